This is an optimization exercise on Yosys and OpenROAD, whose aim is small area, a short achievable clock period and few clock cycles, not a production implementation. RTL that was checked went through simulation tests only; none was proved equivalent to the original. Order is by start time. A run may have started before the one above it ended, and the first run may already hold edits. The series may have gaps, and a smaller design here may also do less where the tests do not look. For runs 4 to 9, only the layout was checked, not whether the RTL still works. No activity file was given, so power comes from the tool's default toggle rates.

## run.sh

```bash
#!/bin/bash
# synth_recipe.tcl (not shown) runs the flow's synth.tcl, then flattens the netlist and writes it again
# the make line also repeats each setting of config.mk as NAME=value (left out here)
make -C /OpenROAD-flow-scripts/flow DESIGN_CONFIG=/design/flow/config.mk WORK_HOME=/design/flow/orfs CLKGATE_MAP_FILE= SYNTH_SCRIPT=/design/flow/synth_recipe.tcl finish
```

## config.mk

```make
export PLATFORM = sky130hd
export DESIGN_NAME = recon_top_level
export DESIGN_NICKNAME = recon_top_level
export VERILOG_FILES = /design/flow/design.v
export SDC_FILE = /design/flow/constraint.sdc
export NUM_CORES = 4
export LEC_CHECK = 0
export CAP_MARGIN = 20
export CORE_MARGIN = 2
export CORE_UTILIZATION = 40
export SLEW_MARGIN = 20
```

## constraint.sdc

```tcl
create_clock -name core_clock -period 8.5 [get_ports {clk}]
set_input_delay 1.7000 -clock core_clock [delete_from_list [all_inputs] [get_ports {clk}]]
set_output_delay 1.7000 -clock core_clock [all_outputs]
set_load 0.01 [all_outputs]
```

## design.v

```verilog
`timescale 1ns / 1ps
module add_sub #(parameter WIDTH = 15)(
input signed [WIDTH:0] a,b,
input sel, 
output signed [WIDTH:0] out
);
wire [WIDTH+1:0] sum;
assign sum = sel?a-b:a+b;
assign out = {sum[WIDTH+1],sum[WIDTH-1:0]};
endmodule
`timescale 1ns / 1ps
module mux #(parameter WIDTH = 15)(
input [WIDTH:0] a,b,
input sel,
output [WIDTH:0]out
);
assign out = sel?b:a;
endmodule
`timescale 1ns / 1ps
module shifter#(parameter WIDTH = 15)(
input signed [WIDTH:0] a,
output signed [WIDTH:0] b,
input m , 
input [3:0] i
);
assign b = m? (a)>>>i :((i!=0)?(a)>>>(i-1):a);
endmodule
`timescale 1ns / 1ps
module rom#(parameter WIDTH = 15)(
input clk,
input sel ,
input [3:0] i,
output [WIDTH:0] rom_out
    );
 reg [WIDTH:0] rom_mem [0:19] ;
 initial begin
 rom_mem[0] =  16'b0000010000000000;
 rom_mem[1] =  16'b0000001000000000;
 rom_mem[2] =  16'b0000000100000000;
 rom_mem[3] =  16'b0000000010000000;
 rom_mem[4] =  16'b0000000001000000;
 rom_mem[5] =  16'b0000000000100000;
 rom_mem[6] =  16'b0000000000010000;
 rom_mem[7] =  16'b0000000000001000;
 rom_mem[8] =  16'b0000000000000100;
 rom_mem[9] =  16'b0000000000000010;
 rom_mem[10] =  16'b0000001000110010;
 rom_mem[11] =  16'b0000000100000110;
 rom_mem[12] =  16'b0000000010000001;
 rom_mem[13] =  16'b0000000001000000;
 rom_mem[14] =  16'b0000000000100000;
 rom_mem[15] =  16'b0000000000010000;
 rom_mem[16] =  16'b0000000000001000;
 rom_mem[17] =  16'b0000000000000100;
 rom_mem[18] =  16'b0000000000000010;
 rom_mem[19] =  16'b0000000000000001;
 end   
 assign rom_out = sel?rom_mem[i+9]:rom_mem[i-1];
endmodule
`timescale 1ns / 1ps
module recon_controlpath(
input clk,reset,
output reg selmx,selmy,selmz,
output reg [3:0]  i
);
reg start;
always @ (posedge clk) begin
    if(reset) begin 
        i <= 0;
        selmx <= 0;
        selmy <= 0;
        selmz <= 0; 
        start <= 1;
    end
    else if(start) begin
        if(i!=0) begin
        selmx <= 1;
        selmy <= 1;
        selmz <= 1; 
        end
        if(i != 10) begin
         i <= i+1;
        end
        else if (i==10) begin
            start <= 0;
            i <= 0;
            selmx <= 0;
            selmy <= 0;
            selmz <= 0; 
        end
    end
end
endmodule
`timescale 1ns / 1ps
module recon_datapath#(parameter WIDTH = 15)(
input clk,
input m,div,
input [WIDTH:0] Xo,Yo,Zo ,
input selmx,selmy,selmz,
output reg [WIDTH:0] Xout,Yout, Zout,
input [WIDTH:0] z_rom,
input [3:0] i
);
wire [WIDTH:0] x_mux, y_mux , z_mux;
wire [WIDTH:0] x_asout, y_asout , z_asout; 
wire [WIDTH:0] x_fout;
mux m_x(Xo , Xout , selmx , x_mux);
mux m_y(Yo , Yout , selmy , y_mux);
mux m_z(Zo , Zout , selmz , z_mux);
reg [WIDTH:0] Xi , Yi , Zi;
wire di = div?(~y_mux[15]):z_mux[15];
always @ (posedge clk) begin 
if(i!=0) begin
    Xout <= x_fout;
    Yout <= y_asout;
    Zout <= z_asout;
end
end
wire [WIDTH:0] x_sft, y_sft; 
shifter shftx(x_mux ,x_sft ,m, i);
shifter shfty(y_mux ,y_sft,m, i);
add_sub X_as(x_mux , y_sft ,di, x_asout);
add_sub Y_as(y_mux , x_sft ,di, y_asout);
add_sub Z_as(z_mux , z_rom ,~(di), z_asout);
mux m_xout(x_mux, x_asout , m , x_fout);
endmodule
`timescale 1ns / 1ps
module recon#(parameter WIDTH = 15)(
input clk,reset,m,div,
input [WIDTH:0] Xo, Yo ,Zo,
output [WIDTH:0] Xout , Yout , Zout,
output [3:0] i
);
wire selmx,selmy,selmz;
wire [WIDTH:0] rom_out ;
recon_datapath dt(clk,m,div,Xo,Yo,Zo,selmx, selmy,selmz,Xout, Yout, Zout ,rom_out, i);
recon_controlpath ct(clk,reset,selmx,selmy,selmz,i);
rom rm(clk,m,i,rom_out);
endmodule
`timescale 1ns / 1ps
module latch#(parameter WIDTH=15)(
input [WIDTH:0] Xout,Yout,Zout,
input [3:0] i,
input clk,reset,
output reg [WIDTH:0] X_H,Y_H,Z_H,
input af_en);
always@(posedge clk) begin
    if(reset) begin
        X_H<=16'b0;
        Y_H<=16'b0;
        Z_H<=16'b0;
    end
    else if(i==10&af_en)begin
        X_H<=16'b0000010011010100;
        Y_H<=16'b0;
        Z_H<=Yout;
    end
end
endmodule
`timescale 1ns / 1ps
module ResetLogic#(parameter WIDTH=15 )(
input ext_reset,
input clk,
output reg reset1,reset2,reset3,complete
);
reg [5:0] counter;
always@(posedge clk)begin
    if(ext_reset) begin
        reset1<=1;
        reset2<=1;
        reset3 <=1;
        complete <= 0;
        counter<=0;
    end
    else if(counter==0)begin
        counter<=counter+1;
        reset1<=0;
    end
    else if(counter==11) begin
        reset2<=0;
        counter <= counter + 1;
    end
    else if (counter == 22) begin 
        reset3 <= 0;
        counter <= counter + 1;
    end
    else if(counter ==33) begin
        complete <= 1;
    end
    else if(counter <34) begin 
        counter <= counter + 1;
    end
end
endmodule
`timescale 1ns / 1ps
module Neuron#(parameter WIDTH=15)(
input [WIDTH:0] Xo,Yo,Zo,
input clk,reset,
output [WIDTH:0] Sin_H,Cos_H,Z, 
output reset3,complete,
output [WIDTH:0] Yout,
input af_en
);
wire reset1,reset2;
wire zz;
assign Z=Yout;
wire[WIDTH:0] Xout,Zout;
wire [3:0] i1,i2;
wire [WIDTH:0] X_H,Y_H,Z_H;
reg [3:0] i1_d;
ResetLogic RL(reset,clk,reset1,reset2,reset3,complete);
recon linear(clk,reset1,1'b0,1'b0,Xo, Yo ,Zo,Xout , Yout , Zout, i1);
always @(posedge clk) i1_d <= i1;
latch l1(Xout,Yout,Zout, i1_d,clk,reset1,X_H,Y_H,Z_H,af_en);
recon hyperbolic(clk,reset2,1'b1,1'b0,X_H,Y_H,Z_H,Cos_H,Sin_H,zz,i2);
endmodule
`timescale 1ns / 1ps
module recon_top_level#(parameter WIDTH = 15)( 
input [WIDTH:0] Xo, Zo , Yo,
input clk,
input ext_reset,
input [1:0] sel,
output [WIDTH:0] mac_out,
output [WIDTH:0] f,
input af_en,
output complete
);
wire [WIDTH:0] z, coshz, sinhz;
wire reset3;
Neuron #(WIDTH)inneuron(Xo,Yo,Zo,clk,ext_reset, sinhz,coshz,z,reset3,complete,mac_out,af_en);
wire sign_z=z[WIDTH];
wire [WIDTH:0]relu ;
assign relu=sign_z?0:z;
wire [WIDTH:0] ez, ez_1;
add_sub #(WIDTH) adder1(coshz, sinhz, sel[0], ez);
add_sub #(WIDTH) adder2(ez, 16'b0000010000000000, sel[0], ez_1);
wire [WIDTH:0] w2,w3;
wire [WIDTH:0] divisor , dividend;
mux  #(WIDTH)m1(ez, coshz, sel[0], w2);
mux #(WIDTH) m2(ez_1, sinhz, sel[0], w3);
wire [WIDTH:0] div_out;
assign divisor =  {w3[15], (w3[14:0]>>2) };
assign dividend = {w2[15], (w2[14:0]>>2) };
wire [WIDTH:0] X_divout,Y_divout;
recon #(WIDTH) r_div(
 clk,reset3,1'b0,1'b1,
divisor, dividend ,16'b0,
 X_divout , Y_divout , div_out
);
assign f=sel[1]?(sel[0]?mac_out:relu):div_out;  
endmodule
```

==> results.json, run 1 <==
{
  "cts_hold_buffers": 0,
  "cts.repair.resized": 0,
  "cts_tree": "built",
  "timing.fmax_mhz": 124,
  "yosysSeqAreaShare_pct": 26.8,
  "cp_common_cell": "a21oi_1",
  "cts_inserted_buffers": 17,
  "antenna_found_initial": 1,
  "critPathMaxFanout": 14,
  "crit_type": "primary input to flop",
  "postSynthAreaPerCell_sq_um": 8.27,
  "timing.final.crit_share_pct": 95.2,
  "start_kind": "primary input",
  "grt_max_degree": 50,
  "worstSkewPairLatency_ps": 500,
  "r2r_end": "r_div.dt.Yout[15]$_DFFE_PN_",
  "power_density_nw_per_um2": 160,
  "synth_top_area_share_pct": 21.4,
  "yosysTopAreaCell": "edfxtp_1",
  "worst_pin_slew_ps": 1070,
  "maxSlewViolCount": 0,
  "hpwl_microns": 49000,
  "clock_sinks": 199,
  "slew_headroom_pct": 28.2,
  "reg2reg_depth": 35,
  "synthTopCellsByArea": "edfxtp_1 (21%), ha_1 (9.7%), xnor2_1 (5.8%)",
  "hp-start": "inneuron.l1.Z_H[3]$_SDFFE_PP0P_",
  "ys_types": 99,
  "critPathSlowestCell": "or3_1",
  "whs_path_depth": 2,
  "netlist_top_cells_count": "nand2_1 (293), nor2_1 (223), a21oi_1 (218)",
  "drtIter0Drc": 1457,
  "die_w_microns": 229,
  "synthArstFlopShare_pct": 0,
  "holdCritPathClass": "flop to flop",
  "avgViaCountPerCell": 5.66,
  "yosysMostFrequentCell": "nand2_1",
  "wl_per_cell_microns": 19.2,
  "nFillCells": 4983,
  "hold-path-endpoint": "inneuron.l1.Z_H[3]$_SDFFE_PP0P_",
  "antenna_left": 0,
  "seq_area_sq_um": 5430,
  "crit_required_ps": 8750,
  "r2r-start": "inneuron.hyperbolic.dt.Yout[1]$_DFFE_PP_",
  "cp.arrival_ps": 8340,
  "placementRows": 82,
  "grt_usage_pct": 23.8,
  "worst-path-buf-inv": 4,
  "h-tree-depth": 4,
  "die_h_microns": 229,
  "syn2layout_area_growth_pct": 14.5,
  "hold_viol_final": 0,
  "multi_input_area_sq_um": 13900,
  "setup_violations": 0,
  "io_buffers": 85,
  "finalPower_mw": 3.69,
  "drc": 0,
  "synth_edf_count": 144,
  "grt_setup_unrepaired": "false",
  "slowest_delay_ps": 390,
  "pin_count": 86,
  "dp.cells": 3220,
  "syn-cell-area_sq_um": 20200,
  "die-area_sq_um": 52400,
  "ys.flop_type": "edfxtp_1",
  "fin_setup_tns_ps": 0,
  "leakage_nw": 9.08,
  "overflow": 0,
  "clkSlewWorstSetupHoldPaths_ps": 80,
  "cts_setup_buffers": 0,
  "yosysWarnings": 7,
  "final_cells": 3253,
  "syn_nets": 2664,
  "cp_top_family": "compound AO/OA/AOI/OAI gates",
  "cap_viol_max_count": 0,
  "ys_ff_latch": 199,
  "place.gp.congestion": 0.950,
  "end_kind": "flop",
  "start_util_pct": 40.4,
  "syn_inst": 2447,
  "clockBufferDepth": 2,
  "drtPass1Iterations": 7,
  "routed_wl_microns": 62400,
  "drive_above_1_share_pct": 13.0,
  "final_nets": 2784,
  "core_sq_um": 50100,
  "cts_root_buf": "clkbuf_16",
  "vias": 18400,
  "r2r_slack_ps": 430,
  "grt_pass1_wl_microns": 98800,
  "grt_pass1_vias": 17900,
  "fin_crit_ps": 8090,
  "skew_ps": 22.6,
  "status": "finished clean",
  "vdd_drop_max_mv": 0.155
}
## worst reg2reg max path, delay by kind of cell, from the launching register on
family | cells | cell delay [ps]
and+or+nand+nor | 11 | 2720
adders and majority gates | 3 | 970
buffers and inverters | 2 | 360
muxes | 1 | 370
DFF | 1 | 480
AOI/OAI and AO/OA | 17 | 2800
xor gates and xnor gates | 1 | 140
## layout by cell type (no fill, tap or decap), types with 41 or more instances in the layout
cell type	instances
a21oi_1	214
xor2_1	61
edfxtp_1	144
mux2i_1	62
nor2_1	221
nand2_1	291
nor3_1	41
and2_1	47
inv_1	133
o21ai_0	168
mux2_2	87
buf_4	131
ha_1	156
dfxtp_1	54
xnor2_1	132
nand3_1	49
clkdlybuf4s50_1	84
## logic make-up after synthesis
logic type | count (synthesis) | share of synthesized area, %
AOI/OAI and AO/OA | 676 | 21.1
adders and majority gates | 164 | 10.4
and+or+nand+nor | 781 | 17.7
muxes | 173 | 10.6
xor gates and xnor gates | 195 | 8.51
DFF | 199 | 26.8
buffers and inverters | 259 | 4.87
## power breakdown
| group | internal [mW] | switching [mW] |
|---|---|---|
| registers | 1.21 | 0.124 |
| clock network | 0.414 | 0.437 |
| logic | 0.705 | 0.809 |
## through the flow
stage	utilization, %	hold slack [ps]	instance area, sq um	setup slack (ps)
detailed placement	45.0	447	22500	-23.5
floorplan	-	329	20300	31.1
finish	46.2	461	23200	407
global placement	45.0	444	22500	22.7
global route	46.2	491	23200	1.33
CTS	46.2	465	23100	301
## registers in the layout (all words and copies together) (netlist names), 6 cells and up
name	cells
inneuron.linear.dt.Zout	16
r_div.dt.Zout	16
inneuron.RL.counter	6
r_div.dt.Xout	16
inneuron.linear.dt.Yout	16
inneuron.hyperbolic.dt.Zout	16
r_div.dt.Yout	16
inneuron.linear.dt.Xout	16
inneuron.hyperbolic.dt.Yout	16
inneuron.l1.Z_H	16
inneuron.hyperbolic.dt.Xout	16
## layer usage
layer	up-vias	share of wire, %	GRT usage [%]
met2	571	46	38.9
li1	9027	-	-
met3	95	5.5	3.67
met1	8731	46	32.1
met5	-	0	0
met4	0	2.6	8.02
## worst max path at each step
stage	startpoint	to	slack (ps)	cells past startpoint
after CTS	inneuron.hyperbolic.dt.Yout[1]$_DFFE_PP_	r_div.dt.Yout[15]$_DFFE_PN_	300	35
after detailed placement	sel[0]	r_div.dt.Yout[15]$_DFFE_PN_	-20	39
after floorplan	sel[0]	r_div.dt.Yout[15]$_DFFE_PN_	30	38
after global placement	sel[0]	r_div.dt.Yout[15]$_DFFE_PN_	20	37
after global routing	inneuron.hyperbolic.dt.Yout[1]$_DFFE_PP_	r_div.dt.Yout[13]$_DFFE_PN_	1	39
final	sel[0]	r_div.dt.Yout[15]$_DFFE_PN_	410	35
## cell type report
cell class	instances	share of cell area [%]
Multi-Input combinational cell	1989	60.0
Sequential cell	199	23.4
Timing Repair Buffer	217	7.99
Tap cell	672	3.63
Inverter	143	2.32
Clock buffer	19	2.00
Clock inverter	13	0.562
Antenna cell	1	0.0108
Testbench counts, summed over its fixed seeds: cycles 84,000.
==> inputs of run 2 (changes only) <==
==> design.v (replaced) <==
module recon_top_level #(parameter WIDTH = 15)(
  input  [WIDTH:0] Xo, Zo, Yo,
  input            clk,
  input            ext_reset,
  input  [1:0]     sel,
  output [WIDTH:0] mac_out,
  output [WIDTH:0] f,
  input            af_en,
  output           complete
);
  localparam [1:0] P_MAC = 2'd0, P_EXP = 2'd1, P_PREP = 2'd2, P_DIV = 2'd3;
  reg [15:0] X, Y, Z, M;
  reg [3:0]  cnt;
  reg [1:0]  ph;
  reg        busy, done;
  assign mac_out  = M;
  assign f        = Z;
  assign complete = done;
  function [15:0] addsub(input [15:0] a, input [15:0] b, input sub);
    reg [16:0] s;
    begin
      s = sub ? ({a[15], a} - {b[15], b}) : ({a[15], a} + {b[15], b});
      addsub = {s[16], s[14:0]};
    end
  endfunction
  function [15:0] divop(input [15:0] w);
    divop = {w[15], w[14:0] >> 2};
  endfunction
  wire start = ext_reset;
  wire [15:0] xa = start ? Xo : X;
  wire [15:0] ya = start ? Yo : Y;
  wire [15:0] za = start ? Zo : Z;
  wire [3:0]  s  = start ? 4'd0 : cnt;
  wire hyp  = !start && ph == P_EXP;
  wire prep = !start && ph == P_PREP;
  wire dv   = !start && ph == P_DIV;
  reg [15:0] rom;
  always @* begin
    if (hyp)
      case (s)
        4'd1:  rom = 16'h0232;
        4'd2:  rom = 16'h0106;
        4'd3:  rom = 16'h0081;
        4'd4:  rom = 16'h0040;
        4'd5:  rom = 16'h0020;
        4'd6:  rom = 16'h0010;
        4'd7:  rom = 16'h0008;
        4'd8:  rom = 16'h0004;
        4'd9:  rom = 16'h0002;
        default: rom = 16'h0001;
      endcase
    else
      rom = 16'h0400 >> s;
  end
  wire di = prep ? sel[0] : dv ? ~ya[15] : za[15];
  wire [31:0] ysx = {{16{ya[15]}}, ya} >> s;
  wire [15:0] ysh = ysx[15:0];
  wire [31:0] xsx = {{16{xa[15]}}, xa} >> s;
  wire [15:0] xsh = xsx[15:0];
  wire [15:0] x_n = addsub(xa, ysh, di);
  wire [15:0] y_n = addsub(ya, xsh, di);
  wire [15:0] z_n = addsub(za, rom, ~di);
  wire [15:0] ez1 = addsub(x_n, 16'h0400, sel[0]);
  wire [15:0] w2  = sel[0] ? X : x_n;
  wire [15:0] w3  = sel[0] ? Y : ez1;
  always @(posedge clk) begin
    if (start) begin
      X    <= Xo;
      Y    <= y_n;
      Z    <= z_n;
      cnt  <= 4'd1;
      ph   <= P_MAC;
      busy <= 1'b1;
      done <= 1'b0;
    end else if (busy) begin
      case (ph)
        P_MAC: begin
          Y   <= y_n;
          Z   <= z_n;
          cnt <= cnt + 4'd1;
          if (cnt == 4'd9) begin
            M <= y_n;
            if (sel[1]) begin
              Z    <= (sel[0] || !y_n[15]) ? y_n : 16'h0000;
              busy <= 1'b0;
              done <= 1'b1;
            end else if (!af_en) begin
              Z    <= sel[0] ? 16'h07fe : 16'h0002;
              busy <= 1'b0;
              done <= 1'b1;
            end else begin
              X   <= 16'h04d4;
              Y   <= 16'h0000;
              Z   <= y_n;
              cnt <= 4'd1;
              ph  <= P_EXP;
            end
          end
        end
        P_EXP: begin
          X   <= x_n;
          Y   <= y_n;
          Z   <= z_n;
          cnt <= cnt + 4'd1;
          if (cnt == 4'd10) begin
            cnt <= 4'd0;
            ph  <= P_PREP;
          end
        end
        P_PREP: begin
          X  <= divop(w3);
          Y  <= divop(w2);
          Z  <= 16'h0000;
          ph <= P_DIV;
        end
        default: begin
          Y   <= y_n;
          Z   <= z_n;
          cnt <= cnt + 4'd1;
          if (cnt == 4'd9) begin
            busy <= 1'b0;
            done <= 1'b1;
          end
        end
      endcase
    end
  end
endmodule
==> run 2 against run 1 <==
Against the previous run:
- count of clock-buffer cells in the layout down 9
- power down 5.8%
- synthesized area down 53%
- via count down 48%
- first-iteration DRC count down 7.5%
- global-route usage up 4.8 points
- die area down 53%
- worst setup slack better by 700 ps
- clock power down 49%
==> results.json, run 2 <==
{
  "status": "finished clean",
  "avgViaCountPerCell": 6.16,
  "worst_pin_slew_ps": 1020,
  "start_kind": "primary input",
  "crit_required_ps": 8570,
  "vias": 9580,
  "drtIter0Drc": 1348,
  "routed_wl_microns": 35800,
  "syn_inst": 1187,
  "antennaDiodeCount": 0,
  "hold_viol_final": 0,
  "hpwl_microns": 27700,
  "p_sw_mw": 1.71,
  "hold-path-endpoint": "done$_SDFFE_PP0P_",
  "io_buffers": 85,
  "cp_top_family": "compound AO/OA/AOI/OAI gates",
  "ys.flop_type": "edfxtp_1",
  "power.share.sequential_pct": 19.8,
  "grtUsageMet3_pct": 3.96,
  "grt_setup_unrepaired": "false",
  "critPathSlowestCell": "a311oi_1",
  "vdd_drop_max_mv": 0.127,
  "grt_pass1_wl_microns": 53400,
  "maxSlewViolCount": 0,
  "crit_type": "primary input to flop",
  "worst-path-buf-inv": 3,
  "hp-start": "done$_SDFFE_PP0P_",
  "p_comb_share_pct": 67.7,
  "start_util_pct": 40.5,
  "wl_per_cell_microns": 23.0,
  "cts_root_buf": "clkbuf_16",
  "ys_ff_latch": 72,
  "syn2layout_area_growth_pct": 15.1,
  "synth_top_area_share_pct": 20.4,
  "r2r-start": "cnt[0]$_SDFFE_PP1P_",
  "timing.final.crit_share_pct": 87.0,
  "swShare_pct": 49.0,
  "synth_edf_count": 64,
  "seq_area_sq_um": 2080,
  "grt_pass1_vias": 8801,
  "end_kind": "flop",
  "cts_inserted_buffers": 9,
  "holdCritPathClass": "flop to flop",
  "grtUsageMet1_pct": 41.7,
  "mostFrequentLayoutCells": "nand2_1 (127), nor2_1 (101), a21oi_1 (99)",
  "r2r_end": "Y[15]$_DFFE_PP_",
  "fin_crit_ps": 7390,
  "yosysWarnings": 1,
  "cts.repair.resized": 0,
  "ys_types": 85,
  "die_h_microns": 157,
  "p_int_mw": 1.77,
  "grt.busiest_layer": "met2",
  "power_frac_clock_pct": 12.6,
  "pin_count": 86,
  "setup_violations": 0,
  "cap_viol_max_count": 0,
  "power_density_nw_per_um2": 321,
  "fin_setup_tns_ps": 0,
  "cts_tree": "built",
  "place.gp.congestion": 0.948,
  "drc": 0,
  "worstSkewPairLatency_ps": 360,
  "whs_path_depth": 2,
  "r2r_slack_ps": 1920,
  "yosysMostFrequentCell": "nand2_1",
  "slowest_delay_ps": 580,
  "final_nets": 1353,
  "slew_headroom_pct": 31.8,
  "core_sq_um": 23300,
  "syn_nets": 1308,
  "cp.arrival_ps": 7470,
  "postSynthAreaPerCell_sq_um": 7.93,
  "grt_use_met2_pct": 43.0,
  "clkSlewWorstSetupHoldPaths_ps": 60,
  "nFillCells": 2392,
  "path_cells": "buf_4 > nand2b_1 > inv_2 > a22o_1 > a22oi_1 > a21oi_1 > o21ai_0 > inv_1 > ha_1 > or3b_2 > o21ai_0 > xnor2_1 > ha_1 > or4_1 > o21ai_0 > a211o_1 > nand3_1 > nand2_1 > and3b_1 > a311oi_1 > o211ai_1",
  "antenna_found_initial": 0,
  "antenna_left": 0,
  "critPathMaxFanout": 53,
  "synthTopCellsByArea": "edfxtp_1 (20%), ha_1 (8.6%), a21oi_1 (5.3%)",
  "cts_setup_buffers": 0,
  "leakage_nw": 4.28,
  "grt_max_degree": 54,
  "cts_hold_buffers": 0,
  "multi_input_area_sq_um": 6810,
  "final_common_cell": "nand2_1",
  "drtPass1Iterations": 5,
  "skew_ps": 11.3,
  "cp_common_cell": "o21ai_0",
  "grt_usage_pct": 28.6,
  "reg2reg_depth": 19,
  "timing.fmax_mhz": 135,
  "die-area_sq_um": 24800,
  "placementRows": 56,
  "fin_util_pct": 46.6,
  "syn-cell-area_sq_um": 9420,
  "synthArstFlopShare_pct": 0,
  "die_w_microns": 157,
  "h-tree-depth": 3,
  "overflow": 0,
  "yosysSeqAreaShare_pct": 22.1,
  "netlist_top_cells_count": "nand2_1 (127), nor2_1 (101), a21oi_1 (100)",
  "yosysTopAreaCell": "edfxtp_1",
  "drive_above_1_share_pct": 8.57,
  "clockBufferDepth": 2,
  "clock_sinks": 72
}
run 2: cell types whose count changed in the layout (fill, tap and decap cells not counted), sizes merged, moves of 33 or more:
cell    before  now
dfxtp       55    8
xor2        61   28
buf        133   16
nor2       223  101
mux2        87   42
and2        48   14
xnor2      133   47
a21oi      224  100
inv        148   66
o21ai      175   92
ha         157   65
edfxtp     144   64
nand2      294  127
run 2: final cells by class:
class	instances	share of cell area [%]
Clock buffer	10	2.11
Timing Repair Buffer	100	8.98
Sequential cell	72	19.2
Inverter	66	2.29
Clock inverter	6	0.855
Multi-Input combinational cell	983	62.8
Tap cell	319	3.68
run 2: worst register-to-register path, stage by stage (launching register included):
cell	delay, ps
dfxtp_2	870
buf_4	460
mux4_2	560
nand2_1	90
o311a_1	360
o221ai_1	240
inv_1	130
ha_1	180
or3b_2	480
o21ai_0	220
xnor2_1	100
ha_1	240
or4_1	570
o21ai_0	370
a211o_1	220
nand3_1	120
nand2_1	140
and3b_1	190
a311oi_1	580
o211ai_1	180
run 2: routing by layer:
| layer | part of all wire, % | vias up |
|---|---|---|
| met5 | 0 | - |
| li1 | - | 4466 |
| met4 | 3.6 | 0 |
| met2 | 43 | 518 |
| met3 | 9.0 | 73 |
| met1 | 45 | 4523 |
run 2: cells by family (layout without fill, tap and decap cells):
logic type / after synthesis / in the layout / synth area share [%]
muxes: 84 / 84 / 11.2
xor gates and xnor gates: 75 / 75 / 6.98
and+or+nand+nor: 381 / 381 / 19.1
DFF: 72 / 72 / 22.1
adders and majority gates: 68 / 68 / 9.27
buffers and inverters: 132 / 182 / 5.63
AOI/OAI and AO/OA: 375 / 375 / 25.7
run 2: worst max-delay path by stage:
stage,start,endpoint,cells after the start
6_report,ext_reset,Y[15]$_DFFE_PP_,21
3_3_place_gp,ext_reset,Y[15]$_DFFE_PP_,21
2_1_floorplan,ext_reset,Z[15]$_DFFE_PP_,26
5_1_grt,ext_reset,Y[15]$_DFFE_PP_,22
4_1_cts,ext_reset,Y[15]$_DFFE_PP_,21
3_5_place_dp,ext_reset,Y[15]$_DFFE_PP_,21
run 2: per-stage QoR:
stage	setup WS, ps	area (sq um)	total power, mW	instances	hold WS, ps
6_report	1110	10800	3.48	1556	492
3_5_place_dp	899	10500	2.99	1540	472
3_3_place_gp	1040	10500	2.98	1540	478
2_1_floorplan	1370	9420	2.29	1187	473
4_1_cts	1260	10800	3.44	1556	497
5_1_grt	829	10800	3.71	1556	511
run 2: power by group through the flow:
| stage | Sequential (mW) | Clock (mW) | Combinational [mW] |
|---|---|---|---|
| 2_1_floorplan | 0.636 | 0 | 1.66 |
| 3_3_place_gp | 0.695 | 0 | 2.29 |
| 3_5_place_dp | 0.691 | 0 | 2.30 |
| 4_1_cts | 0.684 | 0.440 | 2.31 |
| 5_1_grt | 0.696 | 0.451 | 2.56 |
| 6_report | 0.687 | 0.438 | 2.35 |
Testbench counts for the RTL of run 2, summed over its fixed seeds: cycles 36,243.
==> inputs of run 3 (changes only) <==
--- a/config.mk
+++ b/config.mk
@@ -8,4 +8,5 @@
 export CAP_MARGIN = 20
 export CORE_MARGIN = 2
 export CORE_UTILIZATION = 40
+export SETUP_SLACK_MARGIN = 5
 export SLEW_MARGIN = 20
==> run 3 against run 2 <==
Against the previous run:
- count of clock-buffer cells in the layout stayed put
- largest power group unchanged
- utilization grew 14 points
- worst setup slack improved by 1500 ps
- global-route usage increased by 4.6 points
- via count rose by 15%
- cell count increased by 11%
==> results.json, run 3 <==
{
  "grt_usage_pct": 33.3,
  "syn_inst": 1187,
  "clock_sinks": 72,
  "ys.flop_type": "edfxtp_1",
  "cap_viol_max_count": 0,
  "grt_pass1_vias": 9966,
  "end_kind": "flop",
  "finalPower_mw": 4.96,
  "timing.final.crit_share_pct": 68.8,
  "maxSlewViolCount": 0,
  "ys_ff_latch": 72,
  "h-tree-depth": 3,
  "place.gp.congestion": 0.990,
  "pin_count": 86,
  "final_common_cell": "buf_4",
  "final_nets": 1528,
  "routed_wl_microns": 43200,
  "start_util_pct": 40.5,
  "cp_top_family": "compound AO/OA/AOI/OAI gates",
  "place_area_sq_um": 10600,
  "core_sq_um": 23300,
  "placementRows": 56,
  "slew_headroom_pct": 31.4,
  "yosysSeqAreaShare_pct": 22.1,
  "yosysTopAreaCell": "edfxtp_1",
  "power_density_nw_per_um2": 349,
  "worst_pin_slew_ps": 1030,
  "grt_setup_unrepaired": "true",
  "reg2reg_depth": 20,
  "syn-cell-area_sq_um": 9420,
  "cts_root_buf": "clkbuf_16",
  "finalWorstSetupSlack_ps": 2650,
  "cts_inserted_buffers": 9,
  "drive_above_1_share_pct": 36.5,
  "cts_tree": "built",
  "syn_nets": 1308,
  "avgViaCountPerCell": 6.37,
  "worst-path-buf-inv": 3,
  "r2r-start": "cnt[2]$_SDFFE_PP0P_",
  "cts_hold_buffers": 0,
  "holdCritPathClass": "flop to flop",
  "postSynthAreaPerCell_sq_um": 7.93,
  "synthArstFlopShare_pct": 0,
  "leakage_nw": 5.75,
  "grt_max_degree": 38,
  "r2r_end": "X[15]$_DFFE_PP_",
  "worstSkewPairLatency_ps": 370,
  "antenna_found_initial": 0,
  "cp.arrival_ps": 5960,
  "start_kind": "primary input",
  "synth_edf_count": 64,
  "clockBufferDepth": 2,
  "fin_crit_ps": 5850,
  "yosysWarnings": 1,
  "grt_pass1_wl_microns": 61300,
  "power_frac_clock_pct": 8.3,
  "crit_required_ps": 8620,
  "nFillCells": 1984,
  "slowest_delay_ps": 540,
  "antennaDiodeCount": 0,
  "swShare_pct": 47.1,
  "dp.cells": 1542,
  "netlist_top_cells_count": "nand2_1 (127), nor2_1 (101), a21oi_1 (100)",
  "p_sw_mw": 2.33,
  "cp.depth": 19,
  "wl_per_cell_microns": 25.0,
  "final_cells": 1731,
  "skew_ps": 11.1,
  "critical_path.endpoint": "X[15]$_DFFE_PP_",
  "p_int_mw": 2.62,
  "power.share.sequential_pct": 13.6,
  "ys_types": 85,
  "yosysMostFrequentCell": "nand2_1",
  "synthTopCellsByArea": "edfxtp_1 (20%), ha_1 (8.6%), a21oi_1 (5.3%)",
  "critPathMaxFanout": 5,
  "overflow": 0,
  "die_h_microns": 157,
  "crit_path_start": "ext_reset",
  "io_buffers": 85,
  "antenna_left": 0,
  "syn2layout_area_growth_pct": 50.7,
  "drc": 0,
  "clkSlewWorstSetupHoldPaths_ps": 70,
  "mostFrequentLayoutCells": "buf_4 (145), nand2_1 (109), nor2_1 (82)",
  "path_cells": "buf_16 > buf_12 > or4b_4 > o211ai_1 > o22ai_2 > o21ai_2 > buf_6 > nor4_4 > a41oi_2 > xnor2_1 > ha_2 > or4_4 > nand3b_1 > a41o_1 > o41ai_2 > xnor2_2 > nor4bb_2 > o21a_1 > o21ai_1",
  "synth_top_area_share_pct": 20.4,
  "drtIter0Drc": 1315,
  "fin_setup_tns_ps": 0,
  "drtPass1Iterations": 6,
  "vdd_drop_max_mv": 0.156,
  "status": "finished clean",
  "setup_violations": 0,
  "timing.fmax_mhz": 171,
  "die_w_microns": 157,
  "crit_type": "primary input to flop",
  "die-area_sq_um": 24800,
  "fin_area_sq_um": 14200,
  "p_comb_share_pct": 78.1,
  "r2r_slack_ps": 2970,
  "vias": 11000,
  "critPathSlowestCell": "or4_4",
  "hold_viol_final": 0,
  "place_ws_ps": 1200,
  "hpwl_microns": 28100
}
run 3: cell counts after synthesis:
Identical to the previous run, type by type.
run 3: how the worst min path moves through the flow:
stage,to,from,depth (start not counted),slack [ps]
after floorplan,busy$_SDFF_PP1_,busy$_SDFF_PP1_,2,480
after global placement,done$_SDFFE_PP0P_,done$_SDFFE_PP0P_,2,470
after detailed placement,done$_SDFFE_PP0P_,done$_SDFFE_PP0P_,2,460
after CTS,done$_SDFFE_PP0P_,done$_SDFFE_PP0P_,2,490
after global routing,done$_SDFFE_PP0P_,done$_SDFFE_PP0P_,2,520
final,done$_SDFFE_PP0P_,done$_SDFFE_PP0P_,2,490
run 3: area by class of cell:
type	count	area [sq um]	share of cell area, %
sequential	72	2090	14.7
tap	319	399	2.81
clock inverter	6	68.8	0.485
inverter	66	268	1.89
multi-input combinational	984	8430	59.4
timing repair buffer	274	2720	19.1
clock buffer	10	229	1.61
run 3: power groups by stage:
stage | sequential, mW | clock (mW) | combinational, mW
2_1_floorplan | 0.636 | 0 | 1.70
3_3_place_gp | 0.675 | 0 | 2.37
3_5_place_dp | 0.675 | 0 | 2.39
4_1_cts | 0.671 | 0.410 | 3.21
5_1_grt | 0.683 | 0.424 | 4.07
6_report | 0.675 | 0.411 | 3.87
run 3: repair_timing:
item	4_1_cts	5_1_grt
setup buffers	97	66
cloned	9	1
endpoints found under the setup margin	99	81
gates resized for setup	224	155
pin swaps	77	118
run 3: per-stage QoR:
stage / utilization, % / hold slack [ps]
after global routing: 61.0 / 516
after floorplan: - / 477
final: 61.0 / 490
after global placement: 45.7 / 470
after detailed placement: 45.7 / 462
after CTS: 55.4 / 495
run 3: per-layer routing:
layer  part of all wire (%)  global-route usage (%)
met3                     12                    7.08
met4                    5.8                    14.5
met5                      0                       0
met1                     40                    45.4
met2                     43                    50.6
run 3: worst reg2reg max path, delay by kind of cell, from the launching register on:
kind | cells | cell delay [ps]
xor gates and xnor gates | 2 | 380
adders and majority gates | 1 | 190
buffers and inverters | 3 | 730
and+or+nand+nor | 6 | 1600
DFF | 1 | 710
muxes | 1 | 400
AOI/OAI and AO/OA | 7 | 1250
run 3: logic make-up (layout without fill, tap and decap cells):
| group | after synthesis | in the layout | share of synthesized area (%) |
|---|---|---|---|
| simple gates | 381 | 381 | 19.1 |
| fa+ha+maj | 68 | 68 | 9.27 |
| xor+xnor | 75 | 75 | 6.98 |
| compound gates | 375 | 375 | 25.7 |
| mux | 84 | 85 | 11.2 |
| flops | 72 | 72 | 22.1 |
| buf+inv | 132 | 356 | 5.63 |
==> inputs of run 4 (changes only) <==
==> design.v (replaced) <==
module pfx_add15 (
  input  [14:0] a, b,
  input         cin,
  output [14:0] s,
  output        cout
);
  wire [15:0] g0 = {a & b, cin};
  wire [15:0] p0 = {a ^ b, 1'b0};
  wire [15:0] g1, p1, g2, p2, g3, p3, g4, p4;
  genvar i;
  generate
    for (i = 0; i < 16; i = i + 1) begin : l1
      if (i & 1) begin
        assign g1[i] = g0[i] | (p0[i] & g0[i-1]);
        assign p1[i] = p0[i] & p0[i-1];
      end else begin
        assign g1[i] = g0[i];
        assign p1[i] = p0[i];
      end
    end
    for (i = 0; i < 16; i = i + 1) begin : l2
      if (i & 2) begin
        assign g2[i] = g1[i] | (p1[i] & g1[(i & ~3) + 1]);
        assign p2[i] = p1[i] & p1[(i & ~3) + 1];
      end else begin
        assign g2[i] = g1[i];
        assign p2[i] = p1[i];
      end
    end
    for (i = 0; i < 16; i = i + 1) begin : l3
      if (i & 4) begin
        assign g3[i] = g2[i] | (p2[i] & g2[(i & ~7) + 3]);
        assign p3[i] = p2[i] & p2[(i & ~7) + 3];
      end else begin
        assign g3[i] = g2[i];
        assign p3[i] = p2[i];
      end
    end
    for (i = 0; i < 16; i = i + 1) begin : l4
      if (i & 8) begin
        assign g4[i] = g3[i] | (p3[i] & g3[7]);
        assign p4[i] = p3[i] & p3[7];
      end else begin
        assign g4[i] = g3[i];
        assign p4[i] = p3[i];
      end
    end
  endgenerate
  assign s    = p0[15:1] ^ g4[14:0];
  assign cout = g4[15];
endmodule
module wadd (
  input  [15:0] a, b,
  input         cin,
  output [15:0] r
);
  wire [14:0] lo;
  wire        c15;
  pfx_add15 u (.a(a[14:0]), .b(b[14:0]), .cin(cin), .s(lo), .cout(c15));
  assign r = {(a[15] == b[15]) ? a[15] : ~c15, lo};
endmodule
module wadd2 (
  input  [15:0] y, a, b,
  input         cin0, cin1,
  output [15:0] r
);
  wire [14:0] L = y[14:0];
  wire [14:0] ss = L ^ a[14:0] ^ b[14:0];
  wire [15:0] cc = {(L & a[14:0]) | (L & b[14:0]) | (a[14:0] & b[14:0]), cin0};
  wire [14:0] lo;
  wire        cpa_c;
  pfx_add15 u (.a(ss), .b(cc[14:0]), .cin(cin1), .s(lo), .cout(cpa_c));
  wire [14:0] lo0_unused;
  wire        c0;
  pfx_add15 u0 (.a(L), .b(a[14:0]), .cin(cin0), .s(lo0_unused), .cout(c0));
  wire csa_c = cc[15];
  wire c1 = (csa_c & cpa_c) | ((csa_c ^ cpa_c) & ~c0);
  wire s1 = (y[15] == a[15]) ? y[15] : ~c0;
  wire s2 = (s1 == b[15]) ? s1 : ~c1;
  assign r = {s2, lo};
endmodule
module recon_top_level #(parameter WIDTH = 15)(
  input  [WIDTH:0] Xo, Zo, Yo,
  input            clk,
  input            ext_reset,
  input  [1:0]     sel,
  output [WIDTH:0] mac_out,
  output [WIDTH:0] f,
  input            af_en,
  output           complete
);
  localparam [2:0] P_MAC = 3'd0, P_EXP = 3'd1, P_PRE1 = 3'd2, P_PRE2 = 3'd3,
                   P_DIV = 3'd4, P_IDLE = 3'd5;
  reg [15:0] X, Y, Z, M;
  reg [3:0]  cnt;
  reg [2:0]  ph;
  reg        D0, D1;           
  reg        s0, s1, af;       
  reg        done;
  assign mac_out  = M;
  assign f        = Z;
  assign complete = done;
  function [15:0] divop(input [15:0] w);
    divop = {w[15], w[14:0] >> 2};
  endfunction
  wire mac  = ph == P_MAC;
  wire hyp  = ph == P_EXP;
  wire pre1 = ph == P_PRE1;
  wire pre2 = ph == P_PRE2;
  wire dv   = ph == P_DIV;
  wire [31:0] xsx = {{16{X[15]}}, X} >> cnt;
  wire [31:0] ysx = {{16{Y[15]}}, Y} >> cnt;
  wire [15:0] xs = xsx[15:0];
  wire [15:0] ys = ysx[15:0];
  wire dy0 = mac ? D0 : dv ? ~Y[15] : Z[15];
  wire dy1 = mac & D1;
  wire [15:0] ya = xs ^ {16{dy0}};
  wire [15:0] yb = mac ? ({xs[15], xs[15:1]} ^ {16{dy1}}) : 16'h0000;
  wire [15:0] y_n;
  wadd2 yadd (.y(Y), .a(ya), .b(yb), .cin0(dy0), .cin1(dy1), .r(y_n));
  wire dx = hyp & Z[15];
  wire [15:0] x_n;
  wadd xadd (.a(X), .b(ys ^ {16{dx}}), .cin(dx), .r(x_n));
  reg [15:0] r0, r1;
  always @* begin
    r1 = 16'h0000;
    if (mac) begin
      r0 = 16'h0400 >> (cnt + 4'd2);
      r1 = 16'h0400 >> (cnt + 4'd3);
    end else if (hyp)
      case (cnt)
        4'd1:  r0 = 16'h0232;
        4'd2:  r0 = 16'h0106;
        4'd3:  r0 = 16'h0081;
        4'd4:  r0 = 16'h0040;
        4'd5:  r0 = 16'h0020;
        4'd6:  r0 = 16'h0010;
        4'd7:  r0 = 16'h0008;
        4'd8:  r0 = 16'h0004;
        4'd9:  r0 = 16'h0002;
        default: r0 = 16'h0001;
      endcase
    else
      r0 = 16'h0400 >> cnt;
  end
  wire dz0 = pre2 ? 1'b1 : dv ? ~Y[15] : Z[15];
  wire [15:0] z1;
  wadd zadd0 (.a(Z), .b(dz0 ? r0 : ~r0), .cin(~dz0), .r(z1));
  wire dz1 = z1[15];
  wire [15:0] z_n = z1 + (dz1 ? r1 : -r1);
  wire        i_d0 = Zo[15];
  wire [15:0] i_z1 = Zo + (i_d0 ? 16'h0400 : 16'hfc00);
  wire        i_d1 = i_z1[15];
  wire [15:0] i_z2 = i_z1 + (i_d1 ? 16'h0200 : 16'hfe00);
  always @(posedge clk) begin
    if (ext_reset) begin
      X    <= Xo;
      Y    <= Yo;
      Z    <= i_z2;
      D0   <= i_d0;
      D1   <= i_d1;
      s0   <= sel[0];
      s1   <= sel[1];
      af   <= af_en;
      cnt  <= 4'd0;
      ph   <= P_MAC;
      done <= 1'b0;
    end else begin
      case (ph)
        P_MAC: begin
          Y   <= y_n;
          Z   <= z_n;
          D0  <= Z[15];
          D1  <= dz1;
          cnt <= cnt + 4'd2;
          if (cnt == 4'd8) begin
            M <= y_n;
            if (s1) begin
              Z    <= (s0 || !y_n[15]) ? y_n : 16'h0000;
              ph   <= P_IDLE;
              done <= 1'b1;
            end else if (!af) begin
              Z    <= s0 ? 16'h07fe : 16'h0002;
              ph   <= P_IDLE;
              done <= 1'b1;
            end else begin
              X   <= 16'h04d4;
              Y   <= 16'h0000;
              Z   <= y_n;
              cnt <= 4'd1;
              ph  <= P_EXP;
            end
          end
        end
        P_EXP: begin
          X   <= x_n;
          Y   <= y_n;
          Z   <= z1;
          cnt <= cnt + 4'd1;
          if (cnt == 4'd10) begin
            cnt <= 4'd0;
            if (s0) begin
              X  <= divop(y_n);
              Y  <= divop(x_n);
              Z  <= 16'h0000;
              ph <= P_DIV;
            end else
              ph <= P_PRE1;
          end
        end
        P_PRE1: begin
          X  <= x_n;
          Z  <= x_n;
          ph <= P_PRE2;
        end
        P_PRE2: begin
          X  <= divop(z1);
          Y  <= divop(Z);
          Z  <= 16'h0000;
          ph <= P_DIV;
        end
        P_DIV: begin
          Y   <= y_n;
          Z   <= z1;
          cnt <= cnt + 4'd1;
          if (cnt == 4'd9) begin
            ph   <= P_IDLE;
            done <= 1'b1;
          end
        end
        default: ;
      endcase
    end
  end
endmodule
--- a/config.mk
+++ b/config.mk
@@ -8,5 +8,4 @@
 export CAP_MARGIN = 20
 export CORE_MARGIN = 2
 export CORE_UTILIZATION = 40
-export SETUP_SLACK_MARGIN = 5
 export SLEW_MARGIN = 20
==> run 4 against run 3 <==
Against the previous run:
- largest cell class unchanged
- sequential share of layout area is 4.7 points higher
- first-iteration DRC count is 14% lower
- clock skew is 4.8 ps higher
- non-clock buffer count is 162 lower
- critical endpoint is now Z[14]$_DFFE_PP_
- highest routed layer unchanged
- count of clock-buffer cells in the layout is 1 lower
- maximum frequency is 22% lower
==> results.json, run 4 <==
{
  "status": "finished clean",
  "clockBufferDepth": 2,
  "h-tree-depth": 3,
  "crit_path_start": "cnt[1]$_SDFFE_PP0N_",
  "synth_top_area_share_pct": 18.8,
  "crit_type": "flop to flop",
  "slew_headroom_pct": 28.2,
  "timing.fmax_mhz": 133,
  "synthTopCellsByArea": "edfxtp_1 (19%), ha_1 (11%), xnor2_1 (6.7%)",
  "grt_max_degree": 62,
  "drc": 0,
  "cp.arrival_ps": 7600,
  "cp_top_family": "compound AO/OA/AOI/OAI gates",
  "crit_required_ps": 8580,
  "routed_wl_microns": 41300,
  "syn-cell-area_sq_um": 11000,
  "r2r_slack_ps": 990,
  "critPathSlowestCell": "a2111oi_0",
  "io_buffers": 85,
  "hpwl_microns": 32500,
  "cts_hold_buffers": 0,
  "finalWorstSetupSlack_ps": 988,
  "critPathMaxFanout": 22,
  "cts_root_buf": "clkbuf_16",
  "synth_edf_count": 69,
  "drtIter0Drc": 1135,
  "whs_path_depth": 2,
  "clkSlewWorstSetupHoldPaths_ps": 70,
  "worst-path-buf-inv": 1,
  "antenna_left": 0,
  "syn_inst": 1313,
  "slowest_delay_ps": 630,
  "place_ws_ps": 1120,
  "r2r_end": "Z[14]$_DFFE_PP_",
  "core_sq_um": 27000,
  "ys.flop_type": "edfxtp_1",
  "yosysTopAreaCell": "edfxtp_1",
  "ys_types": 78,
  "drive_above_1_share_pct": 7.03,
  "die_w_microns": 170,
  "fin_crit_ps": 7510,
  "start_util_pct": 40.8,
  "syn2layout_area_growth_pct": 13.6,
  "postSynthAreaPerCell_sq_um": 8.40,
  "fin_hold_ws_ps": 491,
  "grt_setup_unrepaired": "false",
  "path_cells": "inv_2 > ha_1 > a21oi_1 > a311oi_1 > xnor2_1 > ha_1 > or2_2 > a21oi_1 > a211oi_1 > a31oi_1 > o21ai_2 > a21o_1 > o21ai_0 > fa_1 > a21o_1 > a21o_1 > a2111oi_0 > o31ai_1 > nor3_1 > o21bai_1 > a21bo_2 > xor2_1 > a221oi_1 > a22oi_1",
  "r2r-start": "cnt[1]$_SDFFE_PP0N_",
  "grt_pass1_vias": 10100,
  "setup_violations": 0,
  "cts_tree": "built",
  "drtPass1Iterations": 5,
  "ys_ff_latch": 87,
  "vias": 10600,
  "die_h_microns": 170,
  "cp.depth": 24,
  "mostFrequentLayoutCells": "nor2_1 (122), a21oi_1 (122), nand2_1 (100)",
  "yosysSeqAreaShare_pct": 22.1,
  "worstSkewPairLatency_ps": 370,
  "cts_setup_buffers": 0,
  "holdCritPathClass": "flop to flop",
  "cp_common_cell": "a21o_1",
  "pin_count": 86,
  "place.gp.congestion": 0.950,
  "fin_setup_tns_ps": 0,
  "synthArstFlopShare_pct": 0,
  "clock_sinks": 87,
  "yosysWarnings": 1,
  "grt_pass1_wl_microns": 61600,
  "wl_per_cell_microns": 24.2,
  "final_nets": 1534,
  "netlist_top_cells_count": "a21oi_1 (122), nor2_1 (122), nand2_1 (100)",
  "worst_pin_slew_ps": 1080,
  "end_kind": "flop",
  "cts.repair.resized": 0,
  "cts_inserted_buffers": 9,
  "hp-start": "done$_SDFFE_PP0P_",
  "skew_ps": 15.9,
  "die-area_sq_um": 28900,
  "maxSlewViolCount": 0,
  "grt_usage_pct": 28.4,
  "overflow": 0,
  "timing.final.crit_share_pct": 88.4,
  "placementRows": 60,
  "syn_nets": 1487,
  "hold_viol_final": 0,
  "antenna_found_initial": 0,
  "cap_viol_max_count": 0,
  "start_kind": "flop",
  "antennaDiodeCount": 0,
  "avgViaCountPerCell": 6.23,
  "reg2reg_depth": 24,
  "hold-path-endpoint": "done$_SDFFE_PP0P_"
}
run 4: cell count changes after synthesis, moves of 21 or more:
cell / before / now
mux2_2: 35 / 12
a21oi_1: 100 / 122
nor2_1: 101 / 122
nand2_1: 127 / 100
fa_1: 3 / 27
clkbuf_1: 41 / 65
ha_1: 65 / 94
xnor2_1: 47 / 84
run 4: routing by layer:
layer	up-vias	track usage, %	share of wire, %
met5	-	0	0
met4	0	13.1	5.0
met3	107	4.12	7.8
met2	531	44.0	44
met1	5063	39.0	43
li1	4930	-	-
run 4: worst register-to-register path: cells and delay by family, from the launching register on:
kind,cells,cell delay [ps]
and+or+nand+nor,2,350
DFF,1,480
xor gates and xnor gates,2,350
AOI/OAI and AO/OA,16,4430
buffers and inverters,1,330
adders and majority gates,3,1290
run 4: per-stage QoR:
step	util, %	cells	cell area, sq um
detailed placement	45.2	1690	12200
CTS	46.4	1706	12500
global placement	45.2	1690	12200
finish	46.4	1706	12500
floorplan	-	1313	11000
global route	46.4	1706	12500
run 4: worst max-delay path by stage:
stage	end	slack (ps)
floorplan	Z[5]$_DFFE_PP_	1450
global placement	Z[14]$_DFFE_PP_	1210
detailed placement	Z[14]$_DFFE_PP_	1120
CTS	Z[14]$_DFFE_PP_	1080
global route	Z[14]$_DFFE_PP_	350
finish	Z[14]$_DFFE_PP_	990
run 4: final cells by class:
cell class | instances | area (sq um)
repair buffers | 112 | 1050
multi-input cells | 1075 | 8040
fillers | 2659 | 14500
flip-flops and latches | 87 | 2430
clock inverters | 7 | 80.1
well taps | 341 | 427
inverters | 75 | 282
clock buffers | 9 | 225
run 4: logic make-up after synthesis:
logic type / count (synthesis) / share of synthesized area [%]
multiplexers: 58 / 7.49
XOR/XNOR: 115 / 9.13
buffers and inverters: 151 / 5.28
AND/OR/NAND/NOR: 356 / 14.8
AO/OA/AOI/OAI: 424 / 25.6
flip-flops: 87 / 22.1
adder cells (fa/ha/maj): 122 / 15.7
Power of run 4 is left out: the tool's default activity adds up to more than one toggle a clock period on the data nets, which glitch-free logic cannot reach.
==> inputs of run 5 (changes only) <==
--- a/config.mk
+++ b/config.mk
@@ -8,4 +8,5 @@
 export CAP_MARGIN = 20
 export CORE_MARGIN = 2
 export CORE_UTILIZATION = 40
+export SETUP_SLACK_MARGIN = 2.5
 export SLEW_MARGIN = 20
==> run 5 against run 4 <==
Against the previous run:
- global-route usage rose by 0.95 points
- hold slack improved by 11 ps
- via count rose by 5.5%
- non-clock buffer count rose by 96
- clock skew fell by 2.6 ps
- highest routed layer unchanged
==> results.json, run 5 <==
{
  "syn_inst": 1313,
  "grt_pass1_wl_microns": 63900,
  "clock_sinks": 87,
  "worst_pin_slew_ps": 1200,
  "nFillCells": 2527,
  "io_buffers": 85,
  "netlist_top_cells_count": "a21oi_1 (122), nor2_1 (122), nand2_1 (100)",
  "syn_nets": 1487,
  "fin_area_sq_um": 14000,
  "yosysSeqAreaShare_pct": 22.1,
  "worstSkewPairLatency_ps": 360,
  "mostFrequentLayoutCells": "a21oi_1 (116), nor2_1 (113), buf_4 (103)",
  "h-tree-depth": 3,
  "cp.arrival_ps": 6210,
  "drive_above_1_share_pct": 19.2,
  "cp_common_cell": "o21ai_2",
  "finalWorstSetupSlack_ps": 2400,
  "cts_tree": "built",
  "start_util_pct": 40.8,
  "antenna_found_initial": 0,
  "fin_crit_ps": 6100,
  "drtPass1Iterations": 7,
  "critPathSlowestCell": "fa_1",
  "ys.flop_type": "edfxtp_1",
  "cts_inserted_buffers": 9,
  "avgViaCountPerCell": 6.22,
  "synth_top_area_share_pct": 18.8,
  "end_kind": "flop",
  "critPathMaxFanout": 5,
  "syn2layout_area_growth_pct": 27.3,
  "placementRows": 60,
  "cts_root_buf": "clkbuf_16",
  "clkSlewWorstSetupHoldPaths_ps": 80,
  "place_ws_ps": 1060,
  "syn-cell-area_sq_um": 11000,
  "cap_viol_max_count": 0,
  "multi_input_area_sq_um": 8630,
  "maxSlewViolCount": 0,
  "die_w_microns": 170,
  "start_kind": "flop",
  "grt_max_degree": 63,
  "ys_types": 78,
  "timing.final.crit_share_pct": 71.7,
  "vias": 11200,
  "routed_wl_microns": 43300,
  "overflow": 0,
  "pin_count": 86,
  "seq_area_sq_um": 2460,
  "holdCritPathClass": "flop to flop",
  "worst-path-buf-inv": 3,
  "setup_violations": 0,
  "timing.fmax_mhz": 164,
  "slew_headroom_pct": 19.6,
  "yosysTopAreaCell": "edfxtp_1",
  "drc": 0,
  "crit_type": "flop to flop",
  "grt_pass1_vias": 10400,
  "fin_util_pct": 51.9,
  "core_sq_um": 27000,
  "status": "finished clean",
  "clockBufferDepth": 2,
  "slowest_delay_ps": 470,
  "synthArstFlopShare_pct": 0,
  "hpwl_microns": 32300,
  "ys_ff_latch": 87,
  "antenna_left": 0,
  "cp_top_family": "compound AO/OA/AOI/OAI gates",
  "final_nets": 1630,
  "die-area_sq_um": 28900,
  "fin_setup_tns_ps": 0,
  "synthTopCellsByArea": "edfxtp_1 (19%), ha_1 (11%), xnor2_1 (6.7%)",
  "drtIter0Drc": 1409,
  "place_area_sq_um": 12200,
  "grt_setup_unrepaired": "true",
  "wl_per_cell_microns": 24.1,
  "cts_hold_buffers": 0,
  "antennaDiodeCount": 0,
  "place.gp.congestion": 0.952,
  "hold_viol_final": 0,
  "yosysWarnings": 1,
  "final_common_cell": "a21oi_1",
  "grt_usage_pct": 29.3,
  "postSynthAreaPerCell_sq_um": 8.40,
  "die_h_microns": 170,
  "synth_edf_count": 69,
  "skew_ps": 13.2,
  "crit_required_ps": 8620
}
-- run 5: layout make-up --
| class | instances | area share [%] |
|---|---|---|
| clock buffers | 9 | 1.60 |
| clock inverters | 7 | 0.383 |
| inverters | 75 | 2.14 |
| multi-input cells | 1075 | 61.5 |
| flip-flops and latches | 87 | 17.5 |
| well taps | 341 | 3.04 |
| repair buffers | 208 | 13.8 |
-- run 5: routing by layer --
metal / vias to the layer above / GRT usage (%) / share of wire (%) / routed length, microns
li1: 5115 / - / - / -
met1: 5381 / 39.5 / 41 / 17600
met2: 611 / 47.4 / 46 / 19800
met3: 108 / 3.93 / 8.7 / 3770
met4: 0 / 12.0 / 4.9 / 2130
met5: - / 0 / 0 / 0
-- run 5: worst paths after layout --
path,from,to,slack (ps),depth (start not counted)
worst max-delay path,cnt[1]$_SDFFE_PP0N_,Z[5]$_DFFE_PP_,2400,28
worst min-delay path,done$_SDFFE_PP0P_,done$_SDFFE_PP0P_,500,2
worst max register to register,cnt[1]$_SDFFE_PP0N_,Z[5]$_DFFE_PP_,2400,28
worst min register to register,done$_SDFFE_PP0P_,done$_SDFFE_PP0P_,500,2
-- run 5: kinds of logic (layout without fill, tap and decap cells) --
kind of cell,count (synthesis),after routing,share of synthesized area [%]
multiplexers,58,58,7.49
AND/OR/NAND/NOR,356,356,14.8
flip-flops,87,87,22.1
XOR/XNOR,115,115,9.13
AO/OA/AOI/OAI,424,424,25.6
buffers and inverters,151,299,5.28
adder cells (fa/ha/maj),122,122,15.7
-- run 5: tightest hold or removal path: cells and delay by family, from the launching register on --
family	cells	cell delay, ps
DFF	1	350
and+or+nand+nor	1	70
AOI/OAI and AO/OA	1	50
-- run 5: timing repair --
item	4_1_cts	5_1_grt
gates cloned	1	0
setup buffers	59	43
pin swaps	29	65
gates resized for setup	82	74
setup endpoints to repair	20	19
-- run 5: per-stage QoR --
step           hold WS (ps)  instances
6_report                502       1802
5_1_grt                 535       1802
4_1_cts                 511       1759
3_5_place_dp            494       1683
3_3_place_gp            492       1683
2_1_floorplan           503       1313
Power of run 5 is left out for the same reason.
==> inputs of run 6 (changes only) <==
==> design.v (replaced) <==
module pfx_add15 (
  input  [14:0] a, b,
  input         cin,
  output [14:0] s,
  output        cout
);
  wire [15:0] g0 = {a & b, cin};
  wire [15:0] p0 = {a ^ b, 1'b0};
  wire [15:0] g1, p1, g2, p2, g3, p3, g4, p4;
  genvar i;
  generate
    for (i = 0; i < 16; i = i + 1) begin : l1
      if (i & 1) begin
        assign g1[i] = g0[i] | (p0[i] & g0[i-1]);
        assign p1[i] = p0[i] & p0[i-1];
      end else begin
        assign g1[i] = g0[i];
        assign p1[i] = p0[i];
      end
    end
    for (i = 0; i < 16; i = i + 1) begin : l2
      if (i & 2) begin
        assign g2[i] = g1[i] | (p1[i] & g1[(i & ~3) + 1]);
        assign p2[i] = p1[i] & p1[(i & ~3) + 1];
      end else begin
        assign g2[i] = g1[i];
        assign p2[i] = p1[i];
      end
    end
    for (i = 0; i < 16; i = i + 1) begin : l3
      if (i & 4) begin
        assign g3[i] = g2[i] | (p2[i] & g2[(i & ~7) + 3]);
        assign p3[i] = p2[i] & p2[(i & ~7) + 3];
      end else begin
        assign g3[i] = g2[i];
        assign p3[i] = p2[i];
      end
    end
    for (i = 0; i < 16; i = i + 1) begin : l4
      if (i & 8) begin
        assign g4[i] = g3[i] | (p3[i] & g3[7]);
        assign p4[i] = p3[i] & p3[7];
      end else begin
        assign g4[i] = g3[i];
        assign p4[i] = p3[i];
      end
    end
  endgenerate
  assign s    = p0[15:1] ^ g4[14:0];
  assign cout = g4[15];
endmodule
module wadd (
  input  [15:0] a, b,
  input         cin,
  output [15:0] r
);
  wire [14:0] lo;
  wire        c15;
  pfx_add15 u (.a(a[14:0]), .b(b[14:0]), .cin(cin), .s(lo), .cout(c15));
  assign r = {(a[15] == b[15]) ? a[15] : ~c15, lo};
endmodule
module wadd3 (
  input  [15:0] y, t0, t1, t2,
  input         cin0, cin1, cin2,
  input         three,
  output [15:0] r
);
  wire [14:0] L = y[14:0];
  wire [14:0] a = t0[14:0], b = t1[14:0], c = t2[14:0];
  wire [14:0] s1 = L ^ a ^ b;
  wire [15:0] k1 = {(L & a) | (L & b) | (a & b), cin0};
  wire [14:0] s2 = s1 ^ k1[14:0] ^ c;
  wire [15:0] k2 = {(s1 & k1[14:0]) | (s1 & c) | (k1[14:0] & c), cin1};
  wire [14:0] lo;
  wire        cpa_c;
  pfx_add15 u (.a(three ? s2 : L), .b(three ? k2[14:0] : a),
               .cin(three ? cin2 : cin0), .s(lo), .cout(cpa_c));
  wire [14:0] u0s, u1s;
  wire        c0, co2;
  pfx_add15 u0 (.a(L), .b(a), .cin(cin0), .s(u0s), .cout(c0));
  pfx_add15 u1 (.a(s1), .b(k1[14:0]), .cin(cin1), .s(u1s), .cout(co2));
  wire c1 = k1[15] ^ co2 ^ c0;
  wire c2 = k2[15] ^ cpa_c ^ co2;
  wire S1 = (y[15] == t0[15]) ? y[15] : ~c0;
  wire S2 = (S1 == t1[15]) ? S1 : ~c1;
  wire S3 = (S2 == t2[15]) ? S2 : ~c2;
  assign r = {three ? S3 : S1, lo};
endmodule
module recon_top_level #(parameter WIDTH = 15)(
  input  [WIDTH:0] Xo, Zo, Yo,
  input            clk,
  input            ext_reset,
  input  [1:0]     sel,
  output [WIDTH:0] mac_out,
  output [WIDTH:0] f,
  input            af_en,
  output           complete
);
  localparam [2:0] P_MAC = 3'd0, P_EXP = 3'd1, P_PRE1 = 3'd2, P_PRE2 = 3'd3,
                   P_DIV = 3'd4, P_IDLE = 3'd5;
  reg [15:0] X, Y, Z, M;
  reg [3:0]  cnt;
  reg [2:0]  ph;
  reg        s0, s1, af;       
  reg        done;
  assign mac_out  = M;
  assign f        = Z;
  assign complete = done;
  function [15:0] divop(input [15:0] w);
    divop = {w[15], w[14:0] >> 2};
  endfunction
  wire mac  = ph == P_MAC;
  wire hyp  = ph == P_EXP;
  wire dv   = ph == P_DIV;
  wire mac3 = mac && cnt != 4'd9;
  wire dy0 = mac ? Z[0] : dv ? ~Y[15] : Z[15];
  wire dy1 = mac3 & Z[1];
  wire dy2 = mac3 & Z[2];
  wire [31:0] xsx = {{16{X[15]}}, X} >> cnt;
  wire [31:0] ysx = {{16{Y[15]}}, Y} >> cnt;
  wire [15:0] xs = hyp ? xsx[15:0] : X;
  wire [15:0] ys = ysx[15:0];
  wire [15:0] t0 = xs ^ {16{dy0}};
  wire [15:0] t1 = mac3 ? ({X[15], X[15:1]} ^ {16{dy1}}) : 16'h0000;
  wire [15:0] t2 = mac3 ? ({{2{X[15]}}, X[15:2]} ^ {16{dy2}}) : 16'h0000;
  wire [15:0] y_n;
  wadd3 yadd (.y(Y), .t0(t0), .t1(t1), .t2(t2), .cin0(dy0), .cin1(dy1),
              .cin2(dy2), .three(mac3), .r(y_n));
  wire dx = hyp & Z[15];
  wire [15:0] x_n;
  wadd xadd (.a(X), .b(ys ^ {16{dx}}), .cin(dx), .r(x_n));
  reg [15:0] rz;
  always @*
    case (cnt)
      4'd1:  rz = 16'h0232;
      4'd2:  rz = 16'h0106;
      4'd3:  rz = 16'h0081;
      4'd4:  rz = 16'h0040;
      4'd5:  rz = 16'h0020;
      4'd6:  rz = 16'h0010;
      4'd7:  rz = 16'h0008;
      4'd8:  rz = 16'h0004;
      4'd9:  rz = 16'h0002;
      default: rz = 16'h0001;
    endcase
  wire [15:0] z_n;
  wadd zadd (.a(Z), .b(Z[15] ? rz : ~rz), .cin(~Z[15]), .r(z_n));
  wire       zin = Zo[15:11] == 5'b00000 || Zo[15:11] == 5'b11111;
  wire [9:0] dvec = zin ? {~Zo[2], ~Zo[3], ~Zo[4], ~Zo[5], ~Zo[6], ~Zo[7],
                           ~Zo[8], ~Zo[9], ~Zo[10], Zo[11]}
                        : {10{Zo[15]}};
  wire q = ~Y[15];
  always @(posedge clk) begin
    if (ext_reset) begin
      X    <= Xo;
      Y    <= Yo;
      Z    <= {6'b000000, dvec};
      s0   <= sel[0];
      s1   <= sel[1];
      af   <= af_en;
      cnt  <= 4'd0;
      ph   <= P_MAC;
      done <= 1'b0;
    end else begin
      case (ph)
        P_MAC: begin
          Y   <= y_n;
          X   <= {{3{X[15]}}, X[15:3]};
          Z   <= {3'b000, Z[15:3]};
          cnt <= cnt + 4'd3;
          if (cnt == 4'd9) begin
            M <= y_n;
            if (s1) begin
              Z    <= (s0 || !y_n[15]) ? y_n : 16'h0000;
              ph   <= P_IDLE;
              done <= 1'b1;
            end else if (!af) begin
              Z    <= s0 ? 16'h07fe : 16'h0002;
              ph   <= P_IDLE;
              done <= 1'b1;
            end else begin
              X   <= 16'h04d4;
              Y   <= 16'h0000;
              Z   <= y_n;
              cnt <= 4'd1;
              ph  <= P_EXP;
            end
          end
        end
        P_EXP: begin
          X   <= x_n;
          Y   <= y_n;
          Z   <= z_n;
          cnt <= cnt + 4'd1;
          if (cnt == 4'd10) begin
            cnt <= 4'd0;
            if (s0) begin
              X  <= divop(y_n);
              Y  <= divop(x_n);
              ph <= P_DIV;
            end else
              ph <= P_PRE1;
          end
        end
        P_PRE1: begin
          X  <= x_n;
          Y  <= 16'h0400;
          ph <= P_PRE2;
        end
        P_PRE2: begin
          X  <= divop(x_n);
          Y  <= divop(X);
          ph <= P_DIV;
        end
        P_DIV: begin
          Y   <= y_n;
          X   <= {X[15], X[15:1]};
          Z   <= {Z[14:0], q};
          cnt <= cnt + 4'd1;
          if (cnt == 4'd9) begin
            Z    <= {{5{~Z[8]}}, Z[7:0], q, 2'b10};
            ph   <= P_IDLE;
            done <= 1'b1;
          end
        end
        default: ;
      endcase
    end
  end
endmodule
--- a/config.mk
+++ b/config.mk
@@ -8,5 +8,5 @@
 export CAP_MARGIN = 20
 export CORE_MARGIN = 2
 export CORE_UTILIZATION = 40
-export SETUP_SLACK_MARGIN = 2.5
+export SETUP_SLACK_MARGIN = 3
 export SLEW_MARGIN = 20
==> run 6 against run 5 <==
Against the previous run:
- first-iteration DRC count is 7.5% higher
- final area down 1.8%
- still clean on timing, DRC and antenna
- worst setup slack better by 140 ps
- via count up 1.3%
- register-to-register slack better by 140 ps
==> results.json, run 6 <==
{
  "status": "finished clean",
  "grt_usage_pct": 29.0,
  "yosysWarnings": 1,
  "r2r_end": "X[15]$_DFFE_PP_",
  "skew_ps": 10.7,
  "dp.cells": 1692,
  "grt_pass1_vias": 10700,
  "yosysSeqAreaShare_pct": 21.5,
  "cp_top_family": "compound AO/OA/AOI/OAI gates",
  "worstSkewPairLatency_ps": 360,
  "place.gp.congestion": 0.960,
  "clockBufferDepth": 2,
  "critPathMaxFanout": 6,
  "avgViaCountPerCell": 6.22,
  "start_util_pct": 40.3,
  "final_cells": 1827,
  "synth_top_area_share_pct": 17.0,
  "crit_type": "flop to flop",
  "syn2layout_area_growth_pct": 28.0,
  "antennaDiodeCount": 0,
  "h-tree-depth": 3,
  "antenna_left": 0,
  "hold_viol_final": 0,
  "clkSlewWorstSetupHoldPaths_ps": 80,
  "holdCritPathClass": "flop to flop",
  "placementRows": 60,
  "end_kind": "flop",
  "clock_sinks": 85,
  "yosysTopAreaCell": "edfxtp_1",
  "r2r-start": "cnt[0]$_SDFFE_PP0N_",
  "hpwl_microns": 29500,
  "syn_inst": 1333,
  "cts_inserted_buffers": 9,
  "ys.flop_type": "edfxtp_1",
  "fin_crit_ps": 5960,
  "timing.fmax_mhz": 168,
  "fin_util_pct": 51.6,
  "drc": 0,
  "syn_nets": 1504,
  "syn-cell-area_sq_um": 10800,
  "mostFrequentLayoutCells": "nand2_1 (159), buf_4 (119), nor2_1 (112)",
  "pin_count": 86,
  "setup_violations": 0,
  "fin_setup_tns_ps": 0,
  "routed_wl_microns": 41800,
  "reg2reg_depth": 22,
  "overflow": 0,
  "synthTopCellsByArea": "edfxtp_1 (17%), ha_1 (9.1%), fa_1 (7.4%)",
  "whs_path_depth": 2,
  "cts_tree": "built",
  "io_buffers": 83,
  "die-area_sq_um": 28300,
  "synth_edf_count": 61,
  "r2r_slack_ps": 2540,
  "grt_setup_unrepaired": "true",
  "worst_pin_slew_ps": 1030,
  "cts_root_buf": "clkbuf_16",
  "hold-path-endpoint": "done$_SDFFE_PP0P_",
  "ys_types": 81,
  "wl_per_cell_microns": 22.9,
  "die_h_microns": 168,
  "start_kind": "flop",
  "finalWorstSetupSlack_ps": 2540,
  "final_nets": 1652,
  "hp-start": "done$_SDFFE_PP0P_",
  "grt_pass1_wl_microns": 62900,
  "drtPass1Iterations": 8,
  "timing.final.crit_share_pct": 70.1,
  "slew_headroom_pct": 30.8,
  "maxSlewViolCount": 0,
  "drive_above_1_share_pct": 19.2,
  "postSynthAreaPerCell_sq_um": 8.08,
  "grt_max_degree": 44,
  "crit_required_ps": 8610,
  "place_ws_ps": 1740,
  "vias": 11400,
  "die_w_microns": 168,
  "cap_viol_max_count": 0,
  "drtIter0Drc": 1515,
  "cts_hold_buffers": 0,
  "antenna_found_initial": 1,
  "cp.arrival_ps": 6070,
  "nFillCells": 2547,
  "yosysMostFrequentCell": "nand2_1",
  "slowest_delay_ps": 520,
  "final_common_cell": "nand2_1",
  "critPathSlowestCell": "fa_1",
  "path_cells": "buf_4 > bufbuf_16 > o311ai_1 > o21ai_2 > a211oi_2 > a21oi_2 > xnor2_2 > fa_1 > inv_1 > fa_1 > o21ai_1 > ha_1 > o21a_1 > o31a_1 > o41ai_4 > a2111o_1 > a21oi_2 > nor2_2 > xnor2_2 > maj3_2 > or2_4 > a221o_1",
  "ys_ff_latch": 85,
  "synthArstFlopShare_pct": 0,
  "worst-path-buf-inv": 3,
  "netlist_top_cells_count": "nand2_1 (162), nor2_1 (117), a21oi_1 (113)",
  "core_sq_um": 26700
}
[run 6: cell types whose count changed after synthesis, sizes merged, moves of 10 or more]
cell | previous run | this run
a21o | 26 | 14
nand2 | 100 | 163
ha | 94 | 78
fa | 27 | 40
buf | 11 | 22
a21oi | 123 | 113
nand2b | 16 | 5
mux2 | 13 | 2
o211ai | 5 | 18
[run 6: worst max path at each step]
stage                              from         endpoint  slack [ps]  depth (start not counted)
finish              cnt[0]$_SDFFE_PP0N_  X[15]$_DFFE_PP_        2540                         22
global placement    cnt[1]$_SDFFE_PP0N_   Z[6]$_DFFE_PP_        1790                         21
global route        cnt[0]$_SDFFE_PP0N_  X[15]$_DFFE_PP_        2340                         22
floorplan           cnt[1]$_SDFFE_PP0N_  X[15]$_DFFE_PP_        3000                         25
detailed placement  cnt[1]$_SDFFE_PP0N_   Z[6]$_DFFE_PP_        1740                         21
CTS                 cnt[1]$_SDFFE_PP0N_  X[15]$_DFFE_PP_        2710                         22
[run 6: worst reg2reg max path, cell delays in order (launching register included)]
cell and delay [ps]:
dfxtp_4 370, buf_4 150, bufbuf_16 260, o311ai_1 440, o21ai_2 170, a211oi_2 280, a21oi_2 70, xnor2_2 170
fa_1 520, inv_1 60, fa_1 490, o21ai_1 70, ha_1 300, o21a_1 190, o31a_1 140, o41ai_4 480
a2111o_1 310, a21oi_2 90, nor2_2 140, xnor2_2 120, maj3_2 350, or2_4 240, a221o_1 310
[run 6: what timing repair did]
action / CTS / global route
cloned: 6 / 0
gates resized for setup: 79 / 67
pin swaps: 37 / 44
buffers inserted: 91 / 22
hold endpoints to repair: 0 / 0
setup endpoints to repair: 53 / 42
[run 6: layout make-up]
cell class / instances / area (sq um) / share of cell area (%)
Inverter: 84 / 324 / 2.35
Clock inverter: 7 / 76.3 / 0.553
Multi-Input combinational cell: 1071 / 8250 / 59.9
Clock buffer: 9 / 225 / 1.63
Timing Repair inverter: 2 / 10.0 / 0.0726
Timing Repair Buffer: 228 / 2150 / 15.6
Tap cell: 341 / 427 / 3.09
Sequential cell: 85 / 2320 / 16.9
[run 6: per-stage QoR]
| stage | hold slack [ps] | area (sq um) |
|---|---|---|
| after global routing | 485 | 13800 |
| final | 449 | 13800 |
| after global placement | 438 | 11900 |
| after CTS | 456 | 13300 |
| after floorplan | 470 | 10800 |
| after detailed placement | 438 | 11900 |
[run 6: cell families (layout without fill, tap and decap cells)]
family | Yosys count | after routing | share of synthesized area [%]
flops | 85 | 85 | 21.5
xor+xnor | 108 | 108 | 8.78
buf+inv | 177 | 330 | 6.45
compound gates | 406 | 406 | 25.0
mux | 48 | 48 | 5.91
simple gates | 389 | 389 | 15.7
fa+ha+maj | 120 | 120 | 16.7
[run 6: per-layer routing]
metal,routed length [microns],global-route usage (%)
met1,16900,39.9
met4,1860,13.0
met2,18600,44.8
met3,4430,4.84
met5,9,0
Power of run 6 is left out for the same reason.
==> inputs of run 7 (changes only) <==
--- a/config.mk
+++ b/config.mk
@@ -8,5 +8,4 @@
 export CAP_MARGIN = 20
 export CORE_MARGIN = 2
 export CORE_UTILIZATION = 40
-export SETUP_SLACK_MARGIN = 3
 export SLEW_MARGIN = 20
==> run 7 against run 6 <==
Against the previous run:
- hold slack better by 1.6 ps
- first-iteration DRC count is 5.1% lower
- cell count is 7.0% lower
- still clean on timing, DRC and antenna
- register-to-register slack worse by 1200 ps
- via count is 7.6% lower
- maximum frequency is 17% lower
- synthesized area stayed put
- worst setup slack worse by 1200 ps
- synthesized cell count stayed put
- largest cell class unchanged
- routed wire length is 7.7% lower
==> results.json, run 7 <==
{
  "fin_setup_tns_ps": 0,
  "syn_inst": 1333,
  "clkSlewWorstSetupHoldPaths_ps": 80,
  "holdCritPathClass": "flop to flop",
  "placementRows": 60,
  "ys_types": 81,
  "vias": 10500,
  "ys_ff_latch": 85,
  "grt_max_degree": 49,
  "synthTopCellsByArea": "edfxtp_1 (17%), ha_1 (9.1%), fa_1 (7.4%)",
  "core_sq_um": 26700,
  "syn_nets": 1504,
  "crit_path_start": "cnt[1]$_SDFFE_PP0N_",
  "drtIter0Drc": 1437,
  "worstSkewPairLatency_ps": 360,
  "avgViaCountPerCell": 6.18,
  "cts_tree": "built",
  "hold_viol_final": 0,
  "h-tree-depth": 3,
  "overflow": 0,
  "antenna_left": 0,
  "clock_sinks": 85,
  "grt_setup_unrepaired": "false",
  "cts_root_buf": "clkbuf_16",
  "grt_pass1_vias": 9858,
  "netlist_top_cells_count": "nand2_1 (162), nor2_1 (117), a21oi_1 (113)",
  "routed_wl_microns": 38500,
  "fin_hold_ws_ps": 451,
  "hpwl_microns": 29100,
  "timing.fmax_mhz": 140,
  "cts.repair.resized": 0,
  "setup_violations": 0,
  "critPathMaxFanout": 44,
  "postSynthAreaPerCell_sq_um": 8.08,
  "grt_pass1_wl_microns": 59400,
  "fin_crit_ps": 7140,
  "hp-start": "done$_SDFFE_PP0P_",
  "drc": 0,
  "clockBufferDepth": 2,
  "place.gp.congestion": 0.967,
  "start_util_pct": 40.3,
  "nFillCells": 2640,
  "maxSlewViolCount": 0,
  "die_h_microns": 168,
  "syn2layout_area_growth_pct": 12.7,
  "dp.cells": 1684,
  "synthArstFlopShare_pct": 0,
  "crit_required_ps": 8580,
  "cap_viol_max_count": 0,
  "cts_hold_buffers": 0,
  "yosysWarnings": 1,
  "status": "finished clean",
  "synth_top_area_share_pct": 17.0,
  "worst_pin_slew_ps": 1270,
  "cp.arrival_ps": 7220,
  "drive_above_1_share_pct": 5.74,
  "die-area_sq_um": 28300,
  "ys.flop_type": "edfxtp_1",
  "drtPass1Iterations": 6,
  "skew_ps": 16.4,
  "final_cells": 1700,
  "timing.final.crit_share_pct": 84.0,
  "r2r-start": "cnt[1]$_SDFFE_PP0N_",
  "antenna_found_initial": 0,
  "yosysMostFrequentCell": "nand2_1",
  "yosysSeqAreaShare_pct": 21.5,
  "yosysTopAreaCell": "edfxtp_1",
  "mostFrequentLayoutCells": "nand2_1 (162), nor2_1 (117), a21oi_1 (113)",
  "die_w_microns": 168,
  "multi_input_area_sq_um": 7790,
  "cts_inserted_buffers": 9,
  "cts_setup_buffers": 0,
  "crit_type": "flop to flop",
  "io_buffers": 83,
  "synth_edf_count": 61,
  "pin_count": 86,
  "final_common_cell": "nand2_1",
  "start_kind": "flop",
  "grt_usage_pct": 27.3,
  "slew_headroom_pct": 14.9,
  "seq_area_sq_um": 2310,
  "syn-cell-area_sq_um": 10800,
  "antennaDiodeCount": 0,
  "wl_per_cell_microns": 22.7,
  "end_kind": "flop",
  "final_nets": 1525
}
[run 7: cell counts after synthesis]
No cell type changed its count.
[run 7: kinds of logic after synthesis]
| group | after synthesis | synth area share (%) |
|---|---|---|
| adder cells (fa/ha/maj) | 120 | 16.7 |
| multiplexers | 48 | 5.91 |
| flip-flops | 85 | 21.5 |
| XOR/XNOR | 108 | 8.78 |
| AO/OA/AOI/OAI | 406 | 25.0 |
| buffers and inverters | 177 | 6.45 |
| AND/OR/NAND/NOR | 389 | 15.7 |
[run 7: through the flow]
| step | worst slack, ps | area [sq um] | util, % |
|---|---|---|---|
| 2_1_floorplan | 2520 | 10800 | - |
| 5_1_grt | 838 | 12100 | 45.4 |
| 4_1_cts | 1420 | 12100 | 45.4 |
| 6_report | 1360 | 12100 | 45.4 |
| 3_5_place_dp | 1460 | 11800 | 44.2 |
| 3_3_place_gp | 1600 | 11800 | 44.2 |
[run 7: final cells by class]
class,instances,share of cell area (%)
Clock buffer,9,1.86
Clock inverter,7,0.753
Timing Repair Buffer,103,8.04
Sequential cell,85,19.1
Tap cell,341,3.52
Inverter,84,2.60
Multi-Input combinational cell,1071,64.2
[run 7: final timing paths]
path              depth (start not counted)  slack [ps]                 to
hold reg to reg                           2         450  done$_SDFFE_PP0P_
setup / recovery                         20        1360    Y[10]$_DFFE_PP_
setup reg to reg                         20        1360    Y[10]$_DFFE_PP_
hold / removal                            2         450  done$_SDFFE_PP0P_
[run 7: metal layers]
| metal | wire, microns | global-route usage (%) | share of wire (%) | vias up |
|---|---|---|---|---|
| li1 | - | - | - | 4837 |
| met1 | 16300 | 38.2 | 42 | 4994 |
| met2 | 17000 | 42.6 | 44 | 576 |
| met3 | 3700 | 3.93 | 9.6 | 91 |
| met4 | 1460 | 10.6 | 3.8 | 0 |
| met5 | 0 | 0 | 0 | - |
[run 7: critical path, cell delays in order (launching register included)]
cell,delay (ps)
dfxtp_2,880
inv_1,330
ha_1,280
and3b_1,170
buf_4,260
nor3_2,190
buf_4,410
nand2_1,140
fa_1,580
fa_1,420
a21oi_1,190
ha_1,260
nor2b_1,140
o31a_1,250
o41ai_1,550
a211o_1,280
o21bai_1,90
xnor2_1,770
o21ai_0,220
a211oi_1,330
a21oi_1,70
Power of run 7 is left out for the same reason.
==> inputs of run 8 (changes only) <==
==> design.v (replaced) <==
module pfx_add15 (
  input  [14:0] a, b,
  input         cin,
  output [14:0] s,
  output        cout
);
  wire [15:0] g0 = {a & b, cin};
  wire [15:0] p0 = {a ^ b, 1'b0};
  wire [15:0] g1, p1, g2, p2, g3, p3, g4, p4;
  genvar i;
  generate
    for (i = 0; i < 16; i = i + 1) begin : l1
      if (i & 1) begin
        assign g1[i] = g0[i] | (p0[i] & g0[i-1]);
        assign p1[i] = p0[i] & p0[i-1];
      end else begin
        assign g1[i] = g0[i];
        assign p1[i] = p0[i];
      end
    end
    for (i = 0; i < 16; i = i + 1) begin : l2
      if (i & 2) begin
        assign g2[i] = g1[i] | (p1[i] & g1[(i & ~3) + 1]);
        assign p2[i] = p1[i] & p1[(i & ~3) + 1];
      end else begin
        assign g2[i] = g1[i];
        assign p2[i] = p1[i];
      end
    end
    for (i = 0; i < 16; i = i + 1) begin : l3
      if (i & 4) begin
        assign g3[i] = g2[i] | (p2[i] & g2[(i & ~7) + 3]);
        assign p3[i] = p2[i] & p2[(i & ~7) + 3];
      end else begin
        assign g3[i] = g2[i];
        assign p3[i] = p2[i];
      end
    end
    for (i = 0; i < 16; i = i + 1) begin : l4
      if (i & 8) begin
        assign g4[i] = g3[i] | (p3[i] & g3[7]);
        assign p4[i] = p3[i] & p3[7];
      end else begin
        assign g4[i] = g3[i];
        assign p4[i] = p3[i];
      end
    end
  endgenerate
  assign s    = p0[15:1] ^ g4[14:0];
  assign cout = g4[15];
endmodule
module wadd (
  input  [15:0] a, b,
  input         cin,
  output [15:0] r
);
  wire [14:0] lo;
  wire        c15;
  pfx_add15 u (.a(a[14:0]), .b(b[14:0]), .cin(cin), .s(lo), .cout(c15));
  assign r = {(a[15] == b[15]) ? a[15] : ~c15, lo};
endmodule
module wadd3 (
  input  [15:0] y, t0, t1, t2, e0,
  input         cin0, cin1, cin2,
  input         three,
  output [15:0] r
);
  wire [14:0] L = y[14:0];
  wire [14:0] a = t0[14:0], b = t1[14:0], c = t2[14:0];
  wire [14:0] s1 = L ^ a ^ b;
  wire [15:0] k1 = {(L & a) | (L & b) | (a & b), cin0};
  wire [14:0] s2 = s1 ^ k1[14:0] ^ c;
  wire [15:0] k2 = {(s1 & k1[14:0]) | (s1 & c) | (k1[14:0] & c), cin1};
  wire [14:0] lo;
  wire        cpa_c;
  pfx_add15 u (.a(three ? s2 : L), .b(three ? k2[14:0] : e0[14:0]),
               .cin(three ? cin2 : cin0), .s(lo), .cout(cpa_c));
  wire [14:0] u0s, u1s;
  wire        c0, co2;
  pfx_add15 u0 (.a(L), .b(a), .cin(cin0), .s(u0s), .cout(c0));
  pfx_add15 u1 (.a(s1), .b(k1[14:0]), .cin(cin1), .s(u1s), .cout(co2));
  wire c1 = k1[15] ^ co2 ^ c0;
  wire c2 = k2[15] ^ cpa_c ^ co2;
  wire S1 = (y[15] == t0[15]) ? y[15] : ~c0;
  wire S2 = (S1 == t1[15]) ? S1 : ~c1;
  wire S3 = (S2 == t2[15]) ? S2 : ~c2;
  wire E1 = (y[15] == e0[15]) ? y[15] : ~cpa_c;
  assign r = {three ? S3 : E1, lo};
endmodule
module recon_top_level #(parameter WIDTH = 15)(
  input  [WIDTH:0] Xo, Zo, Yo,
  input            clk,
  input            ext_reset,
  input  [1:0]     sel,
  output [WIDTH:0] mac_out,
  output [WIDTH:0] f,
  input            af_en,
  output           complete
);
  reg [15:0] X, Y, Z, M;
  reg [3:0]  cnt;
  reg        mac, hyp, pre1, pre2, dv;
  reg        three;            
  reg        last;             
  reg        s0, s1, af;       
  reg        done;
  assign mac_out  = M;
  assign f        = Z;
  assign complete = done;
  function [15:0] divop(input [15:0] w);
    divop = {w[15], w[14:0] >> 2};
  endfunction
  wire dy0 = mac ? Z[0] : dv ? ~Y[15] : Z[15];
  wire dy1 = three & Z[1];
  wire dy2 = three & Z[2];
  wire [31:0] xsx = {{16{X[15]}}, X} >> cnt;
  wire [31:0] ysx = {{16{Y[15]}}, Y} >> cnt;
  wire [15:0] xs = hyp ? xsx[15:0] : X;
  wire [15:0] ys = ysx[15:0];
  wire [15:0] e0 = xs ^ {16{dy0}};
  wire [15:0] t0 = X ^ {16{dy0}};
  wire [15:0] t1 = three ? ({X[15], X[15:1]} ^ {16{dy1}}) : 16'h0000;
  wire [15:0] t2 = three ? ({{2{X[15]}}, X[15:2]} ^ {16{dy2}}) : 16'h0000;
  wire [15:0] y_n;
  wadd3 yadd (.y(Y), .t0(t0), .t1(t1), .t2(t2), .e0(e0), .cin0(dy0),
              .cin1(dy1), .cin2(dy2), .three(three), .r(y_n));
  wire dx = hyp & Z[15];
  wire [15:0] x_n;
  wadd xadd (.a(X), .b(ys ^ {16{dx}}), .cin(dx), .r(x_n));
  reg [15:0] rz;
  always @*
    case (cnt)
      4'd1:  rz = 16'h0232;
      4'd2:  rz = 16'h0106;
      4'd3:  rz = 16'h0081;
      4'd4:  rz = 16'h0040;
      4'd5:  rz = 16'h0020;
      4'd6:  rz = 16'h0010;
      4'd7:  rz = 16'h0008;
      4'd8:  rz = 16'h0004;
      4'd9:  rz = 16'h0002;
      default: rz = 16'h0001;
    endcase
  wire [15:0] z_n;
  wadd zadd (.a(Z), .b(Z[15] ? rz : ~rz), .cin(~Z[15]), .r(z_n));
  wire       zin = Zo[15:11] == 5'b00000 || Zo[15:11] == 5'b11111;
  wire [9:0] dvec = zin ? {~Zo[2], ~Zo[3], ~Zo[4], ~Zo[5], ~Zo[6], ~Zo[7],
                           ~Zo[8], ~Zo[9], ~Zo[10], Zo[11]}
                        : {10{Zo[15]}};
  wire q = ~Y[15];
  wire go_exp = !s1 && af;
  wire [15:0] zmac = (s1 && !s0 && y_n[15]) ? 16'h0000 : y_n;
  always @(posedge clk) begin
    if (ext_reset) begin
      X     <= Xo;
      Y     <= Yo;
      Z     <= {6'b000000, dvec};
      s0    <= sel[0];
      s1    <= sel[1];
      af    <= af_en;
      cnt   <= 4'd0;
      mac   <= 1'b1;
      hyp   <= 1'b0;
      pre1  <= 1'b0;
      pre2  <= 1'b0;
      dv    <= 1'b0;
      three <= 1'b1;
      last  <= 1'b0;
      done  <= 1'b0;
    end else begin
      if (mac) begin
        Y     <= y_n;
        X     <= {{3{X[15]}}, X[15:3]};
        Z     <= {3'b000, Z[15:3]};
        cnt   <= cnt + 4'd3;
        three <= cnt != 4'd6;
        last  <= cnt == 4'd6;
        if (last) begin
          M     <= y_n;
          mac   <= 1'b0;
          three <= 1'b0;
          last  <= 1'b0;
          if (go_exp) begin
            X   <= 16'h04d4;
            Y   <= 16'h0000;
            Z   <= y_n;
            cnt <= 4'd1;
            hyp <= 1'b1;
          end else begin
            Z    <= s1 ? zmac : s0 ? 16'h07fe : 16'h0002;
            done <= 1'b1;
          end
        end
      end
      if (hyp) begin
        X    <= x_n;
        Y    <= y_n;
        Z    <= z_n;
        cnt  <= cnt + 4'd1;
        last <= cnt == 4'd9;
        if (last) begin
          cnt  <= 4'd0;
          hyp  <= 1'b0;
          last <= 1'b0;
          if (s0) begin
            X  <= divop(y_n);
            Y  <= divop(x_n);
            dv <= 1'b1;
          end else
            pre1 <= 1'b1;
        end
      end
      if (pre1) begin
        X    <= x_n;
        Y    <= 16'h0400;
        pre1 <= 1'b0;
        pre2 <= 1'b1;
      end
      if (pre2) begin
        X    <= divop(x_n);
        Y    <= divop(X);
        pre2 <= 1'b0;
        dv   <= 1'b1;
      end
      if (dv) begin
        Y    <= y_n;
        X    <= {X[15], X[15:1]};
        Z    <= {Z[14:0], q};
        cnt  <= cnt + 4'd1;
        last <= cnt == 4'd8;
        if (last) begin
          Z    <= {{5{~Z[8]}}, Z[7:0], q, 2'b10};
          dv   <= 1'b0;
          last <= 1'b0;
          done <= 1'b1;
        end
      end
    end
  end
endmodule
==> run 8 against run 7 <==
Against the previous run:
- still clean on timing, DRC and antenna
- first-iteration DRC count fell by 11%
- routed wire length rose by 7.1%
- critical path depth rose by 1
- global-route usage barely moved
- synthesized cell count rose by 4.7%
- die area rose by 5.6%
- sequential cell count rose by 4
- synthesized area rose by 5.7%
- count of clock-buffer cells in the layout did not move
- cell count rose by 5.7%
- critical path type unchanged
- critical endpoint is now Z[4]$_DFFE_PP_
- largest cell class unchanged
==> results.json, run 8 <==
{
  "status": "finished clean",
  "drive_above_1_share_pct": 7.33,
  "synthArstFlopShare_pct": 0,
  "wl_per_cell_microns": 23.0,
  "netlist_top_cells_count": "nand2_1 (154), nor2_1 (114), a21oi_1 (102)",
  "cap_viol_max_count": 0,
  "grt_pass1_wl_microns": 62900,
  "skew_ps": 9.34,
  "grt_pass1_vias": 10500,
  "end_kind": "flop",
  "nFillCells": 2807,
  "holdCritPathClass": "flop to flop",
  "drtPass1Iterations": 6,
  "slew_headroom_pct": 22.4,
  "synth_top_area_share_pct": 16.1,
  "avgViaCountPerCell": 6.12,
  "cts_tree": "built",
  "io_buffers": 83,
  "start_kind": "flop",
  "clock_sinks": 89,
  "multi_input_area_sq_um": 8260,
  "die-area_sq_um": 29800,
  "hold_viol_final": 0,
  "maxSlewViolCount": 0,
  "critPathSlowestCell": "o31ai_4",
  "cp.depth": 21,
  "setup_violations": 0,
  "finalWorstSetupSlack_ps": 2080,
  "postSynthAreaPerCell_sq_um": 8.16,
  "clockBufferDepth": 2,
  "grt_max_degree": 69,
  "mostFrequentLayoutCells": "nand2_1 (154), nor2_1 (114), a21oi_1 (102)",
  "syn_inst": 1396,
  "syn-cell-area_sq_um": 11400,
  "fin_hold_ws_ps": 480,
  "worstSkewPairLatency_ps": 370,
  "grt_setup_unrepaired": "false",
  "whs_path_depth": 2,
  "core_sq_um": 27900,
  "cp.arrival_ps": 6500,
  "worst-path-buf-inv": 5,
  "place_ws_ps": 2230,
  "critPathMaxFanout": 54,
  "seq_area_sq_um": 2400,
  "antenna_left": 0,
  "overflow": 0,
  "antenna_found_initial": 0,
  "worst_pin_slew_ps": 1160,
  "fin_setup_tns_ps": 0,
  "die_h_microns": 173,
  "synth_edf_count": 61,
  "crit_required_ps": 8580,
  "slowest_delay_ps": 780,
  "synthTopCellsByArea": "edfxtp_1 (16%), ha_1 (8.7%), fa_1 (7.0%)",
  "final_nets": 1586,
  "path_cells": "buf_4 > and2_1 > o31ai_4 > buf_4 > xor2_1 > inv_1 > fa_1 > inv_1 > fa_1 > nand2_1 > o21ai_0 > ha_1 > a21o_1 > a21o_1 > a21o_1 > o21ai_0 > nand3_1 > nor3b_1 > buf_4 > o21ai_2 > a31oi_1",
  "place.gp.congestion": 0.953,
  "placementRows": 61,
  "dp.cells": 1781,
  "drtIter0Drc": 1284,
  "routed_wl_microns": 41300,
  "timing.final.crit_share_pct": 75.5,
  "clkSlewWorstSetupHoldPaths_ps": 80,
  "timing.fmax_mhz": 156,
  "drc": 0,
  "pin_count": 86,
  "syn_nets": 1568,
  "ys.flop_type": "edfxtp_1",
  "die_w_microns": 173,
  "final_cells": 1797,
  "cts_hold_buffers": 0,
  "fin_crit_ps": 6420,
  "antennaDiodeCount": 0,
  "crit_type": "flop to flop",
  "cts_setup_buffers": 0,
  "yosysTopAreaCell": "edfxtp_1",
  "yosysSeqAreaShare_pct": 21.0,
  "ys_ff_latch": 89,
  "h-tree-depth": 3,
  "cts.repair.resized": 0,
  "final_common_cell": "nand2_1",
  "syn2layout_area_growth_pct": 12.4,
  "vias": 11000,
  "cts_inserted_buffers": 9,
  "cp_top_family": "compound AO/OA/AOI/OAI gates",
  "yosysWarnings": 1,
  "grt_usage_pct": 27.3,
  "hpwl_microns": 31300,
  "cts_root_buf": "clkbuf_16",
  "start_util_pct": 40.8,
  "reg2reg_depth": 21,
  "yosysMostFrequentCell": "nand2_1",
  "ys_types": 84
}
-- run 8: cell count changes in the layout (fill, tap and decap cells not counted), moves of 8 or more --
cell      delta
o211ai_1     +8
nand2_1      -8
a31oi_1      +8
a21oi_1     -11
nor3_1       +8
mux2_2      +17
nand2b_1     +9
nand3_1      +9
a22oi_1     +12
-- run 8: area by class of cell --
| class | instances | area share, % |
|---|---|---|
| clock buffers | 9 | 1.76 |
| well taps | 378 | 3.70 |
| repair buffers | 108 | 7.92 |
| flip-flops and latches | 89 | 18.7 |
| multi-input cells | 1110 | 64.5 |
| clock inverters | 7 | 0.577 |
| inverters | 96 | 2.82 |
-- run 8: cell families after synthesis --
| family | after synthesis | synth area share (%) |
|---|---|---|
| AOI/OAI and AO/OA | 411 | 23.7 |
| xor gates and xnor gates | 110 | 8.52 |
| adders and majority gates | 124 | 16.2 |
| buffers and inverters | 197 | 6.79 |
| DFF | 89 | 21.0 |
| muxes | 74 | 8.77 |
| and+or+nand+nor | 391 | 15.1 |
-- run 8: worst reg2reg max path, cell delays in order (launching register included) --
cell and delay, ps:
dfxtp_2 350, buf_4 320, and2_1 290, o31ai_4 780, buf_4 430, xor2_1 230, inv_1 90, fa_1 380
inv_1 110, fa_1 410, nand2_1 90, o21ai_0 110, ha_1 400, a21o_1 190, a21o_1 180, a21o_1 180
o21ai_0 570, nand3_1 340, nor3b_1 250, buf_4 180, o21ai_2 130, a31oi_1 130
-- run 8: worst paths after layout --
check	end	start	slack, ps
max	Z[4]$_DFFE_PP_	dv$_SDFF_PP0_	2080
min	done$_SDFF_PP0_	done$_SDFF_PP0_	480
max reg2reg	Z[4]$_DFFE_PP_	dv$_SDFF_PP0_	2080
min reg2reg	done$_SDFF_PP0_	done$_SDFF_PP0_	480
-- run 8: metrics by stage --
stage          utilization [%]  instance area (sq um)
4_1_cts                   45.7                  12800
5_1_grt                   45.8                  12800
6_report                  45.8                  12800
3_3_place_gp              44.7                  12500
3_5_place_dp              44.7                  12500
2_1_floorplan                -                  11400
-- run 8: routing by layer --
layer	GRT usage, %	routed length [microns]	up-vias
met5	0	0	-
met4	12.5	1910	0
met3	5.58	3760	104
met2	42.1	18200	541
met1	36.8	17400	5281
li1	-	-	5076
Power of run 8 is left out for the same reason.
==> inputs of run 9 (changes only) <==
--- a/config.mk
+++ b/config.mk
@@ -8,4 +8,5 @@
 export CAP_MARGIN = 20
 export CORE_MARGIN = 2
 export CORE_UTILIZATION = 40
+export SETUP_SLACK_MARGIN = 3
 export SLEW_MARGIN = 20
==> run 9 against run 8 <==
Against the previous run:
- cell count grew 0.95%
- maximum frequency grew 20%
- still clean on timing, DRC and antenna
- hold slack gained 1.0 ps
==> results.json, run 9 <==
{
  "worstSkewPairLatency_ps": 370,
  "timing.fmax_mhz": 187,
  "die_h_microns": 173,
  "die-area_sq_um": 29800,
  "end_kind": "flop",
  "yosysTopAreaCell": "edfxtp_1",
  "h-tree-depth": 3,
  "maxSlewViolCount": 0,
  "pin_count": 86,
  "fin_crit_ps": 5350,
  "crit_required_ps": 8580,
  "grt_pass1_vias": 10500,
  "placementRows": 61,
  "io_buffers": 83,
  "clockBufferDepth": 2,
  "timing.final.crit_share_pct": 63.0,
  "yosysSeqAreaShare_pct": 21.0,
  "seq_area_sq_um": 2400,
  "synthTopCellsByArea": "edfxtp_1 (16%), ha_1 (8.7%), fa_1 (7.0%)",
  "worst_pin_slew_ps": 1290,
  "grt_pass1_wl_microns": 63500,
  "multi_input_area_sq_um": 8410,
  "routed_wl_microns": 42300,
  "synth_edf_count": 61,
  "avgViaCountPerCell": 6.16,
  "critPathSlowestCell": "fa_1",
  "cts_inserted_buffers": 9,
  "final_nets": 1602,
  "skew_ps": 8.21,
  "holdCritPathClass": "flop to flop",
  "hp-start": "done$_SDFF_PP0_",
  "crit_type": "flop to flop",
  "synthArstFlopShare_pct": 0,
  "clkSlewWorstSetupHoldPaths_ps": 80,
  "yosysMostFrequentCell": "nand2_1",
  "hpwl_microns": 31300,
  "hold_viol_final": 0,
  "r2r-start": "dv$_SDFF_PP0_",
  "slew_headroom_pct": 13.2,
  "status": "finished clean",
  "vias": 11200,
  "mostFrequentLayoutCells": "nand2_1 (154), nor2_1 (112), a21oi_1 (101)",
  "critPathMaxFanout": 16,
  "antenna_found_initial": 0,
  "path_cells": "buf_12 > and2_1 > o31ai_4 > buf_12 > buf_12 > buf_6 > xor2_1 > inv_1 > fa_1 > inv_1 > ha_1 > a211oi_1 > o211ai_1 > and3_1 > a211o_1 > maj3_2 > mux2_2 > maj3_2 > o21ai_2 > a31oi_1",
  "antenna_left": 0,
  "place.gp.congestion": 0.953,
  "clock_sinks": 89,
  "grt_setup_unrepaired": "true",
  "crit_path_start": "dv$_SDFF_PP0_",
  "die_w_microns": 173,
  "cp.arrival_ps": 5440,
  "syn-cell-area_sq_um": 11400,
  "start_kind": "flop",
  "netlist_top_cells_count": "nand2_1 (154), nor2_1 (114), a21oi_1 (102)",
  "cts_root_buf": "clkbuf_16",
  "final_common_cell": "nand2_1",
  "overflow": 0,
  "drc": 0,
  "wl_per_cell_microns": 23.3,
  "nFillCells": 2764,
  "drtPass1Iterations": 5,
  "core_sq_um": 27900,
  "setup_violations": 0,
  "ys_ff_latch": 89,
  "ys.flop_type": "edfxtp_1",
  "cts_hold_buffers": 0,
  "syn2layout_area_growth_pct": 15.6,
  "grt_usage_pct": 27.5,
  "slowest_delay_ps": 530,
  "yosysWarnings": 1,
  "drtIter0Drc": 1367,
  "postSynthAreaPerCell_sq_um": 8.16,
  "cts_tree": "built",
  "synth_top_area_share_pct": 16.1,
  "cp_common_cell": "buf_12",
  "cap_viol_max_count": 0,
  "start_util_pct": 40.8,
  "fin_setup_tns_ps": 0,
  "syn_inst": 1396,
  "ys_types": 84,
  "syn_nets": 1568,
  "grt_max_degree": 69,
  "drive_above_1_share_pct": 10.2
}
-- run 9: cell counts after synthesis --
Identical to the previous run, type by type.
-- run 9: critical path: cells and delay by family (launching register included) --
kind	cells	cell delay, ps
AO/OA/AOI/OAI	6	1410
XOR/XNOR	1	210
adder cells (fa/ha/maj)	4	1460
buffers and inverters	6	830
flip-flops	1	360
multiplexers	1	340
AND/OR/NAND/NOR	2	430
-- run 9: area by class of cell --
type                       instances  area share [%]
antenna                            1          0.0190
clock buffer                       9            1.71
clock inverter                     7           0.561
inverter                          96            2.74
multi-input combinational       1111            63.9
sequential                        89            18.3
tap                              378            3.59
timing repair buffer             123            9.25
-- run 9: path summary, 6_finish.rpt --
path	end	slack, ps	cells past startpoint
setup / recovery	Z[4]$_DFFE_PP_	3150	20
hold / removal	done$_SDFF_PP0_	480	2
setup reg to reg	Z[4]$_DFFE_PP_	3150	20
hold reg to reg	done$_SDFF_PP0_	480	2
-- run 9: repair_timing --
item / CTS / global route
pin swaps: 2 / 9
endpoints found under the hold margin: 0 / 0
setup endpoints to repair: 46 / 36
setup buffers: 4 / 9
cloned: 1 / 2
resized for setup: 19 / 28
-- run 9: through the flow --
| step | hold WS, ps | util, % | worst slack [ps] | instance area, sq um | std cells |
|---|---|---|---|---|---|
| floorplan | 505 | - | 3090 | 11400 | 1396 |
| global placement | 461 | 44.7 | 2330 | 12500 | 1781 |
| detailed placement | 472 | 44.7 | 2230 | 12500 | 1781 |
| CTS | 494 | 46.4 | 2970 | 13000 | 1802 |
| global route | 527 | 47.1 | 2960 | 13200 | 1813 |
| finish | 481 | 47.1 | 3150 | 13200 | 1814 |
-- run 9: logic make-up (layout without fill, tap and decap cells) --
logic type	Yosys count	in the layout	share of synthesized area, %
simple gates	391	391	15.1
compound gates	411	411	23.7
fa+ha+maj	124	125	16.2
xor+xnor	110	110	8.52
buf+inv	197	235	6.79
flops	89	89	21.0
other cells	0	1	0
mux	74	74	8.77
-- run 9: routing by layer --
layer | up-vias | track usage [%] | routed length [microns]
li1 | 5121 | - | -
met1 | 5381 | 37.8 | 17700
met2 | 570 | 42.7 | 18800
met3 | 108 | 4.64 | 3920
met4 | 0 | 12.0 | 1870
met5 | - | 0 | 0
Power of run 9 is left out for the same reason.
==> inputs of run 10 (changes only) <==
--- a/design.v
+++ b/design.v
@@ -101,6 +101,7 @@
   reg [3:0]  cnt;
   reg        mac, hyp, pre1, pre2, dv;
   reg        three;            
+  reg        dr;               
   reg        last;             
   reg        s0, s1, af;       
   reg        done;
@@ -110,7 +111,7 @@
   function [15:0] divop(input [15:0] w);
     divop = {w[15], w[14:0] >> 2};
   endfunction
-  wire dy0 = mac ? Z[0] : dv ? ~Y[15] : Z[15];
+  wire dy0 = dr;
   wire dy1 = three & Z[1];
   wire dy2 = three & Z[2];
   wire [31:0] xsx = {{16{X[15]}}, X} >> cnt;
@@ -124,7 +125,7 @@
   wire [15:0] y_n;
   wadd3 yadd (.y(Y), .t0(t0), .t1(t1), .t2(t2), .e0(e0), .cin0(dy0),
               .cin1(dy1), .cin2(dy2), .three(three), .r(y_n));
-  wire dx = hyp & Z[15];
+  wire dx = hyp & dr;
   wire [15:0] x_n;
   wadd xadd (.a(X), .b(ys ^ {16{dx}}), .cin(dx), .r(x_n));
   reg [15:0] rz;
@@ -155,6 +156,7 @@
       X     <= Xo;
       Y     <= Yo;
       Z     <= {6'b000000, dvec};
+      dr    <= dvec[0];
       s0    <= sel[0];
       s1    <= sel[1];
       af    <= af_en;
@@ -172,6 +174,7 @@
         Y     <= y_n;
         X     <= {{3{X[15]}}, X[15:3]};
         Z     <= {3'b000, Z[15:3]};
+        dr    <= Z[3];
         cnt   <= cnt + 4'd3;
         three <= cnt != 4'd6;
         last  <= cnt == 4'd6;
@@ -184,6 +187,7 @@
             X   <= 16'h04d4;
             Y   <= 16'h0000;
             Z   <= y_n;
+            dr  <= y_n[15];
             cnt <= 4'd1;
             hyp <= 1'b1;
           end else begin
@@ -196,29 +200,33 @@
         X    <= x_n;
         Y    <= y_n;
         Z    <= z_n;
+        dr   <= z_n[15];
         cnt  <= cnt + 4'd1;
         last <= cnt == 4'd9;
         if (last) begin
           cnt  <= 4'd0;
           hyp  <= 1'b0;
           last <= 1'b0;
-          if (s0) begin
-            X  <= divop(y_n);
-            Y  <= divop(x_n);
-            dv <= 1'b1;
-          end else
-            pre1 <= 1'b1;
+          pre1 <= 1'b1;
         end
       end
       if (pre1) begin
-        X    <= x_n;
-        Y    <= 16'h0400;
         pre1 <= 1'b0;
-        pre2 <= 1'b1;
+        if (s0) begin
+          X  <= divop(Y);
+          Y  <= divop(X);
+          dr <= ~X[15];
+          dv <= 1'b1;
+        end else begin
+          X    <= x_n;
+          Y    <= 16'h0400;
+          pre2 <= 1'b1;
+        end
       end
       if (pre2) begin
         X    <= divop(x_n);
         Y    <= divop(X);
+        dr   <= ~X[15];
         pre2 <= 1'b0;
         dv   <= 1'b1;
       end
@@ -226,6 +234,7 @@
         Y    <= y_n;
         X    <= {X[15], X[15:1]};
         Z    <= {Z[14:0], q};
+        dr   <= ~y_n[15];
         cnt  <= cnt + 4'd1;
         last <= cnt == 4'd8;
         if (last) begin
--- a/config.mk
+++ b/config.mk
@@ -8,5 +8,5 @@
 export CAP_MARGIN = 20
 export CORE_MARGIN = 2
 export CORE_UTILIZATION = 40
-export SETUP_SLACK_MARGIN = 3
+export SETUP_SLACK_MARGIN = 4
 export SLEW_MARGIN = 20
==> run 10 against run 9 <==
Against the previous run:
- still clean
- sequential share of layout area fell by 0.34 points
- final area up 2.8%
- non-clock buffer count grew 64
- clock skew hardly changed
- via count shrank 3.3%
- utilization is 3.0 points higher
- count of clock-buffer cells in the layout up 4
- sequential cell count rose by 1
- global-route usage is 1.2 points lower
- critical path depth did not move
- cell count decreased by 1.7%
- highest routed layer unchanged
==> results.json, run 10 <==
{
  "status": "finished clean",
  "synth_edf_count": 61,
  "grt_usage_pct": 26.3,
  "clock_sinks": 90,
  "yosysWarnings": 1,
  "place.gp.congestion": 0.928,
  "mostFrequentLayoutCells": "nand2_1 (155), nor2_1 (97), o21ai_0 (88)",
  "yosysTopAreaCell": "edfxtp_1",
  "syn-cell-area_sq_um": 11000,
  "place_ws_ps": 2300,
  "synthArstFlopShare_pct": 0,
  "cts_hold_buffers": 0,
  "fin_setup_tns_ps": 0,
  "h-tree-depth": 3,
  "die-area_sq_um": 28900,
  "path_cells": "buf_4 > buf_6 > xor2_1 > and2_1 > fa_1 > inv_1 > fa_1 > a21oi_1 > ha_1 > o21a_1 > o31ai_2 > buf_4 > a21oi_4 > buf_6 > o21a_1 > o21a_1 > o21a_1 > nor2_4 > xnor2_4 > a221o_1",
  "drtPass1Iterations": 5,
  "syn_inst": 1334,
  "dp.cells": 1684,
  "slowest_delay_ps": 520,
  "yosysMostFrequentCell": "nand2_1",
  "worst-path-buf-inv": 5,
  "start_kind": "flop",
  "io_buffers": 83,
  "die_h_microns": 170,
  "grt_setup_unrepaired": "true",
  "overflow": 0,
  "hpwl_microns": 27700,
  "drc": 0,
  "holdCritPathClass": "flop to flop",
  "crit_type": "flop to flop",
  "ys_types": 70,
  "clkSlewWorstSetupHoldPaths_ps": 70,
  "critPathSlowestCell": "edfxtp_1",
  "skew_ps": 8.43,
  "routed_wl_microns": 39200,
  "hold_viol_final": 0,
  "cp_common_cell": "o21a_1",
  "final_cells": 1784,
  "crit_required_ps": 8610,
  "synth_top_area_share_pct": 16.6,
  "grt_pass1_vias": 10300,
  "avgViaCountPerCell": 6.06,
  "clockBufferDepth": 2,
  "grt_max_degree": 73,
  "placementRows": 60,
  "syn_nets": 1506,
  "grt_pass1_wl_microns": 59000,
  "cap_viol_max_count": 0,
  "maxSlewViolCount": 0,
  "worst_pin_slew_ps": 976,
  "critPathMaxFanout": 5,
  "cts_tree": "built",
  "ys.flop_type": "edfxtp_1",
  "finalWorstSetupSlack_ps": 3720,
  "setup_violations": 0,
  "die_w_microns": 170,
  "antenna_found_initial": 0,
  "slew_headroom_pct": 34.4,
  "vias": 10800,
  "cp_top_family": "adder cells",
  "core_sq_um": 27000,
  "synthTopCellsByArea": "edfxtp_1 (17%), ha_1 (9.0%), fa_1 (7.3%)",
  "timing.final.crit_share_pct": 56.2,
  "pin_count": 86,
  "yosysSeqAreaShare_pct": 21.9,
  "end_kind": "flop",
  "fin_util_pct": 50.1,
  "cp.arrival_ps": 4880,
  "drtIter0Drc": 1003,
  "final_nets": 1610,
  "antenna_left": 0,
  "syn2layout_area_growth_pct": 22.9,
  "drive_above_1_share_pct": 15.4,
  "fin_crit_ps": 4780,
  "wl_per_cell_microns": 22.0,
  "start_util_pct": 40.8,
  "final_common_cell": "nand2_1",
  "ys_ff_latch": 90,
  "antennaDiodeCount": 0,
  "timing.fmax_mhz": 209,
  "worstSkewPairLatency_ps": 360,
  "cts_root_buf": "clkbuf_16",
  "cts_inserted_buffers": 9,
  "postSynthAreaPerCell_sq_um": 8.26,
  "netlist_top_cells_count": "nand2_1 (156), nor2_1 (100), o21ai_0 (100)"
}
-- run 10: cell count changes after synthesis, moves of 11 or more --
cell / previous run / this run
nand3_1: 30 / 18
nor2_1: 114 / 100
and2_1: 5 / 21
xnor2_1: 75 / 51
xor2_1: 34 / 65
a21oi_1: 102 / 91
-- run 10: layer usage --
layer | track usage, % | vias up | part of all wire (%)
li1 | - | 4988 | -
met1 | 33.3 | 5240 | 41
met2 | 45.6 | 515 | 49
met3 | 3.91 | 71 | 7.0
met4 | 9.77 | 0 | 3.2
met5 | 0 | - | 0
-- run 10: path summary, 6_finish.rpt --
path / from / endpoint / slack (ps) / depth (start not counted)
setup / recovery: Z[1]$_DFFE_PP_ / Y[10]$_DFFE_PP_ / 3720 / 20
hold / removal: done$_SDFF_PP0_ / done$_SDFF_PP0_ / 490 / 2
setup reg to reg: Z[1]$_DFFE_PP_ / Y[10]$_DFFE_PP_ / 3720 / 20
hold reg to reg: done$_SDFF_PP0_ / done$_SDFF_PP0_ / 490 / 2
-- run 10: what timing repair did --
item | 4_1_cts | 5_1_grt
setup buffers | 39 | 40
setup endpoints to repair | 54 | 40
pin swaps | 12 | 36
resized for setup | 42 | 63
cloned | 1 | 4
-- run 10: cells by family (layout without fill, tap and decap cells) --
group / count (synthesis) / count (layout) / synth area share (%)
mux: 70 / 70 / 8.67
simple gates: 377 / 377 / 15.4
flops: 90 / 90 / 21.9
compound gates: 375 / 375 / 22.1
xor+xnor: 116 / 116 / 9.22
fa+ha+maj: 120 / 120 / 16.3
buf+inv: 186 / 295 / 6.38
-- run 10: cell type report --
| class | instances | area (sq um) |
|---|---|---|
| Fill cell | 2555 | 13500 |
| Timing Repair Buffer | 187 | 1780 |
| Clock inverter | 3 | 20.0 |
| Inverter | 92 | 370 |
| Multi-Input combinational cell | 1058 | 8240 |
| Clock buffer | 13 | 272 |
| Tap cell | 341 | 427 |
| Sequential cell | 90 | 2430 |
-- run 10: worst reg2reg max path, stage by stage, from the launching register on --
cell,delay (ps)
edfxtp_1,520
buf_4,200
buf_6,130
xor2_1,130
and2_1,180
fa_1,510
inv_1,60
fa_1,480
a21oi_1,70
ha_1,360
o21a_1,220
o31ai_2,50
buf_4,170
a21oi_4,80
buf_6,130
o21a_1,180
o21a_1,200
o21a_1,210
nor2_4,180
xnor2_4,130
a221o_1,340
-- run 10: through the flow --
stage / area (sq um) / hold slack, ps
floorplan: 11100 / 503
detailed placement: 12100 / 476
CTS: 12900 / 497
global route: 13500 / 535
finish: 13500 / 494
global placement: 12100 / 461
Testbench counts for the RTL of run 10, summed over its fixed seeds: cycles 24,542.
Power of run 10 is left out for the same reason.
==> inputs of run 11 (changes only) <==
--- a/design.v
+++ b/design.v
@@ -102,11 +102,12 @@
   reg        mac, hyp, pre1, pre2, dv;
   reg        three;            
   reg        dr;               
+  reg        zfirst;           
   reg        last;             
   reg        s0, s1, af;       
   reg        done;
   assign mac_out  = M;
-  assign f        = Z;
+  assign f        = s1 ? ((s0 || !M[15]) ? M : 16'h0000) : Z;
   assign complete = done;
   function [15:0] divop(input [15:0] w);
     divop = {w[15], w[14:0] >> 2};
@@ -143,14 +144,13 @@
       default: rz = 16'h0001;
     endcase
   wire [15:0] z_n;
-  wadd zadd (.a(Z), .b(Z[15] ? rz : ~rz), .cin(~Z[15]), .r(z_n));
+  wadd zadd (.a(zfirst ? M : Z), .b(dr ? rz : ~rz), .cin(~dr), .r(z_n));
   wire       zin = Zo[15:11] == 5'b00000 || Zo[15:11] == 5'b11111;
   wire [9:0] dvec = zin ? {~Zo[2], ~Zo[3], ~Zo[4], ~Zo[5], ~Zo[6], ~Zo[7],
                            ~Zo[8], ~Zo[9], ~Zo[10], Zo[11]}
                         : {10{Zo[15]}};
   wire q = ~Y[15];
   wire go_exp = !s1 && af;
-  wire [15:0] zmac = (s1 && !s0 && y_n[15]) ? 16'h0000 : y_n;
   always @(posedge clk) begin
     if (ext_reset) begin
       X     <= Xo;
@@ -186,12 +186,12 @@
           if (go_exp) begin
             X   <= 16'h04d4;
             Y   <= 16'h0000;
-            Z   <= y_n;
             dr  <= y_n[15];
+            zfirst <= 1'b1;
             cnt <= 4'd1;
             hyp <= 1'b1;
           end else begin
-            Z    <= s1 ? zmac : s0 ? 16'h07fe : 16'h0002;
+            Z    <= s0 ? 16'h07fe : 16'h0002;
             done <= 1'b1;
           end
         end
@@ -201,6 +201,7 @@
         Y    <= y_n;
         Z    <= z_n;
         dr   <= z_n[15];
+        zfirst <= 1'b0;
         cnt  <= cnt + 4'd1;
         last <= cnt == 4'd9;
         if (last) begin
==> run 11 against run 10 <==
Against the previous run:
- still clean on timing, DRC and antenna
- global-route usage down 0.67 points
- count of clock-buffer cells in the layout is 4 lower
- worst setup slack better by 260 ps
- synthesized area up 3.2%
- non-clock buffer count decreased by 13
- critical endpoint is now dr$_DFF_P_
==> results.json, run 11 <==
{
  "h-tree-depth": 3,
  "grt_pass1_wl_microns": 59800,
  "final_nets": 1659,
  "cts_tree": "built",
  "cp.arrival_ps": 4790,
  "netlist_top_cells_count": "nand2_1 (153), o21ai_0 (134), a21oi_1 (112)",
  "vias": 10900,
  "fin_util_pct": 48.7,
  "final_cells": 1870,
  "cap_viol_max_count": 0,
  "syn2layout_area_growth_pct": 19.3,
  "grt_setup_unrepaired": "true",
  "postSynthAreaPerCell_sq_um": 8.09,
  "antennaDiodeCount": 0,
  "slowest_delay_ps": 530,
  "routed_wl_microns": 39600,
  "skew_ps": 17.1,
  "place_area_sq_um": 12400,
  "fin_crit_ps": 4520,
  "syn-cell-area_sq_um": 11400,
  "drtPass1Iterations": 6,
  "crit_required_ps": 8770,
  "cts_inserted_buffers": 9,
  "grt_usage_pct": 25.7,
  "start_util_pct": 40.8,
  "nFillCells": 2722,
  "ys_types": 72,
  "grt_max_degree": 67,
  "holdCritPathClass": "flop to flop",
  "crit_type": "flop to flop",
  "synth_edf_count": 62,
  "ys_ff_latch": 91,
  "cts_hold_buffers": 0,
  "hp-start": "done$_SDFF_PP0_",
  "setup_violations": 0,
  "slew_headroom_pct": 30.8,
  "clkSlewWorstSetupHoldPaths_ps": 80,
  "path_cells": "buf_12 > xor2_1 > nand2_1 > fa_1 > inv_2 > fa_1 > nand2_1 > o21ai_2 > fa_2 > a21o_1 > a21o_1 > buf_4 > a211o_1 > nand3_2 > a31oi_4 > xnor2_2 > o22ai_1 > o211ai_1 > buf_4 > a31o_2 > a32oi_1",
  "whs_path_depth": 2,
  "timing.final.crit_share_pct": 53.2,
  "yosysMostFrequentCell": "nand2_1",
  "worstSkewPairLatency_ps": 370,
  "clock_sinks": 91,
  "end_kind": "flop",
  "drive_above_1_share_pct": 12.7,
  "dp.cells": 1779,
  "r2r_slack_ps": 3980,
  "synthTopCellsByArea": "edfxtp_1 (16%), ha_1 (8.7%), fa_1 (7.0%)",
  "avgViaCountPerCell": 5.85,
  "cts_root_buf": "clkbuf_16",
  "pin_count": 86,
  "worst_pin_slew_ps": 1030,
  "die-area_sq_um": 29800,
  "critPathSlowestCell": "fa_1",
  "yosysWarnings": 1,
  "start_kind": "flop",
  "synth_top_area_share_pct": 16.4,
  "antenna_left": 0,
  "synthArstFlopShare_pct": 0,
  "fin_area_sq_um": 13600,
  "core_sq_um": 27900,
  "yosysTopAreaCell": "edfxtp_1",
  "ys.flop_type": "edfxtp_1",
  "drtIter0Drc": 1105,
  "placementRows": 61,
  "hpwl_microns": 28000,
  "die_h_microns": 173,
  "yosysSeqAreaShare_pct": 21.5,
  "critPathMaxFanout": 4,
  "grt_pass1_vias": 10200,
  "clockBufferDepth": 2,
  "maxSlewViolCount": 0,
  "timing.fmax_mhz": 221,
  "crit_path_start": "Z[1]$_DFFE_PP_",
  "fin_setup_tns_ps": 0,
  "status": "finished clean",
  "io_buffers": 83,
  "mostFrequentLayoutCells": "nand2_1 (153), o21ai_0 (127), a21oi_1 (105)",
  "die_w_microns": 173,
  "drc": 0,
  "antenna_found_initial": 0,
  "r2r_end": "dr$_DFF_P_",
  "hold-path-endpoint": "done$_SDFF_PP0_",
  "syn_inst": 1406,
  "wl_per_cell_microns": 21.2,
  "syn_nets": 1578,
  "final_common_cell": "nand2_1",
  "hold_viol_final": 0,
  "r2r-start": "Z[1]$_DFFE_PP_",
  "overflow": 0,
  "reg2reg_depth": 21,
  "place.gp.congestion": 0.903
}
## run 11: critical path: cells and delay by family (launching register included)
kind	cells	cell delay, ps
simple gates	3	300
fa+ha+maj	3	1320
flops	1	430
xor+xnor	2	320
buf+inv	4	540
compound gates	9	1510
## run 11: repair_timing
| item | 4_1_cts | 5_1_grt |
|---|---|---|
| pin swaps | 10 | 16 |
| cloned | 2 | 4 |
| buffers inserted | 35 | 34 |
| resized for setup | 32 | 23 |
| endpoints found under the setup margin | 37 | 17 |
## run 11: cell families (layout without fill, tap and decap cells)
family,count (synthesis),count (layout),synth area share [%]
AND/OR/NAND/NOR,355,355,13.6
flip-flops,91,91,21.5
buffers and inverters,211,297,7.01
AO/OA/AOI/OAI,429,429,23.4
XOR/XNOR,117,117,9.01
multiplexers,81,81,9.45
adder cells (fa/ha/maj),122,122,16.0
## run 11: metrics by stage
stage	hold WS (ps)	setup slack [ps]
after detailed placement	465	3340
after global routing	536	3770
after global placement	458	3410
after CTS	483	4000
final	475	3980
after floorplan	465	3980
## run 11: metal layers
metal / track usage [%] / share of wire, % / vias to the layer above
met5: 0 / 0 / -
met4: 6.37 / 3.1 / 0
met3: 4.38 / 8.5 / 106
met2: 39.2 / 43 / 534
met1: 37.5 / 45 / 5169
li1: - / - / 5131
## run 11: how the worst max path moves through the flow
stage / slack, ps / endpoint / cells past startpoint
after global placement: 3410 / Y[8]$_DFFE_PP_ / 22
after floorplan: 3980 / Y[8]$_DFFE_PP_ / 19
after CTS: 4000 / Y[8]$_DFFE_PP_ / 20
final: 3980 / dr$_DFF_P_ / 21
after global routing: 3770 / Y[8]$_DFFE_PP_ / 20
after detailed placement: 3340 / Y[8]$_DFFE_PP_ / 22
## run 11: area by class of cell
| class | instances | area [sq um] | share of cell area (%) |
|---|---|---|---|
| clock buffer | 9 | 225 | 1.66 |
| clock inverter | 7 | 71.3 | 0.526 |
| inverter | 106 | 405 | 2.99 |
| multi-input combinational | 1104 | 8260 | 60.9 |
| sequential | 91 | 2460 | 18.1 |
| tap | 378 | 473 | 3.49 |
| timing repair buffer | 174 | 1660 | 12.3 |
| timing repair inverter | 1 | 7.51 | 0.0553 |
Testbench counts for the RTL of run 11, summed over its fixed seeds: cycles 24,542.
Power of run 11 is left out for the same reason.
==> inputs of run 12 (changes only) <==
--- a/design.v
+++ b/design.v
@@ -149,18 +149,20 @@
   wire [9:0] dvec = zin ? {~Zo[2], ~Zo[3], ~Zo[4], ~Zo[5], ~Zo[6], ~Zo[7],
                            ~Zo[8], ~Zo[9], ~Zo[10], Zo[11]}
                         : {10{Zo[15]}};
+  wire [15:0] st_y;
+  wadd sadd (.a(Yo), .b(Xo ^ {16{dvec[0]}}), .cin(dvec[0]), .r(st_y));
   wire q = ~Y[15];
   wire go_exp = !s1 && af;
   always @(posedge clk) begin
     if (ext_reset) begin
-      X     <= Xo;
-      Y     <= Yo;
-      Z     <= {6'b000000, dvec};
-      dr    <= dvec[0];
+      X     <= {Xo[15], Xo[15:1]};
+      Y     <= st_y;
+      Z     <= {7'b0000000, dvec[9:1]};
+      dr    <= dvec[1];
       s0    <= sel[0];
       s1    <= sel[1];
       af    <= af_en;
-      cnt   <= 4'd0;
+      cnt   <= 4'd1;
       mac   <= 1'b1;
       hyp   <= 1'b0;
       pre1  <= 1'b0;
@@ -176,8 +178,7 @@
         Z     <= {3'b000, Z[15:3]};
         dr    <= Z[3];
         cnt   <= cnt + 4'd3;
-        three <= cnt != 4'd6;
-        last  <= cnt == 4'd6;
+        last  <= cnt == 4'd4;
         if (last) begin
           M     <= y_n;
           mac   <= 1'b0;
--- a/config.mk
+++ b/config.mk
@@ -5,6 +5,7 @@
 export SDC_FILE = /design/flow/constraint.sdc
 export NUM_CORES = 4
 export LEC_CHECK = 0
+export ABC_AREA = 1
 export CAP_MARGIN = 20
 export CORE_MARGIN = 2
 export CORE_UTILIZATION = 40
==> run 12 against run 11 <==
Against the previous run:
- global-route usage rose by 3.5 points
- still clean
- critical path depth rose by 3
- synthesized area rose by 2.6%
==> results.json, run 12 <==
{
  "status": "finished clean",
  "drtPass1Iterations": 6,
  "final_common_cell": "nand2_1",
  "fin_util_pct": 49.2,
  "cap_viol_max_count": 0,
  "antenna_left": 0,
  "muxShareOfSynthArea_pct": 0.343,
  "io_buffers": 83,
  "drtIter0Drc": 1376,
  "crit_type": "flop to flop",
  "overflow": 0,
  "ys_ff_latch": 91,
  "crit_required_ps": 8740,
  "synth_top_family_by_area": "compound AO/OA/AOI/OAI gates",
  "holdCritPathClass": "flop to flop",
  "yosysWarnings": 1,
  "cts_inserted_buffers": 9,
  "antenna_found_initial": 0,
  "clkSlewWorstSetupHoldPaths_ps": 80,
  "hpwl_microns": 34600,
  "drive_above_1_share_pct": 11.7,
  "timing.final.crit_share_pct": 52.4,
  "routed_wl_microns": 46000,
  "ys.flop_type": "edfxtp_1",
  "grt_usage_pct": 29.2,
  "seq_area_sq_um": 2440,
  "maxSlewViolCount": 0,
  "yosysTopAreaCell": "edfxtp_1",
  "cts_root_buf": "clkbuf_16",
  "grt_setup_unrepaired": "true",
  "fin_area_sq_um": 14100,
  "fin_crit_ps": 4450,
  "synthTopCellsByArea": "edfxtp_1 (16%), nand2_1 (12%), ha_1 (9.9%)",
  "avgViaCountPerCell": 5.76,
  "hold_viol_final": 0,
  "syn_inst": 1704,
  "h-tree-depth": 3,
  "wl_per_cell_microns": 21.0,
  "start_kind": "flop",
  "syn-cell-area_sq_um": 11700,
  "syn2layout_area_growth_pct": 21.0,
  "synth_top_area_share_pct": 15.7,
  "cp.arrival_ps": 4690,
  "place_area_sq_um": 12700,
  "synthArstFlopShare_pct": 0,
  "yosysMostFrequentCell": "nand2_1",
  "synthSimpleGateAreaFrac_pct": 22.4,
  "place.gp.congestion": 1.02,
  "mostFrequentLayoutCells": "nand2_1 (368), inv_1 (195), o21ai_0 (174)",
  "synth_edf_count": 61,
  "drc": 0,
  "yosysSeqAreaShare_pct": 20.8,
  "grt_pass1_vias": 11700,
  "multi_input_area_sq_um": 8460,
  "skew_ps": 16.7,
  "start_util_pct": 40.7,
  "netlist_top_cells_count": "nand2_1 (387), inv_1 (202), o21ai_0 (202)",
  "grt_pass1_wl_microns": 68300,
  "die-area_sq_um": 30600,
  "fin_setup_tns_ps": 0,
  "worst_pin_slew_ps": 1070,
  "end_kind": "flop",
  "critPathMaxFanout": 22,
  "postSynthAreaPerCell_sq_um": 6.85,
  "synth-compound-area-share_pct": 22.9,
  "cts_tree": "built",
  "clock_sinks": 91,
  "synth_xor_area_share_pct": 6.53,
  "clockBufferDepth": 2,
  "pin_count": 86,
  "placementRows": 62,
  "setup_violations": 0,
  "slew_headroom_pct": 28.2,
  "ys_types": 56,
  "final_nets": 1988,
  "worstSkewPairLatency_ps": 370,
  "vias": 12600,
  "grt_max_degree": 67,
  "synthAdderAreaFrac_pct": 17.2,
  "nFillCells": 2935,
  "core_sq_um": 28700,
  "fin_hold_ws_ps": 530,
  "die_h_microns": 175,
  "antennaDiodeCount": 0,
  "timing.fmax_mhz": 225,
  "syn_nets": 1892,
  "die_w_microns": 175
}
## run 12: cell types whose count changed after synthesis, sizes merged, moves of 28 or more
cell / before / now
nand2: 153 / 398
inv: 105 / 208
o21ai: 138 / 225
nand3: 16 / 96
mux2i: 48 / 4
xnor2: 58 / 30
## run 12: timing repair
| item | 4_1_cts | 5_1_grt |
|---|---|---|
| buffers inserted | 9 | 55 |
| gates resized for setup | 56 | 83 |
| setup endpoints to repair | 20 | 18 |
| pin swaps | 8 | 46 |
| hold endpoints to repair | 0 | 0 |
| hold buffers | 0 | 0 |
| cloned | 2 | 3 |
## run 12: final timing paths
kind | from | to | slack (ps) | cells after the start
min reg2reg | done$_SDFF_PP0_ | done$_SDFF_PP0_ | 530 | 2
max reg2reg | dr$_DFF_P_ | Y[14]$_DFFE_PP_ | 4050 | 24
min | done$_SDFF_PP0_ | done$_SDFF_PP0_ | 530 | 2
max | dr$_DFF_P_ | Y[14]$_DFFE_PP_ | 4050 | 24
## run 12: layer usage
layer,GRT usage (%),routed length [microns],share of wire [%],vias up
met5,0,0,0,-
met2,47.4,20900,46,659
met3,5.59,4580,10,109
met4,9.48,1580,3.4,0
li1,-,-,-,5955
met1,39.2,18800,41,5895
## run 12: critical path, cell delays in order (launching register included)
cell	delay, ps
dfxtp_4	410
buf_12	160
inv_6	110
nor2_1	790
inv_1	380
nand3_1	170
o21ai_0	100
inv_1	100
fa_1	250
nand3_2	100
nand3_2	90
inv_2	60
o21ai_4	310
a31o_4	220
nand2_1	60
nand2_2	90
nand2_1	70
nand2_2	130
nand2_2	70
nand2_2	60
nand2_2	70
nand2_4	80
xor2_4	280
nand2_1	80
nand2_1	60
## run 12: cell families (layout without fill, tap and decap cells)
logic type | after synthesis | after routing
AND/OR/NAND/NOR | 632 | 632
flip-flops | 91 | 91
AO/OA/AOI/OAI | 464 | 464
XOR/XNOR | 87 | 87
adder cells (fa/ha/maj) | 135 | 135
buffers and inverters | 291 | 392
multiplexers | 4 | 4
## run 12: cell type report
cell class	instances	area share (%)
Inverter	210	5.80
Tap cell	384	3.40
Timing Repair inverter	1	0.0354
Multi-Input combinational cell	1322	59.9
Clock inverter	4	0.248
Sequential cell	91	17.3
Clock buffer	12	1.98
Timing Repair Buffer	165	11.4
## run 12: per-stage QoR
step	instances	worst slack, ps
after global routing	2189	3880
after floorplan	1704	4070
after detailed placement	2104	2940
after global placement	2104	2970
after CTS	2131	4000
final	2189	4050
Testbench counts for the RTL of run 12, summed over its fixed seeds: cycles 22,142.
Power of run 12 is left out for the same reason.
==> inputs of run 13 (changes only) <==
--- a/design.v
+++ b/design.v
@@ -172,6 +172,8 @@
       last  <= 1'b0;
       done  <= 1'b0;
     end else begin
+      X <= {{3{X[15]}}, X[15:3]};
+      Y <= y_n;
       if (mac) begin
         Y     <= y_n;
         X     <= {{3{X[15]}}, X[15:3]};
==> run 13 against run 12 <==
Against the previous run:
- final area decreased by 4.6%
- first-iteration DRC count is 16% lower
- non-clock buffer count fell by 35
- cell count barely moved
- clock skew is 6.9 ps higher
==> results.json, run 13 <==
{
  "crit_type": "flop to flop",
  "grt_pass1_wl_microns": 67500,
  "cts_root_buf": "clkbuf_16",
  "start_kind": "flop",
  "timing.fmax_mhz": 234,
  "wl_per_cell_microns": 20.4,
  "slowest_delay_ps": 540,
  "routed_wl_microns": 44500,
  "slew_headroom_pct": 44.6,
  "postSynthAreaPerCell_sq_um": 6.64,
  "drtPass1Iterations": 5,
  "drtIter0Drc": 1160,
  "core_sq_um": 28500,
  "die-area_sq_um": 30300,
  "overflow": 0,
  "setup_violations": 0,
  "clock_sinks": 91,
  "worst-path-buf-inv": 8,
  "h-tree-depth": 3,
  "ys_ff_latch": 91,
  "place.gp.congestion": 1.01,
  "nFillCells": 3073,
  "syn_nets": 1930,
  "ys.flop_type": "dfxtp_1",
  "mostFrequentLayoutCells": "nand2_1 (403), inv_1 (207), o21ai_0 (160)",
  "cts_tree": "built",
  "vias": 12400,
  "fin_util_pct": 47.2,
  "die_w_microns": 174,
  "clockBufferDepth": 2,
  "io_buffers": 83,
  "ys_types": 62,
  "synth_edf_count": 30,
  "cts_hold_buffers": 0,
  "antenna_found_initial": 0,
  "cts_inserted_buffers": 9,
  "hpwl_microns": 34000,
  "yosysWarnings": 1,
  "cp_top_family": "adder cells",
  "holdCritPathClass": "flop to flop",
  "status": "finished clean",
  "pin_count": 86,
  "antenna_left": 0,
  "dp.cells": 2139,
  "grt_pass1_vias": 11700,
  "cp.arrival_ps": 4520,
  "syn2layout_area_growth_pct": 16.5,
  "fin_setup_tns_ps": 0,
  "hold_viol_final": 0,
  "clkSlewWorstSetupHoldPaths_ps": 80,
  "start_util_pct": 40.5,
  "grt_max_degree": 48,
  "die_h_microns": 174,
  "critPathSlowestCell": "fa_1",
  "critPathMaxFanout": 21,
  "antennaDiodeCount": 0,
  "synthArstFlopShare_pct": 0,
  "worst_pin_slew_ps": 828,
  "drive_above_1_share_pct": 8.59,
  "yosysTopAreaCell": "nand2_1",
  "cp_common_cell": "nand2_1",
  "grt_usage_pct": 29.0,
  "yosysSeqAreaShare_pct": 18.4,
  "synthTopCellsByArea": "nand2_1 (13%), dfxtp_1 (11%), ha_1 (10%)",
  "placementRows": 62,
  "yosysMostFrequentCell": "nand2_1",
  "fin_crit_ps": 4270,
  "netlist_top_cells_count": "nand2_1 (408), inv_1 (210), o21ai_0 (165)",
  "crit_required_ps": 8740,
  "r2r_slack_ps": 4230,
  "final_cells": 2188,
  "finalWorstSetupSlack_ps": 4230,
  "avgViaCountPerCell": 5.65,
  "final_common_cell": "nand2_1",
  "timing.final.crit_share_pct": 50.3,
  "worstSkewPairLatency_ps": 380,
  "syn_inst": 1742,
  "synth_top_area_share_pct": 13.2,
  "cap_viol_max_count": 0,
  "grt_setup_unrepaired": "false",
  "final_nets": 1987,
  "syn-cell-area_sq_um": 11600,
  "skew_ps": 23.6,
  "maxSlewViolCount": 0,
  "end_kind": "flop",
  "drc": 0,
  "place_ws_ps": 3200
}
run 13: cell count changes after synthesis, moves of 6 or more:
cell,change
nor3_1,-8
dfxtp_1,+31
edfxtp_1,-31
nor2_1,-12
inv_2,+12
a211oi_1,-6
o21ai_1,+62
o211ai_1,+9
nand2_1,+21
inv_1,+8
o221ai_1,-9
o21ai_0,-37
nand3_1,-13
run 13: kinds of logic after synthesis:
family	synth area share, %
adders and majority gates	17.4
DFF	18.4
buffers and inverters	10.8
AOI/OAI and AO/OA	23.7
muxes	0.779
xor gates and xnor gates	6.96
and+or+nand+nor	22.0
run 13: per-layer routing:
metal	share of wire, %	GRT usage [%]	up-vias
li1	-	-	5930
met1	42	37.5	5808
met2	48	50.0	553
met3	7.4	3.65	75
met4	3.1	9.31	0
met5	0	0	-
run 13: final cells by class:
type / count / area (sq um) / share of cell area, %
clock buffers: 9 / 225 / 1.67
repair buffers: 130 / 1280 / 9.50
inverters: 229 / 896 / 6.65
clock inverters: 7 / 93.8 / 0.697
well taps: 384 / 480 / 3.57
repair inverters: 3 / 26.3 / 0.195
flip-flops and latches: 91 / 2140 / 15.9
multi-input cells: 1335 / 8330 / 61.8
run 13: what timing repair did:
| item | CTS | global route |
|---|---|---|
| gates resized for setup | 26 | 41 |
| pin swaps | 2 | 17 |
| endpoints found under the setup margin | 26 | 28 |
| endpoints found under the hold margin | 0 | 0 |
| setup buffers | 7 | 21 |
| gates cloned | 4 | 1 |
run 13: path summary, 6_finish.rpt:
path,startpoint,to,depth (start not counted)
max,three$_SDFFE_PP1P_,Y[14]$_DFF_P_,26
min,Z[15]$_SDFFE_PP0N_,Z[12]$_SDFFE_PP0N_,2
max reg2reg,three$_SDFFE_PP1P_,Y[14]$_DFF_P_,26
min reg2reg,Z[15]$_SDFFE_PP0N_,Z[12]$_SDFFE_PP0N_,2
run 13: worst register-to-register path, delay by kind of cell (launching register included):
family | cells | cell delay (ps)
and+or+nand+nor | 9 | 790
adders and majority gates | 3 | 1350
DFF | 1 | 360
xor gates and xnor gates | 1 | 150
buffers and inverters | 8 | 850
AOI/OAI and AO/OA | 5 | 660
run 13: metrics by stage:
stage                     hold WS (ps)  area, sq um
after global placement             506        12600
after CTS                          519        13200
final                              524        13500
after detailed placement           507        12600
after global routing               555        13500
after floorplan                    475        11600
Testbench counts for the RTL of run 13, summed over its fixed seeds: cycles 22,142.
Power of run 13 is left out for the same reason.
==> inputs of run 14 (changes only) <==
--- a/design.v
+++ b/design.v
@@ -150,7 +150,7 @@
                            ~Zo[8], ~Zo[9], ~Zo[10], Zo[11]}
                         : {10{Zo[15]}};
   wire [15:0] st_y;
-  wadd sadd (.a(Yo), .b(Xo ^ {16{dvec[0]}}), .cin(dvec[0]), .r(st_y));
+  wadd sadd (.a(Yo), .b(Xo ^ {16{Zo[15]}}), .cin(Zo[15]), .r(st_y));
   wire q = ~Y[15];
   wire go_exp = !s1 && af;
   always @(posedge clk) begin
==> flow/run.sh (new file) <==
#!/bin/bash
# The standard layout (standard.sh, unchanged synthesis and steps); the only
# difference: the input and output port buffers are buf_2 cells instead of the
# default pick (a delay buffer). Every tool's output goes to make.log here, and
# ORFS keeps each step's own log under orfs/logs/.
set -euo pipefail
export BUFFER_PORTS_ARGS="-buffer_cell sky130_fd_sc_hd__buf_2"
bash standard.sh > make.log 2>&1
==> standard.sh (new file) <==
#!/bin/bash
# synth_recipe.tcl (not shown) runs the flow's synth.tcl, then flattens the netlist and writes it again
# the make line also repeats each setting of config.mk as NAME=value (left out here)
make -C /OpenROAD-flow-scripts/flow DESIGN_CONFIG=/design/flow/config.mk WORK_HOME=/design/flow/orfs CLKGATE_MAP_FILE= SYNTH_SCRIPT=/design/flow/synth_recipe.tcl "${@:-finish}"
removed: run.sh
==> run 14 against run 13 <==
Against the previous run:
- utilization down 1.5 points
- still clean
- final area down 3.4%
- cell count down 0.55%
- highest routed layer unchanged
- hold slack worse by 21 ps
- synthesized area down 0.51%
- routed wire length up 0.97%
- critical path depth down 9
- critical path type unchanged
==> results.json, run 14 <==
{
  "status": "finished clean",
  "holdCritPathClass": "flop to flop",
  "die-area_sq_um": 30100,
  "r2r_slack_ps": 4160,
  "reg2reg_depth": 17,
  "pin_count": 86,
  "h-tree-depth": 3,
  "ys_types": 56,
  "synth-compound-area-share_pct": 22.9,
  "place.gp.congestion": 1.04,
  "postSynthAreaPerCell_sq_um": 6.64,
  "fin_util_pct": 45.7,
  "ys.flop_type": "dfxtp_1",
  "crit_path_start": "dr$_DFF_P_",
  "placementRows": 62,
  "nFillCells": 3003,
  "cts_root_buf": "clkbuf_16",
  "drc": 0,
  "netlist_top_cells_count": "nand2_1 (405), inv_1 (217), o21ai_0 (210)",
  "syn2layout_area_growth_pct": 13.1,
  "yosysSeqAreaShare_pct": 18.4,
  "end_kind": "flop",
  "crit_type": "flop to flop",
  "wl_per_cell_microns": 20.7,
  "cts_tree": "built",
  "worst-path-buf-inv": 3,
  "cp.arrival_ps": 4660,
  "final_common_cell": "nand2_1",
  "die_w_microns": 174,
  "grt_usage_pct": 29.0,
  "grt_pass1_wl_microns": 67600,
  "multi_input_area_sq_um": 8290,
  "fin_setup_tns_ps": 0,
  "path_cells": "buf_12 > xor2_1 > fa_1 > inv_1 > fa_1 > o21ai_0 > ha_1 > nand3_1 > nand3_2 > nand4_1 > nand3_2 > a31o_2 > xor2_1 > nand2_1 > o211ai_1 > o21ai_0 > inv_1",
  "synth_top_area_share_pct": 13.2,
  "yosysTopAreaCell": "nand2_1",
  "critPathSlowestCell": "xor2_1",
  "io_buffers": 83,
  "hold_viol_final": 0,
  "worst_pin_slew_ps": 1060,
  "r2r_end": "Y[9]$_DFF_P_",
  "start_util_pct": 40.4,
  "synthTopCellsByArea": "nand2_1 (13%), dfxtp_1 (11%), ha_1 (10%)",
  "overflow": 0,
  "cts_hold_buffers": 0,
  "vias": 12500,
  "clock_sinks": 91,
  "routed_wl_microns": 45000,
  "ys_ff_latch": 91,
  "cts_inserted_buffers": 9,
  "maxSlewViolCount": 0,
  "timing.fmax_mhz": 230,
  "syn-cell-area_sq_um": 11500,
  "synth_top_family_by_area": "simple AND/OR/NAND/NOR gates",
  "worstSkewPairLatency_ps": 370,
  "grt_setup_unrepaired": "false",
  "die_h_microns": 174,
  "synth_edf_count": 30,
  "crit_required_ps": 8820,
  "syn_inst": 1733,
  "final_nets": 1975,
  "mostFrequentLayoutCells": "nand2_1 (403), inv_1 (211), o21ai_0 (197)",
  "drtPass1Iterations": 6,
  "antenna_found_initial": 0,
  "avgViaCountPerCell": 5.74,
  "syn_nets": 1921,
  "antenna_left": 0,
  "seq_area_sq_um": 2140,
  "grt_max_degree": 65,
  "synthArstFlopShare_pct": 0,
  "cp_top_family": "adder cells",
  "timing.final.crit_share_pct": 51.1,
  "clockBufferDepth": 2,
  "critical_path.endpoint": "Y[9]$_DFF_P_",
  "cap_viol_max_count": 0,
  "yosysWarnings": 1,
  "cp.depth": 17,
  "drive_above_1_share_pct": 12.7,
  "hpwl_microns": 34100,
  "fin_crit_ps": 4340,
  "setup_violations": 0,
  "synth_xor_area_share_pct": 6.85,
  "antennaDiodeCount": 0,
  "clkSlewWorstSetupHoldPaths_ps": 80,
  "grt_pass1_vias": 11400,
  "r2r-start": "dr$_DFF_P_",
  "drtIter0Drc": 1307,
  "muxShareOfSynthArea_pct": 0.522,
  "critPathMaxFanout": 36,
  "slowest_delay_ps": 500,
  "slew_headroom_pct": 29.1,
  "synthSimpleGateAreaFrac_pct": 23.1,
  "skew_ps": 12.7,
  "core_sq_um": 28500,
  "yosysMostFrequentCell": "nand2_1",
  "synthAdderAreaFrac_pct": 17.5,
  "start_kind": "flop"
}
## run 14: cell count changes in the layout (fill, tap and decap cells not counted), sizes merged, moves of 14 or more
| cell | before | now |
|---|---|---|
| buf | 45 | 127 |
| clkdlybuf4s50 | 81 | 0 |
| a21oi | 124 | 103 |
| o21ai | 251 | 232 |
| nor2 | 92 | 110 |
| a221oi | 7 | 21 |
## run 14: how the worst min path moves through the flow
stage | start | end | slack (ps) | depth (start not counted)
after CTS | mac$_SDFF_PP1_ | done$_SDFF_PP0_ | 500 | 2
after floorplan | mac$_SDFF_PP1_ | done$_SDFF_PP0_ | 480 | 2
final | mac$_SDFF_PP1_ | done$_SDFF_PP0_ | 500 | 2
after global placement | mac$_SDFF_PP1_ | done$_SDFF_PP0_ | 500 | 2
after detailed placement | mac$_SDFF_PP1_ | done$_SDFF_PP0_ | 500 | 2
after global routing | mac$_SDFF_PP1_ | done$_SDFF_PP0_ | 530 | 2
## run 14: cells by family after synthesis
kind of cell               count (synthesis)
adders and majority gates                135
and+or+nand+nor                          647
AOI/OAI and AO/OA                        450
buffers and inverters                    314
muxes                                      6
xor gates and xnor gates                  90
DFF                                       91
## run 14: metal layers
layer  vias to the layer above  GRT usage, %  wire length (microns)
met3                       110          4.28                   3430
met1                      5913          39.0                  19300
met5                         -             0                      0
li1                       5892             -                      -
met2                       586          45.5                  20000
met4                         0          15.0                   2290
## run 14: timing repair
action	CTS	global route
pin swaps	2	17
gates resized for setup	28	55
setup buffers	14	15
cloned	2	2
setup endpoints to repair	28	20
## run 14: area by class of cell
cell class	instances	area share, %
Clock inverter	7	0.644
Multi-Input combinational cell	1328	63.7
Timing Repair inverter	2	0.144
Sequential cell	91	16.5
Clock buffer	9	1.73
Timing Repair Buffer	129	6.79
Inverter	226	6.84
Tap cell	384	3.69
## run 14: tightest hold or removal path, stage by stage, from the launching register on
cell and delay (ps):
dfxtp_1 340, nand2_1 70, a21oi_1 50
## run 14: metrics by stage
stage                     std cells  hold slack, ps  instance area (sq um)  worst slack, ps
final                          2176             503                  13000             4160
after floorplan                1733             478                  11500             4120
after global placement         2127             497                  12100             2890
after detailed placement       2127             498                  12100             2710
after CTS                      2159             503                  12700             4030
after global routing           2176             534                  13000             3980
Testbench counts for the RTL of run 14, summed over its fixed seeds: cycles 22,142.
Power of run 14 is left out for the same reason.
==> inputs of run 15 (changes only) <==
--- a/design.v
+++ b/design.v
@@ -99,8 +99,9 @@
 );
   reg [15:0] X, Y, Z, M;
   reg [3:0]  cnt;
-  reg        mac, hyp, pre1, pre2, dv;
+  reg        mac, hyp, pre, dv;
   reg        three;            
+  reg        tm;               
   reg        dr;               
   reg        zfirst;           
   reg        last;             
@@ -113,16 +114,16 @@
     divop = {w[15], w[14:0] >> 2};
   endfunction
   wire dy0 = dr;
-  wire dy1 = three & Z[1];
-  wire dy2 = three & Z[2];
+  wire dy1 = tm & Z[1];
+  wire dy2 = tm & Z[2];
   wire [31:0] xsx = {{16{X[15]}}, X} >> cnt;
   wire [31:0] ysx = {{16{Y[15]}}, Y} >> cnt;
   wire [15:0] xs = hyp ? xsx[15:0] : X;
   wire [15:0] ys = ysx[15:0];
   wire [15:0] e0 = xs ^ {16{dy0}};
   wire [15:0] t0 = X ^ {16{dy0}};
-  wire [15:0] t1 = three ? ({X[15], X[15:1]} ^ {16{dy1}}) : 16'h0000;
-  wire [15:0] t2 = three ? ({{2{X[15]}}, X[15:2]} ^ {16{dy2}}) : 16'h0000;
+  wire [15:0] t1 = tm ? ({X[15], X[15:1]} ^ {16{dy1}}) : {5'b00000, pre, 10'b0};
+  wire [15:0] t2 = tm ? ({{2{X[15]}}, X[15:2]} ^ {16{dy2}}) : 16'h0000;
   wire [15:0] y_n;
   wadd3 yadd (.y(Y), .t0(t0), .t1(t1), .t2(t2), .e0(e0), .cin0(dy0),
               .cin1(dy1), .cin2(dy2), .three(three), .r(y_n));
@@ -165,10 +166,10 @@
       cnt   <= 4'd1;
       mac   <= 1'b1;
       hyp   <= 1'b0;
-      pre1  <= 1'b0;
-      pre2  <= 1'b0;
+      pre   <= 1'b0;
       dv    <= 1'b0;
       three <= 1'b1;
+      tm    <= 1'b1;
       last  <= 1'b0;
       done  <= 1'b0;
     end else begin
@@ -185,6 +186,7 @@
           M     <= y_n;
           mac   <= 1'b0;
           three <= 1'b0;
+          tm    <= 1'b0;
           last  <= 1'b0;
           if (go_exp) begin
             X   <= 16'h04d4;
@@ -211,28 +213,25 @@
           cnt  <= 4'd0;
           hyp  <= 1'b0;
           last <= 1'b0;
-          pre1 <= 1'b1;
+          if (s0) begin
+            X  <= divop(y_n);
+            Y  <= divop(x_n);
+            dr <= ~x_n[15];
+            dv <= 1'b1;
+          end else begin
+            dr    <= 1'b0;
+            three <= 1'b1;
+            pre   <= 1'b1;
+          end
         end
       end
-      if (pre1) begin
-        pre1 <= 1'b0;
-        if (s0) begin
-          X  <= divop(Y);
-          Y  <= divop(X);
-          dr <= ~X[15];
-          dv <= 1'b1;
-        end else begin
-          X    <= x_n;
-          Y    <= 16'h0400;
-          pre2 <= 1'b1;
-        end
-      end
-      if (pre2) begin
-        X    <= divop(x_n);
-        Y    <= divop(X);
-        dr   <= ~X[15];
-        pre2 <= 1'b0;
-        dv   <= 1'b1;
+      if (pre) begin
+        X     <= divop(y_n);
+        Y     <= divop(x_n);
+        dr    <= ~x_n[15];
+        three <= 1'b0;
+        pre   <= 1'b0;
+        dv    <= 1'b1;
       end
       if (dv) begin
         Y    <= y_n;
==> run 15 against run 14 <==
Against the previous run:
- still clean on timing, DRC and antenna
- sequential share of layout area fell by 0.46 points
- via count rose by 0.23%
- final area rose by 3.3%
- cell count rose by 0.78%
- critical path type unchanged
==> results.json, run 15 <==
{
  "status": "finished clean",
  "synthTopCellsByArea": "nand2_1 (13%), dfxtp_1 (10%), ha_1 (10%)",
  "fin_crit_ps": 4360,
  "skew_ps": 18.9,
  "start_kind": "flop",
  "dr_wl_met2_microns": 19300,
  "wl_met3_microns": 4340,
  "grt_pass1_vias": 11400,
  "hpwl_microns": 32600,
  "drtPass1Iterations": 6,
  "worst_pin_slew_ps": 1110,
  "antenna_left": 0,
  "synthArstFlopShare_pct": 0,
  "holdCritPathClass": "flop to flop",
  "timing.fmax_mhz": 230,
  "end_kind": "flop",
  "overflow": 0,
  "fin_setup_tns_ps": 0,
  "yosysWarnings": 1,
  "cp_common_cell": "nand2_1",
  "critPathMaxFanout": 11,
  "io_buffers": 83,
  "pin_count": 86,
  "postSynthAreaPerCell_sq_um": 6.64,
  "cp.arrival_ps": 4480,
  "vias": 12500,
  "netlist_top_cells_count": "nand2_1 (405), o21ai_0 (224), inv_1 (217)",
  "drtIter0Drc": 1374,
  "die_h_microns": 174,
  "yosysSeqAreaShare_pct": 18.5,
  "grt_max_degree": 61,
  "ys_types": 56,
  "ys_ff_latch": 91,
  "crit_required_ps": 8630,
  "core_sq_um": 28500,
  "setup_violations": 0,
  "slew_headroom_pct": 26.0,
  "antennaDiodeCount": 0,
  "die_w_microns": 174,
  "placementRows": 62,
  "yosysTopAreaCell": "nand2_1",
  "syn-cell-area_sq_um": 11500,
  "syn2layout_area_growth_pct": 16.6,
  "grt_usage_pct": 28.2,
  "h-tree-depth": 3,
  "die-area_sq_um": 30200,
  "clockBufferDepth": 2,
  "final_common_cell": "nand2_1",
  "m1WireLength_microns": 19200,
  "avgViaCountPerCell": 5.71,
  "grt_pass1_wl_microns": 66200,
  "grt_setup_unrepaired": "true",
  "hold_viol_final": 0,
  "timing.final.crit_share_pct": 51.2,
  "antenna_found_initial": 1,
  "synth_edf_count": 31,
  "ys.flop_type": "dfxtp_1",
  "worstSkewPairLatency_ps": 370,
  "start_util_pct": 40.4,
  "maxSlewViolCount": 0,
  "syn_nets": 1924,
  "clkSlewWorstSetupHoldPaths_ps": 80,
  "synth_top_area_share_pct": 13.2,
  "place.gp.congestion": 0.963,
  "yosysMostFrequentCell": "nand2_1",
  "reg2reg_depth": 31,
  "syn_inst": 1736,
  "drc": 0,
  "cap_viol_max_count": 0,
  "slowest_delay_ps": 510,
  "drive_above_1_share_pct": 16.9,
  "routed_wl_microns": 44100,
  "crit_type": "flop to flop",
  "whs_path_depth": 2,
  "critPathSlowestCell": "fa_1",
  "wl_per_cell_microns": 20.1,
  "mostFrequentLayoutCells": "nand2_1 (388), inv_1 (205), o21ai_0 (202)",
  "top_layer_used": "met4",
  "cts_inserted_buffers": 9,
  "clock_sinks": 91,
  "cts_root_buf": "clkbuf_16",
  "final_nets": 1992,
  "cts_tree": "built"
}
==> run 15: changes by cell type after synthesis, moves of 7 or more <==
cell,previous run,this run
a21oi_1,102,136
o211ai_1,15,22
nor3_1,5,13
nor2_1,108,78
a221oi_1,21,11
o21ai_0,210,224
nand3_1,95,83
xor2_1,57,48
==> run 15: worst paths after layout <==
| kind | from | endpoint | slack [ps] |
|---|---|---|---|
| setup / recovery | Z[1]$_DFFE_PP_ | dr$_DFFE_PP_ | 4140 |
| hold / removal | done$_SDFF_PP0_ | done$_SDFF_PP0_ | 490 |
| setup reg to reg | Z[1]$_DFFE_PP_ | dr$_DFFE_PP_ | 4140 |
| hold reg to reg | done$_SDFF_PP0_ | done$_SDFF_PP0_ | 490 |
==> run 15: cells by family after synthesis <==
group	after synthesis	synth area share, %
xor gates and xnor gates	81	6.15
and+or+nand+nor	632	23.4
adders and majority gates	135	17.4
DFF	91	18.5
muxes	6	0.521
buffers and inverters	314	10.8
AOI/OAI and AO/OA	477	23.2
==> run 15: metrics by stage <==
| stage | std cells | hold slack [ps] | util [%] | instance area (sq um) | setup slack [ps] |
|---|---|---|---|---|---|
| floorplan | 1736 | 495 | - | 11500 | 4100 |
| CTS | 2162 | 492 | 44.6 | 12700 | 4010 |
| finish | 2193 | 488 | 47.1 | 13400 | 4140 |
| detailed placement | 2128 | 471 | 42.5 | 12100 | 3020 |
| global route | 2193 | 556 | 47.1 | 13400 | 3840 |
| global placement | 2128 | 465 | 42.5 | 12100 | 3050 |
==> run 15: final cells by class <==
cell class                 instances  area, sq um
clock inverter                     6         96.3
timing repair inverter             4         30.0
tap                              384          480
fill                            3035        15100
clock buffer                      10          229
timing repair buffer             140         1000
sequential                        91         2150
multi-input combinational       1331         8570
inverter                         227          888
==> run 15: repair_timing <==
item	CTS	global route
gates cloned	4	3
resized for setup	31	123
buffers inserted	14	28
hold buffers	0	0
setup endpoints to repair	39	31
pin swaps	4	28
==> run 15: worst max-delay path: cells and delay by family, from the launching register on <==
kind / cells / cell delay, ps
AO/OA/AOI/OAI: 4 / 480
adder cells (fa/ha/maj): 3 / 1220
AND/OR/NAND/NOR: 19 / 1430
buffers and inverters: 5 / 590
flip-flops: 1 / 410
==> run 15: metal layers <==
metal / GRT usage [%] / up-vias
met1: 40.4 / 5819
met4: 8.68 / 0
met2: 43.7 / 683
met5: 0 / -
met3: 4.50 / 93
li1: - / 5935
Testbench counts for the RTL of run 15, summed over its fixed seeds: cycles 21,559.
Power of run 15 is left out for the same reason.
==> inputs of run 16 (changes only) <==
--- a/design.v
+++ b/design.v
@@ -99,9 +99,8 @@
 );
   reg [15:0] X, Y, Z, M;
   reg [3:0]  cnt;
-  reg        mac, hyp, pre, dv;
+  reg        mac, hyp, pre1, pre2, dv;
   reg        three;            
-  reg        tm;               
   reg        dr;               
   reg        zfirst;           
   reg        last;             
@@ -114,36 +113,25 @@
     divop = {w[15], w[14:0] >> 2};
   endfunction
   wire dy0 = dr;
-  wire dy1 = tm & Z[1];
-  wire dy2 = tm & Z[2];
+  wire dy1 = three & Z[1];
+  wire dy2 = three & Z[2];
   wire [31:0] xsx = {{16{X[15]}}, X} >> cnt;
   wire [31:0] ysx = {{16{Y[15]}}, Y} >> cnt;
   wire [15:0] xs = hyp ? xsx[15:0] : X;
   wire [15:0] ys = ysx[15:0];
   wire [15:0] e0 = xs ^ {16{dy0}};
   wire [15:0] t0 = X ^ {16{dy0}};
-  wire [15:0] t1 = tm ? ({X[15], X[15:1]} ^ {16{dy1}}) : {5'b00000, pre, 10'b0};
-  wire [15:0] t2 = tm ? ({{2{X[15]}}, X[15:2]} ^ {16{dy2}}) : 16'h0000;
+  wire [15:0] t1 = three ? ({X[15], X[15:1]} ^ {16{dy1}}) : 16'h0000;
+  wire [15:0] t2 = three ? ({{2{X[15]}}, X[15:2]} ^ {16{dy2}}) : 16'h0000;
   wire [15:0] y_n;
   wadd3 yadd (.y(Y), .t0(t0), .t1(t1), .t2(t2), .e0(e0), .cin0(dy0),
               .cin1(dy1), .cin2(dy2), .three(three), .r(y_n));
   wire dx = hyp & dr;
   wire [15:0] x_n;
   wadd xadd (.a(X), .b(ys ^ {16{dx}}), .cin(dx), .r(x_n));
-  reg [15:0] rz;
-  always @*
-    case (cnt)
-      4'd1:  rz = 16'h0232;
-      4'd2:  rz = 16'h0106;
-      4'd3:  rz = 16'h0081;
-      4'd4:  rz = 16'h0040;
-      4'd5:  rz = 16'h0020;
-      4'd6:  rz = 16'h0010;
-      4'd7:  rz = 16'h0008;
-      4'd8:  rz = 16'h0004;
-      4'd9:  rz = 16'h0002;
-      default: rz = 16'h0001;
-    endcase
+  wire [15:0] rz = cnt == 4'd1 ? 16'h0232 :
+                   cnt == 4'd2 ? 16'h0106 :
+                   cnt == 4'd3 ? 16'h0081 : 16'h0400 >> cnt;
   wire [15:0] z_n;
   wadd zadd (.a(zfirst ? M : Z), .b(dr ? rz : ~rz), .cin(~dr), .r(z_n));
   wire       zin = Zo[15:11] == 5'b00000 || Zo[15:11] == 5'b11111;
@@ -166,10 +154,10 @@
       cnt   <= 4'd1;
       mac   <= 1'b1;
       hyp   <= 1'b0;
-      pre   <= 1'b0;
+      pre1  <= 1'b0;
+      pre2  <= 1'b0;
       dv    <= 1'b0;
       three <= 1'b1;
-      tm    <= 1'b1;
       last  <= 1'b0;
       done  <= 1'b0;
     end else begin
@@ -186,7 +174,6 @@
           M     <= y_n;
           mac   <= 1'b0;
           three <= 1'b0;
-          tm    <= 1'b0;
           last  <= 1'b0;
           if (go_exp) begin
             X   <= 16'h04d4;
@@ -213,25 +200,28 @@
           cnt  <= 4'd0;
           hyp  <= 1'b0;
           last <= 1'b0;
-          if (s0) begin
-            X  <= divop(y_n);
-            Y  <= divop(x_n);
-            dr <= ~x_n[15];
-            dv <= 1'b1;
-          end else begin
-            dr    <= 1'b0;
-            three <= 1'b1;
-            pre   <= 1'b1;
-          end
-        end
-      end
-      if (pre) begin
-        X     <= divop(y_n);
-        Y     <= divop(x_n);
-        dr    <= ~x_n[15];
-        three <= 1'b0;
-        pre   <= 1'b0;
-        dv    <= 1'b1;
+          pre1 <= 1'b1;
+        end
+      end
+      if (pre1) begin
+        pre1 <= 1'b0;
+        if (s0) begin
+          X  <= divop(Y);
+          Y  <= divop(X);
+          dr <= ~X[15];
+          dv <= 1'b1;
+        end else begin
+          X    <= x_n;
+          Y    <= 16'h0400;
+          pre2 <= 1'b1;
+        end
+      end
+      if (pre2) begin
+        X    <= divop(x_n);
+        Y    <= divop(X);
+        dr   <= ~X[15];
+        pre2 <= 1'b0;
+        dv   <= 1'b1;
       end
       if (dv) begin
         Y    <= y_n;
==> run 16 against run 15 <==
Against the previous run:
- still clean
- hold slack gained 4.8 ps
- cell count is 5.0% lower
- synthesized area shrank 4.0%
- register-to-register slack barely moved
- first-iteration DRC count down 2.4%
- via count shrank 4.3%
- maximum frequency increased by 0.21%
- critical path type unchanged
- highest routed layer unchanged
==> results.json, run 16 <==
{
  "synth_edf_count": 30,
  "slew_headroom_pct": 34.3,
  "netlist_top_cells_count": "nand2_1 (366), inv_1 (220), o21ai_0 (214)",
  "end_kind": "flop",
  "place_area_sq_um": 11800,
  "worst-path-buf-inv": 3,
  "antenna_found_initial": 0,
  "nFillCells": 2872,
  "h-tree-depth": 3,
  "critical_path.endpoint": "Y[8]$_DFF_P_",
  "ys_types": 58,
  "postSynthAreaPerCell_sq_um": 6.68,
  "cp_top_family": "adder cells",
  "crit_path_start": "Z[1]$_DFFE_PP_",
  "drc": 0,
  "timing.fmax_mhz": 230,
  "drtPass1Iterations": 6,
  "cp.arrival_ps": 4570,
  "syn-cell-area_sq_um": 11100,
  "holdCritPathClass": "flop to flop",
  "clock_sinks": 81,
  "timing.final.crit_share_pct": 51.1,
  "grt_setup_unrepaired": "true",
  "die-area_sq_um": 29000,
  "wl_per_cell_microns": 21.4,
  "critPathSlowestCell": "fa_1",
  "antennaDiodeCount": 0,
  "die_h_microns": 170,
  "core_sq_um": 27100,
  "reg2reg_depth": 19,
  "cp.depth": 19,
  "hold_viol_final": 0,
  "final_common_cell": "nand2_1",
  "worst_pin_slew_ps": 986,
  "pin_count": 86,
  "ys_ff_latch": 81,
  "hpwl_microns": 33500,
  "drive_above_1_share_pct": 11.9,
  "seq_area_sq_um": 1940,
  "skew_ps": 16.0,
  "clkSlewWorstSetupHoldPaths_ps": 70,
  "routed_wl_microns": 44600,
  "status": "finished clean",
  "syn2layout_area_growth_pct": 12.6,
  "ys.flop_type": "dfxtp_1",
  "avgViaCountPerCell": 5.75,
  "fin_setup_tns_ps": 0,
  "grt_pass1_wl_microns": 67500,
  "final_nets": 1895,
  "multi_input_area_sq_um": 8080,
  "overflow": 0,
  "clockBufferDepth": 2,
  "mostFrequentLayoutCells": "nand2_1 (363), inv_1 (217), o21ai_0 (194)",
  "syn_nets": 1846,
  "start_util_pct": 40.9,
  "drtIter0Drc": 1341,
  "yosysWarnings": 1,
  "grt_usage_pct": 30.9,
  "r2r_end": "Y[8]$_DFF_P_",
  "placementRows": 60,
  "grt_pass1_vias": 11300,
  "cap_viol_max_count": 0,
  "r2r-start": "Z[1]$_DFFE_PP_",
  "place.gp.congestion": 0.948,
  "r2r_slack_ps": 4150,
  "grt_max_degree": 65,
  "die_w_microns": 170,
  "slowest_delay_ps": 460,
  "yosysSeqAreaShare_pct": 17.4,
  "crit_type": "flop to flop",
  "antenna_left": 0,
  "path_cells": "buf_6 > nor2_4 > buf_6 > nand2_1 > o21ai_2 > fa_1 > inv_1 > fa_1 > o21ai_1 > ha_1 > nand2_1 > nand2_1 > a31o_2 > nand2_2 > nand3_4 > fa_1 > xor2_1 > a221oi_2 > a21oi_1",
  "synthTopCellsByArea": "nand2_1 (12%), ha_1 (10%), o21ai_0 (9.7%)",
  "fin_crit_ps": 4350,
  "critPathMaxFanout": 7,
  "final_cells": 2084,
  "syn_inst": 1658,
  "maxSlewViolCount": 0,
  "fin_area_sq_um": 12500,
  "cts_inserted_buffers": 9,
  "yosysTopAreaCell": "nand2_1",
  "synth_top_area_share_pct": 12.4,
  "fin_hold_ws_ps": 493,
  "dp.cells": 2049,
  "io_buffers": 83,
  "cts_tree": "built",
  "setup_violations": 0,
  "crit_required_ps": 8720,
  "cts_root_buf": "clkbuf_16",
  "yosysMostFrequentCell": "nand2_1",
  "worstSkewPairLatency_ps": 370,
  "synthArstFlopShare_pct": 0,
  "vias": 12000,
  "cts_hold_buffers": 0,
  "start_kind": "flop"
}
run 16: worst min-delay path by stage:
stage | startpoint | to | cells after the start
after floorplan | mac$_SDFF_PP1_ | done$_SDFF_PP0_ | 2
after global routing | done$_SDFF_PP0_ | done$_SDFF_PP0_ | 2
after global placement | Z[15]$_SDFFE_PP0P_ | Z[12]$_SDFFE_PP0P_ | 2
final | Z[15]$_SDFFE_PP0P_ | Z[12]$_SDFFE_PP0P_ | 2
after detailed placement | Z[15]$_SDFFE_PP0P_ | Z[12]$_SDFFE_PP0P_ | 2
after CTS | Z[15]$_SDFFE_PP0P_ | Z[12]$_SDFFE_PP0P_ | 2
run 16: per-stage QoR:
step / utilization [%] / setup WS [ps]
floorplan: - / 4020
global placement: 43.4 / 3060
detailed placement: 43.4 / 3010
CTS: 45.2 / 4000
global route: 46.0 / 3970
finish: 46.0 / 4150
run 16: final cells by class:
class	count	area share, %
clock buffer	9	1.81
clock inverter	7	0.622
inverter	229	7.05
multi-input combinational	1265	64.8
sequential	81	15.5
tap	372	3.73
timing repair buffer	121	6.46
run 16: timing repair:
item                                    CTS  global route
endpoints found under the setup margin   36            14
cloned                                    2             0
resized for setup                        23            57
pin swaps                                 1            22
endpoints found under the hold margin     0             0
buffers inserted                          6            11
run 16: kinds of logic after synthesis:
group / Yosys count / synth area share (%)
xor+xnor: 89 / 7.04
simple gates: 564 / 20.9
fa+ha+maj: 135 / 18.2
compound gates: 468 / 24.8
flops: 81 / 17.4
buf+inv: 312 / 11.0
mux: 9 / 0.813
run 16: worst min-delay path, cell delays in order (launching register included):
cell and delay, ps:
dfxtp_1 310, nand2_1 60, a31oi_1 70
run 16: layer usage:
metal	routed length (microns)	vias to the layer above	GRT usage (%)	part of all wire, %
met4	2040	0	13.3	4.6
met5	0	-	0	0
li1	-	5685	-	-
met2	20400	593	50.5	46
met3	3910	111	5.56	8.8
met1	18200	5596	40.0	41
Testbench counts for the RTL of run 16, summed over its fixed seeds: cycles 22,142.
Power of run 16 is left out for the same reason.
==> inputs of run 17 (changes only) <==
--- a/config.mk
+++ b/config.mk
@@ -9,5 +9,5 @@
 export CAP_MARGIN = 20
 export CORE_MARGIN = 2
 export CORE_UTILIZATION = 40
-export SETUP_SLACK_MARGIN = 4
+export SETUP_SLACK_MARGIN = 4.5
 export SLEW_MARGIN = 20
==> run 17 against run 16 <==
Against the previous run:
- largest cell class unchanged
- hold slack worse by 8.3 ps
- die area stayed put
- sequential cell count stayed put
- via count is 3.7% higher
- critical path type unchanged
- critical endpoint is now Y[15]$_DFF_P_
- global-route usage is 0.55 points higher
- still clean
- routed wire length is 4.1% higher
- non-clock buffer count is 38 higher
- first-iteration DRC count is 6.5% higher
- register-to-register slack better by 90 ps
- cell count is 1.9% higher
- utilization is 3.3 points higher
- maximum frequency is 2.1% higher
==> results.json, run 17 <==
{
  "fin_crit_ps": 4260,
  "yosysTopAreaCell": "nand2_1",
  "cts_root_buf": "clkbuf_16",
  "syn2layout_area_growth_pct": 20.7,
  "synth_top_area_share_pct": 12.4,
  "place.gp.congestion": 0.954,
  "yosysSeqAreaShare_pct": 17.4,
  "hpwl_microns": 33200,
  "final_cells": 2123,
  "dp.cells": 2048,
  "avgViaCountPerCell": 5.86,
  "mostFrequentLayoutCells": "nand2_1 (346), inv_1 (207), o21ai_0 (169)",
  "timing.final.crit_share_pct": 50.1,
  "slew_headroom_pct": 23.8,
  "critPathSlowestCell": "fa_1",
  "synth_edf_count": 30,
  "postSynthAreaPerCell_sq_um": 6.68,
  "status": "finished clean",
  "crit_type": "flop to flop",
  "slowest_delay_ps": 500,
  "syn-cell-area_sq_um": 11100,
  "die_h_microns": 170,
  "place_area_sq_um": 11800,
  "drc": 0,
  "syn_inst": 1658,
  "drtIter0Drc": 1428,
  "cp_common_cell": "nand2_1",
  "drive_above_1_share_pct": 19.1,
  "critPathMaxFanout": 7,
  "skew_ps": 11.9,
  "clock_sinks": 81,
  "cap_viol_max_count": 0,
  "overflow": 0,
  "synthTopCellsByArea": "nand2_1 (12%), ha_1 (10%), o21ai_0 (9.7%)",
  "grt_pass1_vias": 11600,
  "cp_top_family": "simple AND/OR/NAND/NOR gates",
  "drtPass1Iterations": 6,
  "routed_wl_microns": 46400,
  "fin_setup_tns_ps": 0,
  "crit_required_ps": 8810,
  "worst-path-buf-inv": 6,
  "maxSlewViolCount": 0,
  "netlist_top_cells_count": "nand2_1 (366), inv_1 (220), o21ai_0 (214)",
  "worstSkewPairLatency_ps": 370,
  "die-area_sq_um": 29000,
  "vias": 12400,
  "cts_hold_buffers": 0,
  "wl_per_cell_microns": 21.9,
  "hold_viol_final": 0,
  "h-tree-depth": 3,
  "antenna_left": 0,
  "grt_setup_unrepaired": "true",
  "setup_violations": 0,
  "end_kind": "flop",
  "die_w_microns": 170,
  "start_util_pct": 40.9,
  "placementRows": 60,
  "io_buffers": 83,
  "final_nets": 1934,
  "core_sq_um": 27100,
  "timing.fmax_mhz": 235,
  "ys_ff_latch": 81,
  "clockBufferDepth": 2,
  "cts_tree": "built",
  "fin_area_sq_um": 13400,
  "pin_count": 86,
  "holdCritPathClass": "flop to flop",
  "syn_nets": 1846,
  "start_kind": "flop",
  "ys_types": 58,
  "cp.arrival_ps": 4560,
  "ys.flop_type": "dfxtp_1",
  "cts_inserted_buffers": 9,
  "fin_util_pct": 49.3,
  "antenna_found_initial": 0,
  "worst_pin_slew_ps": 1140,
  "clkSlewWorstSetupHoldPaths_ps": 80,
  "grt_pass1_wl_microns": 68800,
  "yosysWarnings": 1,
  "yosysMostFrequentCell": "nand2_1",
  "grt_usage_pct": 31.5,
  "synthArstFlopShare_pct": 0,
  "grt_max_degree": 41,
  "final_common_cell": "nand2_1",
  "antennaDiodeCount": 0
}
[run 17: changes by cell type in the layout (fill, tap and decap cells not counted), moves of 10 or more]
| cell | previous run | this run |
|---|---|---|
| buf_4 | 30 | 60 |
| o21ai_0 | 194 | 169 |
| nand2_1 | 363 | 346 |
| o21ai_2 | 7 | 24 |
| nand2_2 | 8 | 20 |
| inv_1 | 217 | 207 |
[run 17: final cells by class]
| type | count | area [sq um] |
|---|---|---|
| well taps | 372 | 465 |
| fillers | 2713 | 13700 |
| multi-input cells | 1266 | 8540 |
| clock inverters | 5 | 61.3 |
| repair buffers | 159 | 1210 |
| inverters | 229 | 892 |
| flip-flops and latches | 81 | 1950 |
| clock buffers | 11 | 246 |
[run 17: layer usage]
metal / vias up / track usage [%] / part of all wire, %
met5: - / 0 / 0
met4: 0 / 14.3 / 5.4
met3: 166 / 5.74 / 10
met2: 775 / 50.9 / 45
met1: 5730 / 40.8 / 39
li1: 5763 / - / -
[run 17: tightest hold or removal path, cell delays in order, from the launching register on]
cell and delay (ps):
dfxtp_1 320, nand2_1 70, a21oi_1 50
[run 17: worst paths after layout]
kind                  start              end  slack, ps  cells after the start
min          mac$_SDFF_PP1_  done$_SDFF_PP0_        480                      2
max          Z[1]$_DFFE_PP_    Y[15]$_DFF_P_       4240                     29
min reg2reg  mac$_SDFF_PP1_  done$_SDFF_PP0_        480                      2
max reg2reg  Z[1]$_DFFE_PP_    Y[15]$_DFF_P_       4240                     29
[run 17: logic make-up (layout without fill, tap and decap cells)]
group	after synthesis	after routing	synth area share (%)
fa+ha+maj	135	135	18.2
buf+inv	312	404	11.0
compound gates	468	468	24.8
xor+xnor	89	89	7.04
simple gates	564	565	20.9
flops	81	81	17.4
mux	9	9	0.813
[run 17: through the flow]
stage,worst slack (ps),hold WS [ps]
6_report,4240,485
5_1_grt,3990,517
4_1_cts,4250,486
3_5_place_dp,3220,476
3_3_place_gp,3290,469
2_1_floorplan,4480,454
[run 17: what timing repair did]
| item | CTS | global route |
|---|---|---|
| resized for setup | 101 | 108 |
| endpoints found under the setup margin | 51 | 26 |
| pin swaps | 44 | 60 |
| gates cloned | 5 | 1 |
| setup buffers | 29 | 24 |
Power of run 17 is left out for the same reason.
==> inputs of run 18 (changes only) <==
--- a/config.mk
+++ b/config.mk
@@ -9,5 +9,5 @@
 export CAP_MARGIN = 20
 export CORE_MARGIN = 2
 export CORE_UTILIZATION = 40
-export SETUP_SLACK_MARGIN = 4.5
+export SETUP_SLACK_MARGIN = 3.5
 export SLEW_MARGIN = 20
==> run 18 against run 17 <==
Against the previous run:
- cell count down 2.4%
- clock skew up 0.93 ps
- utilization down 4.4 points
- critical endpoint is now Y[8]$_DFF_P_
- register-to-register slack worse by 540 ps
- maximum frequency down 11%
==> results.json, run 18 <==
{
  "final_common_cell": "nand2_1",
  "drive_above_1_share_pct": 9.48,
  "hpwl_microns": 33500,
  "hold_viol_final": 0,
  "wl_per_cell_microns": 21.3,
  "dr_wl_met2_microns": 20200,
  "slowest_delay_ps": 560,
  "cts_hold_buffers": 0,
  "overflow": 0,
  "ys.flop_type": "dfxtp_1",
  "timing.final.crit_share_pct": 56.5,
  "final_cells": 2071,
  "routed_wl_microns": 44000,
  "fin_crit_ps": 4800,
  "cts_tree": "built",
  "drc": 0,
  "grt_max_degree": 65,
  "fin_setup_tns_ps": 0,
  "ys_types": 58,
  "setup_violations": 0,
  "dp.cells": 2049,
  "ys_ff_latch": 81,
  "syn_nets": 1846,
  "m1WireLength_microns": 18300,
  "yosysWarnings": 1,
  "vias": 11900,
  "start_util_pct": 40.9,
  "synthArstFlopShare_pct": 0,
  "slew_headroom_pct": 33.4,
  "cp_top_family": "adder cells",
  "die-area_sq_um": 29000,
  "antenna_found_initial": 0,
  "holdCritPathClass": "flop to flop",
  "drtPass1Iterations": 6,
  "end_kind": "flop",
  "start_kind": "flop",
  "mostFrequentLayoutCells": "nand2_1 (365), inv_1 (219), o21ai_0 (213)",
  "fin_util_pct": 44.9,
  "maxSlewViolCount": 0,
  "timing.fmax_mhz": 208,
  "yosysMostFrequentCell": "nand2_1",
  "crit_type": "flop to flop",
  "syn-cell-area_sq_um": 11100,
  "crit_required_ps": 8720,
  "grt_pass1_vias": 11200,
  "antennaDiodeCount": 0,
  "yosysTopAreaCell": "nand2_1",
  "worst_pin_slew_ps": 998,
  "wl_met3_microns": 3850,
  "drtIter0Drc": 1292,
  "io_buffers": 83,
  "path_cells": "buf_12 > inv_1 > nor2_4 > buf_6 > nand2_1 > o21ai_0 > fa_1 > inv_1 > fa_1 > o21ai_0 > ha_1 > nand2_1 > nand2_1 > a31o_2 > nand2_1 > nand3_4 > fa_1 > xor2_1 > a221oi_1 > a21oi_1",
  "worstSkewPairLatency_ps": 360,
  "critPathMaxFanout": 21,
  "critPathSlowestCell": "a221oi_1",
  "clockBufferDepth": 2,
  "netlist_top_cells_count": "nand2_1 (366), inv_1 (220), o21ai_0 (214)",
  "cp.arrival_ps": 5020,
  "synthTopCellsByArea": "nand2_1 (12%), ha_1 (10%), o21ai_0 (9.7%)",
  "status": "finished clean",
  "final_nets": 1882,
  "worst-path-buf-inv": 4,
  "die_h_microns": 170,
  "postSynthAreaPerCell_sq_um": 6.68,
  "cp_common_cell": "nand2_1",
  "die_w_microns": 170,
  "top_layer_used": "met4",
  "synth_edf_count": 30,
  "clock_sinks": 81,
  "skew_ps": 12.9,
  "clkSlewWorstSetupHoldPaths_ps": 70,
  "cap_viol_max_count": 0,
  "avgViaCountPerCell": 5.72,
  "syn2layout_area_growth_pct": 9.87,
  "fin_hold_ws_ps": 494,
  "syn_inst": 1658,
  "core_sq_um": 27100,
  "yosysSeqAreaShare_pct": 17.4,
  "grt_setup_unrepaired": "true",
  "grt_usage_pct": 30.4,
  "grt_pass1_wl_microns": 66700,
  "placementRows": 60,
  "cts_root_buf": "clkbuf_16",
  "cts_inserted_buffers": 9,
  "antenna_left": 0,
  "h-tree-depth": 3,
  "pin_count": 86,
  "synth_top_area_share_pct": 12.4,
  "place.gp.congestion": 0.948
}
## run 18: cell counts after synthesis
Identical to the previous run, type by type.
## run 18: worst min-delay path, cell delays in order, from the launching register on
cell	delay [ps]
dfxtp_1	310
nand2_1	70
a31oi_1	70
## run 18: kinds of logic (layout without fill, tap and decap cells)
| logic type | count (synthesis) | after routing | share of synthesized area (%) |
|---|---|---|---|
| AO/OA/AOI/OAI | 468 | 468 | 24.8 |
| XOR/XNOR | 89 | 89 | 7.04 |
| adder cells (fa/ha/maj) | 135 | 135 | 18.2 |
| buffers and inverters | 312 | 353 | 11.0 |
| flip-flops | 81 | 81 | 17.4 |
| multiplexers | 9 | 9 | 0.813 |
| AND/OR/NAND/NOR | 564 | 564 | 20.9 |
## run 18: repair_timing
action,4_1_cts,5_1_grt
gates cloned,0,1
resized for setup,6,10
pin swaps,0,1
setup endpoints to repair,12,12
setup buffers,2,3
## run 18: per-stage QoR
step	area [sq um]	worst slack [ps]
final	12200	3700
after global routing	12200	3500
after CTS	12100	3430
after detailed placement	11800	3010
after global placement	11800	3060
after floorplan	11100	4020
## run 18: final cells by class
cell class,instances,area (sq um)
inverter,229,867
clock buffer,9,225
fill,2886,14900
multi-input combinational,1265,7970
tap,372,465
timing repair buffer,108,634
sequential,81,1930
clock inverter,7,77.6
## run 18: routing by layer
layer	up-vias	global-route usage (%)
met1	5501	39.7
met4	0	11.9
met2	603	49.8
met5	-	0
li1	5653	-
met3	95	5.56
## run 18: path summary, 6_finish.rpt
check,startpoint,end,slack [ps],cells past startpoint
min,Z[15]$_SDFFE_PP0P_,Z[12]$_SDFFE_PP0P_,490,2
max reg2reg,three$_SDFFE_PP1P_,Y[8]$_DFF_P_,3700,20
min reg2reg,Z[15]$_SDFFE_PP0P_,Z[12]$_SDFFE_PP0P_,490,2
max,three$_SDFFE_PP1P_,Y[8]$_DFF_P_,3700,20
Power of run 18 is left out for the same reason.
==> inputs of run 19 (changes only) <==
==> run.sh (new file) <==
#!/bin/bash
# synth_recipe.tcl (not shown) runs the flow's synth.tcl, then flattens the netlist and writes it again
# the make line also repeats each setting of config.mk as NAME=value (left out here)
make -C /OpenROAD-flow-scripts/flow DESIGN_CONFIG=/design/flow/config.mk WORK_HOME=/design/flow/orfs CLKGATE_MAP_FILE= SYNTH_SCRIPT=/design/flow/synth_recipe.tcl finish
--- a/config.mk
+++ b/config.mk
@@ -9,5 +9,5 @@
 export CAP_MARGIN = 20
 export CORE_MARGIN = 2
 export CORE_UTILIZATION = 40
-export SETUP_SLACK_MARGIN = 3.5
+export SETUP_SLACK_MARGIN = 4
 export SLEW_MARGIN = 20
removed: flow/run.sh
removed: standard.sh
==> run 19 against run 18 <==
Against the previous run:
- synthesized area unchanged
- still clean on timing, DRC and antenna
- clock skew grew 5.1 ps
- non-clock buffer count grew 25
- die area unchanged
- critical endpoint unchanged
- synthesized cell count is the same
- worst setup slack gained 440 ps
- maximum frequency up 10%
- sequential cell count unchanged
==> results.json, run 19 <==
{
  "multi_input_area_sq_um": 8170,
  "start_kind": "flop",
  "place.gp.congestion": 0.959,
  "placementRows": 60,
  "timing.final.crit_share_pct": 51.3,
  "synth_top_area_share_pct": 12.4,
  "top_layer_used": "met4",
  "worstSkewPairLatency_ps": 370,
  "wl_per_cell_microns": 21.8,
  "yosysSeqAreaShare_pct": 17.4,
  "setup_violations": 0,
  "whs_path_depth": 2,
  "crit_type": "flop to flop",
  "antenna_found_initial": 0,
  "die_h_microns": 170,
  "fin_setup_tns_ps": 0,
  "ys_types": 58,
  "clockBufferDepth": 2,
  "die_w_microns": 170,
  "ys.flop_type": "dfxtp_1",
  "cp.arrival_ps": 4590,
  "syn_inst": 1658,
  "final_common_cell": "nand2_1",
  "synthArstFlopShare_pct": 0,
  "clkSlewWorstSetupHoldPaths_ps": 80,
  "routed_wl_microns": 45700,
  "critPathMaxFanout": 4,
  "yosysMostFrequentCell": "nand2_1",
  "worst_pin_slew_ps": 1040,
  "seq_area_sq_um": 1940,
  "core_sq_um": 27100,
  "reg2reg_depth": 21,
  "syn_nets": 1846,
  "drive_above_1_share_pct": 8.06,
  "critPathSlowestCell": "fa_1",
  "syn-cell-area_sq_um": 11100,
  "netlist_top_cells_count": "nand2_1 (366), inv_1 (220), o21ai_0 (214)",
  "nFillCells": 2847,
  "path_cells": "buf_6 > nor2_4 > buf_6 > buf_12 > o21ai_2 > fa_1 > fa_2 > a21oi_2 > nand2_1 > o21ai_1 > ha_1 > nand2_1 > nand2_1 > a31o_4 > nand2_4 > nand3_4 > buf_4 > fa_2 > xor2_4 > a221oi_4 > a21oi_1",
  "yosysTopAreaCell": "nand2_1",
  "drtPass1Iterations": 6,
  "clock_sinks": 81,
  "mostFrequentLayoutCells": "nand2_1 (362), inv_1 (218), o21ai_0 (193)",
  "die-area_sq_um": 29000,
  "avgViaCountPerCell": 5.77,
  "grt_usage_pct": 31.5,
  "final_nets": 1907,
  "wl_met3_microns": 3470,
  "postSynthAreaPerCell_sq_um": 6.68,
  "dr_wl_met2_microns": 21100,
  "fin_crit_ps": 4360,
  "syn2layout_area_growth_pct": 17.7,
  "overflow": 0,
  "yosysWarnings": 1,
  "cts_root_buf": "clkbuf_16",
  "status": "finished clean",
  "grt_pass1_vias": 11500,
  "drtIter0Drc": 1106,
  "synth_edf_count": 30,
  "grt_max_degree": 65,
  "io_buffers": 83,
  "h-tree-depth": 3,
  "antennaDiodeCount": 0,
  "holdCritPathClass": "flop to flop",
  "cp_common_cell": "nand2_1",
  "drc": 0,
  "end_kind": "flop",
  "hold_viol_final": 0,
  "cap_viol_max_count": 0,
  "pin_count": 86,
  "maxSlewViolCount": 0,
  "crit_required_ps": 8730,
  "skew_ps": 18.0,
  "grt_pass1_wl_microns": 68700,
  "hpwl_microns": 34300,
  "antenna_left": 0,
  "slew_headroom_pct": 30.7,
  "vias": 12100,
  "m1WireLength_microns": 18800,
  "ys_ff_latch": 81,
  "cts_tree": "built",
  "slowest_delay_ps": 510,
  "grt_setup_unrepaired": "true",
  "cts_inserted_buffers": 9,
  "start_util_pct": 40.9,
  "synthTopCellsByArea": "nand2_1 (12%), ha_1 (10%), o21ai_0 (9.7%)",
  "timing.fmax_mhz": 229
}
-- run 19: cell counts after synthesis --
No cell type changed its count.
-- run 19: worst paths after layout --
| check | from | to | slack, ps |
|---|---|---|---|
| setup reg to reg | Z[1]$_DFFE_PP_ | Y[8]$_DFF_P_ | 4140 |
| hold / removal | Z[15]$_SDFFE_PP0P_ | Z[12]$_SDFFE_PP0P_ | 500 |
| hold reg to reg | Z[15]$_SDFFE_PP0P_ | Z[12]$_SDFFE_PP0P_ | 500 |
| setup / recovery | Z[1]$_DFFE_PP_ | Y[8]$_DFF_P_ | 4140 |
-- run 19: cell type report --
class	count	share of cell area, %
sequential	81	14.9
clock inverter	4	0.230
inverter	229	6.70
multi-input combinational	1265	62.6
clock buffer	12	1.81
timing repair buffer	133	10.2
tap	372	3.57
-- run 19: metal layers --
layer | vias to the layer above | track usage (%)
li1 | 5720 | -
met3 | 136 | 4.84
met5 | - | 0
met1 | 5668 | 39.7
met4 | 0 | 13.8
met2 | 575 | 53.5
-- run 19: stage by stage --
step	area (sq um)	util, %	cells	setup slack, ps	hold slack, ps
floorplan	11100	-	1658	4020	454
global placement	12200	44.9	2051	3260	483
finish	13000	48.1	2096	4140	499
global route	13000	48.1	2096	3930	525
detailed placement	12200	44.9	2051	3170	487
CTS	12700	46.9	2080	4000	497
-- run 19: timing repair --
item                       4_1_cts  5_1_grt
cloned                           3        0
buffers inserted                10       16
hold buffers                     0        0
setup endpoints to repair       24       13
pin swaps                        4       25
resized for setup               30       66
-- run 19: cells by family (layout without fill, tap and decap cells) --
group	after synthesis	count (layout)	synth area share (%)
simple gates	564	564	20.9
compound gates	468	468	24.8
buf+inv	312	378	11.0
fa+ha+maj	135	135	18.2
xor+xnor	89	89	7.04
flops	81	81	17.4
mux	9	9	0.813
-- run 19: critical path: cells and delay by family (launching register included) --
kind                       cells  cell delay, ps
adders and majority gates      4            1590
AOI/OAI and AO/OA              6             860
buffers and inverters          4             620
and+or+nand+nor                6             550
DFF                            1             380
xor gates and xnor gates       1             220
Power of run 19 is left out for the same reason.

port drivers added, routing unchanged:
No port has a modelled driver above. Below, the same layouts with a new extraction and two added sets of constraints. Step 1 sets driving cells, clkbuf_16 on the clock port and buf_2 on the other inputs (assumed; they add their load-dependent delay and slew). Step 2 moves the port delays by t, midway between the first and last clock arrival at a register: inputs arrive t later, outputs are due t later. That takes back most of the time a late clock gives input paths. a / b / c = ideal ports / drivers / drivers and shift; a / b = the first two.
run	shift t [ns]	slack for setup (ns)	cell pins on the clock port's net
run 1	0.550	0.407 / 0.431 / -0.108	1
run 2	0.404	1.106 / 1.131 / 0.727	1
run 3	0.410	2.652 / 2.537 / 2.127	1
run 4	0.404	0.988 / 0.988 / 0.988	1
run 5	0.396	2.405 / 2.405 / 2.405	1
run 6	0.399	2.541 / 2.541 / 2.541	1
run 7	0.397	1.356 / 1.356 / 1.356	1
run 8	0.410	2.082 / 2.082 / 2.082	1
run 9	0.410	3.148 / 3.148 / 3.148	1
run 10	0.404	3.723 / 3.723 / 3.723	1
run 11	0.403	3.981 / 3.981 / 3.981	1
run 12	0.403	4.046 / 4.046 / 3.855	1
run 13	0.416	4.225 / 4.186 / 3.864	1
run 14	0.413	4.157 / 4.157 / 3.973	1
run 15	0.406	4.145 / 4.145 / 3.977	1
run 16	0.410	4.154 / 4.154 / 3.892	1
run 17	0.409	4.243 / 4.243 / 4.209	1
run 18	0.409	3.700 / 3.700 / 3.543	1
run 19	0.409	4.141 / 4.097 / 3.937	1
Met with ideal ports but missed after step 2: setup timing in run 1. The setup slack of run 3, which loses most, moves by -0.115 ns with the drivers and by -0.525 ns with both steps.
